From an optimization exercise on the open Yosys and OpenROAD flow, aimed at small area, a short achievable clock period and few clock cycles; shortcuts taken in it are not production practice.
Where RTL was checked, it was by simulation tests only, not by an equivalence proof against the original.
Runs are listed by start time; runs that overlapped did not see each other's results, and the first one shown may already differ from the original design.
The series may have gaps, and a smaller design here may also do less where the tests do not look.
The RTL of runs 2 to 5, 8, 19 and 20 was laid out without a check of its function.

--- design/flow/design.v ---
`timescale 1ns/100ps
module mult_stage( input clock, reset, start, nuke, 
		   input [63:0] product_in, mplier_in, mcand_in,
		   output logic done,
		   output logic [63:0] product_out, mplier_out, mcand_out
		  );
	logic [63:0] prod_in_reg, partial_prod_reg;
	logic [63:0] partial_product, next_mplier, next_mcand;
	assign product_out = prod_in_reg + partial_prod_reg;
	assign partial_product = mplier_in[7:0] * mcand_in;
	assign next_mplier = {8'b0,mplier_in[63:8]};
	assign next_mcand = {mcand_in[55:0],8'b0};
	always_ff @(posedge clock) begin
		prod_in_reg      <= product_in;
		partial_prod_reg <= partial_product;
		mplier_out       <= next_mplier;
		mcand_out        <= next_mcand;
	end
	always_ff @(posedge clock) begin
		if(reset)
			done <= 1'b0;
		else if(nuke)
			done <= 1'b0;
		else
			done <= start;
	end
endmodule
`timescale 1ns/100ps
module mult(	input clock, reset, nuke, 
		input [63:0] mcand, mplier,
		input start,
		output [63:0] product,
		output done
	   );
  	logic [63:0] mcand_out, mplier_out;
  	logic [(7*64)-1:0] internal_products, internal_mcands, internal_mpliers;
  	logic [6:0] internal_dones;
	mult_stage mstage [7:0]  (
		.clock(clock),
		.reset(reset),
		.nuke(nuke), 
		.product_in({internal_products,64'h0}),
		.mplier_in({internal_mpliers,mplier}),
		.mcand_in({internal_mcands,mcand}),
		.start({internal_dones,start}),
		.product_out({product,internal_products}),
		.mplier_out({mplier_out,internal_mpliers}),
		.mcand_out({mcand_out,internal_mcands}),
		.done({done,internal_dones})
	);
endmodule
--- design/flow/constraint.sdc ---
create_clock -name core_clock -period 7.0 [get_ports {clock}]
set_input_delay 1.4000 -clock core_clock [delete_from_list [all_inputs] [get_ports {clock}]]
set_output_delay 1.4000 -clock core_clock [all_outputs]
set_load 0.01 [all_outputs]
--- design/flow/run.sh ---
#!/bin/bash
# synth_recipe.tcl (not shown) runs the flow's synth.tcl, then flattens the netlist and writes it again
# the make line also repeats each setting of config.mk as NAME=value (left out here)
make -C /OpenROAD-flow-scripts/flow DESIGN_CONFIG=/design/flow/config.mk WORK_HOME=/design/flow/orfs CLKGATE_MAP_FILE= SYNTH_SCRIPT=/design/flow/synth_recipe.tcl finish
--- design/flow/config.mk ---
export PLATFORM = sky130hd
export DESIGN_NAME = mult
export DESIGN_NICKNAME = mult
export VERILOG_FILES = /design/flow/design.v
export SDC_FILE = /design/flow/constraint.sdc
export NUM_CORES = 4
export LEC_CHECK = 0
export CAP_MARGIN = 20
export CORE_MARGIN = 2
export CORE_UTILIZATION = 40
export SLEW_MARGIN = 20
==> metrics.cfg, run 1 <==
[run_status]
status = no timing/DRC/antenna violations

[synth]
netlist_top_cells_area = fa_1 31%, dfxtp_1 25%, and2_1 10%
synth_top_cell_by_area = fa_1
synth_top_area_share_pct = 30.8
ys_types = 79
synth_ff_type = dfxtp_1
synth_edf_count = 0
postSynth.asyncResetShare_pct = 0
syn_area_um2 = 94200
synth_seq_area_share_pct = 25.3
netlist_instances = 9442
synthMostInstantiatedCell = and2_1
synth_warnings = 1
ys_seq_elements = 1192
synth_common_cells = 1505 x and2_1, 1447 x fa_1, 1262 x inv_1
avgSynthCellArea_um2 = 9.97

[floorplanning]
fp.dieW_um = 489
io_pins = 197
core_area_um2 = 235000
dieArea_um2 = 239000
dieHeight_um = 489
start_util_pct = 40.1
num_rows = 178

[global_routing]
grt_pass1_wl_mm = 368
grt.overflow.total = 0
grt_pass1_vias = 70100
grt_usage_pct = 19.2
antenna_found_initial = 4
grt_max_degree = 50

[critical_path]
worstSetupPathType = input pin to flop
r2r-start = mstage[0].mplier_out[3]
slowest_stage = fa_1
critPathBufInv = 5
critPathCaptureType = flop
path_cells = clkdlybuf4s50_1 -> buf_12 -> and2_1 -> fa_1 -> fa_1 -> fa_1 -> inv_1 -> fa_1 -> inv_1 -> ha_1 -> a21o_1 -> or3_1 -> o2111ai_1 -> o211ai_1 -> a21oi_1 -> buf_4 -> nor4_1 -> o21ai_0 -> nand2_1 -> a221o_1 -> a21boi_0 -> xnor2_1
startpoint_type = input pin
crit_top_cell = fa_1
required_ns = 7.71
max_stage_delay_ns = 0.52
cpLargestDelayFamily = adder cells
worstPathArrival_ns = 7.31
cp_max_fo = 6
crit_path_start = mplier[2]

[timing]
period_share_pct = 94.2
drv_slew = 0
fin_crit_ns = 6.60
rsz0062_at_grt = false
finalSetupTns_ns = 0
fmax_mhz = 152
hold_viol = 0
finalSetupViolations = 0
skew_ns = 0.0658
worstMarginPinSlew_ns = 1.04
max_slew_margin_pct = 30.4

[detailed_routing]
wirelength_mm = 226
ant_nets = 0
viasPerCell = 4.97
drc = 0
drt_iter0_drc = 3235
avgRoutedWirePerCell_um = 17.5
vias = 64400
drtPass1Iterations = 5

[clocking]
cts.sinks = 1192
cts_tree = done
root_buffer = clkbuf_16
ctsHoldBuffers = 0
clock_path_buffers = 3
post_cts.repair.setup_buffers = 0
worstSkewPairLatency_ns = 0.84
cts_resized = 0
clkTransAtPathRegs_ns = 0.06
htree_levels = 4
numCtsBuffers = 139

[worst_hold_path]
hp-class = flop to flop
hold_start = mstage[4].prod_in_reg[16]

[layout]
synthToLayoutAreaGrowth_pct = 12.1
fin_nets = 11800
drive_gt1_share_pct = 4.91
finish.utilization_pct = 45.0
fill_cells = 22200
stdcell_count = 13000
largest_reg_flops = 448

[place]
place_congestion = 0.920
dp_hpwl_mm = 179
placed_cells = 12700
io_buffer_count = 196

[run]
maxCapViolations = 0

## layer usage
layer	routed length (µm)	up-vias	GRT usage, %
met5	19	-	0
met3	10900	384	2.63
li1	-	30000	-
met4	7400	2	6.87
met1	100000	32400	25.1
met2	107000	1590	32.5
## cell type report
type                            instances  area, µm²  area share [%]
Antenna cell                            1       2.50         0.00237
Clock buffer                          167       3710            3.52
Clock inverter                         87       1420            1.35
Inverter                             1262       4740            4.49
Multi-Input combinational cell       6699      64300            60.9
Sequential cell                      1192      23900            22.6
Tap cell                             3150       3940            3.73
Timing Repair Buffer                  396       3580            3.39
## metrics by stage
step	instance area, µm²	hold slack [ns]	setup WS [ns]
6_report	106000	0.307	0.403
5_1_grt	106000	0.308	0.0481
4_1_cts	106000	0.294	0.443
3_5_place_dp	100000	0.312	-0.378
3_3_place_gp	100000	0.310	-0.371
2_1_floorplan	94200	0.310	0.516
## cell usage in the layout, fill, tap and decap left out, types with 18 or more instances in the layout
cell and n:
inv_1 1262, o21ai_0 222, nor2b_1 47, xnor2_1 401, fa_1 1447, a31oi_1 33, o31ai_1 18, xor2_1 129
nor2_1 251, nand3_1 90, bufinv_16 22, and2_1 1505, buf_4 190, a211oi_1 35, o211ai_1 19, nor3_1 54
dfxtp_1 1189, a21o_1 232, clkbuf_16 140, a21boi_0 20, clkdlybuf4s50_1 194, o21a_1 67, and3_1 28, nand2b_1 66
a21oi_1 381, nand2_1 768, nand4_1 43, clkinv_2 20, o21bai_1 61, ha_1 569
## kinds of logic after synthesis
group,count (synthesis),share of synthesized area (%)
compound gates,1222,8.33
xor+xnor,530,4.93
fa+ha+maj,2016,38.3
buf+inv,1551,6.41
flops,1192,25.3
mux,2,0.0213
simple gates,2929,16.6
## worst register-to-register path, cell delays in order (launching register included)
cell	delay [ns]
dfxtp_1	0.56
buf_4	0.48
and2_1	0.24
fa_1	0.46
fa_1	0.51
fa_1	0.50
inv_1	0.06
fa_1	0.47
inv_1	0.04
ha_1	0.36
a21o_1	0.19
a21o_1	0.19
a2111oi_0	0.42
nor3_1	0.18
o2111ai_1	0.34
nand2_1	0.15
o211a_1	0.31
o22ai_1	0.34
o21a_1	0.27
o21ai_0	0.18
xnor2_1	0.16
## worst paths after layout
kind,end,slack [ns],cells past startpoint
setup / recovery,mstage[0].partial_prod_reg[59],0.40,22
hold / removal,mstage[5].prod_in_reg[16],0.31,0
setup reg to reg,mstage[1].partial_prod_reg[63],0.42,20
hold reg to reg,mstage[5].prod_in_reg[16],0.31,0
Testbench counts, summed over its fixed seeds: cycles 6,304.
Power of run 1 is not shown: the default activity estimate is doubtful for this run.
--- run 2: outline of the changes from run 1 ---
design/flow/design.v: 51 -> 6265 lines; modules unchanged: 0
  mult_stage: edited, 26 -> 6 lines
  mult: edited, 23 -> 6257 lines, shown in part
==> module mult_stage as of run 2 <==
module mult_stage (
  input clock, reset, nuke, start,
  output reg done
);
  always @(posedge clock) done <= start & ~reset & ~nuke;
endmodule
==> module mult, changes in run 2, first 90 of 6280 lines <==
@@ -1,23 +1,6257 @@
-module mult(	input clock, reset, nuke, 
-		input [63:0] mcand, mplier,
-		input start,
-		output [63:0] product,
-		output done
-	   );
-  	logic [63:0] mcand_out, mplier_out;
-  	logic [(7*64)-1:0] internal_products, internal_mcands, internal_mpliers;
-  	logic [6:0] internal_dones;
-	mult_stage mstage [7:0]  (
-		.clock(clock),
-		.reset(reset),
-		.nuke(nuke), 
-		.product_in({internal_products,64'h0}),
-		.mplier_in({internal_mpliers,mplier}),
-		.mcand_in({internal_mcands,mcand}),
-		.start({internal_dones,start}),
-		.product_out({product,internal_products}),
-		.mplier_out({mplier_out,internal_mpliers}),
-		.mcand_out({mcand_out,internal_mcands}),
-		.done({done,internal_dones})
-	);
+module mult(input clock, reset, nuke,
+            input [63:0] mcand, mplier,
+            input start,
+            output [63:0] product,
+            output done);
+  wire one0;
+  wire two0;
+  wire neg0;
+  wire one1;
+  wire two1;
+  wire neg1;
+  wire one2;
+  wire two2;
+  wire neg2;
+  wire one3;
+  wire two3;
+  wire neg3;
+  wire one4;
+  wire two4;
+  wire neg4;
+  wire one5;
+  wire two5;
+  wire neg5;
+  wire one6;
+  wire two6;
+  wire neg6;
+  wire one7;
+  wire two7;
+  wire neg7;
+  wire one8;
+  wire two8;
+  wire neg8;
+  wire one9;
+  wire two9;
+  wire neg9;
+  wire one10;
+  wire two10;
+  wire neg10;
+  wire one11;
+  wire two11;
+  wire neg11;
+  wire one12;
+  wire two12;
+  wire neg12;
+  wire one13;
+  wire two13;
+  wire neg13;
+  wire one14;
+  wire two14;
+  wire neg14;
+  wire one15;
+  wire two15;
+  wire neg15;
+  wire one16;
+  wire two16;
+  wire neg16;
+  wire one17;
+  wire two17;
+  wire neg17;
+  wire one18;
+  wire two18;
+  wire neg18;
+  wire one19;
+  wire two19;
+  wire neg19;
+  wire one20;
+  wire two20;
==> run 2 against run 1 <==
Highest routed layer unchanged. Non-clock buffer count increased by 2273. Core utilization increased by 12 points. The layout now fails its checks (negative setup slack). Routed wire length increased by 91%.
==> metrics.cfg, run 2 <==
[run_status]
status = finished with violations
failed_checks = negative setup slack

[synth]
ys_seq_elements = 65
synth_top_area_share_pct = 27.9
synth_seq_area_share_pct = 2.02
synth_common_cells = 1042 x clkbuf_1, 1028 x a21oi_1, 979 x nand2_1
synth_ff_type = dfxtp_1
syn_area_um2 = 64500
synthMostInstantiatedCell = clkbuf_1
synth_top_cell_by_area = fa_1
synth_edf_count = 0
synth_warnings = 2
postSynth.asyncResetShare_pct = 0
avgSynthCellArea_um2 = 6.93
ys_types = 73
netlist_instances = 9306
netlist_top_cells_area = fa_1 28%, a21oi_1 8.0%, clkbuf_1 6.1%

[timing]
rsz0062_at_grt = true
fmax_mhz = 126
drv_slew = 0
finalSetupViolations = 29
max_slew_margin_pct = 29.7
hold_viol = 0
fin_crit_ns = 7.95
worstMarginPinSlew_ns = 1.05
period_share_pct = 114
hold_ws_ns = 1.46
finalWorstSetupSlack_ns = -0.952

[detailed_routing]
vias = 83800
ant_nets = 0
avgRoutedWirePerCell_um = 33.5
drt_iter0_drc = 13500
viasPerCell = 6.50
wirelength_mm = 431
drc = 0
drtPass1Iterations = 8

[clocking]
cts_tree = done
clkTransAtPathRegs_ns = 0.11
clock_path_buffers = 2
cts.sinks = 65
numCtsBuffers = 9
htree_levels = 3
ctsHoldBuffers = 0
root_buffer = clkbuf_16

[critical_path]
required_ns = 7.40
slowest_stage = fa_2
worstPathArrival_ns = 8.35
cpLargestDelayFamily = adder cells
worstSetupPathType = input pin to flop
cp_max_fo = 8
path_cells = buf_4 -> buf_4 -> buf_4 -> nand2b_1 -> buf_4 -> o21ai_0 -> a21oi_1 -> fa_1 -> fa_1 -> inv_1 -> fa_1 -> inv_1 -> fa_1 -> inv_1 -> fa_1 -> inv_1 -> fa_1 -> fa_2 -> ha_2 -> nand4_1 -> buf_4 -> nor2_2 -> a32o_1 -> nor4_4
critPathCaptureType = flop
critPathBufInv = 9
startpoint_type = input pin
max_stage_delay_ns = 0.73
crit_top_cell = fa_1

[layout]
final_common_cell = buf_4
stdcell_count = 12900
finalInstanceArea_um2 = 90900
largest_reg_flops = 64
fill_cells = 15200
fin_nets = 11900
final_cell_mix = 2101 x buf_4, 975 x a21oi_1, 956 x nand2_1, 825 x inv_1, 717 x nor2_1
synthToLayoutAreaGrowth_pct = 41.0
drive_gt1_share_pct = 31.4

[place]
dp_hpwl_mm = 352
place_congestion = 1.12
pre_cts_slack_ns = -2.49
io_buffer_count = 196
placed_cell_area_um2 = 85700
placed_cells = 12700

[global_routing]
grt.overflow.total = 0
grt_usage_pct = 50.7
grt_pass1_wl_mm = 591
antenna_found_initial = 31
grt_max_degree = 50
grt_pass1_vias = 77300

[floorplanning]
dieArea_um2 = 165000
io_pins = 197
start_util_pct = 40.2
fp.dieW_um = 406
core_area_um2 = 160000
dieHeight_um = 406
num_rows = 147

[worst_hold_path]
hp-class = input pin to flop

[run]
maxCapViolations = 0

-- run 2: cell count changes in the layout (fill, tap and decap cells not counted), sizes merged, moves of 445 or more --
cell / delta
dfxtp: -1127
fa: -548
a22oi: +458
buf: +2348
and2: -1438
ha: -445
nor2: +503
a21oi: +647
-- run 2: timing repair --
action | CTS | global route
setup buffers | 87 | 66
hold endpoints to repair | 0 | 0
resized for setup | 520 | 469
pin swaps | 121 | 215
setup endpoints to repair | 42 | 41
gates cloned | 7 | 4
-- run 2: cells by family (layout without fill, tap and decap cells) --
group	Yosys count	in the layout	share of synthesized area [%]
compound gates	3423	3423	33.7
buf+inv	2180	3591	12.7
simple gates	2096	2098	13.6
fa+ha+maj	1256	1256	33.9
xor+xnor	271	271	3.74
flops	65	65	2.02
mux	15	15	0.246
other cells	0	12	0
-- run 2: worst paths after layout --
kind / from / end / slack, ns / cells after the start
setup / recovery: mplier[16] / product_r[60] / -0.95 / 24
hold / removal: nuke / ctl.done / 1.46 / 2
-- run 2: layer usage --
layer	global-route usage [%]	vias up	routed length [µm]
met2	68.8	6631	166000
met1	64.6	40600	160000
li1	-	34900	-
met3	19.3	1582	63400
met4	38.1	28	42600
met5	0	-	254
-- run 2: area by class of cell --
cell class              instances  area, µm²  share of cell area [%]
flip-flops and latches         65       1300                    1.43
well taps                    2160       2700                    2.97
multi-input cells            7063      58800                    64.6
clock buffers                   9        225                   0.248
repair buffers               2669      24400                    26.8
inverters                     906       3430                    3.77
diodes                         12       30.0                  0.0330
clock inverters                 7       82.6                  0.0908
-- run 2: through the flow --
step | utilization [%] | setup TNS (ns)
global placement | 53.4 | -60.89
global route | 56.7 | -18.22
finish | 56.7 | -16.58
detailed placement | 53.4 | -64.08
floorplan | - | -7.18
CTS | 55.3 | -14.97
Power of run 2 is left out: the tool's default activity adds up to more than one toggle a clock period on the data nets, which glitch-free logic cannot reach.
--- run 3: outline of the changes from run 2 ---
design/flow/design.v: 6265 -> 6109 lines; modules unchanged: 0
  mult_stage: edited, 6 -> 11 lines
  mult: edited, 6257 -> 6096 lines, shown in part
==> module mult_stage as of run 3 <==
module mult_stage #(parameter N = 3) (
  input clock, reset, nuke, start,
  output done
);
  reg [N-1:0] v;
  assign done = v[N-1];
  always @(posedge clock) begin
    if (reset || nuke) v <= {N{1'b0}};
    else v <= {v, start};
  end
endmodule
==> module mult, changes in run 3, first 112 of 6003 lines <==
@@ -100,4 +100,164 @@
   wire two31;
   wire neg31;
+  reg e_one0;
+  reg e_two0;
+  reg e_neg0;
+  reg e_one1;
+  reg e_two1;
+  reg e_neg1;
+  reg e_one2;
+  reg e_two2;
+  reg e_neg2;
+  reg e_one3;
+  reg e_two3;
+  reg e_neg3;
+  reg e_one4;
+  reg e_two4;
+  reg e_neg4;
+  reg e_one5;
+  reg e_two5;
+  reg e_neg5;
+  reg e_one6;
+  reg e_two6;
+  reg e_neg6;
+  reg e_one7;
+  reg e_two7;
+  reg e_neg7;
+  reg e_one8;
+  reg e_two8;
+  reg e_neg8;
+  reg e_one9;
+  reg e_two9;
+  reg e_neg9;
+  reg e_one10;
+  reg e_two10;
+  reg e_neg10;
+  reg e_one11;
+  reg e_two11;
+  reg e_neg11;
+  reg e_one12;
+  reg e_two12;
+  reg e_neg12;
+  reg e_one13;
+  reg e_two13;
+  reg e_neg13;
+  reg e_one14;
+  reg e_two14;
+  reg e_neg14;
+  reg e_one15;
+  reg e_two15;
+  reg e_neg15;
+  reg e_one16;
+  reg e_two16;
+  reg e_neg16;
+  reg e_one17;
+  reg e_two17;
+  reg e_neg17;
+  reg e_one18;
+  reg e_two18;
+  reg e_neg18;
+  reg e_one19;
+  reg e_two19;
+  reg e_neg19;
+  reg e_one20;
+  reg e_two20;
+  reg e_neg20;
+  reg e_one21;
+  reg e_two21;
+  reg e_neg21;
+  reg e_one22;
+  reg e_two22;
+  reg e_neg22;
+  reg e_one23;
+  reg e_two23;
+  reg e_neg23;
+  reg e_one24;
+  reg e_two24;
+  reg e_neg24;
+  reg e_one25;
+  reg e_two25;
+  reg e_neg25;
+  reg e_one26;
+  reg e_two26;
+  reg e_neg26;
+  reg e_one27;
+  reg e_two27;
+  reg e_neg27;
+  reg e_one28;
+  reg e_two28;
+  reg e_neg28;
+  reg e_one29;
+  reg e_two29;
+  reg e_neg29;
+  reg e_one30;
+  reg e_two30;
+  reg e_neg30;
+  reg e_one31;
+  reg e_two31;
+  reg e_neg31;
+  reg e_mcand_0;
+  reg e_mcand_1;
+  reg e_mcand_2;
+  reg e_mcand_3;
+  reg e_mcand_4;
+  reg e_mcand_5;
+  reg e_mcand_6;
+  reg e_mcand_7;
+  reg e_mcand_8;
+  reg e_mcand_9;
+  reg e_mcand_10;
+  reg e_mcand_11;
+  reg e_mcand_12;
--- a/design/flow/config.mk
+++ b/design/flow/config.mk
@@ -6,4 +6,5 @@
 export NUM_CORES = 4
 export LEC_CHECK = 0
+export ABC_AREA = 1
 export CAP_MARGIN = 20
 export CORE_MARGIN = 2
==> run 3 against run 2 <==
The run now finishes clean. Critical path depth decreased by 14. First-iteration DRC count fell by 48%. Global-route usage is 17 points lower. Via count fell by 42%. Synthesized cell count fell by 34%. Final area down 33%. Worst hold slack worse by 1.0 ns. Cell count is 39% lower.
==> metrics.cfg, run 3 <==
[run]
maxCapViolations = 0

[critical_path]
required_ns = 7.59
r2r-start = e_neg0
cpLargestDelayFamily = adder cells
worst-r2r-cell-count = 10
path_cells = clkinv_2 -> buf_4 -> xor2_1 -> fa_1 -> fa_1 -> inv_1 -> fa_1 -> inv_1 -> fa_1 -> inv_1
cp_max_fo = 36
startpoint_type = flop
max_stage_delay_ns = 0.78
r2r_setup_slack_ns = 2.46
crit_top_cell = fa_1
critPathCaptureType = flop
slowest_stage = clkinv_2
timing.rr.end = t1_s1559
worstPathArrival_ns = 5.13
worstSetupPathType = flop to flop
critPathBufInv = 5

[floorplanning]
dieHeight_um = 377
io_pins = 197
num_rows = 136
core_area_um2 = 138000
dieArea_um2 = 142000
fp.dieW_um = 377
start_util_pct = 40.4

[global_routing]
grt_pass1_wl_mm = 343
antenna_found_initial = 10
top_usage_layer = met2
grt_max_degree = 62
use_met3_pct = 16.4
grt.overflow.total = 0
gr-usage-met2_pct = 47.6
use_met1_pct = 40.5
grt_usage_pct = 33.3
grt_pass1_vias = 49300

[clocking]
cts.sinks = 483
numCtsBuffers = 60
cts_tree = done
htree_levels = 2
cts_resized = 0
ctsHoldBuffers = 0
root_buffer = clkbuf_16
worstSkewPairLatency_ns = 0.72
post_cts.repair.setup_buffers = 0
clock_path_buffers = 3
clkTransAtPathRegs_ns = 0.06

[place]
io_buffer_count = 196
pre_cts_slack_ns = 2.55
dp_hpwl_mm = 157
place_congestion = 0.977

[timing]
drv_slew = 0
worstMarginPinSlew_ns = 1.22
finalSetupTns_ns = 0
finalWorstSetupSlack_ns = 2.46
fin_crit_ns = 4.54
hold_viol = 0
skew_ns = 0.0562
fmax_mhz = 220
max_slew_margin_pct = 18.3
rsz0062_at_grt = false
finalSetupViolations = 0
period_share_pct = 64.9

[synth]
syn_area_um2 = 55600
synth_top_cell_by_area = fa_1
ys_types = 52
synth_warnings = 2
synth_common_cells = 1073 x xor2_1, 992 x o22ai_1, 962 x inv_1
netlist_top_cells_area = fa_1 32%, dfxtp_1 17%, xor2_1 17%
postSynth.asyncResetShare_pct = 0
avgSynthCellArea_um2 = 9.05
ys_seq_elements = 483
synthMostInstantiatedCell = xor2_1
netlist_instances = 6142
synth_seq_area_share_pct = 17.4
synth_top_area_share_pct = 32.0
synth_edf_count = 0
synth_ff_type = dfxtp_1

[worst_hold_path]
hold-path-cell-count = 2
hp-class = flop to flop
min_to = ctl.v[2]
hold_start = ctl.v[1]

[detailed_routing]
drtPass1Iterations = 11
viasPerCell = 6.14
ant_nets = 0
drc = 0
drt_iter0_drc = 6957
avgRoutedWirePerCell_um = 30.5
vias = 48400
wirelength_mm = 241

[layout]
drive_gt1_share_pct = 6.13
fin_nets = 7171
synthToLayoutAreaGrowth_pct = 9.42
largest_reg_flops = 64
final_cell_mix = 1073 x xor2_1, 992 x o22ai_1, 939 x inv_1, 889 x fa_1, 482 x dfxtp_1
final_common_cell = xor2_1
fill_cells = 13400

[run_status]
status = no timing/DRC/antenna violations

==> run 3: changes by cell type in the layout (fill, tap and decap cells not counted), sizes merged, moves of 233 or more <==
| cell | delta |
|---|---|
| a221oi | -264 |
| buf | -2453 |
| xor2 | +956 |
| o22ai | +573 |
| a22oi | -459 |
| nand2 | -514 |
| maj3 | -233 |
| o21ai | -552 |
| a21oi | -947 |
| a211oi | -244 |
| dfxtp | +418 |
| nor2 | -556 |
==> run 3: cell type report <==
| class | count | area [µm²] | area share, % |
|---|---|---|---|
| inverters | 1054 | 3980 | 6.54 |
| clock buffers | 75 | 1640 | 2.69 |
| clock inverters | 36 | 427 | 0.701 |
| multi-input cells | 4142 | 40200 | 66.0 |
| repair buffers | 293 | 2720 | 4.46 |
| well taps | 1794 | 2240 | 3.69 |
| diodes | 4 | 10.0 | 0.0164 |
| flip-flops and latches | 483 | 9670 | 15.9 |
==> run 3: cells by family after synthesis <==
logic type                 share of synthesized area [%]
muxes                                              0.911
xor gates and xnor gates                            17.4
DFF                                                 17.4
and+or+nand+nor                                     5.99
adders and majority gates                           34.6
buffers and inverters                               10.4
AOI/OAI and AO/OA                                   13.3
==> run 3: routing by layer <==
metal | vias to the layer above | part of all wire [%]
li1 | 19400 | -
met1 | 23400 | 35
met2 | 4351 | 41
met3 | 1215 | 17
met4 | 12 | 7.4
met5 | - | 0.032
==> run 3: metrics by stage <==
step / cell area [µm²] / util (%) / instances / hold slack [ns]
after floorplan: 55600 / - / 6142 / 0.330
after global placement: 58700 / 42.7 / 7764 / 0.395
after detailed placement: 58700 / 42.7 / 7764 / 0.406
after CTS: 60800 / 44.2 / 7875 / 0.417
after global routing: 60800 / 44.2 / 7877 / 0.443
final: 60900 / 44.2 / 7881 / 0.410
==> run 3: worst max-delay path by stage <==
stage	from	endpoint	slack [ns]	depth (start not counted)
2_1_floorplan	t1_c1586	product_r[62]	3.29	14
3_3_place_gp	e_neg0	t1_s1565	2.59	10
3_5_place_dp	e_neg0	t1_s1559	2.55	10
4_1_cts	e_neg0	t1_s1559	2.52	10
5_1_grt	t1_c1592	product_r[62]	2.34	16
6_report	e_neg0	t1_s1559	2.46	10
==> run 3: worst reg2reg max path, stage by stage (launching register included) <==
cell      delay (ns)
dfxtp_1         0.44
clkinv_2        0.78
buf_4           0.65
xor2_1          0.30
fa_1            0.55
fa_1            0.55
inv_1           0.06
fa_1            0.54
inv_1           0.05
fa_1            0.48
inv_1           0.04
Power of run 3 is left out for the same reason.
--- run 4: outline of the changes from run 3 ---
design/flow/design.v: 6109 -> 5987 lines; modules unchanged: 0
  mult_stage: edited, 11 -> 11 lines
  mult: edited, 6096 -> 5974 lines, shown in part
==> module mult_stage, changes in run 4 <==
@@ -1,3 +1,3 @@
-module mult_stage #(parameter N = 3) (
+module mult_stage #(parameter N = 2) (
   input clock, reset, nuke, start,
   output done
==> module mult as of run 4, first 123 of 5974 lines <==
module mult(input clock, reset, nuke,
            input [63:0] mcand, mplier,
            input start,
            output [63:0] product,
            output done);
  wire one0;
  wire two0;
  wire neg0;
  wire one1;
  wire two1;
  wire neg1;
  wire one2;
  wire two2;
  wire neg2;
  wire one3;
  wire two3;
  wire neg3;
  wire one4;
  wire two4;
  wire neg4;
  wire one5;
  wire two5;
  wire neg5;
  wire one6;
  wire two6;
  wire neg6;
  wire one7;
  wire two7;
  wire neg7;
  wire one8;
  wire two8;
  wire neg8;
  wire one9;
  wire two9;
  wire neg9;
  wire one10;
  wire two10;
  wire neg10;
  wire one11;
  wire two11;
  wire neg11;
  wire one12;
  wire two12;
  wire neg12;
  wire one13;
  wire two13;
  wire neg13;
  wire one14;
  wire two14;
  wire neg14;
  wire one15;
  wire two15;
  wire neg15;
  wire one16;
  wire two16;
  wire neg16;
  wire one17;
  wire two17;
  wire neg17;
  wire one18;
  wire two18;
  wire neg18;
  wire one19;
  wire two19;
  wire neg19;
  wire one20;
  wire two20;
  wire neg20;
  wire one21;
  wire two21;
  wire neg21;
  wire one22;
  wire two22;
  wire neg22;
  wire one23;
  wire two23;
  wire neg23;
  wire one24;
  wire two24;
  wire neg24;
  wire one25;
  wire two25;
  wire neg25;
  wire one26;
  wire two26;
  wire neg26;
  wire one27;
  wire two27;
  wire neg27;
  wire one28;
  wire two28;
  wire neg28;
  wire one29;
  wire two29;
  wire neg29;
  wire one30;
  wire two30;
  wire neg30;
  wire one31;
  wire two31;
  wire neg31;
  wire pp0_0;
  wire pp0_1;
  wire pp0_2;
  wire pp0_3;
  wire pp0_4;
  wire pp0_5;
  wire pp0_6;
  wire pp0_7;
  wire pp0_8;
  wire pp0_9;
  wire pp0_10;
  wire pp0_11;
  wire pp0_12;
  wire pp0_13;
  wire pp0_14;
  wire pp0_15;
  wire pp0_16;
  wire pp0_17;
  wire pp0_18;
  wire pp0_19;
  wire pp0_20;
  wire pp0_21;
==> run 4 against run 3 <==
Core utilization is 0.24 points lower. Clock-buffer cell count is 5 lower. Register-to-register slack worse by 0.62 ns. Worst setup slack worse by 0.87 ns. Cell count is 1.7% higher. Clock skew is 0.031 ns lower. Fmax is 16% lower. Routed wire length is 7.7% lower. Area after synthesis is 1.0% lower. First-iteration DRC count is 8.6% lower. Sequential share of layout area is 1.9 points lower. Critical path type is now input pin to flop. Critical endpoint is now t0_s1247. Highest routed layer unchanged.
==> metrics.cfg, run 4 <==
[timing]
skew_ns = 0.0248
worstMarginPinSlew_ns = 1.25
hold_ws_ns = 0.454
finalSetupViolations = 0
fin_crit_ns = 5.41
drv_slew = 0
rsz0062_at_grt = false
max_slew_margin_pct = 16.7
fmax_mhz = 185
period_share_pct = 77.3
hold_viol = 0
finalSetupTns_ns = 0

[synth]
synth_edf_count = 0
synth_common_cells = 1165 x inv_1, 1067 x xor2_1, 996 x o22ai_1
ys_types = 56
postSynth.asyncResetShare_pct = 0
netlist_instances = 6285
netlist_top_cells_area = fa_1 32%, xor2_1 17%, dfxtp_1 15%
synth_top_area_share_pct = 32.3
synth_ff_type = dfxtp_1
synth_warnings = 2
synth_seq_area_share_pct = 15.3
synthMostInstantiatedCell = inv_1
syn_area_um2 = 55000
ys_seq_elements = 421
avgSynthCellArea_um2 = 8.76
synth_top_cell_by_area = fa_1

[place]
dp_hpwl_mm = 163
placed_cells = 7914
placed_cell_area_um2 = 58400
io_buffer_count = 196
place_congestion = 0.994

[floorplanning]
num_rows = 136
dieArea_um2 = 141000
start_util_pct = 40.2
fp.dieW_um = 375
io_pins = 197
core_area_um2 = 137000
dieHeight_um = 375

[layout]
drive_gt1_share_pct = 5.73
synthToLayoutAreaGrowth_pct = 9.43
final_common_cell = inv_1
largest_reg_flops = 64
finalInstanceArea_um2 = 60200
stdcell_count = 8014
final_cell_mix = 1152 x inv_1, 1066 x xor2_1, 996 x o22ai_1, 888 x fa_1, 442 x nand2_1
fin_nets = 7312

[clocking]
clkTransAtPathRegs_ns = 0.06
cts.sinks = 421
htree_levels = 2
cts_resized = 0
clock_path_buffers = 3
worstSkewPairLatency_ns = 0.67
ctsHoldBuffers = 0
cts_tree = done
root_buffer = clkbuf_16
post_cts.repair.setup_buffers = 0
numCtsBuffers = 52

[run_status]
status = no timing/DRC/antenna violations

[critical_path]
startpoint_type = input pin
critPathCaptureType = flop
worstPathArrival_ns = 5.98
path_cells = clkdlybuf4s50_1 -> inv_4 -> nand2_1 -> nand2_1 -> nand2_2 -> o22ai_1 -> xor2_1 -> fa_1 -> inv_1 -> fa_1 -> inv_1 -> fa_1 -> inv_1
slowest_stage = clkdlybuf4s50_1
required_ns = 7.57
worstSetupPathType = input pin to flop
cp_max_fo = 32
max_stage_delay_ns = 0.71

[global_routing]
grt_pass1_wl_mm = 322
grt_max_degree = 63
grt_usage_pct = 31.1
grt.overflow.total = 0
grt_pass1_vias = 47700
antenna_found_initial = 13

[detailed_routing]
vias = 47000
drtPass1Iterations = 9
viasPerCell = 5.86
drc = 0
ant_nets = 0
drt_iter0_drc = 6362
avgRoutedWirePerCell_um = 27.7
wirelength_mm = 222

[run]
maxCapViolations = 0

[worst_hold_path]
hp-class = flop to flop

==> run 4: worst max-delay path, delay by kind of cell <==
family / cells / cell delay (ns)
simple gates: 3 / 0.95
buf+inv: 5 / 1.35
xor+xnor: 1 / 0.16
compound gates: 1 / 0.50
fa+ha+maj: 3 / 1.60
==> run 4: metrics by stage <==
| stage | setup WS [ns] | util (%) |
|---|---|---|
| final | 1.59 | 44.0 |
| after global routing | 1.57 | 44.0 |
| after CTS | 1.77 | 43.9 |
| after detailed placement | 1.12 | 42.6 |
| after global placement | 1.18 | 42.6 |
| after floorplan | 2.68 | - |
==> run 4: final cells by class <==
type | count | area (µm²)
Inverter | 1235 | 4670
Clock inverter | 25 | 344
Multi-Input combinational cell | 4144 | 40000
Sequential cell | 421 | 8430
Clock buffer | 70 | 1490
Tap cell | 1794 | 2240
Antenna cell | 5 | 12.5
Fill cell | 13400 | 76800
Timing Repair Buffer | 320 | 3030
==> run 4: cell families (layout without fill, tap and decap cells) <==
group / after synthesis / after routing / synth area share (%)
AO/OA/AOI/OAI: 1217 / 1217 / 13.7
XOR/XNOR: 1120 / 1120 / 17.8
adder cells (fa/ha/maj): 1006 / 1006 / 35.0
buffers and inverters: 1720 / 1650 / 12.1
flip-flops: 421 / 421 / 15.3
other: 0 / 5 / 0
AND/OR/NAND/NOR: 801 / 801 / 6.10
==> run 4: per-layer routing <==
metal,GRT usage [%],vias to the layer above,part of all wire [%]
li1,-,19600,-
met1,39.6,23000,38
met2,45.7,3500,42
met3,12.2,874,14
met4,15.5,20,6.0
met5,0.309,-,0.081
==> run 4: worst paths after layout <==
path / startpoint / end / slack (ns) / depth (start not counted)
worst max-delay path: mplier[29] / t0_s1247 / 1.59 / 13
worst min-delay path: ctl.v[0] / ctl.v[1] / 0.45 / 1
worst max register to register: t0_c1262 / product_r[53] / 1.84 / 15
worst min register to register: ctl.v[0] / ctl.v[1] / 0.45 / 1
Power of run 4 is left out for the same reason.
==> run 5: changes to the inputs <==
==> design/flow/design.v: back to that of run 3 <==
--- a/design/flow/config.mk
+++ b/design/flow/config.mk
@@ -10,3 +10,4 @@
 export CORE_MARGIN = 2
 export CORE_UTILIZATION = 40
+export SETUP_SLACK_MARGIN = 3.0
 export SLEW_MARGIN = 20
==> run 5 against run 4 <==
Still clean on timing, DRC and antenna. Cell count down 1.6%. Critical path depth increased by 1. Routed wire length grew 8.4%. Fmax grew 32%. Clock-buffer cell count up 5. Worst setup slack better by 1.3 ns. Highest routed layer unchanged.
==> metrics.cfg, run 5 <==
[timing]
skew_ns = 0.0546
finalSetupTns_ns = 0
fin_crit_ns = 4.09
rsz0062_at_grt = true
finalSetupViolations = 0
drv_slew = 0
period_share_pct = 58.4
worstMarginPinSlew_ns = 1.21
fmax_mhz = 245
max_slew_margin_pct = 19.5
hold_viol = 0

[synth]
muxShareOfSynthArea_pct = 0.911
ys_seq_elements = 483
postSynth.asyncResetShare_pct = 0
synth_warnings = 2
synth_edf_count = 0
avgSynthCellArea_um2 = 9.05
synth_seq_area_share_pct = 17.4
synthSimpleGateAreaFrac_pct = 5.99
synth_ff_type = dfxtp_1
syn_area_um2 = 55600
synth_top_cell_by_area = fa_1
netlist_instances = 6142
netlist_top_cells_area = fa_1 32%, dfxtp_1 17%, xor2_1 17%
synth_top_area_share_pct = 32.0
synthMostInstantiatedCell = xor2_1
synth_top_family_by_area = adder cells
synth_adder_area_share_pct = 34.6
synth_compound_area_share_pct = 13.3
synth_common_cells = 1073 x xor2_1, 992 x o22ai_1, 962 x inv_1
synth-xor-area-share_pct = 17.4
ys_types = 52

[critical_path]
startpoint_type = flop
worstPathArrival_ns = 4.64
worstSetupPathType = flop to flop
critPathCaptureType = flop
cp_max_fo = 3
required_ns = 7.56

[clocking]
cts_tree = done
cts.sinks = 483
numCtsBuffers = 60
root_buffer = clkbuf_16
clkTransAtPathRegs_ns = 0.06
worstSkewPairLatency_ns = 0.72
htree_levels = 2
clock_path_buffers = 3
ctsHoldBuffers = 0

[layout]
drive_gt1_share_pct = 7.70
largest_reg_flops = 64
final_cell_mix = 1072 x xor2_1, 991 x o22ai_1, 929 x inv_1, 880 x fa_1, 479 x dfxtp_1
synthToLayoutAreaGrowth_pct = 10.7
fill_cells = 13300
final_common_cell = xor2_1
fin_nets = 7180

[global_routing]
grt_pass1_vias = 49500
grt_max_degree = 62
grt.overflow.total = 0
grt_usage_pct = 33.3
grt_pass1_wl_mm = 343
antenna_found_initial = 13

[floorplanning]
num_rows = 136
core_area_um2 = 138000
dieArea_um2 = 142000
dieHeight_um = 377
io_pins = 197
start_util_pct = 40.4
fp.dieW_um = 377

[run]
maxCapViolations = 0

[place]
dp_hpwl_mm = 157
io_buffer_count = 196
place_congestion = 0.977

[detailed_routing]
wirelength_mm = 241
avgRoutedWirePerCell_um = 30.5
drt_iter0_drc = 7117
viasPerCell = 6.13
ant_nets = 0
drc = 0
vias = 48400
drtPass1Iterations = 9

[run_status]
status = no timing/DRC/antenna violations

[worst_hold_path]
hp-class = flop to flop

## run 5: stage by stage
stage	hold slack, ns	area, µm²	utilization (%)	std cells	setup WS (ns)
finish	0.410	61600	44.7	7889	2.91
global route	0.443	61600	44.7	7886	2.75
CTS	0.417	61100	44.4	7879	2.92
detailed placement	0.406	58700	42.7	7764	2.55
global placement	0.395	58700	42.7	7764	2.59
floorplan	0.330	55600	-	6142	3.29
## run 5: layer usage
| metal | vias to the layer above | share of wire (%) | track usage, % |
|---|---|---|---|
| met5 | - | 0.056 | 0.377 |
| met4 | 22 | 8.0 | 20.0 |
| met3 | 1291 | 16 | 16.8 |
| met2 | 4285 | 40 | 47.3 |
| met1 | 23300 | 36 | 40.2 |
| li1 | 19400 | - | - |
## run 5: worst paths after layout
path | startpoint | end | slack (ns) | cells after the start
worst min-delay path | ctl.v[1] | ctl.v[2] | 0.41 | 2
worst max register to register | t1_c1586 | product_r[62] | 2.91 | 14
worst max-delay path | t1_c1586 | product_r[62] | 2.91 | 14
worst min register to register | ctl.v[1] | ctl.v[2] | 0.41 | 2
## run 5: layout make-up
type | count | area, µm² | share of cell area [%]
Clock inverter | 36 | 427 | 0.693
Inverter | 1054 | 4120 | 6.69
Timing Repair inverter | 1 | 7.51 | 0.0122
Antenna cell | 3 | 7.51 | 0.0122
Sequential cell | 483 | 9670 | 15.7
Tap cell | 1794 | 2240 | 3.65
Clock buffer | 75 | 1640 | 2.66
Multi-Input combinational cell | 4142 | 40500 | 65.8
Timing Repair Buffer | 301 | 2910 | 4.72
## run 5: critical path, cell delays in order (launching register included)
cell	delay, ns
dfxtp_2	0.32
fa_1	0.54
inv_2	0.04
fa_1	0.53
fa_1	0.44
fa_2	0.70
inv_2	0.08
ha_4	0.30
inv_4	0.04
nor4_4	0.30
nand2_1	0.11
nor4_1	0.27
nand2_1	0.11
nand3_1	0.08
nand2_1	0.05
## run 5: cells by family after synthesis
family / Yosys count
xor+xnor: 1104
flops: 483
fa+ha+maj: 1005
compound gates: 1191
mux: 45
buf+inv: 1517
simple gates: 797
## run 5: repair_timing
| item | 4_1_cts | 5_1_grt |
|---|---|---|
| gates resized for setup | 79 | 108 |
| pin swaps | 15 | 17 |
| setup endpoints to repair | 179 | 151 |
| gates cloned | 0 | 1 |
| setup buffers | 4 | 4 |
Power of run 5 is left out for the same reason.
## Run 6: large edit since run 5, in outline
design/flow/design.v: 6109 -> 6109 lines; modules unchanged: 0
  mult_fa: new, 4 lines
  mult_ha: new, 4 lines
  mult: edited, 6096 -> 6099 lines, shown in part
  removed: mult_stage
==> module mult_fa as of run 6 <==
module mult_fa(input a, b, c, output s, co);
  assign s = a ^ b ^ c;
  assign co = (a & b) | (a & c) | (b & c);
endmodule
==> module mult_ha as of run 6 <==
module mult_ha(input a, b, output s, co);
  assign s = a ^ b;
  assign co = a & b;
endmodule
==> module mult, changes in run 6, first 137 of 6275 lines <==
@@ -1318,2211 +1318,2211 @@
   wire s1;
   wire c2;
-  wire s3;
-  wire c4;
-  wire s5;
-  wire c6;
+  wire s4;
+  wire c5;
   wire s7;
   wire c8;
-  wire s9;
-  wire c10;
-  wire s11;
-  wire c12;
+  wire s10;
+  wire c11;
   wire s13;
   wire c14;
-  wire s15;
-  wire c16;
-  wire s17;
-  wire c18;
+  wire s16;
+  wire c17;
   wire s19;
   wire c20;
-  wire s21;
-  wire c22;
-  wire s23;
-  wire c24;
+  wire s22;
+  wire c23;
   wire s25;
   wire c26;
-  wire s27;
-  wire c28;
-  wire s29;
-  wire c30;
+  wire s28;
+  wire c29;
   wire s31;
   wire c32;
-  wire s33;
-  wire c34;
-  wire s35;
-  wire c36;
+  wire s34;
+  wire c35;
   wire s37;
   wire c38;
-  wire s39;
-  wire c40;
-  wire s41;
-  wire c42;
+  wire s40;
+  wire c41;
   wire s43;
   wire c44;
-  wire s45;
-  wire c46;
-  wire s47;
-  wire c48;
+  wire s46;
+  wire c47;
   wire s49;
   wire c50;
-  wire s51;
-  wire c52;
-  wire s53;
-  wire c54;
+  wire s52;
+  wire c53;
   wire s55;
   wire c56;
-  wire s57;
-  wire c58;
-  wire s59;
-  wire c60;
+  wire s58;
+  wire c59;
   wire s61;
   wire c62;
-  wire s63;
-  wire c64;
-  wire s65;
-  wire c66;
+  wire s64;
+  wire c65;
   wire s67;
   wire c68;
-  wire s69;
-  wire c70;
-  wire s71;
-  wire c72;
+  wire s70;
+  wire c71;
   wire s73;
   wire c74;
-  wire s75;
-  wire c76;
-  wire s77;
-  wire c78;
+  wire s76;
+  wire c77;
   wire s79;
   wire c80;
-  wire s81;
-  wire c82;
-  wire s83;
-  wire c84;
+  wire s82;
+  wire c83;
   wire s85;
   wire c86;
-  wire s87;
-  wire c88;
-  wire s89;
-  wire c90;
+  wire s88;
+  wire c89;
   wire s91;
   wire c92;
-  wire s93;
-  wire c94;
-  wire s95;
-  wire c96;
+  wire s94;
+  wire c95;
   wire s97;
   wire c98;
-  wire s99;
-  wire c100;
-  wire s101;
-  wire c102;
+  wire s100;
+  wire c101;
--- a/design/flow/config.mk
+++ b/design/flow/config.mk
@@ -12,2 +12,3 @@
 export SETUP_SLACK_MARGIN = 3.0
 export SLEW_MARGIN = 20
+export SYNTH_HIERARCHICAL = 1
==> run 6 against run 5 <==
Clock skew shrank 0.021 ns. Via count down 5.1%. Global-route usage up 0.29 points. Register-to-register slack better by 0.06 ns. Fmax up 1.5%. Flip-flop and latch count did not move. Clock-buffer cell count stayed put.
==> metrics.cfg, run 6 <==
[global_routing]
antenna_found_initial = 6
gr-usage-met2_pct = 48.8
use_met1_pct = 40.9
grt_pass1_wl_mm = 335
top_usage_layer = met2
grt_usage_pct = 33.6
use_met3_pct = 14.7
grt_max_degree = 64
grt_pass1_vias = 48300
grt.overflow.total = 0

[timing]
rsz0062_at_grt = true
hold_viol = 0
max_slew_margin_pct = 17.6
skew_ns = 0.0335
fmax_mhz = 248
period_share_pct = 57.5
worstMarginPinSlew_ns = 1.24
finalSetupTns_ns = 0
drv_slew = 0
fin_crit_ns = 4.03
finalSetupViolations = 0

[floorplanning]
io_pins = 197
start_util_pct = 40.3
num_rows = 134
dieArea_um2 = 138000
fp.dieW_um = 371
dieHeight_um = 371
core_area_um2 = 134000

[place]
io_buffer_count = 196
place_congestion = 0.988
dp_hpwl_mm = 147

[detailed_routing]
drtPass1Iterations = 9
wirelength_mm = 233
viasPerCell = 6.34
drt_iter0_drc = 5857
ant_nets = 0
drc = 0
vias = 45900
avgRoutedWirePerCell_um = 32.2

[synth]
synth_ff_type = dfxtp_1
postSynth.asyncResetShare_pct = 0
avgSynthCellArea_um2 = 9.68
synth_warnings = 7
synth_common_cells = 1056 x xor2_1, 1022 x o22ai_1, 934 x fa_1
synthMostInstantiatedCell = xor2_1
netlist_instances = 5562
synth_edf_count = 0
ys_types = 34
ys_seq_elements = 483
netlist_top_cells_area = fa_1 35%, dfxtp_1 18%, xor2_1 17%
syn_area_um2 = 53900
synth_top_cell_by_area = fa_1
synth_seq_area_share_pct = 18.0
synth_top_area_share_pct = 34.7

[layout]
multi_input_area_um2 = 40700
largest_reg_flops = 64
final_common_cell = xor2_1
seq_area_um2 = 9720
synthToLayoutAreaGrowth_pct = 10.4
fill_cells = 12600
drive_gt1_share_pct = 8.25
final_cell_mix = 1056 x xor2_1, 1022 x o22ai_1, 925 x fa_1, 579 x nand2_1, 461 x dfxtp_1
fin_nets = 6609

[clocking]
clock_path_buffers = 3
root_buffer = clkbuf_16
clkTransAtPathRegs_ns = 0.06
htree_levels = 2
worstSkewPairLatency_ns = 0.70
cts_tree = done
ctsHoldBuffers = 0
numCtsBuffers = 61
cts.sinks = 483

[run]
maxCapViolations = 0

[critical_path]
crit_path_start = e_mcand_18
r2r_setup_slack_ns = 2.97
critPathCaptureType = flop
timing.rr.end = t1_s2419
required_ns = 7.55
worstPathArrival_ns = 4.58
startpoint_type = flop
cp_max_fo = 28
max_stage_delay_ns = 0.59
r2r-start = e_mcand_18
path_cells = inv_2 -> buf_6 -> o22ai_1 -> xor2_1 -> fa_1 -> fa_1 -> fa_1 -> fa_1
crit_top_cell = fa_1
slowest_stage = fa_1
worst-r2r-cell-count = 8
worstSetupPathType = flop to flop

[worst_hold_path]
hp-class = flop to flop
min_to = valid[1]
hold-path-cell-count = 2
hold_start = valid[0]

[run_status]
status = no timing/DRC/antenna violations

run 6: worst max-delay path by stage:
stage / endpoint / slack, ns / cells after the start
6_report: t1_s2419 / 2.97 / 8
5_1_grt: product_r[55] / 2.96 / 15
4_1_cts: product_r[62] / 2.94 / 14
3_5_place_dp: product_r[62] / 2.68 / 13
3_3_place_gp: product_r[62] / 2.67 / 13
2_1_floorplan: product_r[60] / 3.63 / 12
run 6: final cells by class:
type	instances	area share, %
Antenna cell	1	0.00421
Clock inverter	41	0.860
Timing Repair Buffer	299	4.80
Multi-Input combinational cell	4134	68.5
Inverter	447	2.94
Tap cell	1768	3.72
Clock buffer	75	2.86
Sequential cell	483	16.3
run 6: what timing repair did:
item / in CTS / in global routing
gates resized for setup: 30 / 58
pin swaps: 0 / 4
setup buffers: 2 / 7
setup endpoints to repair: 133 / 140
run 6: per-layer routing:
metal | vias to the layer above | share of wire (%)
met5 | - | 0.086
met4 | 10 | 7.8
met3 | 1357 | 16
met2 | 4303 | 41
met1 | 22300 | 35
li1 | 18000 | -
run 6: kinds of logic after synthesis:
| logic type | after synthesis | share of synthesized area (%) |
|---|---|---|
| AOI/OAI and AO/OA | 1081 | 12.5 |
| adders and majority gates | 1051 | 37.4 |
| DFF | 483 | 18.0 |
| xor gates and xnor gates | 1091 | 17.8 |
| muxes | 31 | 0.648 |
| buffers and inverters | 945 | 6.87 |
| and+or+nand+nor | 880 | 6.82 |
run 6: worst max-delay path: cells and delay by family, from the launching register on:
| kind | cells | cell delay [ns] |
|---|---|---|
| compound gates | 1 | 0.17 |
| xor+xnor | 1 | 0.23 |
| fa+ha+maj | 4 | 2.11 |
| buf+inv | 2 | 1.03 |
| flops | 1 | 0.31 |
run 6: per-module statistics from Yosys (local to each module, per instance):
module / cells inside / area [µm²] / flip-flops and latches
mult_ha: 1 / 12.5 / 0
mult_fa: 1 / 20.0 / 0
mult: 4570 / 34400 / 483
run 6: through the flow:
stage               std cells  util, %  hold slack [ns]  setup WS (ns)  area (µm²)
detailed placement       7122     42.5            0.402           2.68       56800
floorplan                5562        -            0.326           3.63       53900
CTS                      7240     44.3            0.411           2.94       59100
finish                   7248     44.5            0.408           2.97       59500
global placement         7122     42.5            0.399           2.67       56800
global route             7248     44.5            0.433           2.96       59500
Testbench counts for the RTL of run 6, summed over its fixed seeds: cycles 3,864.
Power of run 6 is left out for the same reason.
==> run 7: changes to the inputs <==
--- a/design/flow/config.mk
+++ b/design/flow/config.mk
@@ -9,5 +9,5 @@
 export CAP_MARGIN = 20
 export CORE_MARGIN = 2
-export CORE_UTILIZATION = 40
+export CORE_UTILIZATION = 55
 export SETUP_SLACK_MARGIN = 3.0
 export SLEW_MARGIN = 20
==> run 7 against run 6 <==
Still clean on timing, DRC and antenna. Highest routed layer unchanged. Final area is 1.3% lower. Global-route usage is 12 points higher. Synthesized cell count stayed put.
==> metrics.cfg, run 7 <==
[timing]
finalSetupViolations = 0
fin_crit_ns = 4.00
worstMarginPinSlew_ns = 1.21
finalWorstSetupSlack_ns = 3.00
hold_viol = 0
drv_slew = 0
skew_ns = 0.0427
rsz0062_at_grt = false
period_share_pct = 57.2
max_slew_margin_pct = 19.7
finalSetupTns_ns = 0
fmax_mhz = 250

[floorplanning]
core_area_um2 = 96900
start_util_pct = 55.6
io_pins = 197
dieArea_um2 = 100000
dieHeight_um = 317
fp.dieW_um = 317
num_rows = 114

[synth]
synth_top_cell_by_area = fa_1
synth_top_family_by_area = adder cells
synth_common_cells = 1056 x xor2_1, 1022 x o22ai_1, 934 x fa_1
synth_seq_area_share_pct = 18.0
synthSimpleGateAreaFrac_pct = 6.82
synth_compound_area_share_pct = 12.5
synth_adder_area_share_pct = 37.4
avgSynthCellArea_um2 = 9.68
muxShareOfSynthArea_pct = 0.648
netlist_top_cells_area = fa_1 35%, dfxtp_1 18%, xor2_1 17%
synth_top_area_share_pct = 34.7
ys_seq_elements = 483
synthMostInstantiatedCell = xor2_1
postSynth.asyncResetShare_pct = 0
ys_types = 34
syn_area_um2 = 53900
netlist_instances = 5562
synth_warnings = 7
synth_edf_count = 0
synth_ff_type = dfxtp_1
synth-xor-area-share_pct = 17.8

[detailed_routing]
drt_iter0_drc = 5994
ant_nets = 0
avgRoutedWirePerCell_um = 33.6
vias = 45600
drc = 0
drtPass1Iterations = 8
wirelength_mm = 226
viasPerCell = 6.76

[run_status]
status = no timing/DRC/antenna violations

[worst_hold_path]
hold_start = valid[1]
min_to = valid[2]
hp-class = flop to flop
hold-path-cell-count = 2

[critical_path]
startpoint_type = flop
timing.rr.end = t1_s2224
required_ns = 7.56
r2r-start = e_neg4
worstSetupPathType = flop to flop
r2r_setup_slack_ns = 3.00
critPathCaptureType = flop
worst-r2r-cell-count = 6
worstPathArrival_ns = 4.56
cp_max_fo = 38

[layout]
fin_nets = 6601
finish.utilization_pct = 60.6
fill_cells = 8278
final_common_cell = xor2_1
final_cell_mix = 1056 x xor2_1, 1022 x o22ai_1, 922 x fa_1, 576 x nand2_1, 462 x dfxtp_1
synthToLayoutAreaGrowth_pct = 9.01
drive_gt1_share_pct = 8.12
largest_reg_flops = 64

[global_routing]
grt_pass1_vias = 47400
grt.overflow.total = 0
antenna_found_initial = 2
gr-usage-met2_pct = 65.8
grt_pass1_wl_mm = 327
top_usage_layer = met2
grt_usage_pct = 45.3
use_met3_pct = 20.3
grt_max_degree = 64
use_met1_pct = 54.4

[place]
pre_cts_slack_ns = 2.82
io_buffer_count = 196
dp_hpwl_mm = 141
place_congestion = 0.987

[clocking]
cts.sinks = 483
cts_tree = done
clkTransAtPathRegs_ns = 0.06
htree_levels = 2
ctsHoldBuffers = 0
worstSkewPairLatency_ns = 0.71
root_buffer = clkbuf_16
numCtsBuffers = 57
clock_path_buffers = 3

[run]
maxCapViolations = 0

## run 7: timing repair
action,in CTS,in global routing
gates resized for setup,16,77
endpoints found under the setup margin,111,107
pin swaps,0,13
buffers inserted,0,4
## run 7: kinds of logic (layout without fill, tap and decap cells)
kind of cell,Yosys count,count (layout)
xor gates and xnor gates,1091,1091
AOI/OAI and AO/OA,1081,1081
muxes,31,31
and+or+nand+nor,880,880
other,0,1
DFF,483,483
buffers and inverters,945,850
adders and majority gates,1051,1051
## run 7: worst max-delay path by stage
stage                        start             to  slack [ns]
after floorplan           t1_c2369  product_r[60]        3.63
after global placement      e_one0       t1_s2224        2.85
after detailed placement    e_one0       t1_s2224        2.82
after CTS                 t1_c2369  product_r[61]        3.00
after global routing      t1_c2369  product_r[62]        3.00
final                       e_neg4       t1_s2224        3.00
## run 7: worst max-delay path, stage by stage (launching register included)
cell	delay, ns
dfxtp_4	0.69
buf_4	0.76
xor2_1	0.25
fa_1	0.48
fa_1	0.58
fa_1	0.61
fa_1	0.41
## run 7: per-layer routing
metal	vias to the layer above	part of all wire (%)
met5	-	0.043
met4	8	8.5
met3	1349	16
met2	4249	41
met1	22000	34
li1	18000	-
## run 7: through the flow
step	instance area, µm²	std cells	hold WS [ns]
after CTS	58300	6738	0.418
after detailed placement	56200	6630	0.408
after global placement	56200	6630	0.397
after global routing	58700	6743	0.435
final	58700	6744	0.413
after floorplan	53900	5562	0.326
## run 7: per-module statistics from Yosys, one instance, submodules excluded
module | cells inside | times used | flops+latches | area [µm²]
mult_fa | 1 | 934 | 0 | 20.0
mult_ha | 1 | 58 | 0 | 12.5
mult | 4570 | 1 | 483 | 34400
## run 7: final cells by class
| type | instances | area [µm²] | area share [%] |
|---|---|---|---|
| clock buffers | 72 | 1610 | 2.73 |
| flip-flops and latches | 483 | 9730 | 16.6 |
| well taps | 1276 | 1600 | 2.72 |
| diodes | 1 | 2.50 | 0.00426 |
| multi-input cells | 4134 | 40700 | 69.4 |
| repair buffers | 295 | 2780 | 4.73 |
| clock inverters | 36 | 505 | 0.861 |
| inverters | 447 | 1740 | 2.96 |
Power of run 7 is left out for the same reason.
## Run 8: large edit since run 7, in outline
design/flow/design.v: 6109 -> 6333 lines; modules unchanged: 2
  mult: edited, 6099 -> 6323 lines, shown in part
==> module mult as of run 8, first 118 of 6323 lines <==
module mult(input clock, reset, nuke,
            input [63:0] mcand, mplier,
            input start,
            output [63:0] product,
            output done);
  wire one0;
  wire two0;
  wire neg0;
  wire one1;
  wire two1;
  wire neg1;
  wire one2;
  wire two2;
  wire neg2;
  wire one3;
  wire two3;
  wire neg3;
  wire one4;
  wire two4;
  wire neg4;
  wire one5;
  wire two5;
  wire neg5;
  wire one6;
  wire two6;
  wire neg6;
  wire one7;
  wire two7;
  wire neg7;
  wire one8;
  wire two8;
  wire neg8;
  wire one9;
  wire two9;
  wire neg9;
  wire one10;
  wire two10;
  wire neg10;
  wire one11;
  wire two11;
  wire neg11;
  wire one12;
  wire two12;
  wire neg12;
  wire one13;
  wire two13;
  wire neg13;
  wire one14;
  wire two14;
  wire neg14;
  wire one15;
  wire two15;
  wire neg15;
  wire one16;
  wire two16;
  wire neg16;
  wire one17;
  wire two17;
  wire neg17;
  wire one18;
  wire two18;
  wire neg18;
  wire one19;
  wire two19;
  wire neg19;
  wire one20;
  wire two20;
  wire neg20;
  wire one21;
  wire two21;
  wire neg21;
  wire one22;
  wire two22;
  wire neg22;
  wire one23;
  wire two23;
  wire neg23;
  wire one24;
  wire two24;
  wire neg24;
  wire one25;
  wire two25;
  wire neg25;
  wire one26;
  wire two26;
  wire neg26;
  wire one27;
  wire two27;
  wire neg27;
  wire one28;
  wire two28;
  wire neg28;
  wire one29;
  wire two29;
  wire neg29;
  wire one30;
  wire two30;
  wire neg30;
  wire one31;
  wire two31;
  wire neg31;
  reg e0_mcand_0;
  reg e0_mcand_1;
  reg e0_mcand_2;
  reg e0_mcand_3;
  reg e0_mcand_4;
  reg e0_mcand_5;
  reg e0_mcand_6;
  reg e0_mcand_7;
  reg e0_mcand_8;
  reg e0_mcand_9;
  reg e0_mcand_10;
  reg e0_mcand_11;
  reg e0_mcand_12;
  reg e0_mcand_13;
  reg e0_mcand_14;
  reg e0_mcand_15;
  reg e0_mcand_16;
--- a/design/flow/config.mk
+++ b/design/flow/config.mk
@@ -9,6 +9,6 @@
 export CAP_MARGIN = 20
 export CORE_MARGIN = 2
-export CORE_UTILIZATION = 55
-export SETUP_SLACK_MARGIN = 3.0
+export CORE_UTILIZATION = 40
+export SETUP_SLACK_MARGIN = 3.6
 export SLEW_MARGIN = 20
 export SYNTH_HIERARCHICAL = 1
==> run 8 against run 7 <==
Still clean. Worst setup slack better by 0.19 ns. Area after synthesis did not move. Non-clock buffer count up 180. Clock skew up 0.0070 ns. Synthesized cell count is the same. Fmax increased by 4.9%. Via count grew 6.0%. Critical path depth grew 7. Clock-buffer cell count fell by 2. Flip-flop and latch count did not move. Register-to-register slack improved by 0.19 ns. First-iteration DRC count is 23% higher. Critical endpoint is now product_r[62].
==> metrics.cfg, run 8 <==
[place]
place_congestion = 0.969
io_buffer_count = 196
dp_hpwl_mm = 148

[global_routing]
grt_usage_pct = 35.1
grt_pass1_wl_mm = 345
grt.overflow.total = 0
antenna_found_initial = 8
grt_pass1_vias = 48500
grt_max_degree = 64

[critical_path]
path_cells = fa_1 -> fa_1 -> fa_2 -> fa_2 -> ha_4 -> a21oi_4 -> o21ai_1 -> a21oi_1 -> nand2_1 -> a21oi_2 -> nand2_1 -> nand2_1 -> nand2_1
required_ns = 7.55
worstPathArrival_ns = 4.37
cp_max_fo = 4
critPathCaptureType = flop
cpLargestDelayFamily = adder cells
critPathBufInv = 0
worstSetupPathType = flop to flop
crit_top_cell = nand2_1
worst-r2r-cell-count = 13
r2r-start = t1_c2369
startpoint_type = flop
max_stage_delay_ns = 0.72
slowest_stage = fa_2
timing.rr.end = product_r[62]
r2r_setup_slack_ns = 3.19

[synth]
synth_common_cells = 1056 x xor2_1, 1022 x o22ai_1, 934 x fa_1
synth_warnings = 7
synth_ff_type = dfxtp_1
postSynth.asyncResetShare_pct = 0
synth_edf_count = 0
ys_seq_elements = 483
synthMostInstantiatedCell = xor2_1
synth_seq_area_share_pct = 18.0
synth_top_cell_by_area = fa_1
netlist_top_cells_area = fa_1 35%, dfxtp_1 18%, xor2_1 17%
ys_types = 34
synth_top_area_share_pct = 34.7
avgSynthCellArea_um2 = 9.68
syn_area_um2 = 53900
netlist_instances = 5562

[timing]
fmax_mhz = 262
worstMarginPinSlew_ns = 1.13
hold_viol = 0
drv_slew = 0
rsz0062_at_grt = true
finalSetupTns_ns = 0
skew_ns = 0.0497
max_slew_margin_pct = 24.1
period_share_pct = 54.5
fin_crit_ns = 3.81
finalSetupViolations = 0

[floorplanning]
core_area_um2 = 134000
dieArea_um2 = 138000
fp.dieW_um = 371
dieHeight_um = 371
num_rows = 134
io_pins = 197
start_util_pct = 40.3

[detailed_routing]
wirelength_mm = 261
vias = 48300
drtPass1Iterations = 12
avgRoutedWirePerCell_um = 35.1
met2WireLength_mm = 102
drt_iter0_drc = 7356
ant_nets = 0
route.met3.wl_mm = 44.6
wl_met1_mm = 87.2
drc = 0
top_layer = met5
viasPerCell = 6.49

[clocking]
root_buffer = clkbuf_16
ctsHoldBuffers = 0
cts.sinks = 483
htree_levels = 2
numCtsBuffers = 57
cts_tree = done
worstSkewPairLatency_ns = 0.71
clkTransAtPathRegs_ns = 0.07
clock_path_buffers = 3

[worst_hold_path]
hold-path-cell-count = 0
hp-class = flop to flop
min_to = t1_e0_neg14
hold_start = e1_neg14

[layout]
final_cell_mix = 1021 x xor2_1, 911 x o22ai_1, 838 x fa_1, 520 x nand2_1, 421 x dfxtp_1
fin_nets = 6796
final_common_cell = xor2_1
largest_reg_flops = 64
synthToLayoutAreaGrowth_pct = 22.2
drive_gt1_share_pct = 19.2

[run_status]
status = no timing/DRC/antenna violations

[run]
maxCapViolations = 0

==> run 8: cell count changes in the layout (fill, tap and decap cells not counted), sizes merged, moves of 4 or more <==
cell / delta
buf: +148
clkbuf: +26
clkinvlp: +12
diode: +9
bufbuf: +4
bufinv: +4
==> run 8: worst max path at each step <==
stage,start,to,slack (ns),depth (start not counted)
5_1_grt,t1_c2369,product_r[62],3.11,13
3_3_place_gp,e1_mcand_15,t1_c2375,2.76,8
3_5_place_dp,e1_mcand_15,t1_s2152,2.70,8
6_report,t1_c2369,product_r[62],3.19,13
2_1_floorplan,t1_c2369,product_r[60],3.63,12
4_1_cts,t1_c2369,product_r[62],3.33,12
==> run 8: final cells by class <==
| class | count | area [µm²] |
|---|---|---|
| repair inverters | 15 | 123 |
| fillers | 11900 | 67800 |
| repair buffers | 475 | 6360 |
| multi-input cells | 4134 | 43000 |
| flip-flops and latches | 483 | 9820 |
| diodes | 10 | 25.0 |
| well taps | 1768 | 2210 |
| clock inverters | 37 | 513 |
| clock buffers | 70 | 1590 |
| inverters | 447 | 2190 |
==> run 8: metal layers <==
layer,GRT usage [%],vias to the layer above
met5,1.05,-
met4,23.3,20
met3,16.7,1744
met2,50.2,4814
met1,41.8,23300
li1,-,18400
==> run 8: stage by stage <==
| stage | instance area [µm²] | worst slack (ns) | utilization [%] | hold WS, ns | instances |
|---|---|---|---|---|---|
| after floorplan | 53900 | 3.63 | - | 0.326 | 5562 |
| after global placement | 56800 | 2.76 | 42.5 | 0.358 | 7120 |
| after detailed placement | 56800 | 2.70 | 42.5 | 0.357 | 7121 |
| after CTS | 62300 | 3.33 | 46.6 | 0.383 | 7335 |
| after global routing | 65800 | 3.11 | 49.2 | 0.386 | 7430 |
| final | 65800 | 3.19 | 49.2 | 0.375 | 7439 |
==> run 8: cell families after synthesis <==
family / Yosys count / share of synthesized area (%)
AOI/OAI and AO/OA: 1081 / 12.5
xor gates and xnor gates: 1091 / 17.8
adders and majority gates: 1051 / 37.4
buffers and inverters: 945 / 6.87
DFF: 483 / 18.0
muxes: 31 / 0.648
and+or+nand+nor: 880 / 6.82
==> run 8: modules after synthesis, one instance, submodules excluded <==
module   copies in the design  flops+latches  cells
mult                        1            483   4570
mult_fa                   934              0      1
mult_ha                    58              0      1
==> run 8: repair_timing <==
item | CTS | global route
pin swaps | 130 | 229
gates cloned | 23 | 32
setup buffers | 84 | 62
hold endpoints to repair | 0 | 0
resized for setup | 529 | 510
endpoints found under the setup margin | 235 | 167
Power of run 8 is left out for the same reason.
## Run 9: large edit since run 8, in outline
design/flow/design.v: 6333 -> 5987 lines; modules unchanged: 2
  mult: edited, 6323 -> 5977 lines, shown in part
==> module mult as of run 9, first 123 of 5977 lines <==
module mult(input clock, reset, nuke,
            input [63:0] mcand, mplier,
            input start,
            output [63:0] product,
            output done);
  wire one0;
  wire two0;
  wire neg0;
  wire one1;
  wire two1;
  wire neg1;
  wire one2;
  wire two2;
  wire neg2;
  wire one3;
  wire two3;
  wire neg3;
  wire one4;
  wire two4;
  wire neg4;
  wire one5;
  wire two5;
  wire neg5;
  wire one6;
  wire two6;
  wire neg6;
  wire one7;
  wire two7;
  wire neg7;
  wire one8;
  wire two8;
  wire neg8;
  wire one9;
  wire two9;
  wire neg9;
  wire one10;
  wire two10;
  wire neg10;
  wire one11;
  wire two11;
  wire neg11;
  wire one12;
  wire two12;
  wire neg12;
  wire one13;
  wire two13;
  wire neg13;
  wire one14;
  wire two14;
  wire neg14;
  wire one15;
  wire two15;
  wire neg15;
  wire one16;
  wire two16;
  wire neg16;
  wire one17;
  wire two17;
  wire neg17;
  wire one18;
  wire two18;
  wire neg18;
  wire one19;
  wire two19;
  wire neg19;
  wire one20;
  wire two20;
  wire neg20;
  wire one21;
  wire two21;
  wire neg21;
  wire one22;
  wire two22;
  wire neg22;
  wire one23;
  wire two23;
  wire neg23;
  wire one24;
  wire two24;
  wire neg24;
  wire one25;
  wire two25;
  wire neg25;
  wire one26;
  wire two26;
  wire neg26;
  wire one27;
  wire two27;
  wire neg27;
  wire one28;
  wire two28;
  wire neg28;
  wire one29;
  wire two29;
  wire neg29;
  wire one30;
  wire two30;
  wire neg30;
  wire one31;
  wire two31;
  wire neg31;
  wire pp0_0;
  wire pp0_1;
  wire pp0_2;
  wire pp0_3;
  wire pp0_4;
  wire pp0_5;
  wire pp0_6;
  wire pp0_7;
  wire pp0_8;
  wire pp0_9;
  wire pp0_10;
  wire pp0_11;
  wire pp0_12;
  wire pp0_13;
  wire pp0_14;
  wire pp0_15;
  wire pp0_16;
  wire pp0_17;
  wire pp0_18;
  wire pp0_19;
  wire pp0_20;
  wire pp0_21;
--- a/design/flow/config.mk
+++ b/design/flow/config.mk
@@ -9,6 +9,6 @@
 export CAP_MARGIN = 20
 export CORE_MARGIN = 2
-export CORE_UTILIZATION = 40
-export SETUP_SLACK_MARGIN = 3.6
+export CORE_UTILIZATION = 55
+export SETUP_SLACK_MARGIN = 3.0
 export SLEW_MARGIN = 20
 export SYNTH_HIERARCHICAL = 1
==> run 9 against run 8 <==
Synthesized cell count down 1.1%. Die area decreased by 28%. Core utilization increased by 15 points. Critical path depth increased by 3. Largest cell class unchanged. Area after synthesis decreased by 1.2%.
==> metrics.cfg, run 9 <==
[timing]
period_share_pct = 60.4
hold_viol = 0
skew_ns = 0.0340
worstMarginPinSlew_ns = 1.09
rsz0062_at_grt = true
max_slew_margin_pct = 27.4
fmax_mhz = 236
finalSetupTns_ns = 0
finalSetupViolations = 0
fin_crit_ns = 4.23
drv_slew = 0

[synth]
ys_seq_elements = 421
syn_area_um2 = 53200
postSynth.asyncResetShare_pct = 0
ys_types = 34
synth_common_cells = 1089 x xor2_1, 955 x o22ai_1, 933 x fa_1
synth_warnings = 7
synth_ff_type = dfxtp_1
synth_edf_count = 0
synthMostInstantiatedCell = xor2_1
synth_top_cell_by_area = fa_1
avgSynthCellArea_um2 = 9.68
netlist_instances = 5500
netlist_top_cells_area = fa_1 35%, xor2_1 18%, dfxtp_1 16%
synth_top_area_share_pct = 35.1
synth_seq_area_share_pct = 15.8

[worst_hold_path]
hp-class = flop to flop
min_to = product_r[0]
hold_start = t0_neg0
hold-path-cell-count = 1

[layout]
fin_nets = 6691
synthToLayoutAreaGrowth_pct = 15.3
largest_reg_flops = 64
final_cell_mix = 1085 x xor2_1, 949 x o22ai_1, 902 x fa_1, 564 x nand2_1, 413 x dfxtp_1
drive_gt1_share_pct = 13.8
fill_cells = 7954
final_common_cell = xor2_1

[clocking]
clkTransAtPathRegs_ns = 0.06
numCtsBuffers = 52
clock_path_buffers = 3
root_buffer = clkbuf_16
cts.sinks = 421
cts_tree = done
htree_levels = 2
worstSkewPairLatency_ns = 0.72

[global_routing]
grt_pass1_wl_mm = 339
grt.overflow.total = 0
antenna_found_initial = 14
grt_pass1_vias = 47000
grt_max_degree = 63
grt_usage_pct = 48.3

[detailed_routing]
top_layer = met5
drt_iter0_drc = 7284
drtPass1Iterations = 12
vias = 48100
wirelength_mm = 254
ant_nets = 0
met2WireLength_mm = 99.1
viasPerCell = 7.04
route.met3.wl_mm = 44.0
avgRoutedWirePerCell_um = 37.2
wl_met1_mm = 82.0
drc = 0

[critical_path]
timing.rr.end = product_r[63]
r2r_setup_slack_ns = 2.77
worstPathArrival_ns = 4.80
critPathCaptureType = flop
worstSetupPathType = flop to flop
cp_max_fo = 5
required_ns = 7.57
startpoint_type = flop
r2r-start = t0_c2057
worst-r2r-cell-count = 16

[floorplanning]
dieHeight_um = 315
start_util_pct = 55.3
core_area_um2 = 96300
num_rows = 114
io_pins = 197
fp.dieW_um = 315
dieArea_um2 = 99300

[place]
io_buffer_count = 196
place_congestion = 1.04
dp_hpwl_mm = 154

[run]
maxCapViolations = 0

[run_status]
status = no timing/DRC/antenna violations

run 9: cell types whose count changed in the layout (fill, tap and decap cells not counted), sizes merged, moves of 41 or more:
cell	change
inv	-41
dfxtp	-62
nand2	+43
clkdlybuf4s50	-47
run 9: area by class of cell:
cell class              count  area (µm²)  share of cell area, %
multi-input cells        4205       42700                   69.6
flip-flops and latches    421        8450                   13.8
repair buffers            434        5040                   8.21
inverters                 393        1710                   2.78
well taps                1276        1600                   2.60
clock buffers              68        1440                   2.35
clock inverters            28         392                  0.638
diodes                     15        37.5                 0.0612
run 9: timing repair:
action | CTS | global route
pin swaps | 32 | 54
gates resized for setup | 285 | 258
endpoints found under the hold margin | 0 | 0
setup buffers | 61 | 43
hold buffers | 0 | 0
cloned | 21 | 25
endpoints found under the setup margin | 348 | 236
run 9: per-stage QoR:
step           area, µm²  hold slack, ns  util, %  worst slack, ns  std cells
2_1_floorplan      53200           0.420        -             3.03       5500
3_3_place_gp       55400           0.423     57.6             1.34       6579
3_5_place_dp       55400           0.429     57.6             1.39       6579
4_1_cts            59600           0.443     61.9             2.86       6757
5_1_grt            61300           0.453     63.7             2.75       6829
6_report           61400           0.440     63.7             2.77       6840
run 9: kinds of logic after synthesis:
kind of cell	count (synthesis)	synth area share [%]
XOR/XNOR	1091	18.0
flip-flops	421	15.8
adder cells (fa/ha/maj)	1052	37.9
AO/OA/AOI/OAI	1106	13.8
buffers and inverters	901	7.35
AND/OR/NAND/NOR	929	7.12
run 9: critical path: stages (launching register included):
cell	delay (ns)
dfxtp_2	0.34
fa_1	0.60
fa_1	0.45
fa_2	0.35
fa_1	0.50
fa_1	0.47
ha_4	0.35
a21oi_4	0.19
buf_12	0.14
buf_4	0.11
o21ai_2	0.06
a21oi_2	0.13
nand2_1	0.08
a21oi_2	0.12
nand2_1	0.06
nand2_1	0.05
nand2_1	0.07
run 9: how the worst max path moves through the flow:
stage                from             to  slack [ns]
2_1_floorplan  mplier[17]       t0_s1993        3.03
5_1_grt          t0_c2072  product_r[62]        2.75
3_5_place_dp   mplier[45]       t0_s1954        1.39
4_1_cts          t0_c2057  product_r[63]        2.86
6_report         t0_c2057  product_r[63]        2.77
3_3_place_gp   mplier[45]       t0_s1945        1.34
run 9: per-layer routing:
layer  up-vias  GRT usage, %
li1      18200             -
met1     23200          56.7
met2      4980          68.1
met3      1787          23.6
met4        22          34.7
met5         -          4.01
run 9: Yosys stat by module, one instance, submodules excluded:
module | flip-flops and latches | times used
mult | 421 | 1
mult_fa | 0 | 933
mult_ha | 0 | 59
Testbench counts for the RTL of run 9, summed over its fixed seeds: cycles 3,376.
Power of run 9 is left out for the same reason.
==> run 10: changes to the inputs <==
--- a/design/flow/config.mk
+++ b/design/flow/config.mk
@@ -10,5 +10,5 @@
 export CORE_MARGIN = 2
 export CORE_UTILIZATION = 55
-export SETUP_SLACK_MARGIN = 3.0
+export SETUP_SLACK_MARGIN = 2.0
 export SLEW_MARGIN = 20
 export SYNTH_HIERARCHICAL = 1
==> run 10 against run 9 <==
Critical path depth fell by 6. Final area fell by 6.6%. Sequential share of layout area is 0.94 points higher. Clock skew is 0.0096 ns lower. Register-to-register slack lost 0.56 ns. Synthesized cell count did not move. Routed wire length decreased by 11%. Critical path type is now input pin to flop. Critical endpoint is now t0_s1861.
==> metrics.cfg, run 10 <==
[timing]
hold_viol = 0
worstMarginPinSlew_ns = 1.25
rsz0062_at_grt = false
finalSetupViolations = 0
period_share_pct = 72.7
fmax_mhz = 196
finalSetupTns_ns = 0
skew_ns = 0.0244
fin_crit_ns = 5.09
max_slew_margin_pct = 16.9
drv_slew = 0

[worst_hold_path]
hold-path-cell-count = 1
hp-class = flop to flop
hold_start = t0_neg0
min_to = product_r[0]

[critical_path]
worstPathArrival_ns = 5.64
worst-r2r-cell-count = 14
path_cells = buf_2 -> buf_4 -> nand2_1 -> nand2_1 -> buf_4 -> o22ai_1 -> xor2_1 -> fa_1 -> fa_1 -> fa_1
slowest_stage = nand2_1
cp_max_fo = 18
required_ns = 7.55
worstSetupPathType = input pin to flop
critPathBufInv = 3
r2r_setup_slack_ns = 2.21
critPathCaptureType = flop
max_stage_delay_ns = 0.64
timing.rr.end = product_r[62]
cpLargestDelayFamily = buffers and inverters
r2r-start = t0_c2072
startpoint_type = input pin
crit_top_cell = fa_1

[detailed_routing]
met2WireLength_mm = 93.1
wirelength_mm = 226
drc = 0
ant_nets = 0
vias = 45100
drtPass1Iterations = 9
top_layer = met5
route.met3.wl_mm = 33.5
drt_iter0_drc = 6188
viasPerCell = 6.74
avgRoutedWirePerCell_um = 33.8
wl_met1_mm = 78.4

[clocking]
clock_path_buffers = 3
clkTransAtPathRegs_ns = 0.06
htree_levels = 2
cts.sinks = 421
cts_tree = done
numCtsBuffers = 52
root_buffer = clkbuf_16
worstSkewPairLatency_ns = 0.70

[synth]
synthMostInstantiatedCell = xor2_1
synth_seq_area_share_pct = 15.8
synth_top_area_share_pct = 35.1
synth_ff_type = dfxtp_1
syn_area_um2 = 53200
netlist_top_cells_area = fa_1 35%, xor2_1 18%, dfxtp_1 16%
avgSynthCellArea_um2 = 9.68
synth_top_cell_by_area = fa_1
netlist_instances = 5500
ys_types = 34
postSynth.asyncResetShare_pct = 0
ys_seq_elements = 421
synth_edf_count = 0
synth_common_cells = 1089 x xor2_1, 955 x o22ai_1, 933 x fa_1
synth_warnings = 7

[floorplanning]
fp.dieW_um = 315
dieArea_um2 = 99300
num_rows = 114
start_util_pct = 55.3
io_pins = 197
dieHeight_um = 315
core_area_um2 = 96300

[layout]
final_common_cell = xor2_1
fill_cells = 8413
synthToLayoutAreaGrowth_pct = 7.71
largest_reg_flops = 64
seq_area_um2 = 8430
fin_nets = 6542
final_cell_mix = 1089 x xor2_1, 955 x o22ai_1, 933 x fa_1, 603 x nand2_1, 421 x dfxtp_1
drive_gt1_share_pct = 7.91
multi_input_area_um2 = 41000

[run]
maxCapViolations = 0

[global_routing]
grt.overflow.total = 0
grt_pass1_wl_mm = 324
grt_max_degree = 63
grt_pass1_vias = 46000
grt_usage_pct = 45.7
antenna_found_initial = 14

[run_status]
status = no timing/DRC/antenna violations

[place]
dp_hpwl_mm = 154
place_congestion = 1.04
io_buffer_count = 196

[run 10: cell count changes in the layout (fill, tap and decap cells not counted), moves of 31 or more]
cell,previous run,this run
nor2_1,156,190
fa_2,31,0
buf_12,51,12
nand2_8,32,0
nand2_1,564,603
buf_6,40,0
fa_1,902,933
[run 10: per-module statistics from Yosys (local to each module, per instance)]
module | cells | area (µm²)
mult | 4508 | 33800
mult_fa | 1 | 20.0
mult_ha | 1 | 12.5
[run 10: cell type report]
class / count / share of cell area [%]
Clock inverter: 28 / 0.683
Multi-Input combinational cell: 4178 / 71.6
Inverter: 393 / 2.59
Timing Repair Buffer: 312 / 5.06
Tap cell: 1276 / 2.79
Antenna cell: 11 / 0.0480
Clock buffer: 68 / 2.51
Sequential cell: 421 / 14.7
[run 10: cells by family (layout without fill, tap and decap cells)]
family	after synthesis	after routing	share of synthesized area [%]
fa+ha+maj	1052	1052	37.9
buf+inv	901	801	7.35
simple gates	929	929	7.12
flops	421	421	15.8
xor+xnor	1091	1091	18.0
compound gates	1106	1106	13.8
other cells	0	11	0
[run 10: metal layers]
metal  up-vias  track usage (%)
met5         -            0.629
met4        10             32.6
met3      1294             19.4
met2      4129             65.3
met1     21800             55.4
li1      17800                -
[run 10: worst max-delay path by stage]
stage	from	endpoint	slack, ns	cells after the start
global route	mplier[21]	t0_s2053	2.02	10
detailed placement	mplier[45]	t0_s1954	1.39	10
floorplan	mplier[17]	t0_s1993	3.03	10
finish	mplier[21]	t0_s1861	1.91	10
global placement	mplier[45]	t0_s1945	1.34	9
CTS	mplier[45]	t0_s1954	2.08	10
[run 10: worst register-to-register path, stage by stage (launching register included)]
cell,delay [ns]
dfxtp_1,0.34
fa_1,0.57
fa_1,0.44
fa_1,0.40
fa_1,0.55
fa_1,0.46
ha_1,0.54
a21oi_2,0.50
o21ai_0,0.18
a21oi_1,0.20
nand2_1,0.08
a21oi_1,0.17
nand2_1,0.07
nand2_1,0.05
nand2_1,0.09
[run 10: repair_timing]
action,4_1_cts,5_1_grt
setup buffers,0,0
endpoints found under the setup margin,0,5
gates resized for setup,0,5
hold buffers,0,0
[run 10: through the flow]
stage	utilization, %	hold slack (ns)	instances	worst slack (ns)	cell area, µm²
finish	59.5	0.442	6687	1.91	57300
global route	59.5	0.453	6682	2.02	57300
CTS	59.5	0.443	6675	2.08	57300
detailed placement	57.6	0.429	6579	1.39	55400
global placement	57.6	0.423	6579	1.34	55400
floorplan	-	0.420	5500	3.03	53200
Power of run 10 is left out for the same reason.
==> run 11: changes to the inputs <==
--- a/design/flow/config.mk
+++ b/design/flow/config.mk
@@ -10,5 +10,5 @@
 export CORE_MARGIN = 2
 export CORE_UTILIZATION = 55
-export SETUP_SLACK_MARGIN = 2.0
+export SETUP_SLACK_MARGIN = 2.5
 export SLEW_MARGIN = 20
 export SYNTH_HIERARCHICAL = 1
==> run 11 against run 10 <==
Sequential share of layout area fell by 0.084 points. Synthesized cell count did not move. Still clean on timing, DRC and antenna. Die area did not move. Highest routed layer unchanged. Clock-buffer cell count did not move. Global-route usage rose by 0.23 points. Clock skew fell by 0.00092 ns. Worst setup slack improved by 0.56 ns.
==> metrics.cfg, run 11 <==
[critical_path]
max_stage_delay_ns = 0.71
worstSetupPathType = input pin to flop
critPathBufInv = 2
required_ns = 7.56
cpLargestDelayFamily = adder cells
path_cells = buf_4 -> nor2_1 -> a21oi_4 -> buf_12 -> o22ai_1 -> xor2_1 -> fa_1 -> fa_1 -> fa_1
slowest_stage = a21oi_4
critPathCaptureType = flop
worstPathArrival_ns = 5.09
cp_max_fo = 36
crit_top_cell = fa_1
startpoint_type = input pin

[place]
io_buffer_count = 196
placed_cell_area_um2 = 55400
dp_hpwl_mm = 154
place_congestion = 1.04

[synth]
netlist_top_cells_area = fa_1 35%, xor2_1 18%, dfxtp_1 16%
postSynth.asyncResetShare_pct = 0
synth_edf_count = 0
ys_seq_elements = 421
avgSynthCellArea_um2 = 9.68
synth_top_area_share_pct = 35.1
ys_types = 34
syn_area_um2 = 53200
synth_top_cell_by_area = fa_1
synth_ff_type = dfxtp_1
synth_seq_area_share_pct = 15.8
netlist_instances = 5500
synth_common_cells = 1089 x xor2_1, 955 x o22ai_1, 933 x fa_1
synth_warnings = 7
synthMostInstantiatedCell = xor2_1

[floorplanning]
core_area_um2 = 96300
io_pins = 197
dieHeight_um = 315
dieArea_um2 = 99300
fp.dieW_um = 315
start_util_pct = 55.3
num_rows = 114

[detailed_routing]
drc = 0
viasPerCell = 6.75
drt_iter0_drc = 6430
avgRoutedWirePerCell_um = 33.9
ant_nets = 0
wirelength_mm = 227
vias = 45100
drtPass1Iterations = 7

[clocking]
clock_path_buffers = 3
worstSkewPairLatency_ns = 0.70
cts_tree = done
root_buffer = clkbuf_16
htree_levels = 2
cts.sinks = 421
ctsHoldBuffers = 0
clkTransAtPathRegs_ns = 0.06
numCtsBuffers = 52

[timing]
fmax_mhz = 221
worstMarginPinSlew_ns = 1.20
period_share_pct = 64.7
hold_viol = 0
drv_slew = 0
finalSetupTns_ns = 0
rsz0062_at_grt = true
finalSetupViolations = 0
max_slew_margin_pct = 19.9
fin_crit_ns = 4.53
skew_ns = 0.0235

[layout]
finalInstanceArea_um2 = 57600
final_common_cell = xor2_1
drive_gt1_share_pct = 8.44
largest_reg_flops = 64
fin_nets = 6554
final_cell_mix = 1089 x xor2_1, 955 x o22ai_1, 933 x fa_1, 598 x nand2_1, 421 x dfxtp_1
synthToLayoutAreaGrowth_pct = 8.33

[global_routing]
grt_max_degree = 63
grt_usage_pct = 46.0
grt_pass1_vias = 46100
grt.overflow.total = 0
grt_pass1_wl_mm = 325
antenna_found_initial = 12

[run_status]
status = no timing/DRC/antenna violations

[worst_hold_path]
hp-class = flop to flop

[run]
maxCapViolations = 0

[run 11: modules after synthesis, one instance, submodules excluded]
| module | copies in the design | flip-flops and latches | area [µm²] |
|---|---|---|---|
| mult_fa | 933 | 0 | 20.0 |
| mult_ha | 59 | 0 | 12.5 |
| mult | 1 | 421 | 33800 |
[run 11: worst paths after layout]
kind         startpoint            end  slack (ns)  cells past startpoint
max reg2reg    t0_c2084  product_r[63]        2.57                     14
max          mplier[11]       t0_s1762        2.47                      9
min             t0_neg0   product_r[0]        0.44                      1
min reg2reg     t0_neg0   product_r[0]        0.44                      1
[run 11: worst reg2reg max path, cell delays in order (launching register included)]
cell and delay, ns:
dfxtp_1 0.32, fa_1 0.56, fa_1 0.44, fa_1 0.40, fa_1 0.47, fa_1 0.58, ha_2 0.41, a21oi_4 0.33
o21ai_0 0.18, a21oi_1 0.18, nand2_1 0.07, a21oi_1 0.16, nand2_1 0.07, nand2_1 0.06, nand2_1 0.07
[run 11: cell type report]
class	count	area, µm²
tap	1276	1600
sequential	421	8430
fill	8401	38600
multi-input combinational	4180	41200
inverter	393	1490
antenna	5	12.5
clock buffer	68	1440
timing repair buffer	322	3040
clock inverter	28	392
[run 11: stage by stage]
stage	setup slack [ns]	hold slack, ns	instances	utilization, %
floorplan	3.03	0.420	5500	-
global placement	1.34	0.423	6579	57.6
detailed placement	1.39	0.429	6579	57.6
CTS	2.52	0.443	6679	59.6
global route	2.44	0.453	6692	59.9
finish	2.47	0.441	6693	59.9
[run 11: timing repair]
action | 4_1_cts | 5_1_grt
gates cloned | 1 | 1
gates resized for setup | 28 | 30
pin swaps | 1 | 3
endpoints found under the setup margin | 212 | 97
setup buffers | 3 | 7
[run 11: cell families (layout without fill, tap and decap cells)]
| kind of cell | count (synthesis) | after routing | synth area share [%] |
|---|---|---|---|
| buffers and inverters | 901 | 811 | 7.35 |
| flip-flops | 421 | 421 | 15.8 |
| AO/OA/AOI/OAI | 1106 | 1108 | 13.8 |
| XOR/XNOR | 1091 | 1091 | 18.0 |
| other | 0 | 5 | 0 |
| AND/OR/NAND/NOR | 929 | 929 | 7.12 |
| adder cells (fa/ha/maj) | 1052 | 1052 | 37.9 |
[run 11: metal layers]
| metal | share of wire [%] | vias to the layer above | global-route usage [%] |
|---|---|---|---|
| met5 | 0.033 | - | 0.629 |
| met4 | 8.9 | 12 | 32.1 |
| met3 | 15 | 1229 | 19.6 |
| met2 | 41 | 4100 | 65.9 |
| met1 | 35 | 21900 | 55.7 |
| li1 | - | 17900 | - |
Power of run 11 is left out for the same reason.
==> run 12: changes to the inputs <==
--- a/design/flow/config.mk
+++ b/design/flow/config.mk
@@ -10,5 +10,5 @@
 export CORE_MARGIN = 2
 export CORE_UTILIZATION = 55
-export SETUP_SLACK_MARGIN = 2.5
+export SETUP_SLACK_MARGIN = 3.5
 export SLEW_MARGIN = 20
 export SYNTH_HIERARCHICAL = 1
==> run 12 against run 11 <==
The flow now stops in 5_1_grt. Area after synthesis stayed put. Synthesized cell count stayed put.
==> metrics.cfg, run 12 <==
[floorplanning]
dieHeight_um = 315
fp.dieW_um = 315
start_util_pct = 55.3
io_pins = 197
num_rows = 114

[synth]
synth_common_cells = 1089 x xor2_1, 955 x o22ai_1, 933 x fa_1
avgSynthCellArea_um2 = 9.68
netlist_instances = 5500
synth_top_cell_by_area = fa_1
synth_compound_area_share_pct = 13.8
ys_types = 34
synthMostInstantiatedCell = xor2_1
ys_seq_elements = 421
syn_area_um2 = 53200
synth_top_area_share_pct = 35.1
synth_top_family_by_area = adder cells
netlist_top_cells_area = fa_1 35%, xor2_1 18%, dfxtp_1 16%
synth_seq_area_share_pct = 15.8
synth_edf_count = 0
synth-xor-area-share_pct = 18.0
synth_warnings = 7
postSynth.asyncResetShare_pct = 0
synthSimpleGateAreaFrac_pct = 7.12
muxShareOfSynthArea_pct = 0
synth_ff_type = dfxtp_1
synth_adder_area_share_pct = 37.9

[run_status]
stop_stage = 5_1_grt
error = [ERROR GRT-0116] Global routing finished with congestion. Check the congestion regions in the DRC Viewer.
status = did not finish

[global_routing]
grt_max_degree = 48

[clocking]
clock_path_buffers = 3
cts.sinks = 421
numCtsBuffers = 52
htree_levels = 2
root_buffer = clkbuf_16
ctsHoldBuffers = 0

[place]
place_congestion = 1.05
io_buffer_count = 196
dp_hpwl_mm = 158
pre_cts_slack_ns = 1.64
placed_cells = 6586

## run 12: cell counts after synthesis
No cell type changed its count.
## run 12: worst max path at each step
stage	startpoint	end	slack, ns
4_1_cts	t0_c2084	product_r[63]	2.83
3_5_place_dp	mplier[1]	t0_s1792	1.64
2_1_floorplan	mplier[17]	t0_s1762	3.15
3_3_place_gp	mplier[1]	t0_s1888	1.70
## run 12: per-stage QoR
step / instance area, µm² / utilization, %
CTS: 73700 / 76.6
detailed placement: 57700 / 59.9
global placement: 57700 / 59.9
floorplan: 56500 / -
## run 12: cells by family after synthesis
| kind of cell | count (synthesis) |
|---|---|
| xor gates and xnor gates | 1091 |
| buffers and inverters | 901 |
| and+or+nand+nor | 929 |
| adders and majority gates | 1052 |
| DFF | 421 |
| AOI/OAI and AO/OA | 1106 |
## run 12: repair_timing
item / CTS
endpoints found under the setup margin: 378
resized for setup: 1487
pin swaps: 434
gates cloned: 192
setup buffers: 374
## run 12: Yosys stat by module, one instance, submodules excluded
module	flops+latches	times used	cells
mult_fa	0	933	1
mult	421	1	4508
mult_ha	0	59	1
==> run 13: changes to the inputs <==
--- a/design/flow/config.mk
+++ b/design/flow/config.mk
@@ -9,6 +9,6 @@
 export CAP_MARGIN = 20
 export CORE_MARGIN = 2
-export CORE_UTILIZATION = 55
-export SETUP_SLACK_MARGIN = 3.5
+export CORE_UTILIZATION = 45
+export SETUP_SLACK_MARGIN = 3.0
 export SLEW_MARGIN = 20
 export SYNTH_HIERARCHICAL = 1
==> run 13 against run 12 <==
Now clean on timing, DRC and antenna. Synthesized cell count unchanged. Area after synthesis unchanged.
==> metrics.cfg, run 13 <==
[synth]
netlist_instances = 5500
ys_seq_elements = 421
synth_common_cells = 1089 x xor2_1, 955 x o22ai_1, 933 x fa_1
postSynth.asyncResetShare_pct = 0
synth_warnings = 7
avgSynthCellArea_um2 = 9.68
syn_area_um2 = 53200
netlist_top_cells_area = fa_1 35%, xor2_1 18%, dfxtp_1 16%
synth_edf_count = 0
ys_types = 34
synth_seq_area_share_pct = 15.8
synthMostInstantiatedCell = xor2_1
synth_ff_type = dfxtp_1
synth_top_cell_by_area = fa_1
synth_top_area_share_pct = 35.1

[floorplanning]
dieArea_um2 = 121000
core_area_um2 = 118000
fp.dieW_um = 348
io_pins = 197
num_rows = 126
start_util_pct = 45.2
dieHeight_um = 348

[place]
io_buffer_count = 196
place_congestion = 1.02
placed_cell_area_um2 = 55900
placed_cells = 6843
dp_hpwl_mm = 154

[run]
maxCapViolations = 0

[timing]
rsz0062_at_grt = true
period_share_pct = 61.0
hold_ws_ns = 0.459
skew_ns = 0.0400
worstMarginPinSlew_ns = 1.20
hold_viol = 0
max_slew_margin_pct = 19.9
finalSetupViolations = 0
drv_slew = 0
finalSetupTns_ns = 0
fmax_mhz = 234
fin_crit_ns = 4.27

[detailed_routing]
drtPass1Iterations = 12
drc = 0
ant_nets = 0
top_layer = met5
wl_met1_mm = 87.1
avgRoutedWirePerCell_um = 36.2
drt_iter0_drc = 8379
viasPerCell = 6.77
vias = 48200
wirelength_mm = 258
met2WireLength_mm = 99.2
route.met3.wl_mm = 44.1

[layout]
drive_gt1_share_pct = 14.4
largest_reg_flops = 64
fin_nets = 6712
final_cell_mix = 1083 x xor2_1, 950 x o22ai_1, 909 x fa_1, 563 x nand2_1, 417 x dfxtp_1
final_common_cell = xor2_1
synthToLayoutAreaGrowth_pct = 16.5
fill_cells = 10400
finalInstanceArea_um2 = 62000
stdcell_count = 7122

[clocking]
cts.sinks = 421
clock_path_buffers = 3
clkTransAtPathRegs_ns = 0.06
root_buffer = clkbuf_16
cts_tree = done
numCtsBuffers = 52
htree_levels = 2
worstSkewPairLatency_ns = 0.73

[global_routing]
grt_usage_pct = 39.4
antenna_found_initial = 16
grt_pass1_vias = 47900
grt.overflow.total = 0
grt_pass1_wl_mm = 341
grt_max_degree = 63

[critical_path]
slowest_stage = fa_2
worstPathArrival_ns = 4.88
critPathCaptureType = flop
timing.rr.end = product_r[63]
crit_top_cell = nand2_1
worst-r2r-cell-count = 14
startpoint_type = flop
max_stage_delay_ns = 0.84
worstSetupPathType = flop to flop
r2r_setup_slack_ns = 2.73
required_ns = 7.61
cp_max_fo = 2
r2r-start = t0_c2090
path_cells = fa_1 -> fa_1 -> fa_2 -> fa_1 -> fa_2 -> ha_4 -> a21oi_4 -> o21ai_2 -> a21oi_2 -> nand2_1 -> a21oi_2 -> nand2_1 -> nand2_1 -> nand2_1

[run_status]
status = no timing/DRC/antenna violations

[worst_hold_path]
hold-path-cell-count = 1
hp-class = flop to flop
min_to = valid[1]
hold_start = valid[0]

-- run 13: cell counts after synthesis --
No cell type changed its count.
-- run 13: layout make-up --
class | instances | area, µm² | area share [%]
antenna | 15 | 37.5 | 0.0605
clock buffer | 62 | 1420 | 2.29
clock inverter | 35 | 450 | 0.726
inverter | 393 | 1690 | 2.72
multi-input combinational | 4198 | 42500 | 68.6
sequential | 421 | 8440 | 13.6
tap | 1536 | 1920 | 3.10
timing repair buffer | 461 | 5500 | 8.87
timing repair inverter | 1 | 7.51 | 0.0121
-- run 13: stage by stage --
stage / util [%] / worst slack (ns)
global route: 52.7 / 2.67
CTS: 50.9 / 2.88
floorplan: - / 3.03
finish: 52.7 / 2.73
global placement: 47.5 / 1.48
detailed placement: 47.5 / 1.44
-- run 13: worst max-delay path: cells and delay by family (launching register included) --
| family | cells | cell delay, ns |
|---|---|---|
| and+or+nand+nor | 4 | 0.24 |
| AOI/OAI and AO/OA | 4 | 0.60 |
| DFF | 1 | 0.32 |
| adders and majority gates | 6 | 2.98 |
-- run 13: what timing repair did --
item                                   CTS  global route
endpoints found under the hold margin    0             0
setup buffers                           68            57
setup endpoints to repair              355           207
hold buffers                             0             0
pin swaps                               37            67
resized for setup                      295           253
gates cloned                            15            27
-- run 13: worst max path at each step --
stage,from,end
floorplan,mplier[17],t0_s1993
global placement,mplier[23],t0_s2131
detailed placement,mplier[23],t0_s2131
CTS,t0_c2090,product_r[63]
global route,t0_c2090,product_r[63]
finish,t0_c2090,product_r[63]
-- run 13: modules after synthesis (local to each module, per instance) --
module | cells | cell area, µm² | flops+latches
mult | 4508 | 33800 | 421
mult_fa | 1 | 20.0 | 0
mult_ha | 1 | 12.5 | 0
-- run 13: logic make-up (layout without fill, tap and decap cells) --
group / count (synthesis) / count (layout) / share of synthesized area (%)
AO/OA/AOI/OAI: 1106 / 1110 / 13.8
XOR/XNOR: 1091 / 1091 / 18.0
adder cells (fa/ha/maj): 1052 / 1052 / 37.9
AND/OR/NAND/NOR: 929 / 945 / 7.12
buffers and inverters: 901 / 952 / 7.35
flip-flops: 421 / 421 / 15.8
other: 0 / 15 / 0
-- run 13: routing by layer --
| metal | vias to the layer above | GRT usage (%) |
|---|---|---|
| li1 | 18200 | - |
| met1 | 23400 | 47.5 |
| met3 | 1656 | 18.5 |
| met4 | 28 | 27.4 |
| met2 | 4905 | 55.0 |
| met5 | - | 1.52 |
Power of run 13 is left out for the same reason.
==> run 14: changes to the inputs <==
==> design/flow/flow/run.sh (new file) <==
#!/bin/bash
set -e
for cfg in config.mk "$FLOW_CONFIG"; do
  [ -n "$cfg" ] && [ -f "$cfg" ] || continue
  grep -q '^export BUFFER_PORTS_ARGS' "$cfg" && continue
  echo 'export BUFFER_PORTS_ARGS = -buffer_cell sky130_fd_sc_hd__buf_2' >> "$cfg"
done
bash standard.sh > standard.log 2>&1
==> design/flow/standard.sh (new file) <==
#!/bin/bash
# synth_recipe.tcl (not shown) runs the flow's synth.tcl, then flattens the netlist and writes it again
# the make line also repeats each setting of config.mk as NAME=value (left out here)
make -C /OpenROAD-flow-scripts/flow DESIGN_CONFIG=/design/flow/config.mk WORK_HOME=/design/flow/orfs CLKGATE_MAP_FILE= SYNTH_SCRIPT=/design/flow/synth_recipe.tcl "${@:-finish}"
--- a/design/flow/config.mk
+++ b/design/flow/config.mk
@@ -9,6 +9,7 @@
 export CAP_MARGIN = 20
 export CORE_MARGIN = 2
-export CORE_UTILIZATION = 45
+export CORE_UTILIZATION = 55
 export SETUP_SLACK_MARGIN = 3.0
 export SLEW_MARGIN = 20
 export SYNTH_HIERARCHICAL = 1
+export BUFFER_PORTS_ARGS = -buffer_cell sky130_fd_sc_hd__buf_2
removed: design/flow/run.sh
==> run 14 against run 13 <==
Still clean on timing, DRC and antenna. Worst setup slack better by 0.082 ns. Synthesized cell count stayed put. Fmax is 2.0% higher. First-iteration DRC count is 28% lower. Register-to-register slack better by 0.08 ns. Sequential share of layout area is 0.84 points higher. Critical path depth stayed put. Clock skew is 0.0094 ns lower. Core utilization is 7.9 points higher. Routed wire length is 12% lower. Clock-buffer cell count is 3 higher. Via count is 6.0% lower. Critical endpoint unchanged.
==> metrics.cfg, run 14 <==
[timing]
finalSetupViolations = 0
fin_crit_ns = 4.19
rsz0062_at_grt = true
fmax_mhz = 239
worstMarginPinSlew_ns = 1.28
skew_ns = 0.0307
drv_slew = 0
max_slew_margin_pct = 14.8
hold_viol = 0
finalSetupTns_ns = 0
hold_ws_ns = 0.458
period_share_pct = 59.8

[critical_path]
startpoint_type = flop
r2r-start = t0_c2084
worstPathArrival_ns = 4.75
required_ns = 7.56
critPathCaptureType = flop
r2r_setup_slack_ns = 2.81
worstSetupEndpoint = product_r[63]
timing.rr.end = product_r[63]
worstSetupPathType = flop to flop
crit_path_start = t0_c2084
worst-r2r-cell-count = 14
cp_max_fo = 4

[detailed_routing]
wirelength_mm = 228
met2WireLength_mm = 94.6
ant_nets = 0
viasPerCell = 6.73
wl_met1_mm = 79.0
drtPass1Iterations = 9
drc = 0
route.met3.wl_mm = 32.8
drt_iter0_drc = 6053
avgRoutedWirePerCell_um = 33.9
top_layer = met5
vias = 45300

[global_routing]
antenna_found_initial = 2
grt_max_degree = 63
grt_usage_pct = 45.5
grt_pass1_vias = 46500
grt_pass1_wl_mm = 324
grt.overflow.total = 0

[layout]
synthToLayoutAreaGrowth_pct = 9.75
largest_reg_flops = 64
fill_cells = 8366
final_cell_mix = 1082 x xor2_1, 954 x o22ai_1, 907 x fa_1, 576 x nand2_1, 416 x dfxtp_1
drive_gt1_share_pct = 14.8
multi_input_area_um2 = 42200
final_common_cell = xor2_1
finalInstanceArea_um2 = 58400
seq_area_um2 = 8430
fin_nets = 6596

[synth]
ys_seq_elements = 421
synth_edf_count = 0
syn_area_um2 = 53200
synth_top_cell_by_area = fa_1
netlist_instances = 5500
netlist_top_cells_area = fa_1 35%, xor2_1 18%, dfxtp_1 16%
synthMostInstantiatedCell = xor2_1
synth_common_cells = 1089 x xor2_1, 955 x o22ai_1, 933 x fa_1
synth_warnings = 7
avgSynthCellArea_um2 = 9.68
synth_ff_type = dfxtp_1
postSynth.asyncResetShare_pct = 0
synth_seq_area_share_pct = 15.8
synth_top_area_share_pct = 35.1
ys_types = 34

[floorplanning]
io_pins = 197
num_rows = 114
dieHeight_um = 315
core_area_um2 = 96300
fp.dieW_um = 315
start_util_pct = 55.3
dieArea_um2 = 99300

[run_status]
status = no timing/DRC/antenna violations

[clocking]
clock_path_buffers = 3
root_buffer = clkbuf_16
cts_tree = done
worstSkewPairLatency_ns = 0.69
cts.sinks = 421
numCtsBuffers = 51
clkTransAtPathRegs_ns = 0.06
htree_levels = 2
ctsHoldBuffers = 0

[worst_hold_path]
hp-class = flop to flop

[place]
io_buffer_count = 196
dp_hpwl_mm = 152
place_congestion = 1.05
placed_cell_area_um2 = 54500

[run]
maxCapViolations = 0

## run 14: cell count changes in the layout (fill, tap and decap cells not counted), moves of 11 or more
cell,before,now
buf_12,74,33
buf_2,3,176
buf_4,142,113
buf_8,15,2
clkbuf_16,69,54
clkdlybuf4s50_1,153,0
diode_2,15,3
inv_1,320,331
inv_2,19,32
inv_4,26,8
nand2_1,563,576
nand2_8,21,10
nor2_1,146,157
## run 14: worst min path at each step
| stage | from | to | slack, ns | depth (start not counted) |
|---|---|---|---|---|
| 2_1_floorplan | t0_neg0 | product_r[0] | 0.42 | 1 |
| 5_1_grt | t0_neg0 | product_r[0] | 0.47 | 1 |
| 3_3_place_gp | t0_neg0 | product_r[0] | 0.42 | 1 |
| 4_1_cts | t0_neg0 | product_r[0] | 0.46 | 1 |
| 6_report | valid[0] | valid[1] | 0.46 | 1 |
| 3_5_place_dp | t0_neg0 | product_r[0] | 0.45 | 1 |
## run 14: stage by stage
step / std cells / util, % / setup slack (ns)
final: 6731 / 60.7 / 2.81
after global routing: 6730 / 60.7 / 2.73
after CTS: 6712 / 59.8 / 2.82
after detailed placement: 6576 / 56.6 / 1.58
after global placement: 6576 / 56.6 / 1.55
after floorplan: 5500 / - / 3.03
## run 14: worst max-delay path: stages, from the launching register on
cell and delay, ns:
dfxtp_2 0.33, fa_1 0.54, fa_1 0.44, fa_2 0.36, fa_1 0.49, fa_2 0.62, ha_4 0.28, a21oi_4 0.38
o21ai_2 0.12, a21oi_2 0.13, nand2_1 0.09, a21oi_2 0.13, nand2_1 0.06, nand2_1 0.05, nand2_1 0.04
## run 14: cells by family after synthesis
group	Yosys count	synth area share (%)
DFF	421	15.8
AOI/OAI and AO/OA	1106	13.8
buffers and inverters	901	7.35
xor gates and xnor gates	1091	18.0
adders and majority gates	1052	37.9
and+or+nand+nor	929	7.12
## run 14: layout make-up
class / count / share of cell area, %
Antenna cell: 3 / 0.0129
Clock buffer: 65 / 2.38
Sequential cell: 421 / 14.4
Inverter: 393 / 2.61
Tap cell: 1276 / 2.73
Timing Repair Buffer: 357 / 4.92
Clock inverter: 28 / 0.668
Multi-Input combinational cell: 4188 / 72.2
## run 14: layer usage
metal | up-vias | track usage, %
li1 | 17900 | -
met1 | 22100 | 55.3
met2 | 3934 | 66.7
met3 | 1290 | 17.6
met4 | 6 | 31.4
met5 | - | 0
## run 14: per-module statistics from Yosys, one instance, submodules excluded
module	times used	cell area (µm²)
mult_fa	933	20.0
mult_ha	59	12.5
mult	1	33800
## run 14: repair_timing
item	CTS	global route
resized for setup	169	171
cloned	9	4
pin swaps	37	56
setup buffers	34	12
setup endpoints to repair	351	170
Power of run 14 is left out for the same reason.
==> run 15: changes to the inputs <==
--- a/design/flow/config.mk
+++ b/design/flow/config.mk
@@ -10,4 +10,5 @@
 export CORE_MARGIN = 2
 export CORE_UTILIZATION = 55
+export CTS_BUF_LIST = sky130_fd_sc_hd__clkbuf_4 sky130_fd_sc_hd__clkbuf_8
 export SETUP_SLACK_MARGIN = 3.0
 export SLEW_MARGIN = 20
==> run 15 against run 14 <==
Via count rose by 0.32%. Routed wire length fell by 0.73%. Critical path depth did not move. Cell count rose by 0.77%. Flip-flop and latch count did not move. Clock-buffer cell count rose by 54. First-iteration DRC count fell by 2.0%. Global-route usage fell by 0.091 points. Die area did not move. Fmax fell by 0.27%. Sequential share of layout area barely moved. Worst setup slack got worse by 0.011 ns.
==> metrics.cfg, run 15 <==
[synth]
synth_top_cell_by_area = fa_1
synth_common_cells = 1089 x xor2_1, 955 x o22ai_1, 933 x fa_1
ys_types = 34
ys_seq_elements = 421
synth_edf_count = 0
synth_seq_area_share_pct = 15.8
postSynth.asyncResetShare_pct = 0
netlist_instances = 5500
synth_warnings = 7
syn_area_um2 = 53200
netlist_top_cells_area = fa_1 35%, xor2_1 18%, dfxtp_1 16%
synth_top_area_share_pct = 35.1
synthMostInstantiatedCell = xor2_1
synth_ff_type = dfxtp_1
avgSynthCellArea_um2 = 9.68

[layout]
seq_area_um2 = 8440
drive_gt1_share_pct = 15.6
final_cell_mix = 1086 x xor2_1, 954 x o22ai_1, 906 x fa_1, 578 x nand2_1, 414 x dfxtp_1
multi_input_area_um2 = 42000
synthToLayoutAreaGrowth_pct = 9.41
fill_cells = 8396
fin_nets = 6629
largest_reg_flops = 64
finish.utilization_pct = 60.5
final_common_cell = xor2_1

[critical_path]
critPathBufInv = 0
worst-r2r-cell-count = 14
cp.depth = 14
max_stage_delay_ns = 0.60
timing.rr.end = product_r[63]
worstSetupEndpoint = product_r[63]
cpLargestDelayFamily = adder cells
slowest_stage = fa_2
critPathCaptureType = flop
cp_max_fo = 4
r2r_setup_slack_ns = 2.80
crit_path_start = t0_c2090
startpoint_type = flop
worstSetupPathType = flop to flop
r2r-start = t0_c2090
required_ns = 7.63
worstPathArrival_ns = 4.82
path_cells = fa_1 -> fa_1 -> fa_1 -> fa_1 -> fa_2 -> ha_4 -> a21oi_4 -> o21ai_2 -> a21oi_2 -> nand2_1 -> a21oi_1 -> nand2_1 -> nand2_1 -> nand2_1

[detailed_routing]
wl_met1_mm = 78.9
wirelength_mm = 227
route.met3.wl_mm = 33.0
drt_iter0_drc = 5933
drc = 0
drtPass1Iterations = 7
ant_nets = 0
avgRoutedWirePerCell_um = 33.4
vias = 45400
top_layer = met5
viasPerCell = 6.70
met2WireLength_mm = 94.6

[clocking]
ctsHoldBuffers = 0
root_buffer = clkbuf_8
clkTransAtPathRegs_ns = 0.07
cts_tree = done
htree_levels = 3
worstSkewPairLatency_ns = 0.79
numCtsBuffers = 82
clock_path_buffers = 3
cts.sinks = 421

[global_routing]
grt_usage_pct = 45.5
grt_pass1_vias = 46500
grt_pass1_wl_mm = 323
grt.overflow.total = 0
grt_max_degree = 63
antenna_found_initial = 5

[timing]
finalSetupTns_ns = 0
finalWorstSetupSlack_ns = 2.80
max_slew_margin_pct = 15.6
fin_crit_ns = 4.20
rsz0062_at_grt = true
period_share_pct = 60.0
drv_slew = 0
skew_ns = 0.0627
finalSetupViolations = 0
fmax_mhz = 238
hold_viol = 0
worstMarginPinSlew_ns = 1.27
hold_ws_ns = 0.456

[floorplanning]
num_rows = 114
start_util_pct = 55.3
fp.dieW_um = 315
io_pins = 197
core_area_um2 = 96300
dieHeight_um = 315
dieArea_um2 = 99300

[place]
dp_hpwl_mm = 152
pre_cts_slack_ns = 1.58
io_buffer_count = 196
place_congestion = 1.05

[worst_hold_path]
hp-class = flop to flop

[run]
maxCapViolations = 0

[run_status]
status = no timing/DRC/antenna violations

run 15: worst min-delay path by stage:
| stage | start | to | slack [ns] | depth (start not counted) |
|---|---|---|---|---|
| after floorplan | t0_neg0 | product_r[0] | 0.42 | 1 |
| final | t0_neg0 | product_r[0] | 0.46 | 1 |
| after CTS | t0_neg0 | product_r[0] | 0.46 | 1 |
| after global routing | t0_neg0 | product_r[0] | 0.47 | 1 |
| after detailed placement | t0_neg0 | product_r[0] | 0.45 | 1 |
| after global placement | t0_neg0 | product_r[0] | 0.42 | 1 |
run 15: layer usage:
metal / global-route usage [%] / up-vias
li1: - / 18000
met1: 54.8 / 22100
met2: 66.7 / 4088
met3: 17.7 / 1259
met4: 32.0 / 4
met5: 0 / -
run 15: what timing repair did:
| action | 4_1_cts | 5_1_grt |
|---|---|---|
| resized for setup | 146 | 150 |
| buffers inserted | 33 | 19 |
| endpoints found under the hold margin | 0 | 0 |
| cloned | 7 | 2 |
| endpoints found under the setup margin | 314 | 221 |
| pin swaps | 29 | 51 |
run 15: final cells by class:
type	count	area share, %
Antenna cell	3	0.0129
Clock buffer	119	2.66
Clock inverter	24	0.406
Inverter	393	2.60
Multi-Input combinational cell	4185	72.2
Sequential cell	421	14.5
Tap cell	1276	2.74
Timing Repair Buffer	362	4.87
run 15: kinds of logic after synthesis:
logic type / share of synthesized area [%]
AOI/OAI and AO/OA: 13.8
DFF: 15.8
xor gates and xnor gates: 18.0
adders and majority gates: 37.9
buffers and inverters: 7.35
and+or+nand+nor: 7.12
run 15: Yosys stat by module, one instance, submodules excluded:
module | cells | times used | cell area, µm²
mult_ha | 1 | 59 | 12.5
mult | 4508 | 1 | 33800
mult_fa | 1 | 933 | 20.0
run 15: through the flow:
step,instances,area (µm²)
finish,6783,58200
global route,6782,58200
CTS,6759,57400
detailed placement,6576,54500
global placement,6576,54500
floorplan,5500,53200
Power of run 15 is left out for the same reason.
==> run 16: changes to the inputs <==
--- a/design/flow/config.mk
+++ b/design/flow/config.mk
@@ -9,6 +9,5 @@
 export CAP_MARGIN = 20
 export CORE_MARGIN = 2
-export CORE_UTILIZATION = 55
-export CTS_BUF_LIST = sky130_fd_sc_hd__clkbuf_4 sky130_fd_sc_hd__clkbuf_8
+export CORE_UTILIZATION = 60
 export SETUP_SLACK_MARGIN = 3.0
 export SLEW_MARGIN = 20
==> run 16 against run 15 <==
Critical path depth unchanged. Synthesized cell count unchanged. Final area up 0.15%. Global-route usage up 5.0 points. Core utilization up 5.7 points. Cell count down 2.3%. Critical path type unchanged. Highest routed layer unchanged.
==> metrics.cfg, run 16 <==
[synth]
postSynth.asyncResetShare_pct = 0
ys_types = 34
synth_warnings = 7
netlist_instances = 5500
avgSynthCellArea_um2 = 9.68
synth_seq_area_share_pct = 15.8
ys_seq_elements = 421
synth_top_cell_by_area = fa_1
synth_top_area_share_pct = 35.1
netlist_top_cells_area = fa_1 35%, xor2_1 18%, dfxtp_1 16%
synth_edf_count = 0
syn_area_um2 = 53200
synth_common_cells = 1089 x xor2_1, 955 x o22ai_1, 933 x fa_1
synthMostInstantiatedCell = xor2_1
synth_ff_type = dfxtp_1

[place]
place_congestion = 1.02
dp_hpwl_mm = 148
placed_cells = 6463
io_buffer_count = 196
pre_cts_slack_ns = 1.57

[layout]
drive_gt1_share_pct = 14.8
largest_reg_flops = 64
fill_cells = 7125
synthToLayoutAreaGrowth_pct = 9.57
final_common_cell = xor2_1
final_cell_mix = 1085 x xor2_1, 953 x o22ai_1, 903 x fa_1, 566 x nand2_1, 411 x dfxtp_1
fin_nets = 6599
stdcell_count = 6626

[critical_path]
critPathCaptureType = flop
cp_max_fo = 2
required_ns = 7.53
worstSetupPathType = flop to flop
worstPathArrival_ns = 4.75
startpoint_type = flop

[floorplanning]
fp.dieW_um = 302
num_rows = 109
dieHeight_um = 302
start_util_pct = 60.4
io_pins = 197
dieArea_um2 = 91100
core_area_um2 = 88100

[detailed_routing]
viasPerCell = 7.05
avgRoutedWirePerCell_um = 35.5
wirelength_mm = 235
ant_nets = 0
vias = 46700
drc = 0
drtPass1Iterations = 10
drt_iter0_drc = 6856

[global_routing]
grt_pass1_wl_mm = 328
top_usage_layer = met2
grt.overflow.total = 0
grt_max_degree = 59
grt_usage_pct = 50.5
use_met3_pct = 23.7
use_met1_pct = 60.3
antenna_found_initial = 14
grt_pass1_vias = 46900
gr-usage-met2_pct = 72.1

[worst_hold_path]
hp-class = flop to flop

[timing]
fmax_mhz = 237
period_share_pct = 60.2
rsz0062_at_grt = true
hold_viol = 0
finalWorstSetupSlack_ns = 2.79
drv_slew = 0
fin_crit_ns = 4.21
max_slew_margin_pct = 18.8
worstMarginPinSlew_ns = 1.22
finalSetupTns_ns = 0
skew_ns = 0.0176
finalSetupViolations = 0

[clocking]
clock_path_buffers = 3
htree_levels = 2
cts.sinks = 421
worstSkewPairLatency_ns = 0.66
cts_tree = done
numCtsBuffers = 50
clkTransAtPathRegs_ns = 0.07
root_buffer = clkbuf_16

[run]
maxCapViolations = 0

[run_status]
status = no timing/DRC/antenna violations

run 16: cell types whose count changed in the layout (fill, tap and decap cells not counted), moves of 6 or more:
cell       change
clkbuf_4      -11
inv_2          -7
nand2_8       +10
clkbuf_1      +14
clkbuf_8     -102
clkinv_2       -6
buf_4         -24
clkbuf_16     +50
buf_8          +9
nand2_1       -12
nand2_4       +10
run 16: layout make-up:
type	instances	area [µm²]	area share, %
diodes	7	17.5	0.0300
clock inverters	25	350	0.601
clock buffers	66	1330	2.28
inverters	393	1530	2.63
well taps	1165	1460	2.50
multi-input cells	4191	42300	72.5
repair buffers	358	2900	4.97
flip-flops and latches	421	8450	14.5
run 16: what timing repair did:
item,4_1_cts,5_1_grt
endpoints found under the hold margin,0,0
hold buffers,0,0
gates cloned,6,9
resized for setup,160,206
endpoints found under the setup margin,324,219
pin swaps,31,52
setup buffers,35,14
run 16: cell families (layout without fill, tap and decap cells):
kind of cell             count (synthesis)  in the layout  share of synthesized area [%]
adder cells (fa/ha/maj)               1052           1052                           37.9
flip-flops                             421            421                           15.8
other                                    0              7                              0
XOR/XNOR                              1091           1091                           18.0
AND/OR/NAND/NOR                        929            938                           7.12
AO/OA/AOI/OAI                         1106           1110                           13.8
buffers and inverters                  901            842                           7.35
run 16: per-module statistics from Yosys (local to each module, per instance):
module	copies in the design	cells inside	cell area [µm²]
mult_ha	59	1	12.5
mult_fa	933	1	20.0
mult	1	4508	33800
run 16: worst max-delay path, cell delays in order, from the launching register on:
cell and delay [ns]:
dfxtp_4 0.36, fa_1 0.55, fa_1 0.47, fa_2 0.39, fa_2 0.54, fa_1 0.45, ha_4 0.29, a21oi_4 0.31
o21ai_1 0.13, a21oi_1 0.18, nand2_1 0.09, a21oi_2 0.13, nand2_1 0.06, nand2_1 0.07, nand2_2 0.07
run 16: routing by layer:
layer	routed length (µm)	vias up
met3	39800	1634
li1	-	18000
met1	77100	22400
met5	170	-
met4	24500	14
met2	93800	4704
run 16: final timing paths:
kind,cells past startpoint,from,to,slack (ns)
hold / removal,1,t0_neg0,product_r[0],0.45
setup / recovery,14,t0_c2072,product_r[62],2.79
setup reg to reg,14,t0_c2072,product_r[62],2.79
hold reg to reg,1,t0_neg0,product_r[0],0.45
run 16: per-stage QoR:
| step | instance area [µm²] | hold WS (ns) | util [%] |
|---|---|---|---|
| after detailed placement | 54400 | 0.441 | 61.7 |
| after floorplan | 53200 | 0.420 | - |
| after global routing | 58300 | 0.469 | 66.2 |
| after global placement | 54300 | 0.425 | 61.7 |
| final | 58300 | 0.451 | 66.2 |
| after CTS | 57300 | 0.457 | 65.0 |
Power of run 16 is left out for the same reason.
==> run 17: changes to the inputs <==
--- a/design/flow/config.mk
+++ b/design/flow/config.mk
@@ -9,5 +9,6 @@
 export CAP_MARGIN = 20
 export CORE_MARGIN = 2
-export CORE_UTILIZATION = 60
+export CORE_UTILIZATION = 55
+export GPL_ROUTABILITY_DRIVEN = 0
 export SETUP_SLACK_MARGIN = 3.0
 export SLEW_MARGIN = 20
==> run 17 against run 16 <==
Sequential share of layout area shrank 0.065 points. Critical path depth is the same. Still clean. Fmax grew 2.0%. Critical path type unchanged. Worst setup slack gained 0.083 ns. Cell count grew 1.9%. Routed wire length shrank 4.4%. Non-clock buffer count grew 12.
==> metrics.cfg, run 17 <==
[run_status]
status = no timing/DRC/antenna violations

[timing]
skew_ns = 0.0302
hold_viol = 0
rsz0062_at_grt = true
worstMarginPinSlew_ns = 1.24
finalSetupTns_ns = 0
fin_crit_ns = 4.13
finalSetupViolations = 0
period_share_pct = 59.0
hold_ws_ns = 0.450
fmax_mhz = 242
max_slew_margin_pct = 17.0
drv_slew = 0

[synth]
synth_top_area_share_pct = 35.1
avgSynthCellArea_um2 = 9.68
synth_common_cells = 1089 x xor2_1, 955 x o22ai_1, 933 x fa_1
ys_seq_elements = 421
synth_edf_count = 0
netlist_instances = 5500
ys_types = 34
synth_warnings = 7
netlist_top_cells_area = fa_1 35%, xor2_1 18%, dfxtp_1 16%
synth_ff_type = dfxtp_1
syn_area_um2 = 53200
synth_top_cell_by_area = fa_1
synthMostInstantiatedCell = xor2_1
postSynth.asyncResetShare_pct = 0
synth_seq_area_share_pct = 15.8

[global_routing]
grt_usage_pct = 44.9
grt_pass1_wl_mm = 320
use_met1_pct = 54.1
antenna_found_initial = 8
grt.overflow.total = 0
grt_max_degree = 63
gr-usage-met2_pct = 65.4
use_met3_pct = 18.8
top_usage_layer = met2
grt_pass1_vias = 46400

[critical_path]
critPathCaptureType = flop
r2r_setup_slack_ns = 2.87
worstPathArrival_ns = 4.69
crit_path_start = t0_c2084
worstSetupPathType = flop to flop
cp_max_fo = 2
startpoint_type = flop
required_ns = 7.56
r2r-start = t0_c2084

[detailed_routing]
wirelength_mm = 225
viasPerCell = 6.78
drtPass1Iterations = 9
drt_iter0_drc = 6171
vias = 45800
avgRoutedWirePerCell_um = 33.3
ant_nets = 0
drc = 0

[floorplanning]
start_util_pct = 55.3
num_rows = 114
dieHeight_um = 315
io_pins = 197
core_area_um2 = 96300
dieArea_um2 = 99300
fp.dieW_um = 315

[clocking]
cts.sinks = 421
numCtsBuffers = 52
clkTransAtPathRegs_ns = 0.06
cts_tree = done
root_buffer = clkbuf_16
htree_levels = 2
clock_path_buffers = 3
worstSkewPairLatency_ns = 0.69

[worst_hold_path]
hp-class = flop to flop
hold_start = t0_pp0_0

[place]
io_buffer_count = 196
dp_hpwl_mm = 148

[layout]
final_cell_mix = 1089 x xor2_1, 952 x o22ai_1, 909 x fa_1, 572 x nand2_1, 412 x dfxtp_1
synthToLayoutAreaGrowth_pct = 9.95
fin_nets = 6612
largest_reg_flops = 64
fill_cells = 8285
final_common_cell = xor2_1
drive_gt1_share_pct = 15.0

[run]
maxCapViolations = 0

-- run 17: cell counts after synthesis --
Identical to the previous run, type by type.
-- run 17: per-stage QoR --
stage / cell area (µm²) / instances / setup WS [ns] / util, %
after floorplan: 53200 / 5500 / 3.03 / -
after global placement: 54500 / 6579 / 1.77 / 56.6
after detailed placement: 54500 / 6579 / 1.72 / 56.6
after CTS: 57400 / 6708 / 2.84 / 59.6
after global routing: 58500 / 6749 / 2.77 / 60.8
final: 58500 / 6753 / 2.87 / 60.8
-- run 17: worst max-delay path, stage by stage (launching register included) --
cell	delay, ns
dfxtp_2	0.33
fa_1	0.55
fa_1	0.43
fa_2	0.36
fa_1	0.49
fa_2	0.64
ha_4	0.25
a21oi_4	0.30
o21ai_1	0.14
a21oi_1	0.15
nand2_1	0.09
a21oi_2	0.13
nand2_1	0.06
nand2_1	0.05
nand2_1	0.05
-- run 17: area by class of cell --
class | count | area, µm² | area share (%)
Antenna cell | 7 | 17.5 | 0.0299
Clock inverter | 31 | 423 | 0.723
Inverter | 393 | 1540 | 2.62
Sequential cell | 421 | 8440 | 14.4
Multi-Input combinational cell | 4190 | 42200 | 72.1
Clock buffer | 65 | 1390 | 2.38
Tap cell | 1276 | 1600 | 2.73
Timing Repair Buffer | 370 | 2930 | 5.01
-- run 17: final timing paths --
kind | endpoint | depth (start not counted)
worst max-delay path | product_r[63] | 14
worst min-delay path | product_r[0] | 1
worst max register to register | product_r[63] | 14
worst min register to register | product_r[0] | 1
-- run 17: metal layers --
layer,wire (µm),share of wire [%]
met4,20300,9.0
met2,93400,41
met1,78000,35
met3,33300,15
met5,29,0.013
-- run 17: per-module statistics from Yosys (local to each module, per instance) --
module,flops+latches,cell area (µm²),times used
mult_fa,0,20.0,933
mult,421,33800,1
mult_ha,0,12.5,59
-- run 17: cells by family after synthesis --
| family | share of synthesized area, % |
|---|---|
| compound gates | 13.8 |
| xor+xnor | 18.0 |
| fa+ha+maj | 37.9 |
| simple gates | 7.12 |
| buf+inv | 7.35 |
| flops | 15.8 |
-- run 17: repair_timing --
action,CTS,global route
buffers inserted,25,33
hold endpoints to repair,0,0
pin swaps,22,69
hold buffers,0,0
gates resized for setup,158,175
setup endpoints to repair,309,187
gates cloned,8,5
Power of run 17 is left out for the same reason.
==> run 18: changes to the inputs <==
--- a/design/flow/design.v
+++ b/design/flow/design.v
@@ -2948,5 +2948,7 @@
   wire c2171;
   wire s2173;
+  wire c2174;
   wire s2176;
+  wire c2177;
   wire s2179;
   wire c2180;
@@ -3092,6 +3094,9 @@
   wire c2390;
   wire s2392;
+  wire c2393;
   wire s2395;
+  wire c2396;
   wire s2398;
+  wire c2399;
   wire s2401;
   wire c2402;
@@ -3103,9 +3108,6 @@
   wire c2411;
   wire s2413;
-  wire c2414;
   wire s2416;
-  wire c2417;
   wire s2419;
-  wire c2420;
   wire s2422;
   wire c2423;
@@ -3149,7 +3151,5 @@
   wire c2480;
   wire s2482;
-  wire c2483;
   wire s2485;
-  wire c2486;
   wire s2488;
   wire c2489;
@@ -3255,5 +3255,7 @@
   wire c2639;
   wire s2641;
+  wire c2642;
   wire s2644;
+  wire c2645;
   wire s2647;
   wire c2648;
@@ -3267,7 +3269,5 @@
   wire c2660;
   wire s2662;
-  wire c2663;
   wire s2665;
-  wire c2666;
   wire s2668;
   wire c2669;
@@ -3357,6 +3357,6 @@
   wire c2795;
   wire s2797;
+  wire c2798;
   wire s2800;
-  wire c2801;
   wire s2803;
   wire c2804;
@@ -5339,227 +5339,227 @@
   mult_fa fa2130(.a(c1673), .b(s1678), .c(s1681), .s(s2128), .co());
   mult_fa fa2133(.a(s1684), .b(s1687), .c(s1690), .s(s2131), .co());
-  mult_ha ha2136(.a(t0_c1997), .b(t0_c2000), .s(s2134), .co(c2135));
-  mult_ha ha2139(.a(t0_c2009), .b(t0_c2012), .s(s2137), .co(c2138));
-  mult_ha ha2142(.a(t0_c2021), .b(t0_c2024), .s(s2140), .co(c2141));
-  mult_ha ha2145(.a(t0_c2033), .b(t0_c2036), .s(s2143), .co(c2144));
-  mult_ha ha2148(.a(t0_c2045), .b(t0_c2048), .s(s2146), .co(c2147));
-  mult_fa fa2151(.a(t0_c2057), .b(t0_c2060), .c(t0_c2063), .s(s2149), .co(c2150));
-  mult_ha ha2154(.a(t0_c2066), .b(t0_c2069), .s(s2152), .co(c2153));
-  mult_fa fa2157(.a(t0_c2072), .b(t0_c2075), .c(t0_c2078), .s(s2155), .co(c2156));
-  mult_ha ha2160(.a(t0_c2081), .b(t0_s2083), .s(s2158), .co(c2159));
-  mult_fa fa2163(.a(t0_c2084), .b(t0_c2087), .c(t0_c2090), .s(s2161), .co(c2162));
-  mult_ha ha2166(.a(t0_c2093), .b(t0_s2095), .s(s2164), .co(c2165));
-  mult_fa fa2169(.a(t0_c2096), .b(t0_c2099), .c(t0_c2102), .s(s2167), .co(c2168));
-  mult_ha ha2172(.a(t0_c2105), .b(t0_s2107), .s(s2170), .co(c2171));
-  mult_fa fa2175(.a(t0_c2108), .b(t0_c2111), .c(t0_c2114), .s(s2173), .co());
-  mult_ha ha2178(.a(t0_c2117), .b(t0_s2119), .s(s2176), .co());
-  mult_ha ha2181(.a(t0_c1796), .b(t0_c1799), .s(s2179), .co(c2180));
-  mult_ha ha2184(.a(t0_c1805), .b(t0_c1808), .s(s2182), .co(c2183));
-  mult_ha ha2187(.a(t0_c1811), .b(t0_c1814), .s(s2185), .co(c2186));
-  mult_ha ha2190(.a(t0_c1817), .b(t0_c1820), .s(s2188), .co(c2189));
-  mult_ha ha2193(.a(t0_c1823), .b(t0_c1826), .s(s2191), .co(c2192));
-  mult_ha ha2196(.a(t0_c1829), .b(t0_c1832), .s(s2194), .co(c2195));
-  mult_ha ha2199(.a(t0_c1838), .b(t0_c1841), .s(s2197), .co(c2198));
-  mult_ha ha2202(.a(t0_c1847), .b(t0_c1850), .s(s2200), .co(c2201));
-  mult_fa fa2205(.a(t0_c1856), .b(t0_c1859), .c(t0_c1862), .s(s2203), .co(c2204));
-  mult_ha ha2208(.a(t0_s1864), .b(t0_s1867), .s(s2206), .co(c2207));
-  mult_fa fa2211(.a(t0_c1865), .b(t0_c1868), .c(t0_c1871), .s(s2209), .co(c2210));
-  mult_ha ha2214(.a(t0_s1873), .b(t0_s1876), .s(s2212), .co(c2213));
-  mult_fa fa2217(.a(t0_c1874), .b(t0_c1877), .c(t0_c1880), .s(s2215), .co(c2216));
-  mult_ha ha2220(.a(t0_s1882), .b(t0_s1885), .s(s2218), .co(c2219));
-  mult_fa fa2223(.a(t0_c1883), .b(t0_c1886), .c(t0_c1889), .s(s2221), .co(c2222));
-  mult_ha ha2226(.a(t0_s1891), .b(t0_s1894), .s(s2224), .co(c2225));
-  mult_fa fa2229(.a(t0_c1892), .b(t0_c1895), .c(t0_c1898), .s(s2227), .co(c2228));
-  mult_ha ha2232(.a(t0_s1900), .b(t0_s1903), .s(s2230), .co(c2231));
-  mult_fa fa2235(.a(t0_c1901), .b(t0_c1904), .c(t0_c1907), .s(s2233), .co(c2234));
-  mult_ha ha2238(.a(t0_s1909), .b(t0_s1912), .s(s2236), .co(c2237));
-  mult_fa fa2241(.a(t0_c1910), .b(t0_c1913), .c(t0_c1916), .s(s2239), .co(c2240));
-  mult_fa fa2244(.a(t0_c1919), .b(t0_s1921), .c(t0_s1924), .s(s2242), .co(c2243));
-  mult_ha ha2247(.a(t0_s1927), .b(t0_s1378), .s(s2245), .co(c2246));
-  mult_fa fa2250(.a(t0_c1922), .b(t0_c1925), .c(t0_c1928), .s(s2248), .co(c2249));
-  mult_fa fa2253(.a(t0_s1930), .b(t0_s1933), .c(t0_s1936), .s(s2251), .co(c2252));
-  mult_ha ha2256(.a(t0_s1393), .b(t0_s1396), .s(s2254), .co(c2255));
-  mult_fa fa2259(.a(t0_c1931), .b(t0_c1934), .c(t0_c1937), .s(s2257), .co(c2258));
-  mult_fa fa2262(.a(t0_s1939), .b(t0_s1942), .c(t0_s1945), .s(s2260), .co(c2261));
-  mult_ha ha2265(.a(t0_s1411), .b(t0_s1414), .s(s2263), .co(c2264));
-  mult_fa fa2268(.a(t0_c1940), .b(t0_c1943), .c(t0_c1946), .s(s2266), .co(c2267));
-  mult_fa fa2271(.a(t0_s1948), .b(t0_s1951), .c(t0_s1954), .s(s2269), .co(c2270));
-  mult_ha ha2274(.a(t0_s1957), .b(t0_s1429), .s(s2272), .co(c2273));
-  mult_fa fa2277(.a(t0_c1949), .b(t0_c1952), .c(t0_c1955), .s(s2275), .co(c2276));
-  mult_fa fa2280(.a(t0_c1958), .b(t0_s1960), .c(t0_s1963), .s(s2278), .co(c2279));
-  mult_ha ha2283(.a(t0_s1966), .b(t0_s1969), .s(s2281), .co(c2282));
-  mult_fa fa2286(.a(t0_c1961), .b(t0_c1964), .c(t0_c1967), .s(s2284), .co(c2285));
-  mult_fa fa2289(.a(t0_c1970), .b(t0_s1972), .c(t0_s1975), .s(s2287), .co(c2288));
-  mult_ha ha2292(.a(t0_s1978), .b(t0_s1981), .s(s2290), .co(c2291));
-  mult_fa fa2295(.a(t0_c1973), .b(t0_c1976), .c(t0_c1979), .s(s2293), .co(c2294));
-  mult_fa fa2298(.a(t0_c1982), .b(t0_s1984), .c(t0_s1987), .s(s2296), .co(c2297));
-  mult_ha ha2301(.a(t0_s1990), .b(t0_s1993), .s(s2299), .co(c2300));
-  mult_fa fa2304(.a(t0_c1985), .b(t0_c1988), .c(t0_c1991), .s(s2302), .co(c2303));
-  mult_fa fa2307(.a(t0_c1994), .b(t0_s1996), .c(t0_s1999), .s(s2305), .co(c2306));
-  mult_ha ha2310(.a(t0_s2002), .b(t0_s2005), .s(s2308), .co(c2309));
-  mult_fa fa2313(.a(t0_c2003), .b(t0_c2006), .c(t0_s2008), .s(s2311), .co(c2312));
-  mult_fa fa2316(.a(t0_s2011), .b(t0_s2014), .c(t0_s2017), .s(s2314), .co(c2315));
-  mult_fa fa2319(.a(t0_s1513), .b(t0_s1516), .c(s2134), .s(s2317), .co(c2318));
-  mult_fa fa2322(.a(t0_c2015), .b(t0_c2018), .c(t0_s2020), .s(s2320), .co(c2321));
-  mult_fa fa2325(.a(t0_s2023), .b(t0_s2026), .c(t0_s2029), .s(s2323), .co(c2324));
-  mult_fa fa2328(.a(t0_s1534), .b(c2135), .c(s2137), .s(s2326), .co(c2327));
-  mult_fa fa2331(.a(t0_c2027), .b(t0_c2030), .c(t0_s2032), .s(s2329), .co(c2330));
-  mult_fa fa2334(.a(t0_s2035), .b(t0_s2038), .c(t0_s2041), .s(s2332), .co(c2333));
-  mult_fa fa2337(.a(t0_s1552), .b(c2138), .c(s2140), .s(s2335), .co(c2336));
-  mult_fa fa2340(.a(t0_c2039), .b(t0_c2042), .c(t0_s2044), .s(s2338), .co(c2339));
-  mult_fa fa2343(.a(t0_s2047), .b(t0_s2050), .c(t0_s2053), .s(s2341), .co(c2342));
-  mult_fa fa2346(.a(t0_s1573), .b(c2141), .c(s2143), .s(s2344), .co(c2345));
-  mult_fa fa2349(.a(t0_c2051), .b(t0_c2054), .c(t0_s2056), .s(s2347), .co(c2348));
-  mult_fa fa2352(.a(t0_s2059), .b(t0_s2062), .c(t0_s2065), .s(s2350), .co(c2351));
-  mult_fa fa2355(.a(t0_s2068), .b(c2144), .c(s2146), .s(s2353), .co(c2354));
-  mult_fa fa2358(.a(t0_s2071), .b(t0_s2074), .c(t0_s2077), .s(s2356), .co(c2357));
-  mult_fa fa2361(.a(t0_s2080), .b(t0_s1606), .c(t0_s1609), .s(s2359), .co(c2360));
-  mult_fa fa2364(.a(c2147), .b(s2152), .c(s2149), .s(s2362), .co(c2363));
-  mult_fa fa2367(.a(t0_s2086), .b(t0_s2089), .c(t0_s2092), .s(s2365), .co(c2366));
-  mult_fa fa2370(.a(t0_s1627), .b(t0_s1630), .c(c2153), .s(s2368), .co(c2369));
-  mult_fa fa2373(.a(s2158), .b(c2150), .c(s2155), .s(s2371), .co(c2372));
-  mult_fa fa2376(.a(t0_s2098), .b(t0_s2101), .c(t0_s2104), .s(s2374), .co(c2375));
-  mult_fa fa2379(.a(t0_s1648), .b(t0_s1651), .c(c2159), .s(s2377), .co(c2378));
-  mult_fa fa2382(.a(s2164), .b(c2156), .c(s2161), .s(s2380), .co(c2381));
-  mult_fa fa2385(.a(t0_s2110), .b(t0_s2113), .c(t0_s2116), .s(s2383), .co(c2384));
-  mult_fa fa2388(.a(t0_s1669), .b(t0_s1672), .c(c2165), .s(s2386), .co(c2387));
-  mult_fa fa2391(.a(s2170), .b(c2162), .c(s2167), .s(s2389), .co(c2390));
-  mult_fa fa2394(.a(t0_s2122), .b(t0_s2125), .c(t0_s2128), .s(s2392), .co());
-  mult_fa fa2397(.a(t0_s2131), .b(t0_s1693), .c(c2171), .s(s2395), .co());
-  mult_fa fa2400(.a(s2176), .b(c2168), .c(s2173), .s(s2398), .co());
-  mult_ha ha2403(.a(t0_c1727), .b(t0_c1730), .s(s2401), .co(c2402));
-  mult_ha ha2406(.a(t0_c1733), .b(t0_s1735), .s(s2404), .co(c2405));
-  mult_ha ha2409(.a(t0_c1736), .b(t0_s1738), .s(s2407), .co(c2408));
-  mult_ha ha2412(.a(t0_c1739), .b(t0_s1741), .s(s2410), .co(c2411));
-  mult_ha ha2415(.a(t0_c1742), .b(t0_c1745), .s(s2413), .co(c2414));
-  mult_ha ha2418(.a(t0_c1748), .b(t0_c1751), .s(s2416), .co(c2417));
-  mult_ha ha2421(.a(t0_c1754), .b(t0_c1757), .s(s2419), .co(c2420));
-  mult_ha ha2424(.a(t0_c1760), .b(t0_c1763), .s(s2422), .co(c2423));
-  mult_fa fa2427(.a(t0_c1766), .b(t0_c1769), .c(t0_s1771), .s(s2425), .co(c2426));
-  mult_ha ha2430(.a(t0_s1774), .b(t0_s1144), .s(s2428), .co(c2429));
-  mult_fa fa2433(.a(t0_c1772), .b(t0_c1775), .c(t0_s1777), .s(s2431), .co(c2432));
-  mult_ha ha2436(.a(t0_s1780), .b(t0_s1156), .s(s2434), .co(c2435));
-  mult_fa fa2439(.a(t0_c1778), .b(t0_c1781), .c(t0_s1783), .s(s2437), .co(c2438));
-  mult_ha ha2442(.a(t0_s1786), .b(t0_s1165), .s(s2440), .co(c2441));
-  mult_fa fa2445(.a(t0_c1784), .b(t0_c1787), .c(t0_s1789), .s(s2443), .co(c2444));
-  mult_ha ha2448(.a(t0_s1792), .b(t0_s1177), .s(s2446), .co(c2447));
-  mult_fa fa2451(.a(t0_c1790), .b(t0_c1793), .c(t0_s1795), .s(s2449), .co(c2450));
-  mult_ha ha2454(.a(t0_s1798), .b(t0_s1801), .s(s2452), .co(c2453));
-  mult_fa fa2457(.a(t0_c1802), .b(t0_s1804), .c(t0_s1807), .s(s2455), .co(c2456));
-  mult_fa fa2460(.a(t0_s1192), .b(t0_s1195), .c(s2179), .s(s2458), .co(c2459));
-  mult_fa fa2463(.a(t0_s1810), .b(t0_s1813), .c(t0_s1204), .s(s2461), .co(c2462));
-  mult_fa fa2466(.a(t0_s1207), .b(c2180), .c(s2182), .s(s2464), .co(c2465));
-  mult_fa fa2469(.a(t0_s1816), .b(t0_s1819), .c(t0_s1216), .s(s2467), .co(c2468));
-  mult_fa fa2472(.a(t0_s1219), .b(c2183), .c(s2185), .s(s2470), .co(c2471));
-  mult_fa fa2475(.a(t0_s1822), .b(t0_s1825), .c(t0_s1228), .s(s2473), .co(c2474));
-  mult_fa fa2478(.a(t0_s1231), .b(c2186), .c(s2188), .s(s2476), .co(c2477));
-  mult_fa fa2481(.a(t0_s1828), .b(t0_s1831), .c(t0_s1834), .s(s2479), .co(c2480));
-  mult_fa fa2484(.a(t0_s1243), .b(c2189), .c(s2191), .s(s2482), .co(c2483));
-  mult_fa fa2487(.a(t0_c1835), .b(t0_s1837), .c(t0_s1840), .s(s2485), .co(c2486));
-  mult_fa fa2490(.a(t0_s1843), .b(c2192), .c(s2194), .s(s2488), .co(c2489));
-  mult_fa fa2493(.a(t0_c1844), .b(t0_s1846), .c(t0_s1849), .s(s2491), .co(c2492));
-  mult_fa fa2496(.a(t0_s1852), .b(c2195), .c(s2197), .s(s2494), .co(c2495));
-  mult_fa fa2499(.a(t0_c1853), .b(t0_s1855), .c(t0_s1858), .s(s2497), .co(c2498));
-  mult_fa fa2502(.a(t0_s1861), .b(c2198), .c(s2200), .s(s2500), .co(c2501));
-  mult_fa fa2505(.a(t0_s1870), .b(t0_s1291), .c(t0_s1294), .s(s2503), .co(c2504));
-  mult_fa fa2508(.a(c2201), .b(s2206), .c(s2203), .s(s2506), .co(c2507));
-  mult_fa fa2511(.a(t0_s1879), .b(t0_s1306), .c(c2207), .s(s2509), .co(c2510));
-  mult_fa fa2514(.a(s2212), .b(c2204), .c(s2209), .s(s2512), .co(c2513));
-  mult_fa fa2517(.a(t0_s1888), .b(t0_s1321), .c(c2213), .s(s2515), .co(c2516));
-  mult_fa fa2520(.a(s2218), .b(c2210), .c(s2215), .s(s2518), .co(c2519));
-  mult_fa fa2523(.a(t0_s1897), .b(t0_s1336), .c(c2219), .s(s2521), .co(c2522));
-  mult_fa fa2526(.a(s2224), .b(c2216), .c(s2221), .s(s2524), .co(c2525));
-  mult_fa fa2529(.a(t0_s1906), .b(t0_s1351), .c(c2225), .s(s2527), .co(c2528));
-  mult_fa fa2532(.a(s2230), .b(c2222), .c(s2227), .s(s2530), .co(c2531));
-  mult_fa fa2535(.a(t0_s1915), .b(t0_s1918), .c(c2231), .s(s2533), .co(c2534));
-  mult_fa fa2538(.a(s2236), .b(c2228), .c(s2233), .s(s2536), .co(c2537));
-  mult_fa fa2541(.a(t0_s1381), .b(c2237), .c(s2245), .s(s2539), .co(c2540));
-  mult_fa fa2544(.a(c2234), .b(s2239), .c(s2242), .s(s2542), .co(c2543));
-  mult_fa fa2547(.a(c2246), .b(s2254), .c(c2240), .s(s2545), .co(c2546));
-  mult_fa fa2550(.a(c2243), .b(s2248), .c(s2251), .s(s2548), .co(c2549));
-  mult_fa fa2553(.a(c2255), .b(s2263), .c(c2249), .s(s2551), .co(c2552));
-  mult_fa fa2556(.a(c2252), .b(s2257), .c(s2260), .s(s2554), .co(c2555));
-  mult_fa fa2559(.a(c2264), .b(s2272), .c(c2258), .s(s2557), .co(c2558));
-  mult_fa fa2562(.a(c2261), .b(s2266), .c(s2269), .s(s2560), .co(c2561));
-  mult_fa fa2565(.a(c2273), .b(s2281), .c(c2267), .s(s2563), .co(c2564));
-  mult_fa fa2568(.a(c2270), .b(s2275), .c(s2278), .s(s2566), .co(c2567));
-  mult_fa fa2571(.a(c2282), .b(s2290), .c(c2276), .s(s2569), .co(c2570));
-  mult_fa fa2574(.a(c2279), .b(s2284), .c(s2287), .s(s2572), .co(c2573));
-  mult_fa fa2577(.a(c2291), .b(s2299), .c(c2285), .s(s2575), .co(c2576));
-  mult_fa fa2580(.a(c2288), .b(s2293), .c(s2296), .s(s2578), .co(c2579));
-  mult_fa fa2583(.a(c2300), .b(s2308), .c(c2294), .s(s2581), .co(c2582));
-  mult_fa fa2586(.a(c2297), .b(s2302), .c(s2305), .s(s2584), .co(c2585));
-  mult_fa fa2589(.a(c2309), .b(c2303), .c(c2306), .s(s2587), .co(c2588));
-  mult_fa fa2592(.a(s2311), .b(s2314), .c(s2317), .s(s2590), .co(c2591));
-  mult_fa fa2595(.a(c2312), .b(c2315), .c(s2320), .s(s2593), .co(c2594));
-  mult_fa fa2598(.a(s2323), .b(c2318), .c(s2326), .s(s2596), .co(c2597));
-  mult_fa fa2601(.a(c2321), .b(c2324), .c(s2329), .s(s2599), .co(c2600));
-  mult_fa fa2604(.a(s2332), .b(c2327), .c(s2335), .s(s2602), .co(c2603));
-  mult_fa fa2607(.a(c2330), .b(c2333), .c(s2338), .s(s2605), .co(c2606));
-  mult_fa fa2610(.a(s2341), .b(c2336), .c(s2344), .s(s2608), .co(c2609));
-  mult_fa fa2613(.a(c2339), .b(c2342), .c(s2347), .s(s2611), .co(c2612));
-  mult_fa fa2616(.a(s2350), .b(c2345), .c(s2353), .s(s2614), .co(c2615));
-  mult_fa fa2619(.a(c2348), .b(c2351), .c(s2356), .s(s2617), .co(c2618));
-  mult_fa fa2622(.a(s2359), .b(c2354), .c(s2362), .s(s2620), .co(c2621));
-  mult_fa fa2625(.a(c2357), .b(c2360), .c(s2365), .s(s2623), .co(c2624));
-  mult_fa fa2628(.a(s2368), .b(c2363), .c(s2371), .s(s2626), .co(c2627));
-  mult_fa fa2631(.a(c2366), .b(s2374), .c(c2369), .s(s2629), .co(c2630));
-  mult_fa fa2634(.a(s2377), .b(c2372), .c(s2380), .s(s2632), .co(c2633));
-  mult_fa fa2637(.a(c2375), .b(s2383), .c(c2378), .s(s2635), .co(c2636));
-  mult_fa fa2640(.a(s2386), .b(c2381), .c(s2389), .s(s2638), .co(c2639));
-  mult_fa fa2643(.a(c2384), .b(s2392), .c(c2387), .s(s2641), .co());
-  mult_fa fa2646(.a(s2395), .b(c2390), .c(s2398), .s(s2644), .co());
-  mult_ha ha2649(.a(t0_c1709), .b(t0_s1711), .s(s2647), .co(c2648));
-  mult_ha ha2652(.a(t0_c1712), .b(t0_s1714), .s(s2650), .co(c2651));
-  mult_ha ha2655(.a(t0_c1715), .b(t0_s1717), .s(s2653), .co(c2654));
-  mult_ha ha2658(.a(t0_c1718), .b(t0_s1720), .s(s2656), .co(c2657));
-  mult_ha ha2661(.a(t0_c1721), .b(t0_s1723), .s(s2659), .co(c2660));
-  mult_ha ha2664(.a(t0_c1724), .b(t0_s1726), .s(s2662), .co(c2663));
-  mult_fa fa2667(.a(t0_s1732), .b(t0_s1081), .c(t0_s1084), .s(s2665), .co(c2666));
-  mult_fa fa2670(.a(t0_s1087), .b(t0_s1090), .c(c2402), .s(s2668), .co(c2669));
-  mult_fa fa2673(.a(t0_s1096), .b(t0_s1099), .c(c2405), .s(s2671), .co(c2672));
-  mult_fa fa2676(.a(t0_s1744), .b(t0_s1105), .c(c2408), .s(s2674), .co(c2675));
-  mult_fa fa2679(.a(t0_s1747), .b(t0_s1750), .c(c2411), .s(s2677), .co(c2678));
-  mult_fa fa2682(.a(t0_s1753), .b(t0_s1756), .c(c2414), .s(s2680), .co(c2681));
-  mult_fa fa2685(.a(t0_s1759), .b(t0_s1762), .c(c2417), .s(s2683), .co(c2684));
-  mult_fa fa2688(.a(t0_s1765), .b(t0_s1768), .c(c2420), .s(s2686), .co(c2687));
-  mult_fa fa2691(.a(t0_s1147), .b(c2423), .c(s2428), .s(s2689), .co(c2690));
-  mult_fa fa2694(.a(c2429), .b(s2434), .c(c2426), .s(s2692), .co(c2693));
-  mult_fa fa2697(.a(c2435), .b(s2440), .c(c2432), .s(s2695), .co(c2696));
-  mult_fa fa2700(.a(c2441), .b(s2446), .c(c2438), .s(s2698), .co(c2699));
-  mult_fa fa2703(.a(c2447), .b(s2452), .c(c2444), .s(s2701), .co(c2702));
-  mult_fa fa2706(.a(c2453), .b(c2450), .c(s2455), .s(s2704), .co(c2705));
-  mult_fa fa2709(.a(c2456), .b(s2461), .c(c2459), .s(s2707), .co(c2708));
-  mult_fa fa2712(.a(c2462), .b(s2467), .c(c2465), .s(s2710), .co(c2711));
-  mult_fa fa2715(.a(c2468), .b(s2473), .c(c2471), .s(s2713), .co(c2714));
-  mult_fa fa2718(.a(c2474), .b(s2479), .c(c2477), .s(s2716), .co(c2717));
-  mult_fa fa2721(.a(c2480), .b(s2485), .c(c2483), .s(s2719), .co(c2720));
-  mult_fa fa2724(.a(c2486), .b(s2491), .c(c2489), .s(s2722), .co(c2723));
-  mult_fa fa2727(.a(c2492), .b(s2497), .c(c2495), .s(s2725), .co(c2726));
-  mult_fa fa2730(.a(c2498), .b(s2503), .c(c2501), .s(s2728), .co(c2729));
-  mult_fa fa2733(.a(c2504), .b(s2509), .c(c2507), .s(s2731), .co(c2732));
-  mult_fa fa2736(.a(c2510), .b(s2515), .c(c2513), .s(s2734), .co(c2735));
-  mult_fa fa2739(.a(c2516), .b(s2521), .c(c2519), .s(s2737), .co(c2738));
-  mult_fa fa2742(.a(c2522), .b(s2527), .c(c2525), .s(s2740), .co(c2741));
-  mult_fa fa2745(.a(c2528), .b(s2533), .c(c2531), .s(s2743), .co(c2744));
-  mult_fa fa2748(.a(c2534), .b(s2539), .c(c2537), .s(s2746), .co(c2747));
-  mult_fa fa2751(.a(c2540), .b(s2545), .c(c2543), .s(s2749), .co(c2750));
-  mult_fa fa2754(.a(c2546), .b(s2551), .c(c2549), .s(s2752), .co(c2753));
-  mult_fa fa2757(.a(c2552), .b(s2557), .c(c2555), .s(s2755), .co(c2756));
-  mult_fa fa2760(.a(c2558), .b(s2563), .c(c2561), .s(s2758), .co(c2759));
-  mult_fa fa2763(.a(c2564), .b(s2569), .c(c2567), .s(s2761), .co(c2762));
-  mult_fa fa2766(.a(c2570), .b(s2575), .c(c2573), .s(s2764), .co(c2765));
-  mult_fa fa2769(.a(c2576), .b(s2581), .c(c2579), .s(s2767), .co(c2768));
-  mult_fa fa2772(.a(c2582), .b(c2585), .c(s2587), .s(s2770), .co(c2771));
-  mult_fa fa2775(.a(c2588), .b(s2593), .c(c2591), .s(s2773), .co(c2774));
-  mult_fa fa2778(.a(c2594), .b(s2599), .c(c2597), .s(s2776), .co(c2777));
-  mult_fa fa2781(.a(c2600), .b(s2605), .c(c2603), .s(s2779), .co(c2780));
-  mult_fa fa2784(.a(c2606), .b(s2611), .c(c2609), .s(s2782), .co(c2783));
-  mult_fa fa2787(.a(c2612), .b(s2617), .c(c2615), .s(s2785), .co(c2786));
-  mult_fa fa2790(.a(c2618), .b(s2623), .c(c2621), .s(s2788), .co(c2789));
-  mult_fa fa2793(.a(c2624), .b(s2629), .c(c2627), .s(s2791), .co(c2792));
-  mult_fa fa2796(.a(c2630), .b(s2635), .c(c2633), .s(s2794), .co(c2795));
-  mult_fa fa2799(.a(c2636), .b(s2641), .c(c2639), .s(s2797), .co());
-  mult_ha ha2802(.a(t0_c1697), .b(t0_c5), .s(s2800), .co(c2801));
+  mult_fa fa2136(.a(t0_c1697), .b(t0_c5), .c(t0_s7), .s(s2134), .co(c2135));
+  mult_fa fa2139(.a(t0_c1709), .b(t0_s1711), .c(t0_c1049), .s(s2137), .co(c2138));
+  mult_fa fa2142(.a(t0_c1712), .b(t0_s1714), .c(t0_s1054), .s(s2140), .co(c2141));
+  mult_fa fa2145(.a(t0_c1715), .b(t0_s1717), .c(t0_s1060), .s(s2143), .co(c2144));
+  mult_fa fa2148(.a(t0_c1718), .b(t0_s1720), .c(t0_s1066), .s(s2146), .co(c2147));
+  mult_fa fa2151(.a(t0_c1721), .b(t0_s1723), .c(t0_s1072), .s(s2149), .co(c2150));
+  mult_fa fa2154(.a(t0_c1724), .b(t0_s1726), .c(t0_s1729), .s(s2152), .co(c2153));
+  mult_fa fa2157(.a(t0_c1727), .b(t0_c1730), .c(t0_s1732), .s(s2155), .co(c2156));
+  mult_fa fa2160(.a(t0_c1733), .b(t0_s1735), .c(t0_s1087), .s(s2158), .co(c2159));
+  mult_fa fa2163(.a(t0_c1736), .b(t0_s1738), .c(t0_s1096), .s(s2161), .co(c2162));
+  mult_fa fa2166(.a(t0_c1739), .b(t0_s1741), .c(t0_s1744), .s(s2164), .co(c2165));
+  mult_fa fa2169(.a(t0_c1742), .b(t0_c1745), .c(t0_s1747), .s(s2167), .co(c2168));
+  mult_fa fa2172(.a(t0_c1748), .b(t0_c1751), .c(t0_s1753), .s(s2170), .co(c2171));
+  mult_fa fa2175(.a(t0_c1754), .b(t0_c1757), .c(t0_s1759), .s(s2173), .co(c2174));
+  mult_fa fa2178(.a(t0_c1760), .b(t0_c1763), .c(t0_s1765), .s(s2176), .co(c2177));
+  mult_fa fa2181(.a(t0_c1766), .b(t0_c1769), .c(t0_s1771), .s(s2179), .co(c2180));
+  mult_fa fa2184(.a(t0_s1774), .b(t0_s1144), .c(t0_s1147), .s(s2182), .co(c2183));
+  mult_fa fa2187(.a(t0_c1772), .b(t0_c1775), .c(t0_s1777), .s(s2185), .co(c2186));
+  mult_fa fa2190(.a(t0_c1778), .b(t0_c1781), .c(t0_s1783), .s(s2188), .co(c2189));
+  mult_fa fa2193(.a(t0_c1784), .b(t0_c1787), .c(t0_s1789), .s(s2191), .co(c2192));
+  mult_fa fa2196(.a(t0_c1790), .b(t0_c1793), .c(t0_s1795), .s(s2194), .co(c2195));
+  mult_fa fa2199(.a(t0_c1796), .b(t0_c1799), .c(t0_c1802), .s(s2197), .co(c2198));
+  mult_fa fa2202(.a(t0_s1804), .b(t0_s1807), .c(t0_s1192), .s(s2200), .co(c2201));
+  mult_fa fa2205(.a(t0_c1805), .b(t0_c1808), .c(t0_s1810), .s(s2203), .co(c2204));
+  mult_fa fa2208(.a(t0_s1813), .b(t0_s1204), .c(t0_s1207), .s(s2206), .co(c2207));
+  mult_fa fa2211(.a(t0_c1811), .b(t0_c1814), .c(t0_s1816), .s(s2209), .co(c2210));
+  mult_fa fa2214(.a(t0_s1819), .b(t0_s1216), .c(t0_s1219), .s(s2212), .co(c2213));
+  mult_fa fa2217(.a(t0_c1817), .b(t0_c1820), .c(t0_s1822), .s(s2215), .co(c2216));
+  mult_fa fa2220(.a(t0_s1825), .b(t0_s1228), .c(t0_s1231), .s(s2218), .co(c2219));
+  mult_fa fa2223(.a(t0_c1823), .b(t0_c1826), .c(t0_s1828), .s(s2221), .co(c2222));
+  mult_fa fa2226(.a(t0_s1831), .b(t0_s1834), .c(t0_s1243), .s(s2224), .co(c2225));
+  mult_fa fa2229(.a(t0_c1829), .b(t0_c1832), .c(t0_c1835), .s(s2227), .co(c2228));
+  mult_fa fa2232(.a(t0_s1837), .b(t0_s1840), .c(t0_s1843), .s(s2230), .co(c2231));
+  mult_fa fa2235(.a(t0_c1838), .b(t0_c1841), .c(t0_c1844), .s(s2233), .co(c2234));
+  mult_fa fa2238(.a(t0_s1846), .b(t0_s1849), .c(t0_s1852), .s(s2236), .co(c2237));
+  mult_fa fa2241(.a(t0_c1847), .b(t0_c1850), .c(t0_c1853), .s(s2239), .co(c2240));
+  mult_fa fa2244(.a(t0_s1855), .b(t0_s1858), .c(t0_s1861), .s(s2242), .co(c2243));
+  mult_fa fa2247(.a(t0_c1856), .b(t0_c1859), .c(t0_c1862), .s(s2245), .co(c2246));
+  mult_fa fa2250(.a(t0_s1864), .b(t0_s1867), .c(t0_s1870), .s(s2248), .co(c2249));
+  mult_fa fa2253(.a(t0_c1865), .b(t0_c1868), .c(t0_c1871), .s(s2251), .co(c2252));
+  mult_fa fa2256(.a(t0_s1873), .b(t0_s1876), .c(t0_s1879), .s(s2254), .co(c2255));
+  mult_fa fa2259(.a(t0_c1874), .b(t0_c1877), .c(t0_c1880), .s(s2257), .co(c2258));
+  mult_fa fa2262(.a(t0_s1882), .b(t0_s1885), .c(t0_s1888), .s(s2260), .co(c2261));
+  mult_fa fa2265(.a(t0_c1883), .b(t0_c1886), .c(t0_c1889), .s(s2263), .co(c2264));
+  mult_fa fa2268(.a(t0_s1891), .b(t0_s1894), .c(t0_s1897), .s(s2266), .co(c2267));
+  mult_fa fa2271(.a(t0_c1892), .b(t0_c1895), .c(t0_c1898), .s(s2269), .co(c2270));
+  mult_fa fa2274(.a(t0_s1900), .b(t0_s1903), .c(t0_s1906), .s(s2272), .co(c2273));
+  mult_fa fa2277(.a(t0_c1901), .b(t0_c1904), .c(t0_c1907), .s(s2275), .co(c2276));
+  mult_fa fa2280(.a(t0_s1909), .b(t0_s1912), .c(t0_s1915), .s(s2278), .co(c2279));
+  mult_fa fa2283(.a(t0_c1910), .b(t0_c1913), .c(t0_c1916), .s(s2281), .co(c2282));
+  mult_fa fa2286(.a(t0_c1919), .b(t0_s1921), .c(t0_s1924), .s(s2284), .co(c2285));
+  mult_fa fa2289(.a(t0_s1927), .b(t0_s1378), .c(t0_s1381), .s(s2287), .co(c2288));
+  mult_fa fa2292(.a(t0_c1922), .b(t0_c1925), .c(t0_c1928), .s(s2290), .co(c2291));
+  mult_fa fa2295(.a(t0_s1930), .b(t0_s1933), .c(t0_s1936), .s(s2293), .co(c2294));
+  mult_fa fa2298(.a(t0_c1931), .b(t0_c1934), .c(t0_c1937), .s(s2296), .co(c2297));
+  mult_fa fa2301(.a(t0_s1939), .b(t0_s1942), .c(t0_s1945), .s(s2299), .co(c2300));
+  mult_fa fa2304(.a(t0_c1940), .b(t0_c1943), .c(t0_c1946), .s(s2302), .co(c2303));
+  mult_fa fa2307(.a(t0_s1948), .b(t0_s1951), .c(t0_s1954), .s(s2305), .co(c2306));
+  mult_fa fa2310(.a(t0_c1949), .b(t0_c1952), .c(t0_c1955), .s(s2308), .co(c2309));
+  mult_fa fa2313(.a(t0_c1958), .b(t0_s1960), .c(t0_s1963), .s(s2311), .co(c2312));
+  mult_fa fa2316(.a(t0_c1961), .b(t0_c1964), .c(t0_c1967), .s(s2314), .co(c2315));
+  mult_fa fa2319(.a(t0_c1970), .b(t0_s1972), .c(t0_s1975), .s(s2317), .co(c2318));
+  mult_fa fa2322(.a(t0_c1973), .b(t0_c1976), .c(t0_c1979), .s(s2320), .co(c2321));
+  mult_fa fa2325(.a(t0_c1982), .b(t0_s1984), .c(t0_s1987), .s(s2323), .co(c2324));
+  mult_fa fa2328(.a(t0_c1985), .b(t0_c1988), .c(t0_c1991), .s(s2326), .co(c2327));
+  mult_fa fa2331(.a(t0_c1994), .b(t0_s1996), .c(t0_s1999), .s(s2329), .co(c2330));
+  mult_fa fa2334(.a(t0_c1997), .b(t0_c2000), .c(t0_c2003), .s(s2332), .co(c2333));
+  mult_fa fa2337(.a(t0_c2006), .b(t0_s2008), .c(t0_s2011), .s(s2335), .co(c2336));
+  mult_fa fa2340(.a(t0_s2014), .b(t0_s2017), .c(t0_s1513), .s(s2338), .co(c2339));
+  mult_fa fa2343(.a(t0_c2009), .b(t0_c2012), .c(t0_c2015), .s(s2341), .co(c2342));
+  mult_fa fa2346(.a(t0_c2018), .b(t0_s2020), .c(t0_s2023), .s(s2344), .co(c2345));
+  mult_fa fa2349(.a(t0_s2026), .b(t0_s2029), .c(t0_s1534), .s(s2347), .co(c2348));
+  mult_fa fa2352(.a(t0_c2021), .b(t0_c2024), .c(t0_c2027), .s(s2350), .co(c2351));
+  mult_fa fa2355(.a(t0_c2030), .b(t0_s2032), .c(t0_s2035), .s(s2353), .co(c2354));
+  mult_fa fa2358(.a(t0_s2038), .b(t0_s2041), .c(t0_s1552), .s(s2356), .co(c2357));
+  mult_fa fa2361(.a(t0_c2033), .b(t0_c2036), .c(t0_c2039), .s(s2359), .co(c2360));
+  mult_fa fa2364(.a(t0_c2042), .b(t0_s2044), .c(t0_s2047), .s(s2362), .co(c2363));
+  mult_fa fa2367(.a(t0_s2050), .b(t0_s2053), .c(t0_s1573), .s(s2365), .co(c2366));
+  mult_fa fa2370(.a(t0_c2045), .b(t0_c2048), .c(t0_c2051), .s(s2368), .co(c2369));
+  mult_fa fa2373(.a(t0_c2054), .b(t0_s2056), .c(t0_s2059), .s(s2371), .co(c2372));
+  mult_fa fa2376(.a(t0_s2062), .b(t0_s2065), .c(t0_s2068), .s(s2374), .co(c2375));
+  mult_fa fa2379(.a(t0_c2057), .b(t0_c2060), .c(t0_c2063), .s(s2377), .co(c2378));
+  mult_fa fa2382(.a(t0_c2066), .b(t0_c2069), .c(t0_s2071), .s(s2380), .co(c2381));
+  mult_fa fa2385(.a(t0_s2074), .b(t0_s2077), .c(t0_s2080), .s(s2383), .co(c2384));
+  mult_fa fa2388(.a(t0_c2072), .b(t0_c2075), .c(t0_c2078), .s(s2386), .co(c2387));
+  mult_fa fa2391(.a(t0_c2081), .b(t0_s2083), .c(t0_s2086), .s(s2389), .co(c2390));
+  mult_fa fa2394(.a(t0_s2089), .b(t0_s2092), .c(t0_s1627), .s(s2392), .co(c2393));
+  mult_fa fa2397(.a(t0_c2084), .b(t0_c2087), .c(t0_c2090), .s(s2395), .co(c2396));
+  mult_fa fa2400(.a(t0_c2093), .b(t0_s2095), .c(t0_s2098), .s(s2398), .co(c2399));
+  mult_fa fa2403(.a(t0_s2101), .b(t0_s2104), .c(t0_s1648), .s(s2401), .co(c2402));
+  mult_fa fa2406(.a(t0_c2096), .b(t0_c2099), .c(t0_c2102), .s(s2404), .co(c2405));
+  mult_fa fa2409(.a(t0_c2105), .b(t0_s2107), .c(t0_s2110), .s(s2407), .co(c2408));
+  mult_fa fa2412(.a(t0_s2113), .b(t0_s2116), .c(t0_s1669), .s(s2410), .co(c2411));
+  mult_fa fa2415(.a(t0_c2108), .b(t0_c2111), .c(t0_c2114), .s(s2413), .co());
+  mult_fa fa2418(.a(t0_c2117), .b(t0_s2119), .c(t0_s2122), .s(s2416), .co());
+  mult_fa fa2421(.a(t0_s2125), .b(t0_s2128), .c(t0_s2131), .s(s2419), .co());
+  mult_ha ha2424(.a(t0_s1393), .b(t0_s1396), .s(s2422), .co(c2423));
+  mult_ha ha2427(.a(t0_s1411), .b(t0_s1414), .s(s2425), .co(c2426));
+  mult_ha ha2430(.a(t0_s1957), .b(t0_s1429), .s(s2428), .co(c2429));
+  mult_ha ha2433(.a(t0_s1966), .b(t0_s1969), .s(s2431), .co(c2432));
+  mult_ha ha2436(.a(t0_s1978), .b(t0_s1981), .s(s2434), .co(c2435));
+  mult_ha ha2439(.a(t0_s1990), .b(t0_s1993), .s(s2437), .co(c2438));
+  mult_ha ha2442(.a(t0_s2002), .b(t0_s2005), .s(s2440), .co(c2441));
+  mult_ha ha2445(.a(t0_s1516), .b(c2327), .s(s2443), .co(c2444));
+  mult_ha ha2448(.a(c2333), .b(c2336), .s(s2446), .co(c2447));
+  mult_ha ha2451(.a(c2342), .b(c2345), .s(s2449), .co(c2450));
+  mult_ha ha2454(.a(c2351), .b(c2354), .s(s2452), .co(c2453));
+  mult_ha ha2457(.a(c2360), .b(c2363), .s(s2455), .co(c2456));
+  mult_fa fa2460(.a(t0_s1606), .b(t0_s1609), .c(c2369), .s(s2458), .co(c2459));
+  mult_ha ha2463(.a(c2372), .b(c2375), .s(s2461), .co(c2462));
+  mult_fa fa2466(.a(t0_s1630), .b(c2378), .c(c2381), .s(s2464), .co(c2465));
+  mult_ha ha2469(.a(c2384), .b(s2386), .s(s2467), .co(c2468));
+  mult_fa fa2472(.a(t0_s1651), .b(c2387), .c(c2390), .s(s2470), .co(c2471));
+  mult_ha ha2475(.a(c2393), .b(s2395), .s(s2473), .co(c2474));
+  mult_fa fa2478(.a(t0_s1672), .b(c2396), .c(c2399), .s(s2476), .co(c2477));
+  mult_ha ha2481(.a(c2402), .b(s2404), .s(s2479), .co(c2480));
+  mult_fa fa2484(.a(t0_s1693), .b(c2405), .c(c2408), .s(s2482), .co());
+  mult_ha ha2487(.a(c2411), .b(s2413), .s(s2485), .co());
+  mult_ha ha2490(.a(t0_s1780), .b(t0_s1156), .s(s2488), .co(c2489));
+  mult_ha ha2493(.a(t0_s1786), .b(t0_s1165), .s(s2491), .co(c2492));
+  mult_ha ha2496(.a(t0_s1792), .b(t0_s1177), .s(s2494), .co(c2495));
+  mult_ha ha2499(.a(t0_s1798), .b(t0_s1801), .s(s2497), .co(c2498));
+  mult_ha ha2502(.a(t0_s1195), .b(c2195), .s(s2500), .co(c2501));
+  mult_ha ha2505(.a(c2198), .b(c2201), .s(s2503), .co(c2504));
+  mult_ha ha2508(.a(c2204), .b(c2207), .s(s2506), .co(c2507));
+  mult_ha ha2511(.a(c2210), .b(c2213), .s(s2509), .co(c2510));
+  mult_ha ha2514(.a(c2216), .b(c2219), .s(s2512), .co(c2513));
+  mult_ha ha2517(.a(c2222), .b(c2225), .s(s2515), .co(c2516));
+  mult_ha ha2520(.a(c2228), .b(c2231), .s(s2518), .co(c2519));
+  mult_ha ha2523(.a(c2234), .b(c2237), .s(s2521), .co(c2522));
+  mult_fa fa2526(.a(t0_s1291), .b(t0_s1294), .c(c2240), .s(s2524), .co(c2525));
+  mult_ha ha2529(.a(c2243), .b(s2245), .s(s2527), .co(c2528));
+  mult_fa fa2532(.a(t0_s1306), .b(c2246), .c(c2249), .s(s2530), .co(c2531));
+  mult_ha ha2535(.a(s2251), .b(s2254), .s(s2533), .co(c2534));
+  mult_fa fa2538(.a(t0_s1321), .b(c2252), .c(c2255), .s(s2536), .co(c2537));
+  mult_ha ha2541(.a(s2257), .b(s2260), .s(s2539), .co(c2540));
+  mult_fa fa2544(.a(t0_s1336), .b(c2258), .c(c2261), .s(s2542), .co(c2543));
+  mult_ha ha2547(.a(s2263), .b(s2266), .s(s2545), .co(c2546));
+  mult_fa fa2550(.a(t0_s1351), .b(c2264), .c(c2267), .s(s2548), .co(c2549));
+  mult_ha ha2553(.a(s2269), .b(s2272), .s(s2551), .co(c2552));
+  mult_fa fa2556(.a(t0_s1918), .b(c2270), .c(c2273), .s(s2554), .co(c2555));
+  mult_ha ha2559(.a(s2275), .b(s2278), .s(s2557), .co(c2558));
+  mult_fa fa2562(.a(c2276), .b(c2279), .c(s2281), .s(s2560), .co(c2561));
+  mult_ha ha2565(.a(s2284), .b(s2287), .s(s2563), .co(c2564));
+  mult_fa fa2568(.a(s2422), .b(c2282), .c(c2285), .s(s2566), .co(c2567));
+  mult_fa fa2571(.a(c2288), .b(s2290), .c(s2293), .s(s2569), .co(c2570));
+  mult_fa fa2574(.a(c2423), .b(s2425), .c(c2291), .s(s2572), .co(c2573));
+  mult_fa fa2577(.a(c2294), .b(s2296), .c(s2299), .s(s2575), .co(c2576));
+  mult_fa fa2580(.a(c2426), .b(s2428), .c(c2297), .s(s2578), .co(c2579));
+  mult_fa fa2583(.a(c2300), .b(s2302), .c(s2305), .s(s2581), .co(c2582));
+  mult_fa fa2586(.a(c2429), .b(s2431), .c(c2303), .s(s2584), .co(c2585));
+  mult_fa fa2589(.a(c2306), .b(s2308), .c(s2311), .s(s2587), .co(c2588));
+  mult_fa fa2592(.a(c2432), .b(s2434), .c(c2309), .s(s2590), .co(c2591));
+  mult_fa fa2595(.a(c2312), .b(s2314), .c(s2317), .s(s2593), .co(c2594));
+  mult_fa fa2598(.a(c2435), .b(s2437), .c(c2315), .s(s2596), .co(c2597));
+  mult_fa fa2601(.a(c2318), .b(s2320), .c(s2323), .s(s2599), .co(c2600));
+  mult_fa fa2604(.a(c2438), .b(s2440), .c(c2321), .s(s2602), .co(c2603));
+  mult_fa fa2607(.a(c2324), .b(s2326), .c(s2329), .s(s2605), .co(c2606));
+  mult_fa fa2610(.a(c2441), .b(c2330), .c(s2332), .s(s2608), .co(c2609));
+  mult_fa fa2613(.a(s2335), .b(s2338), .c(s2443), .s(s2611), .co(c2612));
+  mult_fa fa2616(.a(c2339), .b(s2341), .c(s2344), .s(s2614), .co(c2615));
+  mult_fa fa2619(.a(s2347), .b(c2444), .c(s2446), .s(s2617), .co(c2618));
+  mult_fa fa2622(.a(c2348), .b(s2350), .c(s2353), .s(s2620), .co(c2621));
+  mult_fa fa2625(.a(s2356), .b(c2447), .c(s2449), .s(s2623), .co(c2624));
+  mult_fa fa2628(.a(c2357), .b(s2359), .c(s2362), .s(s2626), .co(c2627));
+  mult_fa fa2631(.a(s2365), .b(c2450), .c(s2452), .s(s2629), .co(c2630));
+  mult_fa fa2634(.a(c2366), .b(s2368), .c(s2371), .s(s2632), .co(c2633));
+  mult_fa fa2637(.a(s2374), .b(c2453), .c(s2455), .s(s2635), .co(c2636));
+  mult_fa fa2640(.a(s2377), .b(s2380), .c(s2383), .s(s2638), .co(c2639));
+  mult_fa fa2643(.a(c2456), .b(s2461), .c(s2458), .s(s2641), .co(c2642));
+  mult_fa fa2646(.a(s2389), .b(s2392), .c(c2462), .s(s2644), .co(c2645));
+  mult_fa fa2649(.a(c2459), .b(s2467), .c(s2464), .s(s2647), .co(c2648));
+  mult_fa fa2652(.a(s2398), .b(s2401), .c(c2468), .s(s2650), .co(c2651));
+  mult_fa fa2655(.a(s2473), .b(c2465), .c(s2470), .s(s2653), .co(c2654));
+  mult_fa fa2658(.a(s2407), .b(s2410), .c(c2474), .s(s2656), .co(c2657));
+  mult_fa fa2661(.a(s2479), .b(c2471), .c(s2476), .s(s2659), .co(c2660));
+  mult_fa fa2664(.a(s2416), .b(s2419), .c(c2480), .s(s2662), .co());
+  mult_fa fa2667(.a(s2485), .b(c2477), .c(s2482), .s(s2665), .co());
+  mult_ha ha2670(.a(t0_s1081), .b(t0_s1084), .s(s2668), .co(c2669));
+  mult_ha ha2673(.a(t0_s1090), .b(c2156), .s(s2671), .co(c2672));
+  mult_ha ha2676(.a(t0_s1099), .b(c2159), .s(s2674), .co(c2675));
+  mult_ha ha2679(.a(t0_s1105), .b(c2162), .s(s2677), .co(c2678));
+  mult_ha ha2682(.a(t0_s1750), .b(c2165), .s(s2680), .co(c2681));
+  mult_ha ha2685(.a(t0_s1756), .b(c2168), .s(s2683), .co(c2684));
+  mult_ha ha2688(.a(t0_s1762), .b(c2171), .s(s2686), .co(c2687));
+  mult_ha ha2691(.a(t0_s1768), .b(c2174), .s(s2689), .co(c2690));
+  mult_ha ha2694(.a(c2177), .b(s2179), .s(s2692), .co(c2693));
+  mult_fa fa2697(.a(s2488), .b(c2180), .c(c2183), .s(s2695), .co(c2696));
+  mult_fa fa2700(.a(c2489), .b(s2491), .c(c2186), .s(s2698), .co(c2699));
+  mult_fa fa2703(.a(c2492), .b(s2494), .c(c2189), .s(s2701), .co(c2702));
+  mult_fa fa2706(.a(c2495), .b(s2497), .c(c2192), .s(s2704), .co(c2705));
+  mult_fa fa2709(.a(c2498), .b(s2197), .c(s2200), .s(s2707), .co(c2708));
+  mult_fa fa2712(.a(s2203), .b(s2206), .c(c2501), .s(s2710), .co(c2711));
+  mult_fa fa2715(.a(s2209), .b(s2212), .c(c2504), .s(s2713), .co(c2714));
+  mult_fa fa2718(.a(s2215), .b(s2218), .c(c2507), .s(s2716), .co(c2717));
+  mult_fa fa2721(.a(s2221), .b(s2224), .c(c2510), .s(s2719), .co(c2720));
+  mult_fa fa2724(.a(s2227), .b(s2230), .c(c2513), .s(s2722), .co(c2723));
+  mult_fa fa2727(.a(s2233), .b(s2236), .c(c2516), .s(s2725), .co(c2726));
+  mult_fa fa2730(.a(s2239), .b(s2242), .c(c2519), .s(s2728), .co(c2729));
+  mult_fa fa2733(.a(s2248), .b(c2522), .c(s2527), .s(s2731), .co(c2732));
+  mult_fa fa2736(.a(c2528), .b(c2525), .c(s2533), .s(s2734), .co(c2735));
+  mult_fa fa2739(.a(c2534), .b(s2539), .c(c2531), .s(s2737), .co(c2738));
+  mult_fa fa2742(.a(c2540), .b(s2545), .c(c2537), .s(s2740), .co(c2741));
+  mult_fa fa2745(.a(c2546), .b(s2551), .c(c2543), .s(s2743), .co(c2744));
+  mult_fa fa2748(.a(c2552), .b(s2557), .c(c2549), .s(s2746), .co(c2747));
+  mult_fa fa2751(.a(c2558), .b(s2563), .c(c2555), .s(s2749), .co(c2750));
+  mult_fa fa2754(.a(c2564), .b(c2561), .c(s2566), .s(s2752), .co(c2753));
+  mult_fa fa2757(.a(s2572), .b(c2567), .c(c2570), .s(s2755), .co(c2756));
+  mult_fa fa2760(.a(c2573), .b(s2578), .c(c2576), .s(s2758), .co(c2759));
+  mult_fa fa2763(.a(c2579), .b(s2584), .c(c2582), .s(s2761), .co(c2762));
+  mult_fa fa2766(.a(c2585), .b(s2590), .c(c2588), .s(s2764), .co(c2765));
+  mult_fa fa2769(.a(c2591), .b(s2596), .c(c2594), .s(s2767), .co(c2768));
+  mult_fa fa2772(.a(c2597), .b(s2602), .c(c2600), .s(s2770), .co(c2771));
+  mult_fa fa2775(.a(c2603), .b(c2606), .c(s2608), .s(s2773), .co(c2774));
+  mult_fa fa2778(.a(c2609), .b(s2614), .c(c2612), .s(s2776), .co(c2777));
+  mult_fa fa2781(.a(c2615), .b(s2620), .c(c2618), .s(s2779), .co(c2780));
+  mult_fa fa2784(.a(c2621), .b(s2626), .c(c2624), .s(s2782), .co(c2783));
+  mult_fa fa2787(.a(c2627), .b(s2632), .c(c2630), .s(s2785), .co(c2786));
+  mult_fa fa2790(.a(c2633), .b(s2638), .c(c2636), .s(s2788), .co(c2789));
+  mult_fa fa2793(.a(c2639), .b(s2644), .c(c2642), .s(s2791), .co(c2792));
+  mult_fa fa2796(.a(c2645), .b(s2650), .c(c2648), .s(s2794), .co(c2795));
+  mult_fa fa2799(.a(c2651), .b(s2656), .c(c2654), .s(s2797), .co(c2798));
+  mult_fa fa2802(.a(c2657), .b(s2662), .c(c2660), .s(s2800), .co());
   mult_ha ha2805(.a(t0_s10), .b(t0_s1027), .s(s2803), .co(c2804));
   mult_ha ha2808(.a(t0_c1028), .b(t0_s1030), .s(s2806), .co(c2807));
@@ -5569,57 +5569,57 @@
   mult_ha ha2820(.a(t0_c1703), .b(t0_s1705), .s(s2818), .co(c2819));
   mult_ha ha2823(.a(t0_c1706), .b(t0_s1708), .s(s2821), .co(c2822));
-  mult_fa fa2826(.a(t0_c1049), .b(t0_s1051), .c(s2647), .s(s2824), .co(c2825));
-  mult_fa fa2829(.a(t0_s1054), .b(c2648), .c(s2650), .s(s2827), .co(c2828));
-  mult_fa fa2832(.a(t0_s1060), .b(c2651), .c(s2653), .s(s2830), .co(c2831));
-  mult_fa fa2835(.a(t0_s1066), .b(c2654), .c(s2656), .s(s2833), .co(c2834));
-  mult_fa fa2838(.a(t0_s1072), .b(c2657), .c(s2659), .s(s2836), .co(c2837));
-  mult_fa fa2841(.a(t0_s1729), .b(c2660), .c(s2662), .s(s2839), .co(c2840));
-  mult_fa fa2844(.a(c2663), .b(s2401), .c(s2665), .s(s2842), .co(c2843));
-  mult_fa fa2847(.a(s2404), .b(c2666), .c(s2668), .s(s2845), .co(c2846));
-  mult_fa fa2850(.a(s2407), .b(c2669), .c(s2671), .s(s2848), .co(c2849));
-  mult_fa fa2853(.a(s2410), .b(c2672), .c(s2674), .s(s2851), .co(c2852));
-  mult_fa fa2856(.a(s2413), .b(c2675), .c(s2677), .s(s2854), .co(c2855));
-  mult_fa fa2859(.a(s2416), .b(c2678), .c(s2680), .s(s2857), .co(c2858));
-  mult_fa fa2862(.a(s2419), .b(c2681), .c(s2683), .s(s2860), .co(c2861));
-  mult_fa fa2865(.a(s2422), .b(c2684), .c(s2686), .s(s2863), .co(c2864));
-  mult_fa fa2868(.a(s2425), .b(c2687), .c(s2689), .s(s2866), .co(c2867));
-  mult_fa fa2871(.a(s2431), .b(c2690), .c(s2692), .s(s2869), .co(c2870));
-  mult_fa fa2874(.a(s2437), .b(c2693), .c(s2695), .s(s2872), .co(c2873));
-  mult_fa fa2877(.a(s2443), .b(c2696), .c(s2698), .s(s2875), .co(c2876));
-  mult_fa fa2880(.a(s2449), .b(c2699), .c(s2701), .s(s2878), .co(c2879));
-  mult_fa fa2883(.a(s2458), .b(c2702), .c(s2704), .s(s2881), .co(c2882));
-  mult_fa fa2886(.a(s2464), .b(c2705), .c(s2707), .s(s2884), .co(c2885));
-  mult_fa fa2889(.a(s2470), .b(c2708), .c(s2710), .s(s2887), .co(c2888));
-  mult_fa fa2892(.a(s2476), .b(c2711), .c(s2713), .s(s2890), .co(c2891));
-  mult_fa fa2895(.a(s2482), .b(c2714), .c(s2716), .s(s2893), .co(c2894));
-  mult_fa fa2898(.a(s2488), .b(c2717), .c(s2719), .s(s2896), .co(c2897));
-  mult_fa fa2901(.a(s2494), .b(c2720), .c(s2722), .s(s2899), .co(c2900));
-  mult_fa fa2904(.a(s2500), .b(c2723), .c(s2725), .s(s2902), .co(c2903));
-  mult_fa fa2907(.a(s2506), .b(c2726), .c(s2728), .s(s2905), .co(c2906));
-  mult_fa fa2910(.a(s2512), .b(c2729), .c(s2731), .s(s2908), .co(c2909));
-  mult_fa fa2913(.a(s2518), .b(c2732), .c(s2734), .s(s2911), .co(c2912));
-  mult_fa fa2916(.a(s2524), .b(c2735), .c(s2737), .s(s2914), .co(c2915));
-  mult_fa fa2919(.a(s2530), .b(c2738), .c(s2740), .s(s2917), .co(c2918));
-  mult_fa fa2922(.a(s2536), .b(c2741), .c(s2743), .s(s2920), .co(c2921));
-  mult_fa fa2925(.a(s2542), .b(c2744), .c(s2746), .s(s2923), .co(c2924));
-  mult_fa fa2928(.a(s2548), .b(c2747), .c(s2749), .s(s2926), .co(c2927));
-  mult_fa fa2931(.a(s2554), .b(c2750), .c(s2752), .s(s2929), .co(c2930));
-  mult_fa fa2934(.a(s2560), .b(c2753), .c(s2755), .s(s2932), .co(c2933));
-  mult_fa fa2937(.a(s2566), .b(c2756), .c(s2758), .s(s2935), .co(c2936));
-  mult_fa fa2940(.a(s2572), .b(c2759), .c(s2761), .s(s2938), .co(c2939));
-  mult_fa fa2943(.a(s2578), .b(c2762), .c(s2764), .s(s2941), .co(c2942));
-  mult_fa fa2946(.a(s2584), .b(c2765), .c(s2767), .s(s2944), .co(c2945));
-  mult_fa fa2949(.a(s2590), .b(c2768), .c(s2770), .s(s2947), .co(c2948));
-  mult_fa fa2952(.a(s2596), .b(c2771), .c(s2773), .s(s2950), .co(c2951));
-  mult_fa fa2955(.a(s2602), .b(c2774), .c(s2776), .s(s2953), .co(c2954));
-  mult_fa fa2958(.a(s2608), .b(c2777), .c(s2779), .s(s2956), .co(c2957));
-  mult_fa fa2961(.a(s2614), .b(c2780), .c(s2782), .s(s2959), .co(c2960));
-  mult_fa fa2964(.a(s2620), .b(c2783), .c(s2785), .s(s2962), .co(c2963));
-  mult_fa fa2967(.a(s2626), .b(c2786), .c(s2788), .s(s2965), .co(c2966));
-  mult_fa fa2970(.a(s2632), .b(c2789), .c(s2791), .s(s2968), .co(c2969));
-  mult_fa fa2973(.a(s2638), .b(c2792), .c(s2794), .s(s2971), .co(c2972));
-  mult_fa fa2976(.a(s2644), .b(c2795), .c(s2797), .s(s2974), .co());
-  wire [63:0] row_a = {c2972, c2969, c2966, c2963, c2960, c2957, c2954, c2951, c2948, c2945, c2942, c2939, c2936, c2933, c2930, c2927, c2924, c2921, c2918, c2915, c2912, c2909, c2906, c2903, c2900, c2897, c2894, c2891, c2888, c2885, c2882, c2879, c2876, c2873, c2870, c2867, c2864, c2861, c2858, c2855, c2852, c2849, c2846, c2843, c2840, c2837, c2834, c2831, c2828, c2825, c2822, c2819, c2816, c2813, c2810, c2807, c2804, c2801, s2800, t0_s1696, t0_s1024, t0_s1, t0_pp0_1, t0_pp0_0};
-  wire [63:0] row_b = {s2974, s2971, s2968, s2965, s2962, s2959, s2956, s2953, s2950, s2947, s2944, s2941, s2938, s2935, s2932, s2929, s2926, s2923, s2920, s2917, s2914, s2911, s2908, s2905, s2902, s2899, s2896, s2893, s2890, s2887, s2884, s2881, s2878, s2875, s2872, s2869, s2866, s2863, s2860, s2857, s2854, s2851, s2848, s2845, s2842, s2839, s2836, s2833, s2830, s2827, s2824, s2821, s2818, s2815, s2812, s2809, s2806, s2803, t0_s7, 1'b0, 1'b0, 1'b0, 1'b0, t0_neg0};
+  mult_ha ha2826(.a(t0_s1051), .b(s2137), .s(s2824), .co(c2825));
+  mult_ha ha2829(.a(c2138), .b(s2140), .s(s2827), .co(c2828));
+  mult_ha ha2832(.a(c2141), .b(s2143), .s(s2830), .co(c2831));
+  mult_ha ha2835(.a(c2144), .b(s2146), .s(s2833), .co(c2834));
+  mult_ha ha2838(.a(c2147), .b(s2149), .s(s2836), .co(c2837));
+  mult_ha ha2841(.a(c2150), .b(s2152), .s(s2839), .co(c2840));
+  mult_fa fa2844(.a(s2668), .b(c2153), .c(s2155), .s(s2842), .co(c2843));
+  mult_fa fa2847(.a(c2669), .b(s2158), .c(s2671), .s(s2845), .co(c2846));
+  mult_fa fa2850(.a(s2161), .b(c2672), .c(s2674), .s(s2848), .co(c2849));
+  mult_fa fa2853(.a(s2164), .b(c2675), .c(s2677), .s(s2851), .co(c2852));
+  mult_fa fa2856(.a(s2167), .b(c2678), .c(s2680), .s(s2854), .co(c2855));
+  mult_fa fa2859(.a(s2170), .b(c2681), .c(s2683), .s(s2857), .co(c2858));
+  mult_fa fa2862(.a(s2173), .b(c2684), .c(s2686), .s(s2860), .co(c2861));
+  mult_fa fa2865(.a(s2176), .b(c2687), .c(s2689), .s(s2863), .co(c2864));
+  mult_fa fa2868(.a(s2182), .b(c2690), .c(s2692), .s(s2866), .co(c2867));
+  mult_fa fa2871(.a(s2185), .b(c2693), .c(s2695), .s(s2869), .co(c2870));
+  mult_fa fa2874(.a(s2188), .b(s2698), .c(c2696), .s(s2872), .co(c2873));
+  mult_fa fa2877(.a(s2191), .b(c2699), .c(s2701), .s(s2875), .co(c2876));
+  mult_fa fa2880(.a(s2194), .b(c2702), .c(s2704), .s(s2878), .co(c2879));
+  mult_fa fa2883(.a(s2500), .b(c2705), .c(s2707), .s(s2881), .co(c2882));
+  mult_fa fa2886(.a(s2503), .b(c2708), .c(s2710), .s(s2884), .co(c2885));
+  mult_fa fa2889(.a(s2506), .b(c2711), .c(s2713), .s(s2887), .co(c2888));
+  mult_fa fa2892(.a(s2509), .b(c2714), .c(s2716), .s(s2890), .co(c2891));
+  mult_fa fa2895(.a(s2512), .b(c2717), .c(s2719), .s(s2893), .co(c2894));
+  mult_fa fa2898(.a(s2515), .b(c2720), .c(s2722), .s(s2896), .co(c2897));
+  mult_fa fa2901(.a(s2518), .b(c2723), .c(s2725), .s(s2899), .co(c2900));
+  mult_fa fa2904(.a(s2521), .b(c2726), .c(s2728), .s(s2902), .co(c2903));
+  mult_fa fa2907(.a(s2524), .b(c2729), .c(s2731), .s(s2905), .co(c2906));
+  mult_fa fa2910(.a(s2530), .b(c2732), .c(s2734), .s(s2908), .co(c2909));
+  mult_fa fa2913(.a(s2536), .b(c2735), .c(s2737), .s(s2911), .co(c2912));
+  mult_fa fa2916(.a(s2542), .b(c2738), .c(s2740), .s(s2914), .co(c2915));
+  mult_fa fa2919(.a(s2548), .b(c2741), .c(s2743), .s(s2917), .co(c2918));
+  mult_fa fa2922(.a(s2554), .b(c2744), .c(s2746), .s(s2920), .co(c2921));
+  mult_fa fa2925(.a(s2560), .b(c2747), .c(s2749), .s(s2923), .co(c2924));
+  mult_fa fa2928(.a(s2569), .b(c2750), .c(s2752), .s(s2926), .co(c2927));
+  mult_fa fa2931(.a(s2575), .b(c2753), .c(s2755), .s(s2929), .co(c2930));
+  mult_fa fa2934(.a(s2581), .b(c2756), .c(s2758), .s(s2932), .co(c2933));
+  mult_fa fa2937(.a(s2587), .b(c2759), .c(s2761), .s(s2935), .co(c2936));
+  mult_fa fa2940(.a(s2593), .b(c2762), .c(s2764), .s(s2938), .co(c2939));
+  mult_fa fa2943(.a(s2599), .b(c2765), .c(s2767), .s(s2941), .co(c2942));
+  mult_fa fa2946(.a(s2605), .b(c2768), .c(s2770), .s(s2944), .co(c2945));
+  mult_fa fa2949(.a(s2611), .b(c2771), .c(s2773), .s(s2947), .co(c2948));
+  mult_fa fa2952(.a(s2617), .b(c2774), .c(s2776), .s(s2950), .co(c2951));
+  mult_fa fa2955(.a(s2623), .b(c2777), .c(s2779), .s(s2953), .co(c2954));
+  mult_fa fa2958(.a(s2629), .b(c2780), .c(s2782), .s(s2956), .co(c2957));
+  mult_fa fa2961(.a(s2635), .b(c2783), .c(s2785), .s(s2959), .co(c2960));
+  mult_fa fa2964(.a(s2641), .b(c2786), .c(s2788), .s(s2962), .co(c2963));
+  mult_fa fa2967(.a(s2647), .b(c2789), .c(s2791), .s(s2965), .co(c2966));
+  mult_fa fa2970(.a(s2653), .b(c2792), .c(s2794), .s(s2968), .co(c2969));
+  mult_fa fa2973(.a(s2659), .b(c2795), .c(s2797), .s(s2971), .co(c2972));
+  mult_fa fa2976(.a(s2665), .b(c2798), .c(s2800), .s(s2974), .co());
+  wire [63:0] row_a = {c2972, c2969, c2966, c2963, c2960, c2957, c2954, c2951, c2948, c2945, c2942, c2939, c2936, c2933, c2930, c2927, c2924, c2921, c2918, c2915, c2912, c2909, c2906, c2903, c2900, c2897, c2894, c2891, c2888, c2885, c2882, c2879, c2876, c2873, c2870, c2867, c2864, c2861, c2858, c2855, c2852, c2849, c2846, c2843, c2840, c2837, c2834, c2831, c2828, c2825, c2822, c2819, c2816, c2813, c2810, c2807, c2804, s2803, s2134, t0_s1696, t0_s1024, t0_s1, t0_pp0_1, t0_pp0_0};
+  wire [63:0] row_b = {s2974, s2971, s2968, s2965, s2962, s2959, s2956, s2953, s2950, s2947, s2944, s2941, s2938, s2935, s2932, s2929, s2926, s2923, s2920, s2917, s2914, s2911, s2908, s2905, s2902, s2899, s2896, s2893, s2890, s2887, s2884, s2881, s2878, s2875, s2872, s2869, s2866, s2863, s2860, s2857, s2854, s2851, s2848, s2845, s2842, s2839, s2836, s2833, s2830, s2827, s2824, s2821, s2818, s2815, s2812, s2809, s2806, c2135, 1'b0, 1'b0, 1'b0, 1'b0, 1'b0, t0_neg0};
   wire [63:0] sum = row_a + row_b;
   always @(posedge clock) begin
--- a/design/flow/config.mk
+++ b/design/flow/config.mk
@@ -10,7 +10,6 @@
 export CORE_MARGIN = 2
 export CORE_UTILIZATION = 55
-export GPL_ROUTABILITY_DRIVEN = 0
 export SETUP_SLACK_MARGIN = 3.0
-export SLEW_MARGIN = 20
+export SLEW_MARGIN = 75
 export SYNTH_HIERARCHICAL = 1
 export BUFFER_PORTS_ARGS = -buffer_cell sky130_fd_sc_hd__buf_2
==> run 18 against run 17 <==
Flip-flop and latch count unchanged. Cell count grew 0.70%. Clock-buffer cell count grew 2. Core utilization is 1.9 points higher. Worst hold slack better by 0.0072 ns. First-iteration DRC count is 3.5% lower. Clock skew rose by 0.015 ns. Routed wire length decreased by 0.27%. Worst setup slack better by 0.0016 ns. Global-route usage about the same. Synthesized cell count is 0.38% lower. Non-clock buffer count up 78. Critical endpoint is now product_r[61].
==> metrics.cfg, run 18 <==
[run_status]
status = no timing/DRC/antenna violations

[layout]
fin_nets = 6657
synthToLayoutAreaGrowth_pct = 13.5
finish.utilization_pct = 62.7
final_cell_mix = 1081 x xor2_1, 956 x o22ai_1, 898 x fa_1, 545 x nand2_1, 418 x dfxtp_1
drive_gt1_share_pct = 16.7
largest_reg_flops = 64
final_common_cell = xor2_1
fill_cells = 8046

[worst_hold_path]
hp-class = flop to flop

[global_routing]
grt_pass1_wl_mm = 320
antenna_found_initial = 7
grt.overflow.total = 0
grt_pass1_vias = 46600
grt_max_degree = 46
grt_usage_pct = 44.9

[critical_path]
worstSetupPathType = flop to flop
critPathCaptureType = flop
path_cells = fa_2 -> fa_2 -> fa_2 -> fa_1 -> fa_2 -> ha_4 -> a21oi_4 -> o21ai_1 -> a21oi_1 -> nand2_1 -> a21oi_2 -> nand2_1 -> nand2_1 -> nand2_1
critPathBufInv = 0
startpoint_type = flop
max_stage_delay_ns = 0.62
worstPathArrival_ns = 4.66
required_ns = 7.54
cp_max_fo = 3
slowest_stage = fa_2
cpLargestDelayFamily = adder cells

[clocking]
clkTransAtPathRegs_ns = 0.06
root_buffer = clkbuf_16
clock_path_buffers = 3
cts.sinks = 421
ctsHoldBuffers = 0
numCtsBuffers = 52
worstSkewPairLatency_ns = 0.69
htree_levels = 2
cts_tree = done

[synth]
synth_warnings = 7
synth-xor-area-share_pct = 18.0
ys_seq_elements = 421
synth_adder_area_share_pct = 37.9
synth_compound_area_share_pct = 13.9
synth_common_cells = 1088 x xor2_1, 957 x o22ai_1, 934 x fa_1
synth_top_cell_by_area = fa_1
synth_top_family_by_area = adder cells
synth_ff_type = dfxtp_1
avgSynthCellArea_um2 = 9.70
postSynth.asyncResetShare_pct = 0
syn_area_um2 = 53200
muxShareOfSynthArea_pct = 0
netlist_instances = 5479
netlist_top_cells_area = fa_1 35%, xor2_1 18%, dfxtp_1 16%
synthMostInstantiatedCell = xor2_1
synth_edf_count = 0
ys_types = 37
synth_seq_area_share_pct = 15.9
synth_top_area_share_pct = 35.2
synthSimpleGateAreaFrac_pct = 7.03

[floorplanning]
io_pins = 197
core_area_um2 = 96300
fp.dieW_um = 315
dieArea_um2 = 99200
start_util_pct = 55.2
num_rows = 114
dieHeight_um = 315

[timing]
finalSetupTns_ns = 0
rsz0062_at_grt = true
fmax_mhz = 242
period_share_pct = 59.0
hold_viol = 0
skew_ns = 0.0451
fin_crit_ns = 4.13
drv_slew = 0
hold_ws_ns = 0.457
worstMarginPinSlew_ns = 0.411
max_slew_margin_pct = 72.6
finalSetupViolations = 0

[detailed_routing]
viasPerCell = 6.73
ant_nets = 0
drt_iter0_drc = 5954
drtPass1Iterations = 7
vias = 45700
drc = 0
avgRoutedWirePerCell_um = 33.0
wirelength_mm = 224

[place]
place_congestion = 0.989
io_buffer_count = 196
dp_hpwl_mm = 163

[run]
maxCapViolations = 0

## run 18: cell types whose count changed after synthesis, sizes merged, moves of 2 or more
cell / change
nand4: +2
clkbuf: -3
inv: -8
o21bai: +2
nand2: -16
ha: -2
nand3: -3
buf: +3
## run 18: layer usage
| metal | vias to the layer above | wire [µm] | global-route usage, % | share of wire (%) |
|---|---|---|---|---|
| met3 | 1259 | 32300 | 16.9 | 14 |
| met5 | - | 149 | 0.725 | 0.066 |
| met1 | 22300 | 78500 | 55.3 | 35 |
| li1 | 18100 | - | - | - |
| met2 | 4091 | 93900 | 66.2 | 42 |
| met4 | 10 | 19500 | 29.0 | 8.7 |
## run 18: area by class of cell
class                   instances  area [µm²]  share of cell area (%)
flip-flops and latches        421        8430                    14.0
diodes                          6        15.0                  0.0249
well taps                    1276        1600                    2.64
inverters                     385        1610                    2.66
repair buffers                448        4750                    7.87
clock inverters                31         408                   0.676
multi-input cells            4166       42100                    69.7
clock buffers                  67        1460                    2.42
## run 18: stage by stage
step	worst slack (ns)	area [µm²]	cells
after floorplan	3.03	53200	5479
after global placement	1.61	54400	6550
after detailed placement	2.15	57200	6665
after CTS	2.91	59600	6773
after global routing	2.85	60400	6796
final	2.87	60400	6800
## run 18: kinds of logic (layout without fill, tap and decap cells)
logic type,count (synthesis),after routing
flops,421,421
buf+inv,893,931
other cells,0,6
xor+xnor,1091,1091
simple gates,912,913
fa+ha+maj,1051,1051
compound gates,1111,1111
## run 18: worst reg2reg max path, stage by stage (launching register included)
cell	delay, ns
dfxtp_2	0.32
fa_2	0.46
fa_2	0.45
fa_2	0.35
fa_1	0.50
fa_2	0.62
ha_4	0.27
a21oi_4	0.28
o21ai_1	0.12
a21oi_1	0.18
nand2_1	0.11
a21oi_2	0.14
nand2_1	0.07
nand2_1	0.05
nand2_1	0.06
## run 18: final timing paths
check | startpoint | to | slack [ns] | depth (start not counted)
max | t0_c2045 | product_r[61] | 2.87 | 14
min | valid[0] | valid[1] | 0.46 | 1
max reg2reg | t0_c2045 | product_r[61] | 2.87 | 14
min reg2reg | valid[0] | valid[1] | 0.46 | 1
## run 18: modules after synthesis (local to each module, per instance)
module / flops+latches / cells / copies in the design / area (µm²)
mult: 421 / 4487 / 1 / 33700
mult_fa: 0 / 1 / 934 / 20.0
mult_ha: 0 / 1 / 58 / 12.5
## run 18: what timing repair did
item                                    4_1_cts  5_1_grt
pin swaps                                    33       48
cloned                                        2        5
endpoints found under the hold margin         0        0
endpoints found under the setup margin       58      114
resized for setup                            90      113
setup buffers                                 8       13
Testbench counts for the RTL of run 18, summed over its fixed seeds: cycles 3,376.
Power of run 18 is left out for the same reason.
==> run 19: too many edits to list; what changed since run 18 <==
design/flow/design.v: 5987 -> 6571 lines; modules unchanged: 2
  mult_inv: new, 3 lines
  mult_enc: new, 5 lines
  mult: edited, 5977 -> 6553 lines, shown in part
==> module mult_inv as of run 19 <==
module mult_inv(input a, output y);
  assign y = ~a;
endmodule
==> module mult_enc as of run 19 <==
module mult_enc(input b2, b1, b0, output one, two, nneg);
  assign one = b1 ^ b0;
  assign two = (b2 & ~b1 & ~b0) | (~b2 & b1 & b0);
  assign nneg = ~b2;
endmodule
==> module mult, changes in run 19, first 113 of 2919 lines <==
@@ -100,4 +100,340 @@
   wire two31;
   wire neg31;
+  wire na0_0;
+  wire na0_1;
+  wire na0_2;
+  wire na0_3;
+  wire na0_4;
+  wire na0_5;
+  wire na0_6;
+  wire na0_7;
+  wire na0_8;
+  wire na0_9;
+  wire na0_10;
+  wire na0_11;
+  wire na0_12;
+  wire na0_13;
+  wire na0_14;
+  wire na0_15;
+  wire na0_16;
+  wire na0_17;
+  wire na0_18;
+  wire na0_19;
+  wire na0_20;
+  wire na0_21;
+  wire na0_22;
+  wire na0_23;
+  wire na0_24;
+  wire na0_25;
+  wire na0_26;
+  wire na0_27;
+  wire na0_28;
+  wire na0_29;
+  wire na0_30;
+  wire na0_31;
+  wire na0_32;
+  wire na0_33;
+  wire na0_34;
+  wire na0_35;
+  wire na0_36;
+  wire na0_37;
+  wire na0_38;
+  wire na0_39;
+  wire na0_40;
+  wire na0_41;
+  wire na0_42;
+  wire na0_43;
+  wire na0_44;
+  wire na0_45;
+  wire na0_46;
+  wire na0_47;
+  wire na0_48;
+  wire na0_49;
+  wire na0_50;
+  wire na0_51;
+  wire na0_52;
+  wire na0_53;
+  wire na0_54;
+  wire na0_55;
+  wire na0_56;
+  wire na0_57;
+  wire na0_58;
+  wire na0_59;
+  wire na0_60;
+  wire na0_61;
+  wire na0_62;
+  wire na0_63;
+  wire na1_0;
+  wire na1_1;
+  wire na1_2;
+  wire na1_3;
+  wire na1_4;
+  wire na1_5;
+  wire na1_6;
+  wire na1_7;
+  wire na1_8;
+  wire na1_9;
+  wire na1_10;
+  wire na1_11;
+  wire na1_12;
+  wire na1_13;
+  wire na1_14;
+  wire na1_15;
+  wire na1_16;
+  wire na1_17;
+  wire na1_18;
+  wire na1_19;
+  wire na1_20;
+  wire na1_21;
+  wire na1_22;
+  wire na1_23;
+  wire na1_24;
+  wire na1_25;
+  wire na1_26;
+  wire na1_27;
+  wire na1_28;
+  wire na1_29;
+  wire na1_30;
+  wire na1_31;
+  wire na1_32;
+  wire na1_33;
+  wire na1_34;
+  wire na1_35;
+  wire na1_36;
+  wire na1_37;
+  wire na1_38;
+  wire na1_39;
+  wire na1_40;
+  wire na1_41;
+  wire na1_42;
+  wire na1_43;
+  wire na1_44;
+  wire na1_45;
--- a/design/flow/config.mk
+++ b/design/flow/config.mk
@@ -11,5 +11,5 @@
 export CORE_UTILIZATION = 55
 export SETUP_SLACK_MARGIN = 3.0
-export SLEW_MARGIN = 75
+export SLEW_MARGIN = 20
 export SYNTH_HIERARCHICAL = 1
 export BUFFER_PORTS_ARGS = -buffer_cell sky130_fd_sc_hd__buf_2
==> run 19 against run 18 <==
Sequential share of layout area increased by 0.41 points. Area after synthesis is 1.2% higher. Worst hold slack got worse by 0.011 ns. Routed wire length is 4.9% higher. Critical path type is now input pin to flop. Critical endpoint is now t0_s1768.
==> metrics.cfg, run 19 <==
[synth]
postSynth.asyncResetShare_pct = 0
avgSynthCellArea_um2 = 9.21
ys_types = 30
synth_ff_type = dfxtp_1
netlist_instances = 5844
synth_top_cell_by_area = fa_1
ys_seq_elements = 421
synth_common_cells = 1137 x xor2_1, 1024 x o22ai_1, 934 x fa_1
synthMostInstantiatedCell = xor2_1
synth_edf_count = 0
synth_warnings = 7
syn_area_um2 = 53800
synth_seq_area_share_pct = 15.7
netlist_top_cells_area = fa_1 35%, xor2_1 19%, dfxtp_1 16%
synth_top_area_share_pct = 34.8

[layout]
fill_cells = 8546
final_common_cell = xor2_1
fin_nets = 6955
largest_reg_flops = 64
synthToLayoutAreaGrowth_pct = 9.06
final_cell_mix = 1127 x xor2_1, 1024 x o22ai_1, 908 x fa_1, 619 x inv_1, 584 x nand2_1
finalInstanceArea_um2 = 58700
drive_gt1_share_pct = 12.1

[detailed_routing]
drtPass1Iterations = 9
avgRoutedWirePerCell_um = 33.1
drc = 0
ant_nets = 0
wirelength_mm = 235
vias = 46300
viasPerCell = 6.52
drt_iter0_drc = 7100

[global_routing]
antenna_found_initial = 11
grt_max_degree = 33
grt_usage_pct = 46.4
grt.overflow.total = 0
grt_pass1_vias = 44800
grt_pass1_wl_mm = 328

[clocking]
clock_path_buffers = 3
root_buffer = clkbuf_16
cts.sinks = 421
worstSkewPairLatency_ns = 0.69
htree_levels = 2
numCtsBuffers = 55
cts_tree = done
ctsHoldBuffers = 0
clkTransAtPathRegs_ns = 0.06

[worst_hold_path]
hp-class = flop to flop

[run_status]
status = no timing/DRC/antenna violations

[run]
maxCapViolations = 0

[timing]
max_slew_margin_pct = 15.8
period_share_pct = 58.8
finalSetupTns_ns = 0
hold_viol = 0
fin_crit_ns = 4.12
worstMarginPinSlew_ns = 1.25
fmax_mhz = 243
drv_slew = 0
skew_ns = 0.0251
finalSetupViolations = 0
rsz0062_at_grt = true

[place]
dp_hpwl_mm = 172
placed_cell_area_um2 = 54900
place_congestion = 1.06
io_buffer_count = 196

[critical_path]
critPathCaptureType = flop
cp_max_fo = 9
startpoint_type = input pin
worstPathArrival_ns = 4.66
worstSetupPathType = input pin to flop
required_ns = 7.54

[floorplanning]
dieHeight_um = 317
start_util_pct = 55.6
fp.dieW_um = 317
core_area_um2 = 96900
num_rows = 114
dieArea_um2 = 100000
io_pins = 197

-- run 19: cell types whose count changed in the layout (fill, tap and decap cells not counted), sizes merged, moves of 34 or more --
cell / delta
inv: +304
buf: -107
nand3: +95
nor2: -87
xor2: +49
clkinvlp: +46
a21oi: -34
-- run 19: cells by family (layout without fill, tap and decap cells) --
| logic type | Yosys count | count (layout) | synth area share (%) |
|---|---|---|---|
| buffers and inverters | 1218 | 1185 | 8.66 |
| xor gates and xnor gates | 1139 | 1139 | 18.5 |
| AOI/OAI and AO/OA | 1075 | 1075 | 12.4 |
| adders and majority gates | 1051 | 1051 | 37.5 |
| and+or+nand+nor | 939 | 939 | 7.22 |
| DFF | 421 | 421 | 15.7 |
| other | 1 | 14 | 0.00697 |
-- run 19: timing repair --
| action | 4_1_cts | 5_1_grt |
|---|---|---|
| buffers inserted | 26 | 59 |
| gates resized for setup | 115 | 147 |
| endpoints found under the setup margin | 179 | 233 |
| pin swaps | 13 | 61 |
| gates cloned | 8 | 10 |
-- run 19: Yosys stat by module (local to each module, per instance) --
module    cells inside  flops+latches  area (µm²)  times used
mult_fa              1              0        20.0         934
mult_enc             7              0        33.8          48
mult_inv             1              0        3.75         160
mult              4356            421       32200           1
mult_ha              1              0        12.5          58
-- run 19: cell type report --
cell class | instances | area, µm² | share of cell area, %
Tap cell | 1276 | 1600 | 2.72
Sequential cell | 421 | 8430 | 14.4
Inverter | 738 | 2940 | 5.00
Timing Repair Buffer | 328 | 2120 | 3.62
Antenna cell | 8 | 20.0 | 0.0341
Timing Repair inverter | 18 | 135 | 0.230
Clock buffer | 68 | 1480 | 2.51
Multi-Input combinational cell | 4210 | 41400 | 70.6
Clock inverter | 33 | 509 | 0.868
-- run 19: final timing paths --
path	start	to	slack (ns)	cells after the start
max reg2reg	t0_s2071	product_r[63]	2.96	16
min reg2reg	t0_negb0	product_r[0]	0.45	1
max	mcand[0]	t0_s1768	2.88	8
min	t0_negb0	product_r[0]	0.45	1
-- run 19: metal layers --
metal	vias up	global-route usage [%]	routed length, µm
met4	17	26.2	18300
li1	18700	-	-
met1	22600	59.2	84300
met5	-	3.13	460
met3	930	19.2	36500
met2	3974	66.1	95800
-- run 19: stage by stage --
step	setup slack (ns)	cells	utilization (%)	hold WS (ns)
5_1_grt	2.86	7094	60.6	0.459
3_3_place_gp	1.70	6888	56.7	0.427
2_1_floorplan	3.03	5849	-	0.420
6_report	2.88	7100	60.6	0.447
4_1_cts	2.90	7023	59.4	0.450
3_5_place_dp	2.00	6888	56.7	0.436
-- run 19: critical path, stage by stage --
cell,delay [ns]
buf_2,0.27
inv_1,0.33
inv_1,0.56
nand2_1,0.15
xor2_1,0.43
fa_1,0.52
fa_1,0.52
fa_1,0.44
Power of run 19 is left out for the same reason.
--- run 20: outline of the changes from run 19 ---
design/flow/design.v: 6571 -> 6955 lines; modules unchanged: 4
  mult: edited, 6553 -> 6937 lines, shown in part
==> module mult, changes in run 20, first 112 of 2534 lines <==
@@ -212,4 +212,12 @@
   wire na1_46;
   wire na1_47;
+  wire na1_48;
+  wire na1_49;
+  wire na1_50;
+  wire na1_51;
+  wire na1_52;
+  wire na1_53;
+  wire na1_54;
+  wire na1_55;
   wire na2_0;
   wire na2_1;
@@ -244,4 +252,20 @@
   wire na2_30;
   wire na2_31;
+  wire na2_32;
+  wire na2_33;
+  wire na2_34;
+  wire na2_35;
+  wire na2_36;
+  wire na2_37;
+  wire na2_38;
+  wire na2_39;
+  wire na2_40;
+  wire na2_41;
+  wire na2_42;
+  wire na2_43;
+  wire na2_44;
+  wire na2_45;
+  wire na2_46;
+  wire na2_47;
   wire na3_0;
   wire na3_1;
@@ -260,4 +284,108 @@
   wire na3_14;
   wire na3_15;
+  wire na3_16;
+  wire na3_17;
+  wire na3_18;
+  wire na3_19;
+  wire na3_20;
+  wire na3_21;
+  wire na3_22;
+  wire na3_23;
+  wire na3_24;
+  wire na3_25;
+  wire na3_26;
+  wire na3_27;
+  wire na3_28;
+  wire na3_29;
+  wire na3_30;
+  wire na3_31;
+  wire na3_32;
+  wire na3_33;
+  wire na3_34;
+  wire na3_35;
+  wire na3_36;
+  wire na3_37;
+  wire na3_38;
+  wire na3_39;
+  wire na4_0;
+  wire na4_1;
+  wire na4_2;
+  wire na4_3;
+  wire na4_4;
+  wire na4_5;
+  wire na4_6;
+  wire na4_7;
+  wire na4_8;
+  wire na4_9;
+  wire na4_10;
+  wire na4_11;
+  wire na4_12;
+  wire na4_13;
+  wire na4_14;
+  wire na4_15;
+  wire na4_16;
+  wire na4_17;
+  wire na4_18;
+  wire na4_19;
+  wire na4_20;
+  wire na4_21;
+  wire na4_22;
+  wire na4_23;
+  wire na4_24;
+  wire na4_25;
+  wire na4_26;
+  wire na4_27;
+  wire na4_28;
+  wire na4_29;
+  wire na4_30;
+  wire na4_31;
+  wire na5_0;
+  wire na5_1;
+  wire na5_2;
+  wire na5_3;
+  wire na5_4;
+  wire na5_5;
+  wire na5_6;
+  wire na5_7;
+  wire na5_8;
+  wire na5_9;
+  wire na5_10;
+  wire na5_11;
+  wire na5_12;
+  wire na5_13;
+  wire na5_14;
+  wire na5_15;
+  wire na5_16;
+  wire na5_17;
+  wire na5_18;
==> run 20 against run 19 <==
Still clean. Routed wire length decreased by 8.6%. Final area increased by 1.2%. Global-route usage shrank 4.6 points. Flip-flop and latch count unchanged. Synthesized cell count up 6.6%. Worst hold slack better by 0.0060 ns. First-iteration DRC count decreased by 29%. Via count fell by 2.2%.
==> metrics.cfg, run 20 <==
[run_status]
status = no timing/DRC/antenna violations

[synth]
avgSynthCellArea_um2 = 8.92
syn_area_um2 = 55600
synth_common_cells = 1169 x xor2_1, 1024 x o22ai_1, 951 x inv_1
netlist_instances = 6232
postSynth.asyncResetShare_pct = 0
ys_types = 33
synth_ff_type = dfxtp_1
synth_seq_area_share_pct = 15.2
synth_edf_count = 0
synth_top_cell_by_area = fa_1
netlist_top_cells_area = fa_1 34%, xor2_1 18%, dfxtp_1 15%
ys_seq_elements = 421
synth_top_area_share_pct = 33.6
synthMostInstantiatedCell = xor2_1
synth_warnings = 7

[timing]
fin_crit_ns = 4.10
max_slew_margin_pct = 24.6
fmax_mhz = 244
skew_ns = 0.0399
finalSetupViolations = 0
drv_slew = 0
hold_viol = 0
finalSetupTns_ns = 0
period_share_pct = 58.6
worstMarginPinSlew_ns = 1.13
rsz0062_at_grt = true

[global_routing]
grt_pass1_vias = 45400
grt_max_degree = 32
grt.overflow.total = 0
antenna_found_initial = 11
grt_usage_pct = 41.8
grt_pass1_wl_mm = 311

[floorplanning]
dieArea_um2 = 104000
num_rows = 116
core_area_um2 = 100000
io_pins = 197
fp.dieW_um = 322
dieHeight_um = 322
start_util_pct = 55.5

[critical_path]
cp_max_fo = 8
max_stage_delay_ns = 0.58
startpoint_type = input pin
worstPathArrival_ns = 4.64
path_cells = buf_2 -> inv_1 -> o22ai_1 -> xor2_1 -> fa_1 -> fa_1 -> fa_1
critPathBufInv = 2
slowest_stage = buf_2
critPathCaptureType = flop
required_ns = 7.55
cpLargestDelayFamily = adder cells
crit_top_cell = fa_1
worstSetupPathType = input pin to flop

[detailed_routing]
viasPerCell = 6.07
wirelength_mm = 215
ant_nets = 0
drtPass1Iterations = 8
drt_iter0_drc = 5028
avgRoutedWirePerCell_um = 28.9
vias = 45300
drc = 0

[layout]
largest_reg_flops = 64
fin_nets = 7289
final_cell_mix = 1165 x xor2_1, 1024 x o22ai_1, 934 x inv_1, 903 x fa_1, 631 x nand2_1
synthToLayoutAreaGrowth_pct = 6.82
fill_cells = 9019
final_common_cell = xor2_1
drive_gt1_share_pct = 8.79

[place]
place_congestion = 1.02
io_buffer_count = 196
dp_hpwl_mm = 173

[clocking]
worstSkewPairLatency_ns = 0.66
cts.sinks = 421
cts_tree = done
htree_levels = 2
clkTransAtPathRegs_ns = 0.05
clock_path_buffers = 3
numCtsBuffers = 49
root_buffer = clkbuf_16

[worst_hold_path]
hp-class = flop to flop

[run]
maxCapViolations = 0

run 20: changes by cell type after synthesis, sizes merged, moves of 32 or more:
cell and change:
buf +39, nand3 +64, xor2 +32, nand2 +32, inv +305, clkbuf -103
run 20: metrics by stage:
stage               setup slack [ns]  area (µm²)  util (%)  hold slack, ns  std cells
floorplan                       3.08       55600         -           0.420       6243
global placement                1.96       56600      56.6           0.425       7333
detailed placement              2.00       56600      56.6           0.435       7333
CTS                             2.91       58800      58.7           0.451       7423
global route                    2.89       59300      59.3           0.460       7445
finish                          2.90       59400      59.3           0.453       7453
run 20: cells by family after synthesis:
family,after synthesis,synth area share (%)
buffers and inverters,1478,10.2
XOR/XNOR,1171,18.5
AO/OA/AOI/OAI,1075,12.0
adder cells (fa/ha/maj),1051,36.3
AND/OR/NAND/NOR,1035,7.87
flip-flops,421,15.2
other,1,0.00675
run 20: final cells by class:
cell class / count / area [µm²] / share of cell area (%)
Multi-Input combinational cell: 4344 / 42100 / 70.9
Inverter: 1062 / 4050 / 6.82
Timing Repair Buffer: 228 / 1310 / 2.20
Tap cell: 1298 / 1620 / 2.74
Antenna cell: 11 / 27.5 / 0.0464
Clock inverter: 28 / 489 / 0.824
Sequential cell: 421 / 8430 / 14.2
Clock buffer: 61 / 1340 / 2.26
run 20: worst reg2reg max path, cell delays in order (launching register included):
cell and delay [ns]:
dfxtp_1 0.31, fa_1 0.43, fa_1 0.49, fa_2 0.36, fa_1 0.48, fa_2 0.64
ha_4 0.28, inv_2 0.14, o22ai_1 0.12, nor2_2 0.17, nand2_1 0.11, a21oi_4 0.16
nand2_1 0.07, nand2_1 0.06, nand2_1 0.09
run 20: repair_timing:
item                       4_1_cts  5_1_grt
setup endpoints to repair       59      110
pin swaps                        3       32
resized for setup               68      108
setup buffers                    1       19
hold buffers                     0        0
run 20: modules after synthesis (local to each module, per instance):
| module | times used | cell area (µm²) | cells | flip-flops and latches |
|---|---|---|---|---|
| mult_fa | 934 | 20.0 | 1 | 0 |
| mult_enc | 80 | 33.8 | 7 | 0 |
| mult | 1 | 32400 | 4392 | 421 |
| mult_inv | 288 | 3.75 | 1 | 0 |
| mult_ha | 58 | 12.5 | 1 | 0 |
run 20: final timing paths:
check,startpoint,to,slack (ns),cells after the start
worst max-delay path,mcand[6],t0_s2005,2.90,7
worst min-delay path,t0_negb0,product_r[0],0.45,1
worst max register to register,t0_c2066,product_r[62],3.00,14
worst min register to register,t0_negb0,product_r[0],0.45,1
run 20: metal layers:
layer | track usage, % | vias up | wire length, µm
met3 | 12.3 | 744 | 24100
met5 | 0 | - | 61
met2 | 63.3 | 2802 | 93100
met4 | 27.9 | 10 | 18000
met1 | 51.8 | 22200 | 79900
li1 | - | 19600 | -
Power of run 20 is left out for the same reason.
==> run 21: changes to the inputs <==
==> design/flow/design.v: back to that of run 18 <==
==> run 21 against run 20 <==
Die area shrank 4.3%. Worst hold slack worse by 0.0065 ns. Critical path type is now flop to flop. Area after synthesis is 4.3% lower. Still clean. Synthesized cell count fell by 12%. Register-to-register slack worse by 0.13 ns. Critical endpoint is now product_r[61]. Clock skew down 0.010 ns. Non-clock buffer count grew 127. Cell count decreased by 10%. Critical path depth is 7 higher. Via count down 0.24%. Worst setup slack lost 0.031 ns.
==> metrics.cfg, run 21 <==
[synth]
ys_types = 37
postSynth.asyncResetShare_pct = 0
synth_warnings = 7
synth_top_cell_by_area = fa_1
synth_ff_type = dfxtp_1
netlist_instances = 5479
synth_top_area_share_pct = 35.2
synthMostInstantiatedCell = xor2_1
syn_area_um2 = 53200
synth_edf_count = 0
avgSynthCellArea_um2 = 9.70
ys_seq_elements = 421
synth_seq_area_share_pct = 15.9
netlist_top_cells_area = fa_1 35%, xor2_1 18%, dfxtp_1 16%
synth_common_cells = 1088 x xor2_1, 957 x o22ai_1, 934 x fa_1

[layout]
synthToLayoutAreaGrowth_pct = 9.50
stdcell_count = 6711
finish.utilization_pct = 60.5
final_cell_mix = 1086 x xor2_1, 957 x o22ai_1, 897 x fa_1, 543 x nand2_1, 417 x dfxtp_1
drive_gt1_share_pct = 15.2
largest_reg_flops = 64
final_common_cell = xor2_1
fin_nets = 6572

[detailed_routing]
ant_nets = 0
drtPass1Iterations = 6
vias = 45200
avgRoutedWirePerCell_um = 33.5
wirelength_mm = 225
drt_iter0_drc = 5767
viasPerCell = 6.73
drc = 0

[floorplanning]
dieHeight_um = 315
core_area_um2 = 96300
num_rows = 114
io_pins = 197
start_util_pct = 55.2
fp.dieW_um = 315
dieArea_um2 = 99200

[clocking]
cts_tree = done
cts.sinks = 421
worstSkewPairLatency_ns = 0.68
numCtsBuffers = 52
clock_path_buffers = 3
htree_levels = 2
root_buffer = clkbuf_16
clkTransAtPathRegs_ns = 0.06

[critical_path]
worstPathArrival_ns = 4.68
startpoint_type = flop
required_ns = 7.55
worstSetupPathType = flop to flop
critPathCaptureType = flop
cp_max_fo = 4

[worst_hold_path]
hp-class = flop to flop

[global_routing]
grt_pass1_wl_mm = 320
grt_usage_pct = 45.1
grt_pass1_vias = 46200
antenna_found_initial = 5
grt_max_degree = 63
grt.overflow.total = 0

[run]
maxCapViolations = 0

[place]
place_congestion = 0.989
dp_hpwl_mm = 148
placed_cells = 6550
io_buffer_count = 196

[timing]
worstMarginPinSlew_ns = 1.20
fin_crit_ns = 4.13
max_slew_margin_pct = 19.9
skew_ns = 0.0296
finalSetupViolations = 0
fmax_mhz = 242
drv_slew = 0
rsz0062_at_grt = true
period_share_pct = 59.0
hold_viol = 0
finalSetupTns_ns = 0

[run_status]
status = no timing/DRC/antenna violations

-- run 21: cell count changes in the layout (fill, tap and decap cells not counted), moves of 15 or more --
cell,before,now
inv_1,934,326
nand3_1,210,51
nand2_1,631,543
buf_4,37,122
xor2_1,1165,1086
nor2_1,88,160
o22ai_1,1024,957
o22ai_2,0,65
clkinv_1,54,11
a21oi_4,2,29
inv_2,55,31
buf_6,0,20
buf_12,3,21
nand2_2,30,45
-- run 21: timing repair --
item,CTS,global route
gates cloned,8,3
gates resized for setup,173,167
buffers inserted,27,21
pin swaps,32,56
hold buffers,0,0
setup endpoints to repair,336,171
-- run 21: area by class of cell --
class	instances	area (µm²)
clock inverter	33	395
inverter	385	1480
sequential	421	8430
timing repair buffer	355	2730
fill	8343	38100
antenna	3	7.51
multi-input combinational	4174	42100
tap	1276	1600
clock buffer	64	1450
-- run 21: modules after synthesis, one instance, submodules excluded --
module / flip-flops and latches / copies in the design / area (µm²)
mult: 421 / 1 / 33700
mult_ha: 0 / 58 / 12.5
mult_fa: 0 / 934 / 20.0
-- run 21: through the flow --
stage          hold WS [ns]  setup WS [ns]  cell area (µm²)
2_1_floorplan         0.420           3.03            53200
3_3_place_gp          0.429           1.61            54400
3_5_place_dp          0.435           1.58            54400
4_1_cts               0.448           2.94            57300
5_1_grt               0.465           2.85            58200
6_report              0.446           2.87            58200
-- run 21: logic make-up (layout without fill, tap and decap cells) --
| kind of cell | after synthesis | after routing | synth area share (%) |
|---|---|---|---|
| DFF | 421 | 421 | 15.9 |
| other | 0 | 3 | 0 |
| AOI/OAI and AO/OA | 1111 | 1116 | 13.9 |
| and+or+nand+nor | 912 | 916 | 7.03 |
| adders and majority gates | 1051 | 1051 | 37.9 |
| buffers and inverters | 893 | 837 | 7.30 |
| xor gates and xnor gates | 1091 | 1091 | 18.0 |
-- run 21: worst max-delay path, cell delays in order (launching register included) --
cell and delay, ns:
dfxtp_1 0.32, fa_2 0.46, fa_2 0.44, fa_2 0.36
fa_1 0.51, fa_2 0.62, ha_4 0.28, a21oi_4 0.28
o21ai_1 0.17, a21oi_2 0.15, nand2_1 0.10, a21oi_2 0.13
nand2_1 0.06, nand2_1 0.06, nand2_1 0.06
-- run 21: path summary, 6_finish.rpt --
| path | start | end | slack [ns] | cells past startpoint |
|---|---|---|---|---|
| worst max register to register | t0_c2051 | product_r[61] | 2.87 | 14 |
| worst min register to register | t0_neg0 | product_r[0] | 0.45 | 1 |
| worst min-delay path | t0_neg0 | product_r[0] | 0.45 | 1 |
| worst max-delay path | t0_c2051 | product_r[61] | 2.87 | 14 |
-- run 21: per-layer routing --
layer / vias up / global-route usage [%] / share of wire [%]
met5: - / 0 / 0.047
met3: 1203 / 17.8 / 15
met4: 8 / 30.2 / 8.8
met1: 22000 / 55.5 / 35
met2: 4053 / 65.6 / 41
li1: 17900 / - / -
Testbench counts for the RTL of run 21, summed over its fixed seeds: cycles 3,376.
Power of run 21 is left out for the same reason.
==> run 22: changes to the inputs <==
--- a/design/flow/config.mk
+++ b/design/flow/config.mk
@@ -10,4 +10,5 @@
 export CORE_MARGIN = 2
 export CORE_UTILIZATION = 55
+export GPL_ROUTABILITY_DRIVEN = 0
 export SETUP_SLACK_MARGIN = 3.0
 export SLEW_MARGIN = 20
==> run 22 against run 21 <==
Still clean on timing, DRC and antenna. Final area rose by 0.83%. Routed wire length grew 6.4%. Die area is the same. Area after synthesis unchanged. Synthesized cell count unchanged. Register-to-register slack about the same. Non-clock buffer count increased by 14. Fmax shrank 0.13%. Critical endpoint is now product_r[63].
==> metrics.cfg, run 22 <==
[place]
dp_hpwl_mm = 148
io_buffer_count = 196

[run_status]
status = no timing/DRC/antenna violations

[layout]
fill_cells = 8242
largest_reg_flops = 64
synthToLayoutAreaGrowth_pct = 10.4
drive_gt1_share_pct = 15.2
final_cell_mix = 1083 x xor2_1, 955 x o22ai_1, 898 x fa_1, 550 x nand2_1, 418 x dfxtp_1
fin_nets = 6593
final_common_cell = xor2_1

[clocking]
root_buffer = clkbuf_16
clock_path_buffers = 3
clkTransAtPathRegs_ns = 0.07
cts_tree = done
cts.sinks = 421
htree_levels = 2
ctsHoldBuffers = 0
worstSkewPairLatency_ns = 0.66
numCtsBuffers = 49

[synth]
synth_top_area_share_pct = 35.2
synthMostInstantiatedCell = xor2_1
postSynth.asyncResetShare_pct = 0
synth_warnings = 7
ys_types = 37
netlist_top_cells_area = fa_1 35%, xor2_1 18%, dfxtp_1 16%
ys_seq_elements = 421
synth_top_cell_by_area = fa_1
netlist_instances = 5479
synth_ff_type = dfxtp_1
synth_seq_area_share_pct = 15.9
syn_area_um2 = 53200
synth_edf_count = 0
synth_common_cells = 1088 x xor2_1, 957 x o22ai_1, 934 x fa_1
avgSynthCellArea_um2 = 9.70

[timing]
finalSetupTns_ns = 0
period_share_pct = 59.1
skew_ns = 0.0296
drv_slew = 0
fin_crit_ns = 4.14
finalSetupViolations = 0
rsz0062_at_grt = true
hold_viol = 0
fmax_mhz = 242
worstMarginPinSlew_ns = 1.27
max_slew_margin_pct = 15.5

[detailed_routing]
wirelength_mm = 239
ant_nets = 0
vias = 46900
drc = 0
avgRoutedWirePerCell_um = 35.5
drt_iter0_drc = 6549
drtPass1Iterations = 9
viasPerCell = 6.97

[floorplanning]
io_pins = 197
core_area_um2 = 96300
start_util_pct = 55.2
fp.dieW_um = 315
dieHeight_um = 315
num_rows = 114
dieArea_um2 = 99200

[global_routing]
grt_pass1_vias = 47600
grt.overflow.total = 0
grt_usage_pct = 46.9
grt_max_degree = 63
antenna_found_initial = 8
grt_pass1_wl_mm = 332

[critical_path]
crit_path_start = t0_c2054
r2r-start = t0_c2054
critPathCaptureType = flop
startpoint_type = flop
cp_max_fo = 4
required_ns = 7.52
worstPathArrival_ns = 4.66
worstSetupPathType = flop to flop

[worst_hold_path]
hold_start = t0_neg0
hp-class = flop to flop

[run]
maxCapViolations = 0

run 22: cell counts after synthesis:
No cell type changed its count.
run 22: through the flow:
step | cell area (µm²) | setup slack (ns) | cells | util, % | hold slack, ns
after floorplan | 53200 | 3.03 | 5479 | - | 0.420
after CTS | 57500 | 2.94 | 6686 | 59.8 | 0.430
after global placement | 54400 | 1.52 | 6551 | 56.5 | 0.424
after global routing | 58700 | 2.83 | 6723 | 61.0 | 0.442
final | 58700 | 2.86 | 6727 | 61.0 | 0.433
after detailed placement | 54400 | 1.50 | 6551 | 56.5 | 0.431
run 22: modules after synthesis, one instance, submodules excluded:
| module | flip-flops and latches | copies in the design |
|---|---|---|
| mult | 421 | 1 |
| mult_fa | 0 | 934 |
| mult_ha | 0 | 58 |
run 22: critical path, cell delays in order, from the launching register on:
cell and delay, ns:
dfxtp_1 0.32, fa_1 0.52, ha_1 0.27, fa_1 0.47, fa_1 0.52, fa_2 0.60, ha_4 0.29, a21oi_4 0.30
o21ai_1 0.10, a21oi_1 0.16, nand2_1 0.08, a21oi_2 0.13, nand2_1 0.06, nand2_1 0.07, nand2_2 0.11
run 22: timing repair:
action	4_1_cts	5_1_grt
endpoints found under the setup margin	335	170
buffers inserted	38	22
pin swaps	38	47
resized for setup	193	160
cloned	11	12
run 22: per-layer routing:
metal	track usage, %	wire [µm]
met5	2.51	700
met4	33.9	24200
met3	23.2	39800
met2	65.7	94100
met1	55.5	80300
run 22: final timing paths:
kind	end	slack, ns	cells past startpoint
worst min register to register	product_r[0]	0.43	1
worst max register to register	product_r[63]	2.86	14
worst min-delay path	product_r[0]	0.43	1
worst max-delay path	product_r[63]	2.86	14
run 22: kinds of logic after synthesis:
kind of cell,Yosys count,share of synthesized area (%)
AO/OA/AOI/OAI,1111,13.9
AND/OR/NAND/NOR,912,7.03
buffers and inverters,893,7.30
flip-flops,421,15.9
adder cells (fa/ha/maj),1051,37.9
XOR/XNOR,1091,18.0
run 22: final cells by class:
type | count | area, µm² | share of cell area [%]
well taps | 1276 | 1600 | 2.72
flip-flops and latches | 421 | 8430 | 14.4
repair buffers | 369 | 3110 | 5.30
diodes | 6 | 15.0 | 0.0256
clock buffers | 66 | 1400 | 2.39
inverters | 385 | 1500 | 2.56
multi-input cells | 4184 | 42400 | 72.2
clock inverters | 20 | 239 | 0.407
Power of run 22 is left out for the same reason.
==> run 23: changes to the inputs <==
--- a/design/flow/config.mk
+++ b/design/flow/config.mk
@@ -10,5 +10,5 @@
 export CORE_MARGIN = 2
 export CORE_UTILIZATION = 55
-export GPL_ROUTABILITY_DRIVEN = 0
+export PLACE_DENSITY = 0.68
 export SETUP_SLACK_MARGIN = 3.0
 export SLEW_MARGIN = 20
==> run 23 against run 22 <==
Worst setup slack got worse by 0.012 ns. Final area is 0.90% lower. Worst hold slack better by 0.020 ns. Via count fell by 0.67%. Largest cell class unchanged. Highest routed layer unchanged.
==> metrics.cfg, run 23 <==
[timing]
max_slew_margin_pct = 12.7
fmax_mhz = 241
finalWorstSetupSlack_ns = 2.85
finalSetupTns_ns = 0
period_share_pct = 59.2
fin_crit_ns = 4.15
rsz0062_at_grt = true
worstMarginPinSlew_ns = 1.31
drv_slew = 0
hold_viol = 0
skew_ns = 0.0326
finalSetupViolations = 0

[synth]
ys_types = 37
synth_warnings = 7
synth_seq_area_share_pct = 15.9
avgSynthCellArea_um2 = 9.70
netlist_instances = 5479
netlist_top_cells_area = fa_1 35%, xor2_1 18%, dfxtp_1 16%
synth_ff_type = dfxtp_1
synth_common_cells = 1088 x xor2_1, 957 x o22ai_1, 934 x fa_1
synthMostInstantiatedCell = xor2_1
synth_top_cell_by_area = fa_1
postSynth.asyncResetShare_pct = 0
synth_top_area_share_pct = 35.2
synth_edf_count = 0
ys_seq_elements = 421
syn_area_um2 = 53200

[critical_path]
critPathCaptureType = flop
worstSetupPathType = flop to flop
crit_top_cell = fa_2
worstPathArrival_ns = 4.68
worst-r2r-cell-count = 14
startpoint_type = flop
slowest_stage = fa_2
required_ns = 7.54
r2r-start = t0_c2057
max_stage_delay_ns = 0.56
timing.rr.end = product_r[62]
r2r_setup_slack_ns = 2.85
cp_max_fo = 5
path_cells = fa_2 -> fa_2 -> fa_2 -> fa_2 -> fa_2 -> ha_4 -> a21oi_4 -> o21ai_2 -> a21oi_2 -> nand2_1 -> a21oi_2 -> nand2_1 -> nand2_1 -> nand2_1
worstSetupEndpoint = product_r[62]
crit_path_start = t0_c2057

[floorplanning]
core_area_um2 = 96300
start_util_pct = 55.2
num_rows = 114
fp.dieW_um = 315
io_pins = 197
dieHeight_um = 315
dieArea_um2 = 99200

[place]
place_congestion = 1.02
dp_hpwl_mm = 146
io_buffer_count = 196
pre_cts_slack_ns = 1.66

[detailed_routing]
avgRoutedWirePerCell_um = 33.8
vias = 46600
ant_nets = 0
viasPerCell = 6.95
wirelength_mm = 227
drt_iter0_drc = 7191
drtPass1Iterations = 13
drc = 0

[layout]
drive_gt1_share_pct = 14.7
final_common_cell = xor2_1
multi_input_area_um2 = 42100
seq_area_um2 = 8430
final_cell_mix = 1088 x xor2_1, 954 x o22ai_1, 893 x fa_1, 545 x nand2_1, 417 x dfxtp_1
finish.utilization_pct = 60.4
synthToLayoutAreaGrowth_pct = 9.41
fin_nets = 6559
fill_cells = 8113
largest_reg_flops = 64

[clocking]
htree_levels = 2
cts.sinks = 421
root_buffer = clkbuf_16
clock_path_buffers = 3
worstSkewPairLatency_ns = 0.67
numCtsBuffers = 52
cts_tree = done
ctsHoldBuffers = 0
clkTransAtPathRegs_ns = 0.06

[worst_hold_path]
hp-class = flop to flop

[global_routing]
grt_pass1_wl_mm = 325
antenna_found_initial = 2
grt_max_degree = 63
grt_pass1_vias = 47600
grt.overflow.total = 0
grt_usage_pct = 45.4

[run]
maxCapViolations = 0

[run_status]
status = no timing/DRC/antenna violations

run 23: what timing repair did:
action                                  in CTS  in global routing
pin swaps                                   30                 71
endpoints found under the hold margin        0                  0
setup buffers                               29                 10
gates cloned                                 4                  6
resized for setup                          170                179
endpoints found under the setup margin     343                230
run 23: worst min-delay path by stage:
stage / start / end / slack (ns) / cells after the start
2_1_floorplan: t0_neg0 / product_r[0] / 0.42 / 1
3_3_place_gp: t0_neg0 / product_r[0] / 0.43 / 1
3_5_place_dp: t0_neg0 / product_r[0] / 0.44 / 1
4_1_cts: t0_neg0 / product_r[0] / 0.43 / 1
5_1_grt: t0_neg0 / product_r[0] / 0.46 / 1
6_report: t0_neg0 / product_r[0] / 0.45 / 1
run 23: cell type report:
| cell class | count | area share (%) |
|---|---|---|
| sequential | 421 | 14.5 |
| timing repair buffer | 344 | 4.68 |
| multi-input combinational | 4172 | 72.4 |
| clock inverter | 28 | 0.650 |
| inverter | 385 | 2.55 |
| tap | 1276 | 2.74 |
| antenna | 5 | 0.0215 |
| clock buffer | 68 | 2.46 |
run 23: through the flow:
step           instance area [µm²]  hold slack, ns  cells
2_1_floorplan                53200           0.420   5479
3_3_place_gp                 54400           0.428   6548
3_5_place_dp                 54400           0.438   6549
4_1_cts                      57300           0.429   6678
5_1_grt                      58200           0.459   6695
6_report                     58200           0.453   6699
run 23: cell families (layout without fill, tap and decap cells):
kind of cell             Yosys count  count (layout)  share of synthesized area [%]
flip-flops                       421             421                           15.9
adder cells (fa/ha/maj)         1051            1051                           37.9
XOR/XNOR                        1091            1091                           18.0
other                              0               5                              0
AO/OA/AOI/OAI                   1111            1114                           13.9
AND/OR/NAND/NOR                  912             916                           7.03
buffers and inverters            893             825                           7.30
run 23: metal layers:
metal	global-route usage, %	wire length (µm)
met5	1.11	265
met3	22.6	39100
met1	54.2	75500
met4	31.1	21400
met2	64.0	90500
run 23: modules after synthesis, one instance, submodules excluded:
| module | copies in the design | area, µm² |
|---|---|---|
| mult | 1 | 33700 |
| mult_fa | 934 | 20.0 |
| mult_ha | 58 | 12.5 |
run 23: critical path, delay by kind of cell (launching register included):
family	cells	cell delay, ns
adders and majority gates	6	2.78
AOI/OAI and AO/OA	4	0.66
and+or+nand+nor	4	0.24
DFF	1	0.32
Power of run 23 is left out for the same reason.

## afterwards: timing with drivers on the ports
The results above use ideal ports. As a check the final layouts listed here were re-extracted and re-timed, cells and wires unchanged.
Step 1: set_driving_cell puts a clkbuf_16 on clock and a buf_2 on each other input, an assumption about the parent block.
Step 2 moves the port delays by t, midway between the first and last clock arrival at a register: inputs arrive t later, outputs are due t later. That takes back most of the time a late clock gives input paths.
a / b / c = ideal ports / drivers / drivers and shift; a / b = the first two.
run	shift t [ns]	setup slack, ns	worst data-port slew with drivers (ns)
run 1	0.893	0.403 / 0.419 / -0.471	0.09
run 2	0.568	-0.952 / -0.887 / -1.455	0.30
run 3	0.770	2.457 / 2.457 / 2.457	0.06
run 4	0.750	1.587 / 1.648 / 0.897	0.09
run 5	0.770	2.914 / 2.914 / 2.914	0.06
run 6	0.764	2.974 / 2.974 / 2.974	0.11
run 7	0.768	2.999 / 2.999 / 2.999	0.08
run 8	0.764	3.185 / 3.185 / 3.185	0.09
run 9	0.778	2.771 / 2.771 / 2.092	0.16
run 10	0.760	1.909 / 1.846 / 1.086	0.19
run 11	0.766	2.473 / 2.463 / 1.696	0.14
run 13	0.794	2.732 / 2.732 / 2.111	0.11
run 14	0.756	2.814 / 2.814 / 2.186	0.10
run 15	0.824	2.803 / 2.803 / 2.138	0.09
run 16	0.722	2.787 / 2.787 / 2.204	0.20
run 17	0.754	2.870 / 2.870 / 2.218	0.12
run 18	0.746	2.871 / 2.871 / 2.210	0.12
run 19	0.754	2.885 / 2.933 / 2.179	0.13
run 20	0.724	2.901 / 2.955 / 2.231	0.13
run 21	0.748	2.870 / 2.870 / 2.191	0.11
run 22	0.728	2.865 / 2.865 / 2.225	0.15
run 23	0.738	2.853 / 2.853 / 2.231	0.10
Met with ideal ports but missed after step 2: setup timing in run 1. For run 1, which loses most, drivers alone change the setup slack by +0.016 ns; drivers and shift together by -0.874 ns.
